This design comes from an exercise in tuning for a short achievable clock period and few clock cycles on the open sky130 flow, not from production work.
Where RTL was checked, it was by simulation tests only, not by an equivalence proof against the original.
Runs are listed by start time; runs that overlapped did not see each other's results, and the first one shown may already differ from the original design.
The series may have gaps, and a smaller design here may also do less where the tests do not look.
No functional check of the RTL was part of runs 2 to 5.
No activity file was given, so power comes from the tool's default toggle rates.

## flow/config.mk

```make
export PLATFORM = sky130hd
export DESIGN_NAME = mips
export DESIGN_NICKNAME = mips
export VERILOG_FILES = /design/flow/design.v
export SDC_FILE = /design/flow/constraint.sdc
export NUM_CORES = 4
export LEC_CHECK = 0
export ABC_CLOCK_PERIOD_IN_PS = 3000
export CAP_MARGIN = 20
export CORE_MARGIN = 2
export CORE_UTILIZATION = 40
export SETUP_SLACK_MARGIN = 5
export SLEW_MARGIN = 20
```

## flow/constraint.sdc

```tcl
create_clock -name core_clock -period 10.0 [get_ports {clk}]
set_input_delay 2.0000 -clock core_clock [delete_from_list [all_inputs] [get_ports {clk}]]
set_output_delay 2.0000 -clock core_clock [all_outputs]
set_load 0.01 [all_outputs]
```

## flow/design.v

```verilog
module mips(input         clk, reset,
            output [31:0] pc,
            input  [31:0] instr,
            output        memwrite,
            output [31:0] memaddr,
            output [31:0] memwritedata,
            input  [31:0] memreaddata);
   reg  [31:0] pc_r;
   reg  [31:0] ras;
   assign pc = pc_r;
   wire [31:0] f_pcp4 = pc_r + 32'd4;
   wire [5:0]  f_op   = instr[31:26];
   wire        f_j    = (f_op == 6'h02);
   wire        f_jal  = (f_op == 6'h03);
   wire        f_beq  = (f_op == 6'h04);
   wire        f_bne  = (f_op == 6'h05);
   wire        f_jr   = (f_op == 6'h00) & (instr[5:0] == 6'h08);
   wire        f_same = (instr[25:21] == instr[20:16]);
   wire        f_bpred = (f_beq & f_same) | (f_bne & ~f_same);
   wire [16:0] f_blo  = {1'b0, f_pcp4[17:2]} + {1'b0, instr[15:0]};
   wire [13:0] f_hi   = f_pcp4[31:18];
   wire [13:0] f_hinc = f_hi + 14'd1;
   wire [13:0] f_hdec = f_hi - 14'd1;
   wire [13:0] f_bhi  = (instr[15] == f_blo[16]) ? f_hi :
                        f_blo[16] ? f_hinc : f_hdec;
   wire [31:0] f_btgt = {f_bhi, f_blo[15:0], f_pcp4[1:0]};
   wire [31:0] f_jtgt = {f_pcp4[31:28], instr[25:0], 2'b00};
   wire        f_taken = f_j | f_jal | f_jr | f_bpred;
   wire [31:0] f_tgt   = f_jr ? ras : (f_j | f_jal) ? f_jtgt : f_btgt;
   wire [31:0] f_alt   = f_jr ? ras : f_bpred ? f_pcp4 : f_btgt;
   reg         fd_valid;
   reg  [31:0] fd_instr, fd_pcp4, fd_alt;
   reg         fd_pred;
   wire [5:0]  op    = fd_instr[31:26];
   wire [4:0]  rs    = fd_instr[25:21];
   wire [4:0]  rt    = fd_instr[20:16];
   wire [4:0]  rd    = fd_instr[15:11];
   wire [5:0]  funct = fd_instr[5:0];
   wire [15:0] imm   = fd_instr[15:0];
   wire        d_r     = (op == 6'h00);
   wire        d_add_r = d_r & ((funct == 6'h20) | (funct == 6'h21));
   wire        d_sub_r = d_r & ((funct == 6'h22) | (funct == 6'h23));
   wire        d_and_r = d_r & (funct == 6'h24);
   wire        d_or_r  = d_r & (funct == 6'h25);
   wire        d_slt_r = d_r & (funct == 6'h2A);
   wire        d_jr    = d_r & (funct == 6'h08);
   wire        d_alur  = d_add_r | d_sub_r | d_and_r | d_or_r | d_slt_r;
   wire        d_addi  = (op == 6'h08) | (op == 6'h09);
   wire        d_ori   = (op == 6'h0D);
   wire        d_lui   = (op == 6'h0F);
   wire        d_lw    = (op == 6'h23);
   wire        d_sw    = (op == 6'h2B);
   wire        d_beq   = (op == 6'h04);
   wire        d_bne   = (op == 6'h05);
   wire        d_jal   = (op == 6'h03);
   wire        d_useimm = d_addi | d_ori | d_lui | d_jal;
   wire [4:0]  d_dst    = d_alur ? rd : d_jal ? 5'd31 : rt;
   wire        d_wr     = (d_alur | d_addi | d_ori | d_lui | d_lw | d_jal) &
                          (d_dst != 5'd0);
   wire [31:0] d_imm    = d_jal ? 32'd0 :
                          d_lui ? {imm, 16'd0} :
                          d_ori ? {16'd0, imm} : {{16{imm[15]}}, imm};
   reg         de_wr, de_load, de_mw, de_br, de_bne, de_jr, de_pred;
   reg         de_sub, de_and, de_or, de_slt;
   reg  [4:0]  de_dst;
   reg  [31:0] de_a, de_b, de_sd, de_addr, de_alt;
   reg         w_wr;
   reg  [4:0]  w_dst;
   reg  [31:0] w_res;
   wire [31:0] e_res;
   reg  [31:0] rf [1:31];
   wire [31:0] rf_s = (rs == 5'd0) ? 32'd0 : rf[rs];
   wire [31:0] rf_t = (rt == 5'd0) ? 32'd0 : rf[rt];
   wire [31:0] w_s = (w_wr & (w_dst == rs)) ? w_res : rf_s;
   wire [31:0] w_t = (w_wr & (w_dst == rt)) ? w_res : rf_t;
   wire        e_fs = de_wr & (de_dst == rs);
   wire        e_ft = de_wr & (de_dst == rt);
   wire [31:0] d_a  = (e_fs & ~d_jal) ? e_res : d_jal ? fd_pcp4 : w_s;
   wire [31:0] d_b  = (e_ft & ~d_useimm) ? e_res : d_useimm ? d_imm : w_t;
   wire [31:0] d_sd = e_ft ? e_res : w_t;
   wire [31:0] d_addr = w_s + {{16{imm[15]}}, imm};
   wire        d_stall = fd_valid & (d_lw | d_sw) & e_fs;
   wire [31:0] e_bx  = (de_sub | de_slt) ? ~de_b : de_b;
   wire [31:0] e_sum = de_a + e_bx + {31'd0, de_sub | de_slt};
   wire        e_lt  = (de_a[31] ^ de_b[31]) ? de_a[31] : e_sum[31];
   wire [31:0] e_alu = de_and ? (de_a & de_b) :
                       de_or  ? (de_a | de_b) :
                       de_slt ? {31'd0, e_lt} : e_sum;
   assign e_res = de_load ? memreaddata : e_alu;
   wire        e_eq    = (de_a == de_b);
   wire        e_taken = de_bne ? ~e_eq : e_eq;
   wire        e_redir = (de_br & (e_taken != de_pred)) |
                         (de_jr & (de_a != de_alt));
   wire [31:0] e_tgt   = de_jr ? de_a : de_alt;
   assign memwrite     = de_mw;
   assign memaddr      = de_addr;
   assign memwritedata = de_sd;
   wire        f_go = ~e_redir & ~d_stall;
   wire        d_go = fd_valid & ~e_redir & ~d_stall;
   always @(posedge clk, posedge reset)
     if (reset) begin
        pc_r     <= 32'd0;
        ras      <= 32'd0;
        fd_valid <= 1'b0;
     end else begin
        if (e_redir)
          pc_r <= e_tgt;
        else if (!d_stall)
          pc_r <= f_taken ? f_tgt : f_pcp4;
        if (f_go & f_jal)
          ras <= f_pcp4;
        if (e_redir)
          fd_valid <= 1'b0;
        else if (!d_stall)
          fd_valid <= 1'b1;
     end
   always @(posedge clk)
     if (f_go) begin
        fd_instr <= instr;
        fd_pcp4  <= f_pcp4;
        fd_alt   <= f_alt;
        fd_pred  <= f_bpred;
     end
   always @(posedge clk, posedge reset)
     if (reset) begin
        de_wr   <= 1'b0;
        de_load <= 1'b0;
        de_mw   <= 1'b0;
        de_br   <= 1'b0;
        de_jr   <= 1'b0;
        w_wr    <= 1'b0;
     end else begin
        de_wr   <= d_go & d_wr;
        de_load <= d_go & d_lw;
        de_mw   <= d_go & d_sw;
        de_br   <= d_go & (d_beq | d_bne);
        de_jr   <= d_go & d_jr;
        w_wr    <= de_wr;
     end
   always @(posedge clk) begin
      de_bne  <= d_bne;
      de_pred <= fd_pred;
      de_sub  <= d_sub_r;
      de_and  <= d_and_r;
      de_or   <= d_or_r | d_ori | d_jal;
      de_slt  <= d_slt_r;
      de_dst  <= d_dst;
      de_a    <= d_a;
      de_b    <= d_b;
      de_sd   <= d_sd;
      de_addr <= d_addr;
      de_alt  <= fd_alt;
      w_dst   <= de_dst;
      w_res   <= e_res;
      if (w_wr)
        rf[w_dst] <= w_res;
   end
endmodule  
```

## flow/run.sh

```bash
#!/bin/bash
# synth_recipe.tcl (not shown) runs the flow's synth.tcl, then flattens the netlist and writes it again
# the make line also repeats each setting of config.mk as NAME=value (left out here)
make -C /OpenROAD-flow-scripts/flow DESIGN_CONFIG=/design/flow/config.mk WORK_HOME=/design/flow/orfs CLKGATE_MAP_FILE= SYNTH_SCRIPT=/design/flow/synth_recipe.tcl finish
```

==> results.cfg, run 1 <==
[timing]
fmax_mhz = 202
period_share = 0.494
relSlewSlack = 0.257
fin_crit_ps = 4940
final-hold-violation-count = 0
setup_violations = 0
worstMarginPinSlew_ps = 1110
fin_worst_skew_ps = 47.8
drv_slew = 0
whs_ps = 341
fin_tns_setup_ps = 0
rsz0062_at_grt = yes

[worst_setup_path]
startpoint = instr[15]
reg2reg_depth = 14
startpoint_type = primary input
arrival_ps = 5470
crit_end = fd_alt[31]
r2r_slack_ps = 5090
crit_fanout = 9
rr_endpoint = de_addr[30]
crit_type = in2reg
worstPathRequired_ps = 10530
cp-end-kind = flop

[finish]
diodes = 0
final_cell_mix = 1089 x edfxtp_1, 554 x mux4_2, 309 x nor2_1
nets = 5036
fillerInstances = 14600
synthToLayoutAreaGrowth_pct = 16.5
drive_above_1_share = 0.237
final_common_cell = edfxtp_1
seqCellArea_um2 = 38900
largest_register_ffs = 992
multi_input_area_um2 = 28400
max_flop_register = rf

[clock_network]
cts_buffer_depth = 3
cts_root_buf = clkbuf_16
cts_buffers = 149
htreeDepth = 4
clk_latency_ps = 810
clk_pin_slew_worst_paths_ps = 60
cts_tree = yes
cts.sinks = 1378

[synth]
synth.yosys.seq_area_share = 0.572
synth_area_um2 = 67900
ys_dominant_reg_cell = edfxtp_1
synth.avg_cell_area_um2 = 14.7
synth_top_area_frac = 0.482
synth_edf_count = 1089
yosys-top-cells-area = edfxtp_1 48%, mux4_2 18%, dfxtp_1 6.4%
synth_cells = 4618
ys_ff_latch = 1378
synth_nets = 4842
yosys.area.top_type = edfxtp_1
yosys_warnings = 1
synth_cell_types = 81
async_reset_ff_frac = 0.0515

[grt]
grt_use_met2 = 0.420
top_usage_layer = met2
use_met1 = 0.353
grt_pass1_vias = 43800
grt_use_met3 = 0.0488
grt_pass1_wl_mm = 330
grt_max_degree = 109
antenna_found_initial = 7
grtUsageTotal = 0.267
overflow = 0

[outcome]
status = finished clean

[drt]
via_per_inst = 6.30
finalWirelength_mm = 235
wire_per_inst_um = 32.8
drt_iter0_markers = 5607
num_vias = 45100
antenna_left = 0
drt_pass1_iterations = 6
drc = 0

[job]
drv_cap = 0

[floorplan]
die_y_um = 416
die_area_um2 = 173000
row_count = 151
die_w_um = 416
initial_core_util = 0.402
ios = 163
core_area_um2 = 169000

[power_and_ir_drop]
vdd_drop_max_mv = 0.147
power.density_nw_per_um2 = 228
leakagePower_nw = 27.0

[place]
io_buffer_count = 162
dp_hpwl_mm = 144
routabilityCongestion = 0.980

[hold_path]
worstHoldPathType = reg2reg
cells in the mapped netlist, types with 20 or more instances:
cell and instances:
a211oi_1 96, a21o_1 34, a21oi_1 244, a31oi_1 29, and3_1 26, buf_1 49, buf_2 50, clkbuf_1 196
dfrtp_1 71, dfxtp_1 218, edfxtp_1 1089, ha_1 154, inv_1 120, mux2_2 20, mux2i_1 155, mux4_2 554
nand2_1 275, nand3_1 36, nand4_1 33, nor2_1 348, nor3_1 58, nor4_1 20, o21a_1 37, o21ai_0 190
o221ai_1 34, o22ai_1 28, xnor2_1 135, xor2_1 55
worst max-delay path, stage by stage:
cell	delay, ps
clkdlybuf4s15_2	380
ha_4	400
o21ai_0	90
or3_4	380
o21a_4	250
buf_12	130
buf_16	140
ha_4	270
nand4_1	90
mux2_2	310
a21boi_4	250
o21ai_4	100
or2_4	270
o31ai_4	170
xnor2_1	140
o21ai_1	70
cell families after synthesis:
family / Yosys count / synth area share
multiplexers: 729 / 0.210
flip-flops: 1378 / 0.572
AO/OA/AOI/OAI: 843 / 0.0798
buffers and inverters: 425 / 0.0249
adder cells (fa/ha/maj): 158 / 0.0296
XOR/XNOR: 190 / 0.0245
AND/OR/NAND/NOR: 895 / 0.0591
through the flow:
step / power [mW] / instances / cell area, um^2 / util / setup WS (ps)
3_5_place_dp: 12.0 / 6821 / 72500 / 0.429 / 3000
4_1_cts: 17.9 / 7130 / 78500 / 0.465 / 4900
2_1_floorplan: 10.2 / 4618 / 68000 / - / 4620
3_3_place_gp: 11.9 / 6821 / 72500 / 0.429 / 3170
5_1_grt: 18.6 / 7156 / 79100 / 0.468 / 4890
6_report: 18.0 / 7156 / 79100 / 0.468 / 5060
power by group:
| group | total [mW] | switching, mW | internal, mW |
|---|---|---|---|
| Sequential | 8.32 | 0.987 | 7.33 |
| Combinational | 3.96 | 2.23 | 1.73 |
| Clock | 5.75 | 2.39 | 3.35 |
worst min-delay path by stage:
stage | startpoint | to | slack (ps) | cells past startpoint
floorplan | fd_alt[0] | de_alt[0] | 320 | 0
global placement | fd_alt[30] | de_alt[30] | 330 | 0
detailed placement | fd_alt[31] | de_alt[31] | 330 | 0
CTS | fd_alt[31] | de_alt[31] | 340 | 0
global route | fd_alt[31] | de_alt[31] | 350 | 0
finish | fd_alt[30] | de_alt[30] | 340 | 0
per-layer routing:
metal / up-vias / share of wire
met5: - / 0.00013
met4: 4 / 0.059
met3: 513 / 0.089
met2: 2562 / 0.47
met1: 23300 / 0.38
li1: 18700 / -
layout make-up:
cell class	instances	share of cell area
Timing Repair Buffer	345	0.0442
Clock buffer	202	0.0526
Multi-Input combinational cell	2816	0.359
Sequential cell	1378	0.492
Clock inverter	75	0.0115
Inverter	122	0.00589
Tap cell	2218	0.0351
what timing repair did:
item / CTS / global route
hold buffers: 0 / 0
endpoints found under the setup margin: 101 / 50
gates resized for setup: 116 / 76
cloned: 6 / 2
pin swaps: 14 / 38
setup buffers: 26 / 23
Testbench counts, summed over its fixed seeds: cycles 48,741.
==> run 2, diff against run 1 <==
--- a/flow/design.v
+++ b/flow/design.v
@@ -1,2 +1,29 @@
+module ksadd #(parameter N = 32)
+             (input  [N-1:0] a, b,
+              input          ci,
+              output [N-1:0] y,
+              output         co);
+   localparam L = $clog2(N);
+   wire [N*(L+1)-1:0] g, p;
+   wire [N-1:0]       x = a ^ b;
+   assign g[N-1:0] = (a & b) | {{(N-1){1'b0}}, x[0] & ci};
+   assign p[N-1:0] = x;
+   genvar i, j;
+   generate
+      for (i = 0; i < L; i = i + 1) begin : lvl
+         for (j = 0; j < N; j = j + 1) begin : bt
+            if (j >= (1 << i)) begin : m
+               assign g[(i+1)*N+j] = g[i*N+j] | (p[i*N+j] & g[i*N+j-(1<<i)]);
+               assign p[(i+1)*N+j] = p[i*N+j] & p[i*N+j-(1<<i)];
+            end else begin : c
+               assign g[(i+1)*N+j] = g[i*N+j];
+               assign p[(i+1)*N+j] = p[i*N+j];
+            end
+         end
+      end
+   endgenerate
+   assign y  = x ^ {g[L*N +: N-1], ci};
+   assign co = g[L*N+N-1];
+endmodule
 module mips(input         clk, reset,
             output [31:0] pc,
@@ -11,4 +38,6 @@
    wire [31:0] f_pcp4 = pc_r + 32'd4;
    wire [5:0]  f_op   = instr[31:26];
+   wire [4:0]  f_rs   = instr[25:21];
+   wire [4:0]  f_rt   = instr[20:16];
    wire        f_j    = (f_op == 6'h02);
    wire        f_jal  = (f_op == 6'h03);
@@ -16,19 +45,24 @@
    wire        f_bne  = (f_op == 6'h05);
    wire        f_jr   = (f_op == 6'h00) & (instr[5:0] == 6'h08);
-   wire        f_same = (instr[25:21] == instr[20:16]);
+   wire        f_same = (f_rs == f_rt);
    wire        f_bpred = (f_beq & f_same) | (f_bne & ~f_same);
-   wire [16:0] f_blo  = {1'b0, f_pcp4[17:2]} + {1'b0, instr[15:0]};
+   wire [15:0] f_blo;
+   wire        f_bco;
+   ksadd #(16) f_badd(.a(f_pcp4[17:2]), .b(instr[15:0]), .ci(1'b0),
+                      .y(f_blo), .co(f_bco));
    wire [13:0] f_hi   = f_pcp4[31:18];
    wire [13:0] f_hinc = f_hi + 14'd1;
    wire [13:0] f_hdec = f_hi - 14'd1;
-   wire [13:0] f_bhi  = (instr[15] == f_blo[16]) ? f_hi :
-                        f_blo[16] ? f_hinc : f_hdec;
-   wire [31:0] f_btgt = {f_bhi, f_blo[15:0], f_pcp4[1:0]};
+   wire [13:0] f_bhi  = (instr[15] == f_bco) ? f_hi : f_bco ? f_hinc : f_hdec;
+   wire [31:0] f_btgt = {f_bhi, f_blo, f_pcp4[1:0]};
    wire [31:0] f_jtgt = {f_pcp4[31:28], instr[25:0], 2'b00};
    wire        f_taken = f_j | f_jal | f_jr | f_bpred;
    wire [31:0] f_tgt   = f_jr ? ras : (f_j | f_jal) ? f_jtgt : f_btgt;
    wire [31:0] f_alt   = f_jr ? ras : f_bpred ? f_pcp4 : f_btgt;
+   reg  [31:0] rf [1:31];
+   wire [31:0] f_rfs = (f_rs == 5'd0) ? 32'd0 : rf[f_rs];
+   wire [31:0] f_rft = (f_rt == 5'd0) ? 32'd0 : rf[f_rt];
    reg         fd_valid;
-   reg  [31:0] fd_instr, fd_pcp4, fd_alt;
+   reg  [31:0] fd_instr, fd_pcp4, fd_alt, fd_s, fd_t;
    reg         fd_pred;
    wire [5:0]  op    = fd_instr[31:26];
@@ -54,4 +88,5 @@
    wire        d_bne   = (op == 6'h05);
    wire        d_jal   = (op == 6'h03);
+   wire        d_br    = d_beq | d_bne;
    wire        d_useimm = d_addi | d_ori | d_lui | d_jal;
    wire [4:0]  d_dst    = d_alur ? rd : d_jal ? 5'd31 : rt;
@@ -65,22 +100,37 @@
    reg  [4:0]  de_dst;
    reg  [31:0] de_a, de_b, de_sd, de_addr, de_alt;
-   reg         w_wr;
-   reg  [4:0]  w_dst;
-   reg  [31:0] w_res;
+   reg         w_wr, x_wr;
+   reg  [4:0]  w_dst, x_dst;
+   reg  [31:0] w_res, x_res;
    wire [31:0] e_res;
-   reg  [31:0] rf [1:31];
-   wire [31:0] rf_s = (rs == 5'd0) ? 32'd0 : rf[rs];
-   wire [31:0] rf_t = (rt == 5'd0) ? 32'd0 : rf[rt];
-   wire [31:0] w_s = (w_wr & (w_dst == rs)) ? w_res : rf_s;
-   wire [31:0] w_t = (w_wr & (w_dst == rt)) ? w_res : rf_t;
+   wire [31:0] d_s = (w_wr & (w_dst == rs)) ? w_res :
+                     (x_wr & (x_dst == rs)) ? x_res : fd_s;
+   wire [31:0] d_t = (w_wr & (w_dst == rt)) ? w_res :
+                     (x_wr & (x_dst == rt)) ? x_res : fd_t;
    wire        e_fs = de_wr & (de_dst == rs);
    wire        e_ft = de_wr & (de_dst == rt);
-   wire [31:0] d_a  = (e_fs & ~d_jal) ? e_res : d_jal ? fd_pcp4 : w_s;
-   wire [31:0] d_b  = (e_ft & ~d_useimm) ? e_res : d_useimm ? d_imm : w_t;
-   wire [31:0] d_sd = e_ft ? e_res : w_t;
-   wire [31:0] d_addr = w_s + {{16{imm[15]}}, imm};
+   wire [31:0] d_a  = (e_fs & ~d_jal) ? e_res : d_jal ? fd_pcp4 : d_s;
+   wire [31:0] d_b  = (e_ft & ~d_useimm) ? e_res : d_useimm ? d_imm : d_t;
+   wire [31:0] d_sd = e_ft ? e_res : d_t;
+   wire [15:0] d_alo;
+   wire        d_aco;
+   ksadd #(16) d_aadd(.a(d_s[15:0]), .b(imm), .ci(1'b0), .y(d_alo), .co(d_aco));
+   wire [15:0] d_ahi  = d_s[31:16];
+   wire [15:0] d_ahin = d_ahi + 16'd1;
+   wire [15:0] d_ahde = d_ahi - 16'd1;
+   wire [31:0] d_addr = {(imm[15] == d_aco) ? d_ahi : d_aco ? d_ahin : d_ahde,
+                         d_alo};
    wire        d_stall = fd_valid & (d_lw | d_sw) & e_fs;
+   wire        d_late  = e_fs | (e_ft & d_br);
+   wire        d_eq    = (d_s == d_t);
+   wire        d_taken = d_bne ? ~d_eq : d_eq;
+   wire        d_redir = fd_valid & ~d_late &
+                         ((d_br & (d_taken != fd_pred)) |
+                          (d_jr & (d_s != fd_alt)));
+   wire [31:0] d_tgt   = d_jr ? d_s : fd_alt;
    wire [31:0] e_bx  = (de_sub | de_slt) ? ~de_b : de_b;
-   wire [31:0] e_sum = de_a + e_bx + {31'd0, de_sub | de_slt};
+   wire [31:0] e_sum;
+   wire        e_co;
+   ksadd #(32) e_add(.a(de_a), .b(e_bx), .ci(de_sub | de_slt), .y(e_sum), .co(e_co));
    wire        e_lt  = (de_a[31] ^ de_b[31]) ? de_a[31] : e_sum[31];
    wire [31:0] e_alu = de_and ? (de_a & de_b) :
@@ -96,6 +146,6 @@
    assign memaddr      = de_addr;
    assign memwritedata = de_sd;
-   wire        f_go = ~e_redir & ~d_stall;
-   wire        d_go = fd_valid & ~e_redir & ~d_stall;
+   wire        f_kill = e_redir | d_redir;
+   wire        d_go   = fd_valid & ~e_redir & ~d_stall;
    always @(posedge clk, posedge reset)
      if (reset) begin
@@ -106,20 +156,28 @@
         if (e_redir)
           pc_r <= e_tgt;
+        else if (d_redir)
+          pc_r <= d_tgt;
         else if (!d_stall)
           pc_r <= f_taken ? f_tgt : f_pcp4;
-        if (f_go & f_jal)
+        if (!d_stall & f_jal)
           ras <= f_pcp4;
-        if (e_redir)
+        if (f_kill)
           fd_valid <= 1'b0;
         else if (!d_stall)
           fd_valid <= 1'b1;
      end
-   always @(posedge clk)
-     if (f_go) begin
-        fd_instr <= instr;
-        fd_pcp4  <= f_pcp4;
-        fd_alt   <= f_alt;
-        fd_pred  <= f_bpred;
-     end
+   always @(posedge clk) begin
+      if (!d_stall) begin
+         fd_instr <= instr;
+         fd_pcp4  <= f_pcp4;
+         fd_alt   <= f_alt;
+         fd_pred  <= f_bpred;
+         fd_s     <= f_rfs;
+         fd_t     <= f_rft;
+      end else begin
+         fd_s     <= d_s;
+         fd_t     <= d_t;
+      end
+   end
    always @(posedge clk, posedge reset)
      if (reset) begin
@@ -130,11 +188,13 @@
         de_jr   <= 1'b0;
         w_wr    <= 1'b0;
+        x_wr    <= 1'b0;
      end else begin
         de_wr   <= d_go & d_wr;
         de_load <= d_go & d_lw;
         de_mw   <= d_go & d_sw;
-        de_br   <= d_go & (d_beq | d_bne);
-        de_jr   <= d_go & d_jr;
+        de_br   <= d_go & d_br & d_late;
+        de_jr   <= d_go & d_jr & d_late;
         w_wr    <= de_wr;
+        x_wr    <= w_wr;
      end
    always @(posedge clk) begin
@@ -153,4 +213,6 @@
       w_dst   <= de_dst;
       w_res   <= e_res;
+      x_dst   <= w_dst;
+      x_res   <= w_res;
       if (w_wr)
         rf[w_dst] <= w_res;
==> flow/flow/run.sh (new file) <==
#!/bin/bash
# The standard layout, with these changes to how it is made:
#  - adders are left to ABC instead of being mapped to adder cells first;
#  - the port buffers are buf_4 cells instead of the delay-type cell that
#    buffer_ports picks by default (every port still gets its buffer);
set -euo pipefail
bash standard.sh ADDER_MAP_FILE= \
  "BUFFER_PORTS_ARGS=-buffer_cell sky130_fd_sc_hd__buf_4" \
  SETUP_SLACK_MARGIN=6.8 finish > standard.log 2>&1
==> flow/standard.sh (new file) <==
#!/bin/bash
# synth_recipe.tcl (not shown) runs the flow's synth.tcl, then flattens the netlist and writes it again
# the make line also repeats each setting of config.mk as NAME=value (left out here)
make -C /OpenROAD-flow-scripts/flow DESIGN_CONFIG=/design/flow/config.mk WORK_HOME=/design/flow/orfs CLKGATE_MAP_FILE= SYNTH_SCRIPT=/design/flow/synth_recipe.tcl "${@:-finish}"
--- a/flow/config.mk
+++ b/flow/config.mk
@@ -9,5 +9,4 @@
 export CAP_MARGIN = 20
 export CORE_MARGIN = 2
-export CORE_UTILIZATION = 40
-export SETUP_SLACK_MARGIN = 5
+export CORE_UTILIZATION = 55
 export SLEW_MARGIN = 20
removed: flow/run.sh
==> run 2 against run 1 <==
Against the previous run: still clean on timing, DRC and antenna; via count increased by 34%; sequential share of layout area decreased by 7.6 points; die area decreased by 20%; synthesized cell count increased by 25%; critical path type unchanged.
==> results.cfg, run 2 <==
[drt]
wire_per_inst_um = 37.9
num_vias = 60400
drt_pass1_iterations = 7
finalWirelength_mm = 318
drc = 0
drt_iter0_markers = 9428
via_per_inst = 7.20
antenna_left = 0

[synth]
ys_dominant_reg_cell = edfxtp_1
synth_cells = 5767
async_reset_ff_frac = 0.0490
yosys_warnings = 1
synth-simple-area-share = 0.0715
ys_ff_latch = 1470
synth.avg_cell_area_um2 = 12.9
synth_top_area_frac = 0.439
synth_edf_count = 1089
synth.yosys.seq_area_share = 0.547
synth_cell_types = 102
yosys.area.top_type = edfxtp_1
synth_top_family_by_area = multiplexers
synth_area_um2 = 74400
synth_nets = 5833
synthXorXnorAreaFrac = 0.0452
synth_common_cells = 1089 x edfxtp_1, 442 x mux4_2, 403 x o21ai_0
synth_most_common_cell = edfxtp_1
synthMuxAreaShare = 0.183
synth_compound_area_frac = 0.121
yosys-top-cells-area = edfxtp_1 44%, mux4_2 13%, dfxtp_1 8.3%
synthAdderAreaFrac = 0.00229

[timing]
final-hold-violation-count = 0
fin_crit_ps = 4870
period_share = 0.487
worstMarginPinSlew_ps = 1100
drv_slew = 0
fmax_mhz = 205
setup_violations = 0
relSlewSlack = 0.261
fin_worst_skew_ps = 27.1
fin_tns_setup_ps = 0
rsz0062_at_grt = yes

[floorplan]
ios = 163
die_area_um2 = 138000
die_w_um = 372
die_y_um = 372
row_count = 134
core_area_um2 = 134000
initial_core_util = 0.556

[clock_network]
htreeDepth = 4
clk_latency_ps = 820
cts_tree = yes
cts_buffer_depth = 3
cts.sinks = 1470
clk_pin_slew_worst_paths_ps = 60
cts_root_buf = clkbuf_16
cts_buffers = 158
ctsHoldBuffers = 0

[finish]
synthToLayoutAreaGrowth_pct = 32.0
nets = 6548
final_area_um2 = 98200
final_cell_mix = 1089 x edfxtp_1, 527 x buf_4, 442 x mux4_2
final_common_cell = edfxtp_1
max_flop_register = rf
largest_register_ffs = 992
drive_above_1_share = 0.409

[worst_setup_path]
crit_type = in2reg
r2r_slack_ps = 5360
worstPathRequired_ps = 10690
arrival_ps = 5560
cp-end-kind = flop
crit_fanout = 6
startpoint_type = primary input

[hold_path]
worstHoldPathType = reg2reg

[outcome]
status = finished clean

[grt]
grt_pass1_vias = 56400
grt_max_degree = 73
grt_pass1_wl_mm = 430
overflow = 0
antenna_found_initial = 7
grtUsageTotal = 0.448

[power_and_ir_drop]
leakagePower_nw = 34.9
power.density_nw_per_um2 = 209
vdd_drop_max_mv = 0.171

[place]
place_area_um2 = 79000
routabilityCongestion = 0.971
io_buffer_count = 162
dp_hpwl_mm = 172

[job]
drv_cap = 0
run 2: cell types whose count changed in the layout (fill, tap and decap cells not counted), moves of 63 or more:
| cell | change |
|---|---|
| dfxtp_2 | +63 |
| nand2_1 | +69 |
| xnor2_1 | +81 |
| clkdlybuf4s50_1 | -147 |
| buf_4 | +379 |
| mux4_2 | -112 |
| buf_6 | +257 |
| a211oi_1 | -75 |
| ha_1 | -132 |
| buf_12 | +70 |
| mux2i_1 | +73 |
| nor2_1 | -72 |
| o21ai_1 | +103 |
run 2: path summary, 6_finish.rpt:
path                              startpoint        to  cells past startpoint
worst max-delay path                instr[1]  pc_r[26]                     18
worst min-delay path               de_dst[3]  w_dst[3]                      0
worst max register to register  fd_instr[21]  pc_r[31]                     20
worst min register to register     de_dst[3]  w_dst[3]                      0
max in group asynchronous              reset   pc_r[2]                      3
min in group asynchronous              reset   ras[10]                      2
run 2: per-stage QoR:
stage | total power, mW | hold WS, ps | instances | worst slack (ps) | util
2_1_floorplan | 10.9 | 326 | 5767 | 4690 | -
3_3_place_gp | 12.7 | 388 | 7387 | 3730 | 0.590
3_5_place_dp | 12.7 | 387 | 7389 | 3750 | 0.590
4_1_cts | 19.6 | 392 | 8129 | 5220 | 0.702
5_1_grt | 21.0 | 398 | 8384 | 5110 | 0.734
6_report | 20.5 | 394 | 8388 | 5130 | 0.734
run 2: where the power goes:
part	internal, mW	switching [mW]
Sequential	7.70	0.670
Combinational	2.68	3.54
Clock	3.37	2.55
run 2: routing by layer:
metal | track usage | up-vias | share of wire
li1 | - | 24000 | -
met1 | 0.564 | 30200 | 0.34
met2 | 0.684 | 4906 | 0.45
met3 | 0.109 | 1294 | 0.12
met4 | 0.315 | 4 | 0.090
met5 | 0 | - | 0.000085
run 2: cells by family (layout without fill, tap and decap cells):
group	Yosys count	after routing
AOI/OAI and AO/OA	1375	1375
xor gates and xnor gates	383	383
other	0	4
muxes	798	798
DFF	1470	1470
buffers and inverters	579	1413
and+or+nand+nor	1145	1160
adders and majority gates	17	17
run 2: worst max-delay path, cell delays in order:
cell      delay, ps
buf_12          120
o31ai_4         290
a311oi_4        160
maj3_2          370
nor3_4          230
o32ai_4         130
o221ai_2        210
a221o_1         290
nand3_2         130
buf_4           170
a211oi_4        220
buf_6           180
nand2_4          90
o22ai_4         190
o21ai_1         110
a211oi_2        320
a211oi_1         80
a221oi_1        250
run 2: layout make-up:
cell class	instances	area, um^2
flip-flops and latches	1470	40900
clock inverters	76	728
diodes	4	10.0
fillers	8639	35500
clock buffers	218	4430
repair inverters	5	61.3
repair buffers	1015	12400
multi-input cells	3733	37100
inverters	99	437
well taps	1768	2210
run 2: repair_timing:
item                                    4_1_cts  5_1_grt
pin swaps                                   229      315
gates cloned                                 96       14
buffers inserted                            350      239
endpoints found under the setup margin      516      484
resized for setup                          1016      487
==> run 3, diff against run 2 <==
--- a/flow/design.v
+++ b/flow/design.v
@@ -47,23 +47,21 @@
    wire        f_same = (f_rs == f_rt);
    wire        f_bpred = (f_beq & f_same) | (f_bne & ~f_same);
-   wire [15:0] f_blo;
-   wire        f_bco;
-   ksadd #(16) f_badd(.a(f_pcp4[17:2]), .b(instr[15:0]), .ci(1'b0),
-                      .y(f_blo), .co(f_bco));
-   wire [13:0] f_hi   = f_pcp4[31:18];
-   wire [13:0] f_hinc = f_hi + 14'd1;
-   wire [13:0] f_hdec = f_hi - 14'd1;
-   wire [13:0] f_bhi  = (instr[15] == f_bco) ? f_hi : f_bco ? f_hinc : f_hdec;
-   wire [31:0] f_btgt = {f_bhi, f_blo, f_pcp4[1:0]};
+   reg  [15:0] btb_v;
+   reg  [3:0]  btb_tag [0:15];
+   reg  [13:0] btb_tgt [0:15];
+   wire [3:0]  f_bi   = pc_r[5:2];
+   wire        f_hit  = btb_v[f_bi] & (btb_tag[f_bi] == pc_r[9:6]);
+   wire [31:0] f_btgt = {f_pcp4[31:16], btb_tgt[f_bi], 2'b00};
    wire [31:0] f_jtgt = {f_pcp4[31:28], instr[25:0], 2'b00};
-   wire        f_taken = f_j | f_jal | f_jr | f_bpred;
+   wire        f_taken = f_j | f_jal | f_jr | (f_bpred & f_hit);
    wire [31:0] f_tgt   = f_jr ? ras : (f_j | f_jal) ? f_jtgt : f_btgt;
-   wire [31:0] f_alt   = f_jr ? ras : f_bpred ? f_pcp4 : f_btgt;
+   wire [31:0] f_next  = f_taken ? f_tgt : f_pcp4;
    reg  [31:0] rf [1:31];
    wire [31:0] f_rfs = (f_rs == 5'd0) ? 32'd0 : rf[f_rs];
    wire [31:0] f_rft = (f_rt == 5'd0) ? 32'd0 : rf[f_rt];
    reg         fd_valid;
-   reg  [31:0] fd_instr, fd_pcp4, fd_alt, fd_s, fd_t;
-   reg         fd_pred;
+   reg  [31:0] fd_instr, fd_pcp4, fd_next, fd_s, fd_t;
+   reg  [7:0]  fd_pcb;
+   reg         fd_pred, fd_ftk;
    wire [5:0]  op    = fd_instr[31:26];
    wire [4:0]  rs    = fd_instr[25:21];
@@ -122,11 +120,18 @@
                          d_alo};
    wire        d_stall = fd_valid & (d_lw | d_sw) & e_fs;
+   wire [29:0] d_btgt30;
+   wire        d_bco;
+   ksadd #(30) d_badd(.a(fd_pcp4[31:2]), .b({{14{imm[15]}}, imm}), .ci(1'b0),
+                      .y(d_btgt30), .co(d_bco));
+   wire [31:0] d_btgt  = {d_btgt30, fd_pcp4[1:0]};
    wire        d_late  = e_fs | (e_ft & d_br);
    wire        d_eq    = (d_s == d_t);
-   wire        d_taken = d_bne ? ~d_eq : d_eq;
-   wire        d_redir = fd_valid & ~d_late &
-                         ((d_br & (d_taken != fd_pred)) |
-                          (d_jr & (d_s != fd_alt)));
-   wire [31:0] d_tgt   = d_jr ? d_s : fd_alt;
+   wire        d_taken = d_late ? fd_pred : (d_bne ? ~d_eq : d_eq);
+   wire        d_mt    = (d_btgt == fd_next);
+   wire        d_redir = fd_valid &
+                         ((d_br & (d_taken ? ~d_mt : fd_ftk)) |
+                          (d_jr & ~d_late & (d_s != fd_next)));
+   wire [31:0] d_tgt   = d_jr ? d_s : d_taken ? d_btgt : fd_pcp4;
+   wire [31:0] d_alt   = d_jr ? fd_next : fd_pred ? fd_pcp4 : d_btgt;
    wire [31:0] e_bx  = (de_sub | de_slt) ? ~de_b : de_b;
    wire [31:0] e_sum;
@@ -152,6 +157,9 @@
         pc_r     <= 32'd0;
         ras      <= 32'd0;
+        btb_v    <= 16'd0;
         fd_valid <= 1'b0;
      end else begin
+        if (d_go & d_br & fd_pred)
+          btb_v[fd_pcb[3:0]] <= 1'b1;
         if (e_redir)
           pc_r <= e_tgt;
@@ -159,5 +167,5 @@
           pc_r <= d_tgt;
         else if (!d_stall)
-          pc_r <= f_taken ? f_tgt : f_pcp4;
+          pc_r <= f_next;
         if (!d_stall & f_jal)
           ras <= f_pcp4;
@@ -171,6 +179,8 @@
          fd_instr <= instr;
          fd_pcp4  <= f_pcp4;
-         fd_alt   <= f_alt;
+         fd_next  <= f_next;
+         fd_pcb   <= pc_r[9:2];
          fd_pred  <= f_bpred;
+         fd_ftk   <= f_taken;
          fd_s     <= f_rfs;
          fd_t     <= f_rft;
@@ -210,5 +220,5 @@
       de_sd   <= d_sd;
       de_addr <= d_addr;
-      de_alt  <= fd_alt;
+      de_alt  <= d_alt;
       w_dst   <= de_dst;
       w_res   <= e_res;
@@ -217,4 +227,8 @@
       if (w_wr)
         rf[w_dst] <= w_res;
+      if (d_go & d_br & fd_pred) begin
+         btb_tag[fd_pcb[3:0]] <= fd_pcb[7:4];
+         btb_tgt[fd_pcb[3:0]] <= d_btgt[15:2];
+      end
    end
 endmodule  
==> run 3 against run 2 <==
Against the previous run: still clean; via count up 14%; sequential cell count up 313; sequential share of layout area up 1.6 points; largest cell class unchanged.
==> results.cfg, run 3 <==
[clock_network]
cts.sinks = 1783
cts_buffers = 186
clk_latency_ps = 860
ctsHoldBuffers = 0
clk_pin_slew_worst_paths_ps = 60
cts_tree = yes
cts_buffer_depth = 3
cts_root_buf = clkbuf_16
htreeDepth = 4

[worst_setup_path]
reg2reg_depth = 19
r2r_slack_ps = 5400
timing.rr.start = fd_instr[25]
startpoint = fd_instr[25]
startpoint_type = flop
crit_type = reg2reg
crit_end = de_addr[19]
arrival_ps = 5250
crit_fanout = 7
rr_endpoint = de_addr[19]
cp-end-kind = flop
worstPathRequired_ps = 10650

[timing]
fin_tns_setup_ps = 0
fin_crit_ps = 4600
fin_worst_skew_ps = 56.9
final-hold-violation-count = 0
fmax_mhz = 217
relSlewSlack = 0.161
layout_setup_ws_ps = 5400
worstMarginPinSlew_ps = 1250
whs_ps = 399
drv_slew = 0
period_share = 0.460
rsz0062_at_grt = yes
setup_violations = 0

[finish]
final_cells = 9523
synthToLayoutAreaGrowth_pct = 33.0
max_flop_register = rf
final_common_cell = edfxtp_1
drive_above_1_share = 0.429
nets = 7345
largest_register_ffs = 992
final_area_um2 = 116000
final_core_util = 0.735
fillerInstances = 9918
final_cell_mix = 1386 x edfxtp_1, 620 x buf_4, 541 x mux4_2

[drt]
drc = 0
drt_iter0_markers = 11700
via_per_inst = 7.24
antenna_left = 0
finalWirelength_mm = 370
num_vias = 68900
wire_per_inst_um = 38.9
drt_pass1_iterations = 8

[power_and_ir_drop]
power.density_nw_per_um2 = 224
vdd_drop_max_mv = 0.207
leakagePower_nw = 41.3
p_total_mw = 26.0

[floorplan]
die_y_um = 403
initial_core_util = 0.553
die_w_um = 403
core_area_um2 = 158000
die_area_um2 = 162000
ios = 163
row_count = 146

[synth]
synth_nets = 6435
yosys-top-cells-area = edfxtp_1 48%, mux4_2 14%, dfxtp_1 7.1%
synth_edf_count = 1386
async_reset_ff_frac = 0.0494
synth_top_area_frac = 0.476
synth.yosys.seq_area_share = 0.572
yosys.area.top_type = edfxtp_1
yosys_warnings = 1
synth_common_cells = 1386 x edfxtp_1, 541 x mux4_2, 391 x nand2_1
ys_ff_latch = 1783
synth_area_um2 = 87400
synth_most_common_cell = edfxtp_1
ys_dominant_reg_cell = edfxtp_1
synth.avg_cell_area_um2 = 13.7
synth_cells = 6369
synth_cell_types = 101

[place]
place_inst = 8303
routabilityCongestion = 1.02
dp_hpwl_mm = 200
pre_cts_ws_ps = 3670
place_area_um2 = 92700
io_buffer_count = 162

[grt]
grt_pass1_vias = 64300
antenna_found_initial = 18
grt_pass1_wl_mm = 498
grt_max_degree = 93
overflow = 0
grtUsageTotal = 0.442

[hold_path]
worstHoldPathType = reg2reg

[outcome]
status = finished clean

[job]
drv_cap = 0
[run 3: changes by cell type in the layout (fill, tap and decap cells not counted), sizes merged, moves of 16 or more]
| cell | change |
|---|---|
| nor2 | +46 |
| dfrtp | +16 |
| clkbuf | +31 |
| o21ai | -40 |
| edfxtp | +297 |
| mux4 | +99 |
| clkinv | +21 |
| buf | +197 |
| a31oi | -27 |
| nand3 | -30 |
| a21oi | +16 |
| xnor2 | +30 |
| mux2i | +56 |
[run 3: timing repair]
item                                     CTS  global route
endpoints found under the setup margin   908           925
endpoints found under the hold margin      0             0
buffers inserted                         493           254
gates resized for setup                 1235           522
pin swaps                                246           303
cloned                                    94            19
[run 3: cell type report]
cell class | count | area (um^2) | area share
Sequential cell | 1783 | 50200 | 0.432
Multi-Input combinational cell | 3983 | 41900 | 0.360
Timing Repair Buffer | 1218 | 14600 | 0.125
Clock buffer | 241 | 5290 | 0.0454
Tap cell | 2072 | 2590 | 0.0223
Clock inverter | 110 | 1290 | 0.0111
Inverter | 106 | 442 | 0.00380
Antenna cell | 9 | 22.5 | 0.000194
Timing Repair inverter | 1 | 11.3 | 0.0000968
[run 3: power breakdown]
| part | total (mW) | internal [mW] | switching (mW) |
|---|---|---|---|
| clock | 7.46 | 4.35 | 3.11 |
| combinational | 8.28 | 3.54 | 4.74 |
| sequential | 10.3 | 9.47 | 0.804 |
[run 3: how the worst min path moves through the flow]
stage,from,end,slack (ps),cells past startpoint
4_1_cts,de_dst[0],w_dst[0],410,0
3_3_place_gp,de_dst[0],w_dst[0],390,0
6_report,de_dst[0],w_dst[0],400,0
5_1_grt,de_dst[0],w_dst[0],430,0
2_1_floorplan,w_dst[0],x_dst[0],330,0
3_5_place_dp,de_dst[0],w_dst[0],390,0
[run 3: metal layers]
| layer | routed length, um | vias up | GRT usage |
|---|---|---|---|
| met4 | 28100 | 16 | 0.255 |
| met2 | 156000 | 5674 | 0.629 |
| met1 | 131000 | 34900 | 0.605 |
| met5 | 90 | - | 0 |
| met3 | 55200 | 1371 | 0.133 |
| li1 | - | 27000 | - |
[run 3: worst max-delay path: stages, from the launching register on]
cell and delay, ps:
edfxtp_1 460, buf_4 180, xnor2_2 190, nand2_2 150
or2_4 350, buf_4 170, a31oi_4 300, a22oi_2 170
a2bb2oi_4 180, a22oi_2 170, buf_6 140, a31oi_4 120
buf_12 190, o31ai_4 320, o221a_4 270, nor2_4 50
buf_6 130, a21oi_4 240, a22oi_2 150, xnor2_2 460
[run 3: cells by family after synthesis]
kind of cell / count (synthesis) / share of synthesized area
buffers and inverters: 617 / 0.0278
adder cells (fa/ha/maj): 13 / 0.00149
flip-flops: 1783 / 0.572
multiplexers: 947 / 0.187
AND/OR/NAND/NOR: 1206 / 0.0641
XOR/XNOR: 415 / 0.0421
AO/OA/AOI/OAI: 1388 / 0.106
==> run 4, diff against run 3 <==
==> flow/design.v (replaced) <==
module ksadd #(parameter N = 32)
             (input  [N-1:0] a, b,
              input          ci,
              output [N-1:0] y,
              output         co);
   localparam L = $clog2(N);
   wire [N*(L+1)-1:0] g, p;
   wire [N-1:0]       x = a ^ b;
   assign g[N-1:0] = (a & b) | {{(N-1){1'b0}}, x[0] & ci};
   assign p[N-1:0] = x;
   genvar i, j;
   generate
      for (i = 0; i < L; i = i + 1) begin : lvl
         for (j = 0; j < N; j = j + 1) begin : bt
            if (j >= (1 << i)) begin : m
               assign g[(i+1)*N+j] = g[i*N+j] | (p[i*N+j] & g[i*N+j-(1<<i)]);
               assign p[(i+1)*N+j] = p[i*N+j] & p[i*N+j-(1<<i)];
            end else begin : c
               assign g[(i+1)*N+j] = g[i*N+j];
               assign p[(i+1)*N+j] = p[i*N+j];
            end
         end
      end
   endgenerate
   assign y  = x ^ {g[L*N +: N-1], ci};
   assign co = g[L*N+N-1];
endmodule
module mips(input         clk, reset,
            output [31:0] pc,
            input  [31:0] instr,
            output        memwrite,
            output [31:0] memaddr,
            output [31:0] memwritedata,
            input  [31:0] memreaddata);
   reg  [31:0] pc_r;
   reg  [31:0] ras;
   reg         fd_valid;
   reg  [31:0] fd_instr, fd_pcp4, fd_next, fd_s, fd_t;
   reg  [31:0] fd_pc;
   reg         fd_pred, fd_ftk;
   reg  [4:0]  fd_dst;
   reg         fd_wr, fd_br, fd_bne, fd_jr, fd_jal, fd_lw, fd_sw, fd_useimm;
   reg         fd_inv, fd_and, fd_or, fd_slt;
   reg         fd_es, fd_ws, fd_xs, fd_et, fd_wt, fd_xt;
   reg         de_wr, de_load, de_mw, de_br, de_jr;
   reg         de_bne, de_pred, de_inv, de_and, de_or, de_slt, de_fa, de_fb;
   reg  [4:0]  de_dst;
   reg  [31:0] de_a, de_bx, de_sd, de_addr, de_alt;
   reg         w_wr, x_wr;
   reg  [4:0]  w_dst, x_dst;
   reg  [31:0] w_res, x_res;
   assign pc = pc_r;
   wire [31:0] f_pcp4 = pc_r + 32'd4;
   wire [5:0]  f_op   = instr[31:26];
   wire [4:0]  f_rs   = instr[25:21];
   wire [4:0]  f_rt   = instr[20:16];
   wire [4:0]  f_rd   = instr[15:11];
   wire [5:0]  f_fn   = instr[5:0];
   wire        f_r    = (f_op == 6'h00);
   wire        f_j    = (f_op == 6'h02);
   wire        f_jal  = (f_op == 6'h03);
   wire        f_beq  = (f_op == 6'h04);
   wire        f_bne  = (f_op == 6'h05);
   wire        f_jr   = f_r & (f_fn == 6'h08);
   wire        f_same = (f_rs == f_rt);
   wire        f_bpred = (f_beq & f_same) | (f_bne & ~f_same);
   reg  [7:0]  btb_v;
   reg  [26:0] btb_tag [0:7];
   reg  [29:0] btb_tgt [0:7];
   wire [2:0]  f_bi   = pc_r[4:2];
   wire        f_hit  = btb_v[f_bi] & (btb_tag[f_bi] == pc_r[31:5]);
   wire [31:0] f_btgt = {btb_tgt[f_bi], 2'b00};
   wire [31:0] f_jtgt = {f_pcp4[31:28], instr[25:0], 2'b00};
   wire        f_taken = f_j | f_jal | f_jr | (f_bpred & f_hit);
   wire [31:0] f_tgt   = f_jr ? ras : (f_j | f_jal) ? f_jtgt : f_btgt;
   wire [31:0] f_next  = f_taken ? f_tgt : f_pcp4;
   wire        f_add_r = f_r & ((f_fn == 6'h20) | (f_fn == 6'h21));
   wire        f_sub_r = f_r & ((f_fn == 6'h22) | (f_fn == 6'h23));
   wire        f_and_r = f_r & (f_fn == 6'h24);
   wire        f_or_r  = f_r & (f_fn == 6'h25);
   wire        f_slt_r = f_r & (f_fn == 6'h2A);
   wire        f_alur  = f_add_r | f_sub_r | f_and_r | f_or_r | f_slt_r;
   wire        f_addi  = (f_op == 6'h08) | (f_op == 6'h09);
   wire        f_ori   = (f_op == 6'h0D);
   wire        f_lui   = (f_op == 6'h0F);
   wire        f_lw    = (f_op == 6'h23);
   wire        f_sw    = (f_op == 6'h2B);
   wire [4:0]  f_dst   = f_alur ? f_rd : f_jal ? 5'd31 : f_rt;
   wire        f_wr    = (f_alur | f_addi | f_ori | f_lui | f_lw | f_jal) &
                         (f_dst != 5'd0);
   reg  [31:0] rf [1:31];
   wire [31:0] f_rfs = (f_rs == 5'd0) ? 32'd0 : rf[f_rs];
   wire [31:0] f_rft = (f_rt == 5'd0) ? 32'd0 : rf[f_rt];
   wire        f_es = fd_valid & fd_wr & (fd_dst == f_rs);
   wire        f_ws = de_wr & (de_dst == f_rs);
   wire        f_xs = w_wr & (w_dst == f_rs);
   wire        f_et = fd_valid & fd_wr & (fd_dst == f_rt);
   wire        f_wt = de_wr & (de_dst == f_rt);
   wire        f_xt = w_wr & (w_dst == f_rt);
   wire [15:0] imm = fd_instr[15:0];
   wire [31:0] d_s = fd_ws ? w_res : fd_xs ? x_res : fd_s;
   wire [31:0] d_t = fd_wt ? w_res : fd_xt ? x_res : fd_t;
   wire [31:0] d_imm = fd_jal ? 32'd0 :
                       fd_instr[28] ? (fd_instr[27] ? {imm, 16'd0} : {16'd0, imm}) :
                       {{16{imm[15]}}, imm};
   wire [31:0] d_a   = fd_jal ? fd_pcp4 : d_s;
   wire [31:0] d_b   = fd_useimm ? d_imm : d_t;
   wire [31:0] e_res;
   wire [31:0] d_sd  = fd_et ? e_res : d_t;
   wire [15:0] d_alo;
   wire        d_aco;
   ksadd #(16) d_aadd(.a(d_s[15:0]), .b(imm), .ci(1'b0), .y(d_alo), .co(d_aco));
   wire [15:0] d_ahi  = d_s[31:16];
   wire [15:0] d_ahin = d_ahi + 16'd1;
   wire [15:0] d_ahde = d_ahi - 16'd1;
   wire [31:0] d_addr = {(imm[15] == d_aco) ? d_ahi : d_aco ? d_ahin : d_ahde,
                         d_alo};
   wire        d_stall = fd_valid & (fd_lw | fd_sw) & fd_es;
   wire        s_f = ~fd_ws & ~fd_xs;
   wire        t_f = ~fd_wt & ~fd_xt;
   wire        s_x = ~fd_ws & fd_xs;
   wire        t_x = ~fd_wt & fd_xt;
   wire        q_ff = (fd_s == fd_t);
   wire        q_fw = (fd_s == w_res);
   wire        q_fx = (fd_s == x_res);
   wire        q_wf = (w_res == fd_t);
   wire        q_xf = (x_res == fd_t);
   wire        q_wx = (w_res == x_res);
   wire        d_eq = s_f ? (t_f ? q_ff : fd_wt ? q_fw : q_fx) :
                      fd_ws ? (t_f ? q_wf : fd_wt ? 1'b1 : q_wx) :
                              (t_f ? q_xf : fd_wt ? q_wx : 1'b1);
   wire        d_late  = fd_es | (fd_et & fd_br);
   wire        d_taken = d_late ? fd_pred : (fd_bne ? ~d_eq : d_eq);
   wire [29:0] d_btgt30;
   wire        d_bco;
   ksadd #(30) d_badd(.a(fd_pcp4[31:2]), .b({{14{imm[15]}}, imm}), .ci(1'b0),
                      .y(d_btgt30), .co(d_bco));
   wire [31:0] d_btgt = {d_btgt30, fd_pcp4[1:0]};
   wire        j_f = (fd_s == fd_next);
   wire        j_w = (w_res == fd_next);
   wire        j_x = (x_res == fd_next);
   wire        d_jok = fd_ws ? j_w : fd_xs ? j_x : j_f;
   wire        d_redir = fd_valid &
                         ((fd_br & (d_taken ^ fd_ftk)) |
                          (fd_jr & ~d_late & ~d_jok));
   wire [31:0] d_tgt   = fd_jr ? d_s : d_taken ? d_btgt : fd_pcp4;
   wire [31:0] d_alt   = fd_jr ? fd_next : fd_pred ? fd_pcp4 : d_btgt;
   wire [31:0] e_a   = de_fa ? w_res : de_a;
   wire [31:0] e_bx  = de_fb ? (de_inv ? ~w_res : w_res) : de_bx;
   wire [31:0] e_sum;
   wire        e_co;
   ksadd #(32) e_add(.a(e_a), .b(e_bx), .ci(de_inv), .y(e_sum), .co(e_co));
   wire        e_lt  = (e_a[31] == e_bx[31]) ? e_a[31] : e_sum[31];
   wire [31:0] e_alu = de_and ? (e_a & e_bx) :
                       de_or  ? (e_a | e_bx) :
                       de_slt ? {31'd0, e_lt} : e_sum;
   assign e_res = de_load ? memreaddata : e_alu;
   wire        e_eq    = (e_a == e_bx);
   wire        e_taken = de_bne ? ~e_eq : e_eq;
   wire        e_redir = (de_br & (e_taken != de_pred)) |
                         (de_jr & (e_a != de_alt));
   wire [31:0] e_tgt   = de_jr ? e_a : de_alt;
   assign memwrite     = de_mw;
   assign memaddr      = de_addr;
   assign memwritedata = de_sd;
   wire        f_kill = e_redir | d_redir;
   wire        d_go   = fd_valid & ~e_redir & ~d_stall;
   wire        d_bw   = fd_valid & fd_br & fd_pred;
   always @(posedge clk, posedge reset)
     if (reset) begin
        pc_r     <= 32'd0;
        ras      <= 32'd0;
        btb_v    <= 8'd0;
        fd_valid <= 1'b0;
     end else begin
        if (e_redir)
          pc_r <= e_tgt;
        else if (d_redir)
          pc_r <= d_tgt;
        else if (!d_stall)
          pc_r <= f_next;
        if (!d_stall & f_jal)
          ras <= f_pcp4;
        if (d_bw)
          btb_v[fd_pc[4:2]] <= 1'b1;
        if (f_kill)
          fd_valid <= 1'b0;
        else if (!d_stall)
          fd_valid <= 1'b1;
     end
   always @(posedge clk) begin
      if (!d_stall) begin
         fd_instr  <= instr;
         fd_pcp4   <= f_pcp4;
         fd_next   <= f_next;
         fd_pc     <= pc_r;
         fd_pred   <= f_bpred;
         fd_ftk    <= f_taken;
         fd_dst    <= f_dst;
         fd_wr     <= f_wr;
         fd_br     <= f_beq | f_bne;
         fd_bne    <= f_bne;
         fd_jr     <= f_jr;
         fd_jal    <= f_jal;
         fd_lw     <= f_lw;
         fd_sw     <= f_sw;
         fd_useimm <= f_addi | f_ori | f_lui | f_jal;
         fd_inv    <= f_sub_r | f_slt_r;
         fd_and    <= f_and_r;
         fd_or     <= f_or_r | f_ori | f_jal;
         fd_slt    <= f_slt_r;
         fd_s      <= f_rfs;
         fd_t      <= f_rft;
         fd_es     <= f_es;
         fd_ws     <= f_ws;
         fd_xs     <= f_xs;
         fd_et     <= f_et;
         fd_wt     <= f_wt;
         fd_xt     <= f_xt;
      end else begin
         fd_s      <= d_s;
         fd_t      <= d_t;
         fd_es     <= 1'b0;
         fd_ws     <= fd_es;
         fd_xs     <= 1'b0;
         fd_et     <= 1'b0;
         fd_wt     <= fd_et;
         fd_xt     <= 1'b0;
      end
   end
   always @(posedge clk, posedge reset)
     if (reset) begin
        de_wr   <= 1'b0;
        de_load <= 1'b0;
        de_mw   <= 1'b0;
        de_br   <= 1'b0;
        de_jr   <= 1'b0;
        w_wr    <= 1'b0;
        x_wr    <= 1'b0;
     end else begin
        de_wr   <= d_go & fd_wr;
        de_load <= d_go & fd_lw;
        de_mw   <= d_go & fd_sw;
        de_br   <= d_go & fd_br & d_late;
        de_jr   <= d_go & fd_jr & d_late;
        w_wr    <= de_wr;
        x_wr    <= w_wr;
     end
   always @(posedge clk) begin
      de_bne  <= fd_bne;
      de_pred <= fd_pred;
      de_inv  <= fd_inv;
      de_and  <= fd_and;
      de_or   <= fd_or;
      de_slt  <= fd_slt;
      de_fa   <= fd_es & ~fd_jal;
      de_fb   <= fd_et & ~fd_useimm;
      de_dst  <= fd_dst;
      de_a    <= d_a;
      de_bx   <= fd_inv ? ~d_b : d_b;
      de_sd   <= d_sd;
      de_addr <= d_addr;
      de_alt  <= d_alt;
      w_dst   <= de_dst;
      w_res   <= e_res;
      x_dst   <= w_dst;
      x_res   <= w_res;
      if (w_wr)
        rf[w_dst] <= w_res;
      if (d_bw) begin
         btb_tag[fd_pc[4:2]] <= fd_pc[31:5];
         btb_tgt[fd_pc[4:2]] <= d_btgt[31:2];
      end
   end
endmodule  
--- a/flow/config.mk
+++ b/flow/config.mk
@@ -11,2 +11,3 @@
 export CORE_UTILIZATION = 55
 export SLEW_MARGIN = 20
+export TNS_END_PERCENT = 5
==> run 4 against run 3 <==
Against the previous run: final cell count is 3.0% lower; first-iteration DRC count is 31% lower; hold slack worse by 55 ps; power is 1.0% higher; clock skew is 3.0 ps lower; critical path type is now in2reg; critical endpoint is now ras[1].
==> results.cfg, run 4 <==
[outcome]
status = finished clean

[synth]
synth_edf_count = 1579
yosys-top-cells-area = edfxtp_1 50%, mux4_2 13%, dfxtp_1 6.6%
ys_dominant_reg_cell = edfxtp_1
yosys_warnings = 1
yosys.area.top_type = edfxtp_1
async_reset_ff_frac = 0.0401
ys_ff_latch = 1970
synth_cell_types = 105
synth_cells = 6480
synth_common_cells = 1579 x edfxtp_1, 550 x mux4_2, 371 x mux2i_1
synth_area_um2 = 94000
synth_nets = 6546
synth.avg_cell_area_um2 = 14.5
synth_most_common_cell = edfxtp_1
synth_top_area_frac = 0.504
synth.yosys.seq_area_share = 0.592

[timing]
fin_worst_skew_ps = 53.9
fin_crit_ps = 4150
rsz0062_at_grt = yes
relSlewSlack = 0.143
fin_tns_setup_ps = 0
drv_slew = 0
worstMarginPinSlew_ps = 1280
fmax_mhz = 241
period_share = 0.415
final-hold-violation-count = 0
setup_violations = 0

[finish]
largest_register_ffs = 992
seqCellArea_um2 = 55700
fillerInstances = 12100
final_common_cell = edfxtp_1
max_flop_register = rf
synthToLayoutAreaGrowth_pct = 18.3
final_cells = 9234
nets = 6896
drive_above_1_share = 0.303
final_area_um2 = 111000
final_cell_mix = 1579 x edfxtp_1, 550 x mux4_2, 490 x buf_4
final_core_util = 0.655
multi_input_area_um2 = 39000

[worst_setup_path]
worstPathRequired_ps = 10730
crit_type = in2reg
arrival_ps = 4880
cp-end-kind = flop
startpoint_type = primary input
crit_fanout = 52

[power_and_ir_drop]
power.density_nw_per_um2 = 236
p_total_mw = 26.3
vdd_drop_max_mv = 0.227
leakagePower_nw = 37.6

[floorplan]
initial_core_util = 0.554
die_w_um = 417
die_y_um = 417
die_area_um2 = 174000
core_area_um2 = 170000
row_count = 151
ios = 163

[drt]
antenna_left = 0
drt_pass1_iterations = 8
num_vias = 64200
via_per_inst = 6.95
drt_iter0_markers = 8031
drc = 0
wire_per_inst_um = 37.3
finalWirelength_mm = 344

[job]
drv_cap = 0

[clock_network]
clk_latency_ps = 890
cts_root_buf = clkbuf_16
cts_buffers = 202
htreeDepth = 4
cts_tree = yes
cts_buffer_depth = 3
clk_pin_slew_worst_paths_ps = 60
cts.sinks = 1970

[hold_path]
worstHoldPathType = reg2reg

[place]
place_inst = 8573
routabilityCongestion = 1.00
dp_hpwl_mm = 216
place_area_um2 = 98100
io_buffer_count = 162

[grt]
grt_max_degree = 100
overflow = 0
grtUsageTotal = 0.389
antenna_found_initial = 26
grt_pass1_wl_mm = 475
grt_pass1_vias = 61800
-- run 4: power by group --
| group | internal [mW] | total (mW) | switching [mW] |
|---|---|---|---|
| Combinational | 2.84 | 7.28 | 4.44 |
| Clock | 4.28 | 7.60 | 3.31 |
| Sequential | 10.4 | 11.4 | 1.03 |
| Total | 17.5 | 26.3 | 8.78 |
-- run 4: logic make-up (layout without fill, tap and decap cells) --
group,count (synthesis),count (layout),share of synthesized area
AOI/OAI and AO/OA,1224,1224,0.0858
xor gates and xnor gates,509,509,0.0474
adders and majority gates,34,34,0.00369
buffers and inverters,570,1095,0.0253
DFF,1970,1970,0.592
muxes,1082,1082,0.191
other,0,8,0
and+or+nand+nor,1091,1094,0.0546
-- run 4: worst max-delay path, cell delays in order --
cell and delay, ps:
buf_4 180, nor2_1 260, nand2_1 140, nor3_1 980
and2_1 480, nand2_2 60, buf_4 330, mux2_2 370
-- run 4: through the flow --
step | worst slack, ps | hold WS [ps]
floorplan | 5560 | 323
global placement | 3290 | 330
detailed placement | 3520 | 332
CTS | 5980 | 347
global route | 5780 | 350
finish | 5850 | 345
-- run 4: layer usage --
layer	share of wire	up-vias	GRT usage
met2	0.46	3918	0.594
met3	0.096	976	0.0797
met4	0.077	18	0.252
li1	-	26200	-
met5	0.00045	-	0
met1	0.37	33100	0.511
-- run 4: layout make-up --
| type | instances | area share |
|---|---|---|
| well taps | 2218 | 0.0250 |
| clock buffers | 257 | 0.0485 |
| diodes | 8 | 0.000180 |
| flip-flops and latches | 1970 | 0.501 |
| repair buffers | 647 | 0.0609 |
| inverters | 66 | 0.00248 |
| clock inverters | 125 | 0.0113 |
| multi-input cells | 3943 | 0.351 |
-- run 4: timing repair --
action,CTS,global route
endpoints found under the setup margin,833,897
resized for setup,523,183
pin swaps,113,91
setup buffers,160,72
gates cloned,30,9
hold buffers,0,0
-- run 4: path summary, 6_finish.rpt --
kind / startpoint / end / slack [ps] / cells past startpoint
setup / recovery: instr[28] / ras[1] / 5850 / 8
setup reg to reg: de_fa / de_sd[13] / 5920 / 16
hold reg to reg: fd_or / de_or / 340 / 0
hold / removal: fd_or / de_or / 340 / 0
min in group asynchronous: reset / btb_v[3] / 1090 / 2
max in group asynchronous: reset / pc_r[4] / 7490 / 3
==> run 5, diff against run 4 <==
--- a/flow/design.v
+++ b/flow/design.v
@@ -72,5 +72,5 @@
    wire [31:0] f_btgt = {btb_tgt[f_bi], 2'b00};
    wire [31:0] f_jtgt = {f_pcp4[31:28], instr[25:0], 2'b00};
-   wire        f_taken = f_j | f_jal | f_jr | (f_bpred & f_hit);
+   wire        f_taken = f_j | f_jal | f_jr | f_hit;
    wire [31:0] f_tgt   = f_jr ? ras : (f_j | f_jal) ? f_jtgt : f_btgt;
    wire [31:0] f_next  = f_taken ? f_tgt : f_pcp4;
@@ -180,6 +180,6 @@
         else if (!d_stall)
           pc_r <= f_next;
-        if (!d_stall & f_jal)
-          ras <= f_pcp4;
+        if (fd_valid & fd_jal)
+          ras <= fd_pcp4;
         if (d_bw)
           btb_v[fd_pc[4:2]] <= 1'b1;
==> run 5 against run 4 <==
Against the previous run: synthesized cell count increased by 3.3%; via count increased by 5.6%; final cell count increased by 2.7%; critical path type is now reg2reg; critical endpoint is now pc_r[16].
==> results.cfg, run 5 <==
[worst_setup_path]
cp_top_family = simple AND/OR/NAND/NOR gates
arrival_ps = 4800
worst-path-buf-inv = 4
slowest_stage = dfxtp_4
timing.rr.start = w_res[22]
path_cells = xor2_1, nor4_1, nand3_1, nor4_4, o32ai_1, a41o_1, or3_4, buf_12, buf_4, buf_8, nand2b_4, a21bo_4, buf_12, nand3_4, o22ai_1, a211oi_2
rr_endpoint = pc_r[16]
cp-end-kind = flop
r2r_slack_ps = 5960
crit_fanout = 23
reg2reg_depth = 16
crit_type = reg2reg
startpoint_type = flop
slowest_delay_ps = 680
crit_top_cell = buf_12
worstPathRequired_ps = 10760

[timing]
setup_violations = 0
relSlewSlack = 0.149
fin_crit_ps = 4040
worstMarginPinSlew_ps = 1270
drv_slew = 0
whs_ps = 345
fin_worst_skew_ps = 46.2
final-hold-violation-count = 0
fmax_mhz = 248
period_share = 0.404
rsz0062_at_grt = yes
fin_tns_setup_ps = 0

[floorplan]
die_area_um2 = 175000
ios = 163
core_area_um2 = 171000
die_w_um = 419
row_count = 152
die_y_um = 419
initial_core_util = 0.553

[synth]
synth_area_um2 = 94600
synth.avg_cell_area_um2 = 14.1
yosys_warnings = 1
async_reset_ff_frac = 0.0401
yosys.area.top_type = edfxtp_1
ys_ff_latch = 1970
synth.yosys.seq_area_share = 0.588
synth_common_cells = 1579 x edfxtp_1, 554 x mux4_2, 444 x nor2_1
synth_top_area_frac = 0.501
yosys-top-cells-area = edfxtp_1 50%, mux4_2 13%, dfxtp_1 6.6%
synth_cells = 6695
synth_nets = 6761
ys_dominant_reg_cell = edfxtp_1
synth_edf_count = 1579
synth_cell_types = 100
synth_most_common_cell = edfxtp_1

[clock_network]
cts_tree = yes
cts_buffers = 205
cts_buffer_depth = 3
clk_latency_ps = 900
clk_pin_slew_worst_paths_ps = 70
htreeDepth = 4
cts_root_buf = clkbuf_16
ctsHoldBuffers = 0
cts.sinks = 1970

[drt]
num_vias = 67800
drc = 0
antenna_left = 0
via_per_inst = 7.15
wire_per_inst_um = 39.4
finalWirelength_mm = 374
drt_iter0_markers = 9913
drt_pass1_iterations = 10

[finish]
largest_register_ffs = 992
final_common_cell = edfxtp_1
final_cell_mix = 1579 x edfxtp_1, 554 x mux4_2, 461 x buf_4
fillerInstances = 12300
synthToLayoutAreaGrowth_pct = 19.5
nets = 7127
max_flop_register = rf
drive_above_1_share = 0.295
final_cells = 9483

[place]
place_inst = 8786
routabilityCongestion = 1.01
dp_hpwl_mm = 223
io_buffer_count = 162

[grt]
grtUsageTotal = 0.415
antenna_found_initial = 26
grt_pass1_vias = 64900
grt_pass1_wl_mm = 503
overflow = 0
grt_max_degree = 84

[hold_path]
worstHoldStart = fd_or
worstHoldPathType = reg2reg
holdPathStages = 0
min_to = de_or

[job]
drv_cap = 0

[power_and_ir_drop]
vdd_drop_max_mv = 0.205
leakagePower_nw = 39.0
power.density_nw_per_um2 = 239

[outcome]
status = finished clean
[run 5: cell types whose count changed in the layout (fill, tap and decap cells not counted), moves of 51 or more]
cell / change
o22ai_1: +99
nor2_1: +96
mux2_2: -60
o21ai_0: -60
o32ai_1: -51
a211oi_1: +99
[run 5: report_power, final]
| group | internal [mW] | total [mW] | switching, mW | leakage, nW |
|---|---|---|---|---|
| sequential | 10.4 | 11.4 | 1.04 | 18.1 |
| clock | 4.33 | 7.68 | 3.35 | 3.25 |
| combinational | 2.99 | 7.96 | 4.97 | 17.6 |
[run 5: layer usage]
layer  share of wire  up-vias  GRT usage
met1            0.35    34600      0.527
met4           0.085       16      0.285
met2            0.45     4894      0.634
met5         0.00028        -          0
met3            0.11     1243     0.0987
li1                -    27000          -
[run 5: layout make-up]
type	instances	area [um^2]	area share
inverter	79	364	0.00322
clock buffer	272	5540	0.0490
timing repair buffer	668	7680	0.0679
tap	2233	2790	0.0247
multi-input combinational	4137	39700	0.352
antenna	14	35.0	0.000310
sequential	1970	55700	0.493
clock inverter	110	1160	0.0103
[run 5: how the worst max path moves through the flow]
| stage | startpoint | end | slack [ps] | cells past startpoint |
|---|---|---|---|---|
| floorplan | instr[16] | fd_t[16] | 5980 | 9 |
| global placement | de_fa | pc_r[10] | 3900 | 15 |
| detailed placement | de_fa | pc_r[10] | 4050 | 14 |
| CTS | pc_r[2] | pc_r[29] | 6140 | 16 |
| global route | fd_xt | pc_r[26] | 5900 | 16 |
| finish | w_res[22] | pc_r[16] | 5960 | 16 |
[run 5: cell families (layout without fill, tap and decap cells)]
group | after synthesis | after routing | synth area share
multiplexers | 1056 | 1056 | 0.186
flip-flops | 1970 | 1970 | 0.588
XOR/XNOR | 477 | 477 | 0.0442
buffers and inverters | 595 | 1129 | 0.0259
AO/OA/AOI/OAI | 1313 | 1315 | 0.0903
AND/OR/NAND/NOR | 1250 | 1255 | 0.0613
other | 0 | 14 | 0
adder cells (fa/ha/maj) | 34 | 34 | 0.00360
[run 5: through the flow]
| stage | power, mW | util | worst slack [ps] | instance area, um^2 |
|---|---|---|---|---|
| global placement | 17.8 | 0.576 | 3900 | 98600 |
| global route | 27.6 | 0.660 | 5900 | 113000 |
| detailed placement | 17.9 | 0.576 | 4050 | 98600 |
| CTS | 26.4 | 0.648 | 6140 | 111000 |
| floorplan | 14.8 | - | 5980 | 94700 |
| finish | 27.1 | 0.661 | 5960 | 113000 |
[run 5: timing repair]
item | in CTS | in global routing
cloned | 43 | 22
pin swaps | 100 | 61
endpoints found under the setup margin | 763 | 798
resized for setup | 625 | 207
setup buffers | 176 | 59
[run 5: worst reg2reg max path: stages (launching register included)]
cell,delay (ps)
dfxtp_4,680
xor2_1,200
nor4_1,260
nand3_1,220
nor4_4,390
o32ai_1,190
a41o_1,310
or3_4,400
buf_12,150
buf_4,140
buf_8,130
nand2b_4,80
a21bo_4,150
buf_12,120
nand3_4,180
o22ai_1,260
a211oi_2,70
==> run 6, diff against run 5 <==
--- a/flow/design.v
+++ b/flow/design.v
@@ -1,8 +1,7 @@
-module ksadd #(parameter N = 32)
+module ksadd #(parameter N = 32, parameter L = 5)
              (input  [N-1:0] a, b,
               input          ci,
               output [N-1:0] y,
               output         co);
-   localparam L = $clog2(N);
    wire [N*(L+1)-1:0] g, p;
    wire [N-1:0]       x = a ^ b;
@@ -43,6 +42,11 @@
    reg         fd_inv, fd_and, fd_or, fd_slt;
    reg         fd_es, fd_ws, fd_xs, fd_et, fd_wt, fd_xt;
-   reg         de_wr, de_load, de_mw, de_br, de_jr;
-   reg         de_bne, de_pred, de_inv, de_and, de_or, de_slt, de_fa, de_fb;
+   reg         de_wr_r, de_load, de_mw_r, de_br_r, de_jr_r, de_bw, e_kill;
+   reg  [29:0] de_bpc, de_btgt;
+   wire        de_wr = de_wr_r & ~e_kill;
+   wire        de_mw = de_mw_r & ~e_kill;
+   wire        de_br = de_br_r & ~e_kill;
+   wire        de_jr = de_jr_r & ~e_kill;
+   reg         de_bne, de_pred, de_inv, de_and, de_or, de_slt, de_fa, de_fb, de_sfw;
    reg  [4:0]  de_dst;
    reg  [31:0] de_a, de_bx, de_sd, de_addr, de_alt;
@@ -107,13 +111,9 @@
    wire [31:0] d_b   = fd_useimm ? d_imm : d_t;
    wire [31:0] e_res;
-   wire [31:0] d_sd  = fd_et ? e_res : d_t;
-   wire [15:0] d_alo;
-   wire        d_aco;
-   ksadd #(16) d_aadd(.a(d_s[15:0]), .b(imm), .ci(1'b0), .y(d_alo), .co(d_aco));
-   wire [15:0] d_ahi  = d_s[31:16];
-   wire [15:0] d_ahin = d_ahi + 16'd1;
-   wire [15:0] d_ahde = d_ahi - 16'd1;
-   wire [31:0] d_addr = {(imm[15] == d_aco) ? d_ahi : d_aco ? d_ahin : d_ahde,
-                         d_alo};
+   wire [31:0] d_addr_f, d_addr_w, d_addr_x;
+   agu d_aguf(.base(fd_s),  .imm(imm), .addr(d_addr_f));
+   agu d_aguw(.base(w_res), .imm(imm), .addr(d_addr_w));
+   agu d_agux(.base(x_res), .imm(imm), .addr(d_addr_x));
+   wire [31:0] d_addr = fd_ws ? d_addr_w : fd_xs ? d_addr_x : d_addr_f;
    wire        d_stall = fd_valid & (fd_lw | fd_sw) & fd_es;
    wire        s_f = ~fd_ws & ~fd_xs;
@@ -134,5 +134,5 @@
    wire [29:0] d_btgt30;
    wire        d_bco;
-   ksadd #(30) d_badd(.a(fd_pcp4[31:2]), .b({{14{imm[15]}}, imm}), .ci(1'b0),
+   ksadd #(.N(30), .L(5)) d_badd(.a(fd_pcp4[31:2]), .b({{14{imm[15]}}, imm}), .ci(1'b0),
                       .y(d_btgt30), .co(d_bco));
    wire [31:0] d_btgt = {d_btgt30, fd_pcp4[1:0]};
@@ -150,5 +150,5 @@
    wire [31:0] e_sum;
    wire        e_co;
-   ksadd #(32) e_add(.a(e_a), .b(e_bx), .ci(de_inv), .y(e_sum), .co(e_co));
+   ksadd #(.N(32), .L(5)) e_add(.a(e_a), .b(e_bx), .ci(de_inv), .y(e_sum), .co(e_co));
    wire        e_lt  = (e_a[31] == e_bx[31]) ? e_a[31] : e_sum[31];
    wire [31:0] e_alu = de_and ? (e_a & e_bx) :
@@ -156,14 +156,18 @@
                        de_slt ? {31'd0, e_lt} : e_sum;
    assign e_res = de_load ? memreaddata : e_alu;
-   wire        e_eq    = (e_a == e_bx);
+   wire        e_q_ab  = (de_a == de_bx);
+   wire        e_q_wb  = (w_res == de_bx);
+   wire        e_q_aw  = (de_a == w_res);
+   wire        e_eq    = de_fa ? (de_fb | e_q_wb) : (de_fb ? e_q_aw : e_q_ab);
+   wire        e_jok   = de_fa ? (w_res == de_alt) : (de_a == de_alt);
    wire        e_taken = de_bne ? ~e_eq : e_eq;
    wire        e_redir = (de_br & (e_taken != de_pred)) |
-                         (de_jr & (e_a != de_alt));
+                         (de_jr & ~e_jok);
    wire [31:0] e_tgt   = de_jr ? e_a : de_alt;
    assign memwrite     = de_mw;
    assign memaddr      = de_addr;
-   assign memwritedata = de_sd;
+   assign memwritedata = de_sfw ? w_res : de_sd;
    wire        f_kill = e_redir | d_redir;
-   wire        d_go   = fd_valid & ~e_redir & ~d_stall;
+   wire        d_go   = fd_valid & ~d_stall;
    wire        d_bw   = fd_valid & fd_br & fd_pred;
    always @(posedge clk, posedge reset)
@@ -182,6 +186,6 @@
         if (fd_valid & fd_jal)
           ras <= fd_pcp4;
-        if (d_bw)
-          btb_v[fd_pc[4:2]] <= 1'b1;
+        if (de_bw)
+          btb_v[de_bpc[2:0]] <= 1'b1;
         if (f_kill)
           fd_valid <= 1'b0;
@@ -231,17 +235,21 @@
    always @(posedge clk, posedge reset)
      if (reset) begin
-        de_wr   <= 1'b0;
+        de_wr_r <= 1'b0;
+        de_bw   <= 1'b0;
+        e_kill  <= 1'b0;
         de_load <= 1'b0;
-        de_mw   <= 1'b0;
-        de_br   <= 1'b0;
-        de_jr   <= 1'b0;
+        de_mw_r <= 1'b0;
+        de_br_r <= 1'b0;
+        de_jr_r <= 1'b0;
         w_wr    <= 1'b0;
         x_wr    <= 1'b0;
      end else begin
-        de_wr   <= d_go & fd_wr;
+        de_wr_r <= d_go & fd_wr;
         de_load <= d_go & fd_lw;
-        de_mw   <= d_go & fd_sw;
-        de_br   <= d_go & fd_br & d_late;
-        de_jr   <= d_go & fd_jr & d_late;
+        de_mw_r <= d_go & fd_sw;
+        de_br_r <= d_go & fd_br & d_late;
+        de_jr_r <= d_go & fd_jr & d_late;
+        de_bw   <= d_bw;
+        e_kill  <= e_redir;
         w_wr    <= de_wr;
         x_wr    <= w_wr;
@@ -259,5 +267,6 @@
       de_a    <= d_a;
       de_bx   <= fd_inv ? ~d_b : d_b;
-      de_sd   <= d_sd;
+      de_sd   <= d_t;
+      de_sfw  <= fd_et;
       de_addr <= d_addr;
       de_alt  <= d_alt;
@@ -268,8 +277,21 @@
       if (w_wr)
         rf[w_dst] <= w_res;
-      if (d_bw) begin
-         btb_tag[fd_pc[4:2]] <= fd_pc[31:5];
-         btb_tgt[fd_pc[4:2]] <= d_btgt[31:2];
+      de_bpc  <= fd_pc[31:2];
+      de_btgt <= d_btgt[31:2];
+      if (de_bw) begin
+         btb_tag[de_bpc[2:0]] <= de_bpc[29:3];
+         btb_tgt[de_bpc[2:0]] <= de_btgt;
       end
    end
 endmodule  
+module agu(input  [31:0] base,
+           input  [15:0] imm,
+           output [31:0] addr);
+   wire [15:0] lo;
+   wire        co;
+   ksadd #(.N(16), .L(4)) add(.a(base[15:0]), .b(imm), .ci(1'b0), .y(lo), .co(co));
+   wire [15:0] hi   = base[31:16];
+   wire [15:0] hinc = hi + 16'd1;
+   wire [15:0] hdec = hi - 16'd1;
+   assign addr = {(imm[15] == co) ? hi : co ? hinc : hdec, lo};
+endmodule
==> run 6 against run 5 <==
Against the previous run: fmax shrank 5.7%; synthesized area grew 4.4%; sequential cell count grew 63; clock power grew 4.9%; clock skew grew 12 ps; largest cell class unchanged; largest power group unchanged.
==> results.cfg, run 6 <==
[drt]
finalWirelength_mm = 370
drt_pass1_iterations = 8
num_vias = 69000
wire_per_inst_um = 37.1
antenna_left = 0
drc = 0
drt_iter0_markers = 9399
via_per_inst = 6.92

[place]
dp_hpwl_mm = 233
pre_cts_ws_ps = 4400
io_buffer_count = 162
routabilityCongestion = 0.999
place_inst = 9360

[timing]
period_share = 0.428
fin_crit_ps = 4280
fin_worst_skew_ps = 57.7
worstMarginPinSlew_ps = 1220
rsz0062_at_grt = yes
drv_slew = 0
fmax_mhz = 234
final-hold-violation-count = 0
fin_tns_setup_ps = 0
setup_violations = 0
relSlewSlack = 0.178
layout_setup_ws_ps = 5720

[synth]
yosys_warnings = 1
synth_common_cells = 1579 x edfxtp_1, 564 x mux4_2, 489 x nor2_1
ys_ff_latch = 2033
synth_cell_types = 103
async_reset_ff_frac = 0.0398
yosys.area.top_type = edfxtp_1
synth_most_common_cell = edfxtp_1
synth.avg_cell_area_um2 = 13.7
synth_top_area_frac = 0.480
synth_top_family_by_area = multiplexers
ys_dominant_reg_cell = edfxtp_1
synth_area_um2 = 98800
yosys-top-cells-area = edfxtp_1 48%, mux4_2 13%, dfxtp_1 7.6%
synth_nets = 7272
synth_cells = 7206
synthAdderAreaFrac = 0.00491
synth_compound_area_frac = 0.0848
synth_edf_count = 1579
synthXorXnorAreaFrac = 0.0562
synth.yosys.seq_area_share = 0.576
synth-simple-area-share = 0.0644
synthMuxAreaShare = 0.184

[power_and_ir_drop]
vdd_drop_max_mv = 0.203
power.density_nw_per_um2 = 241
leakagePower_nw = 39.3
p_total_mw = 27.6

[clock_network]
ctsHoldBuffers = 0
clk_pin_slew_worst_paths_ps = 60
htreeDepth = 4
cts_buffers = 206
cts_tree = yes
cts.sinks = 2033
cts_buffer_depth = 3
cts_root_buf = clkbuf_16
clk_latency_ps = 900

[worst_setup_path]
startpoint_type = primary input
slowest_stage = nor2b_2
arrival_ps = 4970
crit_top_cell = buf_4
path_cells = buf_4, buf_4, nor2b_2, a21oi_1, nand3_1, o21ai_0
crit_fanout = 33
crit_type = in2reg
cp-end-kind = flop
slowest_delay_ps = 950
worstPathRequired_ps = 10690

[finish]
synthToLayoutAreaGrowth_pct = 15.7
fillerInstances = 13200
final_cells = 9976
nets = 7491
max_flop_register = rf
final_common_cell = edfxtp_1
largest_register_ffs = 992
drive_above_1_share = 0.262
final_cell_mix = 1579 x edfxtp_1, 564 x mux4_2, 467 x buf_4

[floorplan]
row_count = 155
core_area_um2 = 178000
ios = 163
die_area_um2 = 183000
die_y_um = 428
initial_core_util = 0.554
die_w_um = 428

[grt]
grt_max_degree = 140
grtUsageTotal = 0.400
overflow = 0
grt_pass1_wl_mm = 509
antenna_found_initial = 34
grt_pass1_vias = 66100

[job]
drv_cap = 0

[outcome]
status = finished clean

[hold_path]
worstHoldPathType = reg2reg
-- run 6: changes by cell type after synthesis, moves of 21 or more --
cell      before  now
clkbuf_1     338  409
a21oi_1      320  377
mux2_2        84  108
nor2_1       444  489
xnor2_1      291  373
xor2_1       186  261
nor3_1        55   77
o22ai_1      172  125
a211oi_1     156  135
o21ai_0      236  274
inv_1         72  104
o211a_1       27    4
dfxtp_1      312  373
-- run 6: layout make-up --
cell class	count	area, um^2	share of cell area
repair buffers	606	6140	0.0537
inverters	111	439	0.00384
clock buffers	276	5710	0.0500
multi-input cells	4467	40600	0.355
diodes	18	45.0	0.000394
flip-flops and latches	2033	57000	0.499
well taps	2355	2950	0.0258
clock inverters	110	1360	0.0119
-- run 6: path summary, 6_finish.rpt --
path	endpoint	depth (start not counted)	startpoint	slack (ps)
min in group asynchronous	btb_v[4]	2	reset	1030
max in group asynchronous	de_load	3	reset	7840
min reg2reg	de_bpc[21]	0	fd_pc[23]	340
max reg2reg	pc_r[23]	19	w_res[24]	5790
max	fd_t[12]	6	instr[19]	5720
min	de_bpc[21]	0	fd_pc[23]	340
-- run 6: timing repair --
action | 4_1_cts | 5_1_grt
gates cloned | 19 | 9
resized for setup | 369 | 147
buffers inserted | 124 | 59
endpoints found under the setup margin | 361 | 426
pin swaps | 46 | 63
-- run 6: report_power, final --
group | switching [mW] | total (mW) | internal, mW
combinational | 4.68 | 7.63 | 2.95
sequential | 1.30 | 11.9 | 10.6
clock | 3.42 | 8.06 | 4.65
total | 9.40 | 27.6 | 18.2
-- run 6: worst max-delay path, delay by kind of cell --
kind	cells	cell delay (ps)
AOI/OAI and AO/OA	2	360
buffers and inverters	2	1150
and+or+nand+nor	2	1390
-- run 6: cell families (layout without fill, tap and decap cells) --
group | Yosys count | after routing
other cells | 0 | 18
flops | 2033 | 2033
xor+xnor | 634 | 634
buf+inv | 707 | 1103
simple gates | 1366 | 1367
mux | 1099 | 1099
fa+ha+maj | 48 | 48
compound gates | 1319 | 1319
-- run 6: through the flow --
step	cell area [um^2]	hold WS [ps]	util
after floorplan	99000	323	-
after global placement	103000	325	0.576
after detailed placement	103000	327	0.576
after CTS	113000	339	0.633
after global routing	114000	345	0.640
final	114000	339	0.641
-- run 6: routing by layer --
layer  vias up  global-route usage  part of all wire
met5         -                   0           0.00040
met4        24               0.241             0.072
met3      1110              0.0873              0.10
met2      4444               0.619              0.46
met1     35200               0.521              0.37
li1      28300                   -                 -
Testbench counts for the RTL of run 6, summed over its fixed seeds: cycles 50,816.
==> run 7, diff against run 6 <==
--- a/flow/design.v
+++ b/flow/design.v
@@ -42,11 +42,6 @@
    reg         fd_inv, fd_and, fd_or, fd_slt;
    reg         fd_es, fd_ws, fd_xs, fd_et, fd_wt, fd_xt;
-   reg         de_wr_r, de_load, de_mw_r, de_br_r, de_jr_r, de_bw, e_kill;
-   reg  [29:0] de_bpc, de_btgt;
-   wire        de_wr = de_wr_r & ~e_kill;
-   wire        de_mw = de_mw_r & ~e_kill;
-   wire        de_br = de_br_r & ~e_kill;
-   wire        de_jr = de_jr_r & ~e_kill;
-   reg         de_bne, de_pred, de_inv, de_and, de_or, de_slt, de_fa, de_fb, de_sfw;
+   reg         de_wr, de_load, de_mw, de_br, de_jr;
+   reg         de_bne, de_pred, de_inv, de_and, de_or, de_slt, de_fa, de_fb;
    reg  [4:0]  de_dst;
    reg  [31:0] de_a, de_bx, de_sd, de_addr, de_alt;
@@ -111,9 +106,13 @@
    wire [31:0] d_b   = fd_useimm ? d_imm : d_t;
    wire [31:0] e_res;
-   wire [31:0] d_addr_f, d_addr_w, d_addr_x;
-   agu d_aguf(.base(fd_s),  .imm(imm), .addr(d_addr_f));
-   agu d_aguw(.base(w_res), .imm(imm), .addr(d_addr_w));
-   agu d_agux(.base(x_res), .imm(imm), .addr(d_addr_x));
-   wire [31:0] d_addr = fd_ws ? d_addr_w : fd_xs ? d_addr_x : d_addr_f;
+   wire [31:0] d_sd  = fd_et ? e_res : d_t;
+   wire [15:0] d_alo;
+   wire        d_aco;
+   ksadd #(.N(16), .L(4)) d_aadd(.a(d_s[15:0]), .b(imm), .ci(1'b0), .y(d_alo), .co(d_aco));
+   wire [15:0] d_ahi  = d_s[31:16];
+   wire [15:0] d_ahin = d_ahi + 16'd1;
+   wire [15:0] d_ahde = d_ahi - 16'd1;
+   wire [31:0] d_addr = {(imm[15] == d_aco) ? d_ahi : d_aco ? d_ahin : d_ahde,
+                         d_alo};
    wire        d_stall = fd_valid & (fd_lw | fd_sw) & fd_es;
    wire        s_f = ~fd_ws & ~fd_xs;
@@ -156,18 +155,14 @@
                        de_slt ? {31'd0, e_lt} : e_sum;
    assign e_res = de_load ? memreaddata : e_alu;
-   wire        e_q_ab  = (de_a == de_bx);
-   wire        e_q_wb  = (w_res == de_bx);
-   wire        e_q_aw  = (de_a == w_res);
-   wire        e_eq    = de_fa ? (de_fb | e_q_wb) : (de_fb ? e_q_aw : e_q_ab);
-   wire        e_jok   = de_fa ? (w_res == de_alt) : (de_a == de_alt);
+   wire        e_eq    = (e_a == e_bx);
    wire        e_taken = de_bne ? ~e_eq : e_eq;
    wire        e_redir = (de_br & (e_taken != de_pred)) |
-                         (de_jr & ~e_jok);
+                         (de_jr & (e_a != de_alt));
    wire [31:0] e_tgt   = de_jr ? e_a : de_alt;
    assign memwrite     = de_mw;
    assign memaddr      = de_addr;
-   assign memwritedata = de_sfw ? w_res : de_sd;
+   assign memwritedata = de_sd;
    wire        f_kill = e_redir | d_redir;
-   wire        d_go   = fd_valid & ~d_stall;
+   wire        d_go   = fd_valid & ~e_redir & ~d_stall;
    wire        d_bw   = fd_valid & fd_br & fd_pred;
    always @(posedge clk, posedge reset)
@@ -186,6 +181,6 @@
         if (fd_valid & fd_jal)
           ras <= fd_pcp4;
-        if (de_bw)
-          btb_v[de_bpc[2:0]] <= 1'b1;
+        if (d_bw)
+          btb_v[fd_pc[4:2]] <= 1'b1;
         if (f_kill)
           fd_valid <= 1'b0;
@@ -235,21 +230,17 @@
    always @(posedge clk, posedge reset)
      if (reset) begin
-        de_wr_r <= 1'b0;
-        de_bw   <= 1'b0;
-        e_kill  <= 1'b0;
+        de_wr   <= 1'b0;
         de_load <= 1'b0;
-        de_mw_r <= 1'b0;
-        de_br_r <= 1'b0;
-        de_jr_r <= 1'b0;
+        de_mw   <= 1'b0;
+        de_br   <= 1'b0;
+        de_jr   <= 1'b0;
         w_wr    <= 1'b0;
         x_wr    <= 1'b0;
      end else begin
-        de_wr_r <= d_go & fd_wr;
+        de_wr   <= d_go & fd_wr;
         de_load <= d_go & fd_lw;
-        de_mw_r <= d_go & fd_sw;
-        de_br_r <= d_go & fd_br & d_late;
-        de_jr_r <= d_go & fd_jr & d_late;
-        de_bw   <= d_bw;
-        e_kill  <= e_redir;
+        de_mw   <= d_go & fd_sw;
+        de_br   <= d_go & fd_br & d_late;
+        de_jr   <= d_go & fd_jr & d_late;
         w_wr    <= de_wr;
         x_wr    <= w_wr;
@@ -267,6 +258,5 @@
       de_a    <= d_a;
       de_bx   <= fd_inv ? ~d_b : d_b;
-      de_sd   <= d_t;
-      de_sfw  <= fd_et;
+      de_sd   <= d_sd;
       de_addr <= d_addr;
       de_alt  <= d_alt;
@@ -277,21 +267,8 @@
       if (w_wr)
         rf[w_dst] <= w_res;
-      de_bpc  <= fd_pc[31:2];
-      de_btgt <= d_btgt[31:2];
-      if (de_bw) begin
-         btb_tag[de_bpc[2:0]] <= de_bpc[29:3];
-         btb_tgt[de_bpc[2:0]] <= de_btgt;
+      if (d_bw) begin
+         btb_tag[fd_pc[4:2]] <= fd_pc[31:5];
+         btb_tgt[fd_pc[4:2]] <= d_btgt[31:2];
       end
    end
 endmodule  
-module agu(input  [31:0] base,
-           input  [15:0] imm,
-           output [31:0] addr);
-   wire [15:0] lo;
-   wire        co;
-   ksadd #(.N(16), .L(4)) add(.a(base[15:0]), .b(imm), .ci(1'b0), .y(lo), .co(co));
-   wire [15:0] hi   = base[31:16];
-   wire [15:0] hinc = hi + 16'd1;
-   wire [15:0] hdec = hi - 16'd1;
-   assign addr = {(imm[15] == co) ? hi : co ? hinc : hdec, lo};
-endmodule
==> run 7 against run 6 <==
Against the previous run: still clean; synthesized area fell by 4.3%; hold slack better by 6.1 ps; die area is 4.2% lower; critical path depth up 10; register-to-register slack better by 170 ps; final cell count shrank 4.9%; core utilization increased by 2.0 points; sequential cell count down 63; first-iteration DRC count increased by 5.5%; non-clock buffer count is 62 higher; count of clock-buffer cells in the layout decreased by 4; largest power group unchanged; highest routed layer unchanged.
==> results.cfg, run 7 <==
[timing]
period_share = 0.404
drv_slew = 0
fin_worst_skew_ps = 46.2
rsz0062_at_grt = yes
relSlewSlack = 0.149
fmax_mhz = 248
setup_violations = 0
worstMarginPinSlew_ps = 1270
final-hold-violation-count = 0
fin_crit_ps = 4040
fin_tns_setup_ps = 0

[finish]
final_cells = 9483
nets = 7127
synthToLayoutAreaGrowth_pct = 19.5
drive_above_1_share = 0.295
final_core_util = 0.661
final_area_um2 = 113000
final_common_cell = edfxtp_1
largest_register_ffs = 992
max_flop_register = rf
final_cell_mix = 1579 x edfxtp_1, 554 x mux4_2, 461 x buf_4

[synth]
synth_common_cells = 1579 x edfxtp_1, 554 x mux4_2, 444 x nor2_1
synth_edf_count = 1579
synth.avg_cell_area_um2 = 14.1
synth_cell_types = 100
yosys.area.top_type = edfxtp_1
synth_area_um2 = 94600
synth_most_common_cell = edfxtp_1
ys_ff_latch = 1970
synth_nets = 6761
synth_top_area_frac = 0.501
synth.yosys.seq_area_share = 0.588
yosys_warnings = 1
yosys-top-cells-area = edfxtp_1 50%, mux4_2 13%, dfxtp_1 6.6%
ys_dominant_reg_cell = edfxtp_1
synth_cells = 6695
async_reset_ff_frac = 0.0401

[worst_setup_path]
cp_top_family = simple AND/OR/NAND/NOR gates
path_cells = xor2_1, nor4_1, nand3_1, nor4_4, o32ai_1, a41o_1, or3_4, buf_12, buf_4, buf_8, nand2b_4, a21bo_4, buf_12, nand3_4, o22ai_1, a211oi_2
arrival_ps = 4800
worstPathRequired_ps = 10760
crit_type = reg2reg
cp-end-kind = flop
slowest_stage = dfxtp_4
worst-path-buf-inv = 4
r2r_slack_ps = 5960
slowest_delay_ps = 680
crit_top_cell = buf_12
startpoint_type = flop
crit_fanout = 23

[floorplan]
ios = 163
core_area_um2 = 171000
die_w_um = 419
row_count = 152
die_area_um2 = 175000
die_y_um = 419
initial_core_util = 0.553

[power_and_ir_drop]
p_total_mw = 27.1
leakagePower_nw = 39.0
power.density_nw_per_um2 = 239
vdd_drop_max_mv = 0.205

[grt]
use_met1 = 0.527
grt_use_met3 = 0.0987
antenna_found_initial = 26
overflow = 0
grt_pass1_vias = 64900
top_usage_layer = met2
grt_use_met2 = 0.634
grt_pass1_wl_mm = 503
grt_max_degree = 84
grtUsageTotal = 0.415

[place]
place_inst = 8786
routabilityCongestion = 1.01
place_area_um2 = 98600
dp_hpwl_mm = 223
io_buffer_count = 162

[clock_network]
clk_latency_ps = 900
cts_buffer_depth = 3
cts_root_buf = clkbuf_16
cts.sinks = 1970
htreeDepth = 4
cts_tree = yes
clk_pin_slew_worst_paths_ps = 70
cts_buffers = 205
ctsHoldBuffers = 0

[drt]
drt_iter0_markers = 9913
num_vias = 67800
antenna_left = 0
via_per_inst = 7.15
drc = 0
finalWirelength_mm = 374
drt_pass1_iterations = 10
wire_per_inst_um = 39.4

[hold_path]
worstHoldPathType = reg2reg

[job]
drv_cap = 0

[outcome]
status = finished clean
run 7: worst paths after layout:
| kind | cells after the start | start | end |
|---|---|---|---|
| min reg2reg | 0 | fd_or | de_or |
| min | 0 | fd_or | de_or |
| max in group asynchronous | 3 | reset | pc_r[3] |
| min in group asynchronous | 2 | reset | btb_v[5] |
| max reg2reg | 16 | w_res[22] | pc_r[16] |
| max | 16 | w_res[22] | pc_r[16] |
run 7: timing repair:
action / CTS / global route
setup endpoints to repair: 763 / 798
cloned: 43 / 22
resized for setup: 625 / 207
buffers inserted: 176 / 59
pin swaps: 100 / 61
run 7: cells by family (layout without fill, tap and decap cells):
family / count (synthesis) / in the layout / share of synthesized area
flip-flops: 1970 / 1970 / 0.588
AO/OA/AOI/OAI: 1313 / 1315 / 0.0903
AND/OR/NAND/NOR: 1250 / 1255 / 0.0613
multiplexers: 1056 / 1056 / 0.186
buffers and inverters: 595 / 1129 / 0.0259
XOR/XNOR: 477 / 477 / 0.0442
adder cells (fa/ha/maj): 34 / 34 / 0.00360
other: 0 / 14 / 0
run 7: final cells by class:
cell class | instances | area, um^2
Inverter | 79 | 364
Tap cell | 2233 | 2790
Clock inverter | 110 | 1160
Fill cell | 12300 | 58100
Clock buffer | 272 | 5540
Sequential cell | 1970 | 55700
Antenna cell | 14 | 35.0
Multi-Input combinational cell | 4137 | 39700
Timing Repair Buffer | 668 | 7680
run 7: where the power goes:
group	total, mW	switching (mW)	internal (mW)
clock network	7.68	3.35	4.33
logic	7.96	4.97	2.99
registers	11.4	1.04	10.4
run 7: routing by layer:
| metal | part of all wire | routed length [um] |
|---|---|---|
| met4 | 0.085 | 31900 |
| met2 | 0.45 | 169000 |
| met1 | 0.35 | 131000 |
| met5 | 0.00028 | 104 |
| met3 | 0.11 | 41100 |
run 7: stage by stage:
stage | setup slack [ps] | hold WS [ps]
global route | 5900 | 360
global placement | 3900 | 329
CTS | 6140 | 345
detailed placement | 4050 | 332
floorplan | 5980 | 323
finish | 5960 | 345
Testbench counts for the RTL of run 7, summed over its fixed seeds: cycles 50,844.
==> run 8, diff against run 7 <==
--- a/flow/design.v
+++ b/flow/design.v
@@ -64,10 +64,10 @@
    wire        f_same = (f_rs == f_rt);
    wire        f_bpred = (f_beq & f_same) | (f_bne & ~f_same);
-   reg  [7:0]  btb_v;
-   reg  [26:0] btb_tag [0:7];
-   reg  [29:0] btb_tgt [0:7];
-   wire [2:0]  f_bi   = pc_r[4:2];
-   wire        f_hit  = btb_v[f_bi] & (btb_tag[f_bi] == pc_r[31:5]);
-   wire [31:0] f_btgt = {btb_tgt[f_bi], 2'b00};
+   reg  [15:0] btb_v;
+   reg  [27:0] btb_tag [0:15];
+   reg  [31:0] btb_tgt [0:15];
+   wire [3:0]  f_bi   = pc_r[5:2];
+   wire        f_hit  = btb_v[f_bi] & (btb_tag[f_bi] == {pc_r[31:6], pc_r[1:0]});
+   wire [31:0] f_btgt = btb_tgt[f_bi];
    wire [31:0] f_jtgt = {f_pcp4[31:28], instr[25:0], 2'b00};
    wire        f_taken = f_j | f_jal | f_jr | f_hit;
@@ -170,5 +170,5 @@
         pc_r     <= 32'd0;
         ras      <= 32'd0;
-        btb_v    <= 8'd0;
+        btb_v    <= 16'd0;
         fd_valid <= 1'b0;
      end else begin
@@ -182,5 +182,5 @@
           ras <= fd_pcp4;
         if (d_bw)
-          btb_v[fd_pc[4:2]] <= 1'b1;
+          btb_v[fd_pc[5:2]] <= 1'b1;
         if (f_kill)
           fd_valid <= 1'b0;
@@ -268,6 +268,6 @@
         rf[w_dst] <= w_res;
       if (d_bw) begin
-         btb_tag[fd_pc[4:2]] <= fd_pc[31:5];
-         btb_tgt[fd_pc[4:2]] <= d_btgt[31:2];
+         btb_tag[fd_pc[5:2]] <= {fd_pc[31:6], fd_pc[1:0]};
+         btb_tgt[fd_pc[5:2]] <= d_btgt;
       end
    end
--- a/flow/config.mk
+++ b/flow/config.mk
@@ -9,5 +9,5 @@
 export CAP_MARGIN = 20
 export CORE_MARGIN = 2
-export CORE_UTILIZATION = 55
+export CORE_UTILIZATION = 45
 export SLEW_MARGIN = 20
 export TNS_END_PERCENT = 5
==> run 8 against run 7 <==
Against the previous run: wire length increased by 9.2%; combinational power grew 13%; critical endpoint is now fd_s[25]; hold slack better by 2.2 ps; sequential share of layout area grew 3.3 points.
==> results.cfg, run 8 <==
[outcome]
status = finished clean

[worst_setup_path]
rr_endpoint = pc_r[1]
cp-end-kind = flop
crit_fanout = 89
r2r_slack_ps = 5770
arrival_ps = 5020
timing.rr.start = fd_xt
reg2reg_depth = 17
startpoint_type = primary input
crit_type = in2reg
worstPathRequired_ps = 10780

[place]
pre_cts_ws_ps = 3250
io_buffer_count = 162
place_area_um2 = 118000
routabilityCongestion = 0.977
dp_hpwl_mm = 244
place_inst = 10500

[timing]
rsz0062_at_grt = yes
whs_ps = 347
layout_setup_ws_ps = 5760
fin_tns_setup_ps = 0
fin_worst_skew_ps = 82.9
setup_violations = 0
period_share = 0.424
relSlewSlack = 0.251
drv_slew = 0
fin_crit_ps = 4240
worstMarginPinSlew_ps = 1120
final-hold-violation-count = 0
fmax_mhz = 236

[drt]
finalWirelength_mm = 408
antenna_left = 0
wire_per_inst_um = 36.1
drc = 0
drt_pass1_iterations = 6
via_per_inst = 6.60
drt_iter0_markers = 11100
num_vias = 74500

[grt]
grt_pass1_vias = 71500
grt_max_degree = 97
overflow = 0
grtUsageTotal = 0.309
grt_pass1_wl_mm = 558
antenna_found_initial = 22

[floorplan]
die_area_um2 = 254000
initial_core_util = 0.453
core_area_um2 = 249000
die_y_um = 504
die_w_um = 504
row_count = 183
ios = 163

[finish]
max_flop_register = rf
final_area_um2 = 133000
final_cells = 11300
drive_above_1_share = 0.299
largest_register_ffs = 992
final_common_cell = edfxtp_1
nets = 7842
synthToLayoutAreaGrowth_pct = 18.3
final_core_util = 0.536
final_cell_mix = 2051 x edfxtp_1, 733 x mux4_2, 551 x buf_4

[clock_network]
cts_tree = yes
ctsHoldBuffers = 0
clk_latency_ps = 980
cts.sinks = 2450
clk_pin_slew_worst_paths_ps = 60
htreeDepth = 5
cts_buffer_depth = 4
cts_buffers = 275
cts_root_buf = clkbuf_16

[synth]
synth_top_area_frac = 0.547
yosys.area.top_type = edfxtp_1
synth_common_cells = 2051 x edfxtp_1, 733 x mux4_2, 405 x nor2_1
yosys_warnings = 1
async_reset_ff_frac = 0.0355
synth_cells = 7314
synth_edf_count = 2051
ys_ff_latch = 2450
ys_dominant_reg_cell = edfxtp_1
yosys-top-cells-area = edfxtp_1 55%, mux4_2 15%, dfxtp_1 5.5%
synth_most_common_cell = edfxtp_1
synth_area_um2 = 113000
synth.yosys.seq_area_share = 0.622
synth_cell_types = 97
synth_nets = 7380
synth.avg_cell_area_um2 = 15.4

[power_and_ir_drop]
leakagePower_nw = 44.5
p_total_mw = 32.5
power.density_nw_per_um2 = 244
vdd_drop_max_mv = 0.194

[hold_path]
worstHoldStart = fd_or
worstHoldPathType = reg2reg
min_to = de_or
holdPathStages = 0

[job]
drv_cap = 0
==> run 8: cell count changes in the layout (fill, tap and decap cells not counted), moves of 29 or more <==
| cell | delta |
|---|---|
| a211oi_1 | -67 |
| a31oi_1 | +31 |
| buf_4 | +90 |
| clkbuf_16 | +66 |
| edfxtp_1 | +472 |
| mux2i_1 | -38 |
| mux4_2 | +179 |
| nand2_1 | +32 |
| nor2_1 | -43 |
| nor3_1 | +29 |
==> run 8: what timing repair did <==
action / in CTS / in global routing
gates resized for setup: 465 / 171
pin swaps: 94 / 57
buffers inserted: 169 / 87
setup endpoints to repair: 903 / 971
gates cloned: 30 / 18
==> run 8: per-layer routing <==
layer / track usage / routed length [um] / vias to the layer above
met1: 0.450 / 165000 / 39100
li1: - / - / 29900
met2: 0.452 / 178000 / 4727
met5: 0 / 69 / -
met3: 0.0635 / 44700 / 827
met4: 0.131 / 19900 / 8
==> run 8: worst max path at each step <==
stage           endpoint  startpoint  cells after the start
6_report        fd_s[25]   instr[22]                      9
5_1_grt         pc_r[30]     pc_r[5]                     16
2_1_floorplan    fd_s[7]   instr[21]                      8
3_5_place_dp    pc_r[18]      de_inv                     15
4_1_cts        de_sd[28]       de_fa                     16
3_3_place_gp     pc_r[4]     pc_r[2]                     12
==> run 8: cells by family after synthesis <==
logic type | after synthesis | synth area share
compound gates | 1213 | 0.0686
xor+xnor | 505 | 0.0393
fa+ha+maj | 36 | 0.00322
buf+inv | 620 | 0.0231
flops | 2450 | 0.622
mux | 1216 | 0.192
simple gates | 1274 | 0.0524
==> run 8: power by group <==
group | internal, mW | total [mW] | switching (mW) | leakage (nW)
clock | 5.58 | 9.66 | 4.08 | 4.10
combinational | 3.70 | 9.00 | 5.30 | 18.1
sequential | 12.8 | 13.9 | 1.11 | 22.4
total | 22.0 | 32.5 | 10.5 | 44.5
==> run 8: cell type report <==
class | count | area [um^2]
inverters | 77 | 343
repair inverters | 1 | 8.76
flip-flops and latches | 2450 | 70100
diodes | 10 | 25.0
multi-input cells | 4254 | 42900
clock inverters | 104 | 960
fillers | 20000 | 115000
clock buffers | 355 | 7380
well taps | 3330 | 4170
repair buffers | 717 | 7390
==> run 8: critical path, stage by stage <==
cell and delay [ps]:
buf_12 440, buf_4 520, nor2b_2 630, buf_4 330, a221oi_1 100, o21ai_0 110, nand2_1 90, a31oi_1 530
o32ai_1 160
Testbench counts for the RTL of run 8, summed over its fixed seeds: cycles 50,633.
==> run 9, diff against run 8 <==
--- a/flow/config.mk
+++ b/flow/config.mk
@@ -9,5 +9,5 @@
 export CAP_MARGIN = 20
 export CORE_MARGIN = 2
-export CORE_UTILIZATION = 45
+export CORE_UTILIZATION = 38
 export SLEW_MARGIN = 20
 export TNS_END_PERCENT = 5
==> run 9 against run 8 <==
Against the previous run: still clean; first-iteration DRC count is 2.4% lower; sequential cell count stayed put; register-to-register slack worse by 30 ps; hold slack worse by 3.0 ps; sequential share of layout area is 0.90 points lower; count of clock-buffer cells in the layout is 50 lower; sequential power hardly changed; combinational power is 3.1% higher; critical path type is now reg2reg; critical endpoint is now pc_r[22].
==> results.cfg, run 9 <==
[worst_setup_path]
timing.rr.start = pc_r[2]
slowest_delay_ps = 560
reg2reg_depth = 18
cp_num_cells = 18
r2r_slack_ps = 5740
worstPathRequired_ps = 10810
path_cells = buf_12, buf_12, buf_16, buf_12, mux4_2, mux4_2, xnor2_2, nand4_1, nor4_2, nand4_1, buf_6, buf_12, o21ai_2, o221ai_1, nand2_1, mux2i_1, a22o_1, a311oi_2
crit_type = reg2reg
cp-end-kind = flop
rr_endpoint = pc_r[22]
startpoint = pc_r[2]
crit_fanout = 8
worst-path-buf-inv = 6
crit_end = pc_r[22]
arrival_ps = 5070
slowest_stage = mux4_2
cp_top_family = multiplexers
startpoint_type = flop
crit_top_cell = buf_12

[clock_network]
htreeDepth = 4
cts_buffers = 244
clk_pin_slew_worst_paths_ps = 60
cts_buffer_depth = 4
cts.sinks = 2450
cts_root_buf = clkbuf_16
ctsHoldBuffers = 0
clk_latency_ps = 930
cts_tree = yes

[finish]
nets = 7871
final_cells = 11900
synthToLayoutAreaGrowth_pct = 20.4
seqCellArea_um2 = 70100
fillerInstances = 25300
final_core_util = 0.460
final_common_cell = edfxtp_1
drive_above_1_share = 0.319
final_cell_mix = 2051 x edfxtp_1, 733 x mux4_2, 569 x buf_4
max_flop_register = rf
largest_register_ffs = 992
multi_input_area_um2 = 43700
final_area_um2 = 136000

[synth]
yosys-top-cells-area = edfxtp_1 55%, mux4_2 15%, dfxtp_1 5.5%
synth_common_cells = 2051 x edfxtp_1, 733 x mux4_2, 405 x nor2_1
ys_ff_latch = 2450
synth.yosys.seq_area_share = 0.622
synth_top_area_frac = 0.547
synth.avg_cell_area_um2 = 15.4
synth_area_um2 = 113000
yosys_warnings = 1
synth_edf_count = 2051
async_reset_ff_frac = 0.0355
ys_dominant_reg_cell = edfxtp_1
synth_most_common_cell = edfxtp_1
yosys.area.top_type = edfxtp_1
synth_cell_types = 97
synth_cells = 7314
synth_nets = 7380

[floorplan]
ios = 163
die_w_um = 548
die_area_um2 = 301000
row_count = 199
die_y_um = 548
core_area_um2 = 294000
initial_core_util = 0.383

[timing]
fin_crit_ps = 4260
fmax_mhz = 235
final-hold-violation-count = 0
drv_slew = 0
rsz0062_at_grt = yes
layout_setup_ws_ps = 5740
fin_worst_skew_ps = 49.8
fin_tns_setup_ps = 0
period_share = 0.426
setup_violations = 0
relSlewSlack = 0.171
worstMarginPinSlew_ps = 1240
whs_ps = 344

[grt]
grt_pass1_vias = 72100
grtUsageTotal = 0.263
grt_pass1_wl_mm = 562
antenna_found_initial = 34
grt_max_degree = 122
overflow = 0

[place]
place_area_um2 = 119000
io_buffer_count = 162
place_inst = 11100
dp_hpwl_mm = 240
pre_cts_ws_ps = 3340
routabilityCongestion = 0.976

[power_and_ir_drop]
power.density_nw_per_um2 = 239
pwr-share-seq = 0.423
vdd_drop_max_mv = 0.152
p_sw_frac = 0.321
clkPwrFrac = 0.291
combPwrFrac = 0.287
power.switching_mw = 10.4
p_total_mw = 32.4
leakagePower_nw = 45.1
p_int_mw = 22.0

[job]
drv_cap = 0

[drt]
drt_iter0_markers = 10900
drt_pass1_iterations = 7
num_vias = 74900
finalWirelength_mm = 411
drc = 0
wire_per_inst_um = 34.4
via_per_inst = 6.27
antenna_left = 0

[hold_path]
worstHoldPathType = reg2reg

[outcome]
status = finished clean
## run 9: cell counts after synthesis
No cell type changed its count.
## run 9: worst min-delay path by stage
| stage | depth (start not counted) | endpoint | startpoint |
|---|---|---|---|
| after global placement | 0 | de_or | fd_or |
| after detailed placement | 0 | de_slt | fd_slt |
| after global routing | 0 | de_or | fd_or |
| final | 0 | de_slt | fd_slt |
| after floorplan | 0 | de_and | fd_and |
| after CTS | 0 | de_slt | fd_slt |
## run 9: logic make-up (layout without fill, tap and decap cells)
family                     after synthesis  after routing  share of synthesized area
and+or+nand+nor                       1274           1285                     0.0524
other                                    0             18                          0
buffers and inverters                  620           1301                     0.0231
muxes                                 1216           1216                      0.192
xor gates and xnor gates               505            505                     0.0393
DFF                                   2450           2450                      0.622
adders and majority gates               36             36                    0.00322
AOI/OAI and AO/OA                     1213           1213                     0.0686
## run 9: timing repair
item / CTS / global route
resized for setup: 661 / 251
endpoints found under the setup margin: 1261 / 1226
pin swaps: 145 / 112
setup buffers: 213 / 89
cloned: 43 / 20
## run 9: cell type report
| cell class | count | area share |
|---|---|---|
| clock buffers | 305 | 0.0482 |
| repair buffers | 777 | 0.0617 |
| multi-input cells | 4255 | 0.323 |
| inverters | 77 | 0.00262 |
| well taps | 3919 | 0.0362 |
| clock inverters | 142 | 0.0113 |
| diodes | 18 | 0.000332 |
| flip-flops and latches | 2450 | 0.517 |
## run 9: per-layer routing
| metal | up-vias | GRT usage | part of all wire |
|---|---|---|---|
| li1 | 30000 | - | - |
| met1 | 39200 | 0.371 | 0.40 |
| met2 | 4844 | 0.395 | 0.45 |
| met3 | 876 | 0.0545 | 0.11 |
| met4 | 18 | 0.111 | 0.047 |
| met5 | - | 0 | 0.00033 |
## run 9: power by group through the flow
stage	logic (mW)	registers, mW	clock network, mW
2_1_floorplan	4.63	13.7	0
3_3_place_gp	7.48	13.9	0
3_5_place_dp	7.55	14.0	0
4_1_cts	8.77	13.6	9.52
5_1_grt	9.66	13.7	9.87
6_report	9.28	13.7	9.40
==> run 10, diff against run 9 <==
--- a/flow/design.v
+++ b/flow/design.v
@@ -64,10 +64,10 @@
    wire        f_same = (f_rs == f_rt);
    wire        f_bpred = (f_beq & f_same) | (f_bne & ~f_same);
-   reg  [15:0] btb_v;
-   reg  [27:0] btb_tag [0:15];
-   reg  [31:0] btb_tgt [0:15];
-   wire [3:0]  f_bi   = pc_r[5:2];
-   wire        f_hit  = btb_v[f_bi] & (btb_tag[f_bi] == {pc_r[31:6], pc_r[1:0]});
-   wire [31:0] f_btgt = btb_tgt[f_bi];
+   reg  [7:0]  btb_v;
+   reg  [26:0] btb_tag [0:7];
+   reg  [29:0] btb_tgt [0:7];
+   wire [2:0]  f_bi   = pc_r[4:2];
+   wire        f_hit  = btb_v[f_bi] & (btb_tag[f_bi] == pc_r[31:5]);
+   wire [31:0] f_btgt = {btb_tgt[f_bi], 2'b00};
    wire [31:0] f_jtgt = {f_pcp4[31:28], instr[25:0], 2'b00};
    wire        f_taken = f_j | f_jal | f_jr | f_hit;
@@ -170,5 +170,5 @@
         pc_r     <= 32'd0;
         ras      <= 32'd0;
-        btb_v    <= 16'd0;
+        btb_v    <= 8'd0;
         fd_valid <= 1'b0;
      end else begin
@@ -182,5 +182,5 @@
           ras <= fd_pcp4;
         if (d_bw)
-          btb_v[fd_pc[5:2]] <= 1'b1;
+          btb_v[fd_pc[4:2]] <= 1'b1;
         if (f_kill)
           fd_valid <= 1'b0;
@@ -268,6 +268,6 @@
         rf[w_dst] <= w_res;
       if (d_bw) begin
-         btb_tag[fd_pc[5:2]] <= {fd_pc[31:6], fd_pc[1:0]};
-         btb_tgt[fd_pc[5:2]] <= d_btgt;
+         btb_tag[fd_pc[4:2]] <= fd_pc[31:5];
+         btb_tgt[fd_pc[4:2]] <= d_btgt[31:2];
       end
    end
--- a/flow/config.mk
+++ b/flow/config.mk
@@ -9,5 +9,5 @@
 export CAP_MARGIN = 20
 export CORE_MARGIN = 2
-export CORE_UTILIZATION = 38
+export CORE_UTILIZATION = 45
 export SLEW_MARGIN = 20
 export TNS_END_PERCENT = 5
==> run 10 against run 9 <==
Against the previous run: non-clock buffer count grew 18; critical path depth shrank 1; final cell count shrank 15%; register-to-register slack gained 240 ps; still clean on timing, DRC and antenna; sequential cell count shrank 480; fmax grew 5.9%; highest routed layer unchanged; combinational power shrank about 10%; largest cell class unchanged; synthesized area shrank 16%.
==> results.cfg, run 10 <==
[synth]
synth_common_cells = 1579 x edfxtp_1, 554 x mux4_2, 444 x nor2_1
synth_nets = 6761
yosys.area.top_type = edfxtp_1
ys_dominant_reg_cell = edfxtp_1
synth_most_common_cell = edfxtp_1
synth_cell_types = 100
yosys_warnings = 1
synth_area_um2 = 94600
yosys-top-cells-area = edfxtp_1 50%, mux4_2 13%, dfxtp_1 6.6%
ys_ff_latch = 1970
synth_edf_count = 1579
synth_top_area_frac = 0.501
synth_cells = 6695
synth.yosys.seq_area_share = 0.588
synth.avg_cell_area_um2 = 14.1
async_reset_ff_frac = 0.0401

[timing]
rsz0062_at_grt = yes
setup_violations = 0
layout_setup_ws_ps = 5980
final-hold-violation-count = 0
fin_crit_ps = 4020
fin_worst_skew_ps = 82.2
relSlewSlack = 0.191
fmax_mhz = 249
drv_slew = 0
fin_tns_setup_ps = 0
worstMarginPinSlew_ps = 1210
period_share = 0.402

[worst_setup_path]
r2r_slack_ps = 5980
startpoint_type = flop
timing.rr.start = de_fa
worstPathRequired_ps = 10780
crit_type = reg2reg
arrival_ps = 4800
reg2reg_depth = 17
rr_endpoint = pc_r[26]
crit_fanout = 25
cp-end-kind = flop

[floorplan]
die_y_um = 462
core_area_um2 = 209000
die_area_um2 = 214000
die_w_um = 462
initial_core_util = 0.452
ios = 163
row_count = 168

[finish]
final_common_cell = edfxtp_1
final_cell_mix = 1579 x edfxtp_1, 554 x mux4_2, 548 x buf_4
drive_above_1_share = 0.316
max_flop_register = rf
final_area_um2 = 116000
fillerInstances = 16600
largest_register_ffs = 992
synthToLayoutAreaGrowth_pct = 22.6
nets = 7261

[power_and_ir_drop]
leakagePower_nw = 40.1
power.density_nw_per_um2 = 239
vdd_drop_max_mv = 0.208

[drt]
via_per_inst = 6.78
wire_per_inst_um = 37.5
drc = 0
num_vias = 69100
finalWirelength_mm = 382
antenna_left = 0
drt_iter0_markers = 10600
drt_pass1_iterations = 8

[hold_path]
holdPathStages = 0
worstHoldStart = de_dst[3]
worstHoldPathType = reg2reg
min_to = w_dst[3]

[clock_network]
cts_buffer_depth = 3
cts.sinks = 1970
cts_buffers = 208
clk_pin_slew_worst_paths_ps = 60
clk_latency_ps = 930
cts_tree = yes
htreeDepth = 4
cts_root_buf = clkbuf_16

[job]
drv_cap = 0

[outcome]
status = finished clean

[grt]
grtUsageTotal = 0.338
grt_max_degree = 119
overflow = 0
grt_pass1_wl_mm = 511
antenna_found_initial = 23
grt_pass1_vias = 65600

[place]
place_area_um2 = 99300
pre_cts_ws_ps = 3970
io_buffer_count = 162
routabilityCongestion = 1.01
dp_hpwl_mm = 221
[run 10: cell count changes in the layout (fill, tap and decap cells not counted), moves of 23 or more]
cell and delta:
a31oi_1 -24, a21oi_1 +31, edfxtp_1 -472, mux2i_1 +37
mux4_2 -179, dfxtp_1 -24, nor2_1 +42, nor3_1 -23
nand2_1 -23, o21a_1 +25, o211a_1 +26, clkbuf_16 -24
a211oi_1 +65
[run 10: how the worst max path moves through the flow]
stage | start | to | slack (ps) | cells past startpoint
floorplan | instr[16] | fd_t[16] | 5980 | 9
global placement | instr[21] | fd_s[7] | 3890 | 8
detailed placement | instr[21] | fd_s[7] | 3970 | 8
CTS | pc_r[2] | pc[2] | 6100 | 3
global route | de_fa | pc_r[26] | 5920 | 16
finish | de_fa | pc_r[26] | 5980 | 17
[run 10: logic make-up after synthesis]
logic type                 Yosys count  synth area share
xor gates and xnor gates           477            0.0442
buffers and inverters              595            0.0259
adders and majority gates           34           0.00360
and+or+nand+nor                   1250            0.0613
muxes                             1056             0.186
AOI/OAI and AO/OA                 1313            0.0903
DFF                               1970             0.588
[run 10: layer usage]
metal | part of all wire | global-route usage | wire length (um) | up-vias
met3 | 0.12 | 0.0831 | 45600 | 1377
li1 | - | - | - | 27300
met1 | 0.35 | 0.434 | 135000 | 35300
met4 | 0.079 | 0.211 | 30000 | 8
met2 | 0.45 | 0.517 | 172000 | 5140
met5 | 0.00014 | 0 | 53 | -
[run 10: worst max-delay path, stage by stage, from the launching register on]
cell	delay (ps)
dfxtp_4	400
buf_4	160
nand2b_4	160
buf_4	160
clkbuf_16	170
mux2_2	270
nand3_1	130
o21ai_4	130
nor4_2	290
nand3_1	160
nor4_4	410
xnor2_1	190
a22oi_2	100
buf_4	210
buf_16	180
nand4_1	110
o21ai_0	110
or4_1	530
[run 10: power breakdown]
group	switching, mW	internal [mW]	total, mW
Sequential	1.08	10.4	11.5
Clock	3.44	4.49	7.93
Combinational	5.10	3.21	8.31
[run 10: final cells by class]
cell class	count	area [um^2]	area share
diodes	11	27.5	0.000237
clock buffers	281	5700	0.0492
clock inverters	111	1280	0.0110
inverters	79	384	0.00331
multi-input cells	4141	40200	0.347
flip-flops and latches	1970	55800	0.481
well taps	2805	3510	0.0303
repair buffers	795	9100	0.0785
[run 10: what timing repair did]
item | CTS | global route
pin swaps | 123 | 102
setup buffers | 244 | 112
hold buffers | 0 | 0
resized for setup | 706 | 299
endpoints found under the setup margin | 784 | 796
cloned | 43 | 37
[run 10: through the flow]
stage / hold WS, ps / total power [mW] / utilization / std cells
global placement: 397 / 17.8 / 0.474 / 9353
global route: 411 / 28.3 / 0.554 / 10200
floorplan: 323 / 14.8 / - / 6695
CTS: 406 / 27.1 / 0.540 / 10000
detailed placement: 393 / 17.9 / 0.475 / 9354
finish: 409 / 27.7 / 0.554 / 10200
Testbench counts for the RTL of run 10, summed over its fixed seeds: cycles 50,844.
==> run 11, diff against run 10 <==
--- a/flow/design.v
+++ b/flow/design.v
@@ -155,8 +155,12 @@
                        de_slt ? {31'd0, e_lt} : e_sum;
    assign e_res = de_load ? memreaddata : e_alu;
-   wire        e_eq    = (e_a == e_bx);
+   wire        e_q_ab  = (de_a == de_bx);
+   wire        e_q_wb  = (w_res == de_bx);
+   wire        e_q_aw  = (de_a == w_res);
+   wire        e_eq    = de_fa ? (de_fb | e_q_wb) : (de_fb ? e_q_aw : e_q_ab);
+   wire        e_jok   = de_fa ? (w_res == de_alt) : (de_a == de_alt);
    wire        e_taken = de_bne ? ~e_eq : e_eq;
    wire        e_redir = (de_br & (e_taken != de_pred)) |
-                         (de_jr & (e_a != de_alt));
+                         (de_jr & ~e_jok);
    wire [31:0] e_tgt   = de_jr ? e_a : de_alt;
    assign memwrite     = de_mw;
==> run 11 against run 10 <==
Against the previous run: sequential share of layout area fell by 0.12 points; setup slack worse by 130 ps; register-to-register slack worse by 130 ps; critical endpoint is now de_sd[31]; sequential cell count unchanged; largest cell class unchanged; sequential power about the same; die area increased by 0.71%; largest power group unchanged; still clean.
==> results.cfg, run 11 <==
[outcome]
status = finished clean

[power_and_ir_drop]
p_sw_frac = 0.349
clkPwrFrac = 0.280
p_int_mw = 17.9
leakagePower_nw = 39.6
power.switching_mw = 9.60
vdd_drop_max_mv = 0.276
combPwrFrac = 0.303
pwr-share-seq = 0.416
p_total_mw = 27.5
power.density_nw_per_um2 = 237

[clock_network]
cts_buffer_depth = 3
cts_tree = yes
ctsHoldBuffers = 0
clk_pin_slew_worst_paths_ps = 60
clk_latency_ps = 880
cts_buffers = 206
cts_root_buf = clkbuf_16
cts.sinks = 1970
htreeDepth = 4

[worst_setup_path]
crit_type = reg2reg
startpoint = de_fa
path_cells = buf_12, buf_16, buf_6, mux2i_4, xor2_1, o22ai_2, nand4_1, or4_4, buf_6, nor3_4, nor3_4, maj3_2, a21oi_4, nand4_1, a31oi_2, nor3_2, buf_4, o22ai_4
timing.rr.start = de_fa
cp_top_family = simple AND/OR/NAND/NOR gates
worstPathRequired_ps = 10760
startpoint_type = flop
arrival_ps = 4910
crit_fanout = 8
worst-path-buf-inv = 5
slowest_delay_ps = 620
slowest_stage = or4_4
cp-end-kind = flop

[grt]
top_usage_layer = met2
grt_use_met3 = 0.0753
overflow = 0
antenna_found_initial = 20
grt_use_met2 = 0.518
grt_pass1_wl_mm = 500
use_met1 = 0.413
grt_max_degree = 134
grtUsageTotal = 0.330
grt_pass1_vias = 64500

[drt]
finalWirelength_mm = 378
antenna_left = 0
drc = 0
drt_iter0_markers = 10300
num_vias = 67800
drt_pass1_iterations = 8
wire_per_inst_um = 37.0
via_per_inst = 6.63

[floorplan]
die_w_um = 464
die_y_um = 464
die_area_um2 = 215000
core_area_um2 = 210000
ios = 163
row_count = 168
initial_core_util = 0.454

[synth]
synth_nets = 6791
ys_dominant_reg_cell = edfxtp_1
yosys_warnings = 1
yosys-top-cells-area = edfxtp_1 50%, mux4_2 13%, dfxtp_1 6.6%
synth_edf_count = 1579
synth_area_um2 = 95300
synth_most_common_cell = edfxtp_1
synth_common_cells = 1579 x edfxtp_1, 558 x mux4_2, 442 x nor2_1
synth.yosys.seq_area_share = 0.584
synth_top_area_frac = 0.498
ys_ff_latch = 1970
yosys.area.top_type = edfxtp_1
synth_cell_types = 100
synth.avg_cell_area_um2 = 14.2
synth_cells = 6725
async_reset_ff_frac = 0.0401

[hold_path]
worstHoldPathType = reg2reg
worstHoldStart = fd_slt

[timing]
setup_violations = 0
worstMarginPinSlew_ps = 1170
period_share = 0.415
final-hold-violation-count = 0
fmax_mhz = 241
relSlewSlack = 0.219
fin_worst_skew_ps = 55.7
fin_tns_setup_ps = 0
drv_slew = 0
rsz0062_at_grt = yes
fin_crit_ps = 4150

[finish]
drive_above_1_share = 0.317
final_cell_mix = 1579 x edfxtp_1, 583 x buf_4, 558 x mux4_2
max_flop_register = rf
nets = 7294
largest_register_ffs = 992
final_common_cell = edfxtp_1
synthToLayoutAreaGrowth_pct = 22.0

[place]
routabilityCongestion = 1.03
io_buffer_count = 162
dp_hpwl_mm = 225

[job]
drv_cap = 0
==> run 11: cell types whose count changed after synthesis, sizes merged, moves of 14 or more <==
| cell | before | now |
|---|---|---|
| nor3b | 5 | 19 |
| xnor2 | 291 | 335 |
| a21oi | 329 | 343 |
| a211oi | 156 | 115 |
| o211a | 27 | 6 |
| mux2 | 84 | 101 |
| mux2i | 418 | 443 |
| o21a | 48 | 28 |
| nand2 | 362 | 302 |
| nand4 | 52 | 67 |
| xor2 | 186 | 232 |
| nor4 | 68 | 53 |
==> run 11: power by group through the flow <==
stage	logic, mW	registers [mW]	clock network (mW)
after floorplan	3.84	11.2	0
after global placement	6.45	11.6	0
after detailed placement	6.50	11.6	0
after CTS	7.53	11.4	7.77
after global routing	8.60	11.5	8.08
final	8.35	11.5	7.71
==> run 11: worst reg2reg max path, delay by kind of cell (launching register included) <==
family	cells	cell delay, ps
fa+ha+maj	1	340
xor+xnor	1	170
compound gates	4	900
simple gates	6	1310
mux	1	180
buf+inv	5	780
flops	1	350
==> run 11: final cells by class <==
type / count / area, um^2
Tap cell: 2805 / 3510
Inverter: 66 / 309
Antenna cell: 13 / 32.5
Sequential cell: 1970 / 55700
Clock inverter: 117 / 1160
Multi-Input combinational cell: 4167 / 40700
Clock buffer: 273 / 5610
Timing Repair Buffer: 817 / 9150
Fill cell: 16600 / 93800
==> run 11: what timing repair did <==
item,4_1_cts,5_1_grt
gates resized for setup,599,328
pin swaps,122,118
setup endpoints to repair,778,860
gates cloned,35,43
buffers inserted,218,164
==> run 11: metrics by stage <==
step | hold slack [ps] | cell area [um^2] | util | instances | worst slack (ps)
global route | 373 | 116000 | 0.553 | 10200 | 5760
floorplan | 323 | 95600 | - | 6725 | 5980
CTS | 370 | 112000 | 0.535 | 10000 | 5890
global placement | 369 | 99900 | 0.476 | 9363 | 3790
finish | 378 | 116000 | 0.553 | 10200 | 5850
detailed placement | 350 | 99900 | 0.476 | 9364 | 3770
==> run 11: worst paths after layout <==
| path | to | slack (ps) | depth (start not counted) |
|---|---|---|---|
| max in group asynchronous | ras[18] | 7840 | 4 |
| setup / recovery | de_sd[31] | 5850 | 18 |
| min in group asynchronous | de_jr | 1150 | 2 |
| hold reg to reg | de_slt | 380 | 0 |
| hold / removal | de_slt | 380 | 0 |
| setup reg to reg | de_sd[31] | 5850 | 18 |
==> run 11: logic make-up (layout without fill, tap and decap cells) <==
group	Yosys count	after routing	share of synthesized area
AOI/OAI and AO/OA	1252	1252	0.0833
adders and majority gates	39	39	0.00423
xor gates and xnor gates	567	567	0.0521
DFF	1970	1970	0.584
other	0	13	0
muxes	1102	1102	0.191
and+or+nand+nor	1203	1207	0.0593
buffers and inverters	592	1273	0.0256
==> run 11: per-layer routing <==
| layer | vias up | wire length [um] |
|---|---|---|
| met4 | 6 | 30400 |
| met3 | 1155 | 40000 |
| met2 | 4662 | 172000 |
| met1 | 34700 | 135000 |
| met5 | - | 54 |
| li1 | 27400 | - |
Testbench counts for the RTL of run 11, summed over its fixed seeds: cycles 50,844.
==> run 12, diff against run 11 <==
--- a/flow/design.v
+++ b/flow/design.v
@@ -65,9 +65,9 @@
    wire        f_bpred = (f_beq & f_same) | (f_bne & ~f_same);
    reg  [7:0]  btb_v;
-   reg  [26:0] btb_tag [0:7];
-   reg  [29:0] btb_tgt [0:7];
+   reg  [28:0] btb_tag [0:7];
+   reg  [31:0] btb_tgt [0:7];
    wire [2:0]  f_bi   = pc_r[4:2];
-   wire        f_hit  = btb_v[f_bi] & (btb_tag[f_bi] == pc_r[31:5]);
-   wire [31:0] f_btgt = {btb_tgt[f_bi], 2'b00};
+   wire        f_hit  = btb_v[f_bi] & (btb_tag[f_bi] == {pc_r[31:5], pc_r[1:0]});
+   wire [31:0] f_btgt = btb_tgt[f_bi];
    wire [31:0] f_jtgt = {f_pcp4[31:28], instr[25:0], 2'b00};
    wire        f_taken = f_j | f_jal | f_jr | f_hit;
@@ -155,12 +155,8 @@
                        de_slt ? {31'd0, e_lt} : e_sum;
    assign e_res = de_load ? memreaddata : e_alu;
-   wire        e_q_ab  = (de_a == de_bx);
-   wire        e_q_wb  = (w_res == de_bx);
-   wire        e_q_aw  = (de_a == w_res);
-   wire        e_eq    = de_fa ? (de_fb | e_q_wb) : (de_fb ? e_q_aw : e_q_ab);
-   wire        e_jok   = de_fa ? (w_res == de_alt) : (de_a == de_alt);
+   wire        e_eq    = (e_a == e_bx);
    wire        e_taken = de_bne ? ~e_eq : e_eq;
    wire        e_redir = (de_br & (e_taken != de_pred)) |
-                         (de_jr & ~e_jok);
+                         (de_jr & (e_a != de_alt));
    wire [31:0] e_tgt   = de_jr ? e_a : de_alt;
    assign memwrite     = de_mw;
@@ -272,6 +268,6 @@
         rf[w_dst] <= w_res;
       if (d_bw) begin
-         btb_tag[fd_pc[4:2]] <= fd_pc[31:5];
-         btb_tgt[fd_pc[4:2]] <= d_btgt[31:2];
+         btb_tag[fd_pc[4:2]] <= {fd_pc[31:5], fd_pc[1:0]};
+         btb_tgt[fd_pc[4:2]] <= d_btgt;
       end
    end
--- a/flow/config.mk
+++ b/flow/config.mk
@@ -7,7 +7,7 @@
 export LEC_CHECK = 0
 export ABC_CLOCK_PERIOD_IN_PS = 3000
-export CAP_MARGIN = 20
+export CAP_MARGIN = 25
 export CORE_MARGIN = 2
-export CORE_UTILIZATION = 45
-export SLEW_MARGIN = 20
+export CORE_UTILIZATION = 50
+export SLEW_MARGIN = 25
 export TNS_END_PERCENT = 5
==> run 12 against run 11 <==
Against the previous run: still clean; wire length down 5.0%; critical path depth down 12; highest routed layer unchanged; cell area down 4.9%; sequential cell count up 16; die area down 10%; core utilization up 3.0 points; hold slack worse by 33 ps; synthesized cell count down 0.49%; fmax down 4.4%.
==> results.cfg, run 12 <==
[outcome]
status = finished clean

[grt]
grt_pass1_vias = 63000
grt_pass1_wl_mm = 494
grt_max_degree = 92
grtUsageTotal = 0.367
overflow = 0
antenna_found_initial = 25

[job]
drv_cap = 0

[timing]
period_share = 0.434
setup_violations = 0
fin_crit_ps = 4340
rsz0062_at_grt = yes
layout_setup_ws_ps = 5660
relSlewSlack = 0.242
fin_worst_skew_ps = 67.3
worstMarginPinSlew_ps = 1130
drv_slew = 0
fmax_mhz = 230
fin_tns_setup_ps = 0
final-hold-violation-count = 0

[floorplan]
die_area_um2 = 194000
initial_core_util = 0.502
die_y_um = 440
die_w_um = 440
row_count = 160
ios = 163
core_area_um2 = 190000

[finish]
final_cell_mix = 1595 x edfxtp_1, 566 x mux4_2, 458 x buf_4
final_common_cell = edfxtp_1
max_flop_register = rf
seqCellArea_um2 = 56200
largest_register_ffs = 992
nets = 7035
final_core_util = 0.583
synthToLayoutAreaGrowth_pct = 16.2
fillerInstances = 14700
multi_input_area_um2 = 38300
drive_above_1_share = 0.263

[synth]
yosys-top-cells-area = edfxtp_1 50%, mux4_2 13%, dfxtp_1 6.6%
ys_dominant_reg_cell = edfxtp_1
ys_ff_latch = 1986
synth_edf_count = 1595
synth_nets = 6758
synth_common_cells = 1595 x edfxtp_1, 566 x mux4_2, 395 x mux2i_1
synth.avg_cell_area_um2 = 14.2
synth_cell_types = 97
synth_area_um2 = 95100
synth_cells = 6692
yosys_warnings = 1
synth_top_area_frac = 0.503
synth_most_common_cell = edfxtp_1
yosys.area.top_type = edfxtp_1
async_reset_ff_frac = 0.0398
synth.yosys.seq_area_share = 0.590

[drt]
antenna_left = 0
drt_pass1_iterations = 6
num_vias = 65700
wire_per_inst_um = 37.1
drc = 0
drt_iter0_markers = 9365
finalWirelength_mm = 359
via_per_inst = 6.79

[clock_network]
cts.sinks = 1986
cts_tree = yes
cts_buffers = 207
clk_latency_ps = 910
cts_root_buf = clkbuf_16
clk_pin_slew_worst_paths_ps = 60
htreeDepth = 4
cts_buffer_depth = 3

[power_and_ir_drop]
pwr-share-seq = 0.421
power.switching_mw = 9.09
power.density_nw_per_um2 = 244
combPwrFrac = 0.282
clkPwrFrac = 0.297
leakagePower_nw = 37.9
p_sw_frac = 0.337
p_total_mw = 26.9
vdd_drop_max_mv = 0.186
p_int_mw = 17.9

[place]
routabilityCongestion = 1.00
pre_cts_ws_ps = 3360
io_buffer_count = 162
dp_hpwl_mm = 229

[worst_setup_path]
crit_type = in2reg
crit_fanout = 81
arrival_ps = 5090
worstPathRequired_ps = 10750
cp-end-kind = flop
startpoint_type = primary input
reg2reg_depth = 15

[hold_path]
holdPathStages = 0
worstHoldPathType = reg2reg
[run 12: changes by cell type after synthesis, moves of 24 or more]
cell	delta
a211oi_1	-28
mux2i_1	-38
o22ai_1	-56
inv_1	+29
nor2_1	-63
a21oi_1	-30
and2_1	+39
a211o_1	+34
nand2b_1	+24
xnor2_1	-49
nand2_1	+74
o211ai_1	+48
xor2_1	-43
[run 12: final cells by class]
class / count / share of cell area
sequential: 1986 / 0.508
multi-input combinational: 4101 / 0.346
clock buffer: 265 / 0.0504
timing repair buffer: 571 / 0.0497
tap: 2511 / 0.0284
clock inverter: 125 / 0.0130
inverter: 102 / 0.00385
antenna: 11 / 0.000249
[run 12: final timing paths]
path                             to       from  slack, ps
hold reg to reg              de_and     fd_and        340
min in group asynchronous   ras[23]      reset       1220
max in group asynchronous   de_load      reset       7600
setup / recovery           fd_s[15]  instr[22]       5660
setup reg to reg           pc_r[27]    pc_r[3]       5670
hold / removal               de_and     fd_and        340
[run 12: routing by layer]
metal  vias up  share of wire  global-route usage
li1      26800              -                   -
met1     33900           0.37               0.475
met2      4020           0.46               0.573
met3      1022          0.093              0.0690
met4         8          0.076               0.226
met5         -        0.00016                   0
[run 12: repair_timing]
item	in CTS	in global routing
gates resized for setup	279	114
cloned	19	5
setup buffers	70	72
hold buffers	0	0
pin swaps	21	34
setup endpoints to repair	516	528
[run 12: stage by stage]
step	cell area, um^2	hold slack [ps]	cells
6_report	111000	345	9672
5_1_grt	110000	362	9662
4_1_cts	109000	344	9584
3_5_place_dp	99900	331	9105
3_3_place_gp	99800	338	9101
2_1_floorplan	95200	323	6692
[run 12: kinds of logic after synthesis]
| family | synth area share |
|---|---|
| flip-flops | 0.590 |
| AND/OR/NAND/NOR | 0.0625 |
| AO/OA/AOI/OAI | 0.0847 |
| multiplexers | 0.190 |
| buffers and inverters | 0.0260 |
| XOR/XNOR | 0.0437 |
| adder cells (fa/ha/maj) | 0.00360 |
[run 12: critical path, cell delays in order]
cell	delay [ps]
buf_8	520
buf_4	680
mux4_2	440
mux4_2	480
mux2i_1	790
o22ai_1	120
[run 12: power groups by stage]
stage / Clock, mW / Combinational (mW) / Sequential (mW)
floorplan: 0 / 3.72 / 11.3
global placement: 0 / 6.64 / 11.5
detailed placement: 0 / 6.67 / 11.6
CTS: 8.07 / 7.15 / 11.3
global route: 8.36 / 7.88 / 11.4
finish: 7.99 / 7.59 / 11.4
Testbench counts for the RTL of run 12, summed over its fixed seeds: cycles 50,844.
==> run 13, diff against run 12 <==
--- a/flow/config.mk
+++ b/flow/config.mk
@@ -7,7 +7,7 @@
 export LEC_CHECK = 0
 export ABC_CLOCK_PERIOD_IN_PS = 3000
-export CAP_MARGIN = 25
+export CAP_MARGIN = 30
 export CORE_MARGIN = 2
-export CORE_UTILIZATION = 50
-export SLEW_MARGIN = 25
+export CORE_UTILIZATION = 45
+export SLEW_MARGIN = 30
 export TNS_END_PERCENT = 5
==> run 13 against run 12 <==
Against the previous run: still clean on timing, DRC and antenna; clock power is essentially flat; critical path depth up 9; non-clock buffer count is 106 higher; power is 0.54% higher; critical path type is now reg2reg; largest cell class unchanged; largest power group unchanged; highest routed layer unchanged.
==> results.cfg, run 13 <==
[timing]
worstMarginPinSlew_ps = 1060
period_share = 0.425
setup_violations = 0
whs_ps = 354
drv_slew = 0
fin_tns_setup_ps = 0
fin_worst_skew_ps = 98.0
rsz0062_at_grt = yes
final-hold-violation-count = 0
relSlewSlack = 0.288
fin_crit_ps = 4250
fmax_mhz = 235

[worst_setup_path]
crit_fanout = 24
arrival_ps = 4990
rr_endpoint = de_sd[19]
crit_type = reg2reg
startpoint_type = flop
worstPathRequired_ps = 10740
reg2reg_depth = 15
cp-end-kind = flop
timing.rr.start = de_inv
r2r_slack_ps = 5750

[floorplan]
initial_core_util = 0.453
die_y_um = 464
die_area_um2 = 215000
row_count = 168
ios = 163
core_area_um2 = 210000
die_w_um = 464

[clock_network]
cts.sinks = 1986
cts_root_buf = clkbuf_16
cts_tree = yes
clk_pin_slew_worst_paths_ps = 80
clk_latency_ps = 910
cts_buffers = 208
htreeDepth = 4
cts_buffer_depth = 3

[synth]
synth_top_family_by_area = multiplexers
synth_common_cells = 1595 x edfxtp_1, 566 x mux4_2, 395 x mux2i_1
yosys.area.top_type = edfxtp_1
synth_compound_area_frac = 0.0847
synth.avg_cell_area_um2 = 14.2
synth_edf_count = 1595
ys_ff_latch = 1986
yosys-top-cells-area = edfxtp_1 50%, mux4_2 13%, dfxtp_1 6.6%
synth_cell_types = 97
synth_top_area_frac = 0.503
yosys_warnings = 1
async_reset_ff_frac = 0.0398
ys_dominant_reg_cell = edfxtp_1
synth.yosys.seq_area_share = 0.590
synthMuxAreaShare = 0.190
synthAdderAreaFrac = 0.00360
synth_area_um2 = 95100
synthXorXnorAreaFrac = 0.0437
synth_nets = 6758
synth_cells = 6692
synth_most_common_cell = edfxtp_1
synth-simple-area-share = 0.0625

[drt]
drt_iter0_markers = 10300
drt_pass1_iterations = 10
wire_per_inst_um = 37.2
drc = 0
via_per_inst = 6.69
finalWirelength_mm = 375
num_vias = 67400
antenna_left = 0

[finish]
nets = 7147
synthToLayoutAreaGrowth_pct = 19.5
drive_above_1_share = 0.287
largest_register_ffs = 992
final_common_cell = edfxtp_1
final_cell_mix = 1595 x edfxtp_1, 566 x mux4_2, 479 x buf_4
max_flop_register = rf

[grt]
overflow = 0
antenna_found_initial = 22
grt_max_degree = 101
grt_pass1_vias = 64100
grt_pass1_wl_mm = 498
grtUsageTotal = 0.328

[hold_path]
min_to = de_slt
holdPathStages = 0
worstHoldPathType = reg2reg
worstHoldStart = fd_slt

[job]
drv_cap = 0

[power_and_ir_drop]
power.density_nw_per_um2 = 238
leakagePower_nw = 39.1
vdd_drop_max_mv = 0.317
p_total_mw = 27.1

[place]
dp_hpwl_mm = 222
routabilityCongestion = 0.985
io_buffer_count = 162

[outcome]
status = finished clean
[run 13: cell counts after synthesis]
Identical to the previous run, type by type.
[run 13: what timing repair did]
action | 4_1_cts | 5_1_grt
gates resized for setup | 445 | 216
endpoints found under the setup margin | 596 | 578
pin swaps | 71 | 30
hold buffers | 0 | 0
setup buffers | 145 | 65
gates cloned | 33 | 48
[run 13: stage by stage]
stage / std cells / area (um^2) / setup slack (ps) / util
finish: 10100 / 114000 / 5750 / 0.542
global route: 10100 / 114000 / 5690 / 0.542
CTS: 9953 / 111000 / 5810 / 0.530
detailed placement: 9384 / 100000 / 3280 / 0.478
global placement: 9381 / 100000 / 3310 / 0.477
floorplan: 6692 / 95200 / 5770 / -
[run 13: worst max-delay path by stage]
stage / from / endpoint / slack, ps / cells after the start
2_1_floorplan: instr[1] / pc_r[17] / 5770 / 10
3_3_place_gp: de_fa / pc_r[1] / 3310 / 14
3_5_place_dp: de_fa / pc_r[9] / 3280 / 14
4_1_cts: pc_r[2] / pc[2] / 5810 / 3
5_1_grt: pc_r[3] / pc_r[25] / 5690 / 17
6_report: de_inv / de_sd[19] / 5750 / 15
[run 13: layer usage]
layer	share of wire	vias up	wire length, um	GRT usage
li1	-	27000	-	-
met1	0.37	34500	138000	0.430
met2	0.45	4782	168000	0.500
met3	0.11	1115	40900	0.0750
met4	0.072	14	27000	0.196
met5	0.00027	-	102	0
[run 13: final cells by class]
type	count	area, um^2
sequential	1986	56200
multi-input combinational	4106	39000
clock inverter	114	1330
inverter	102	444
timing repair buffer	677	7560
fill	17000	96100
antenna	10	25.0
clock buffer	277	5700
tap	2805	3510
[run 13: kinds of logic (layout without fill, tap and decap cells)]
| kind of cell | count (synthesis) | after routing |
|---|---|---|
| AOI/OAI and AO/OA | 1247 | 1248 |
| xor gates and xnor gates | 475 | 475 |
| adders and majority gates | 34 | 34 |
| buffers and inverters | 614 | 1170 |
| DFF | 1986 | 1986 |
| muxes | 1076 | 1076 |
| other | 0 | 10 |
| and+or+nand+nor | 1260 | 1273 |
[run 13: critical path, stage by stage, from the launching register on]
cell	delay, ps
dfxtp_4	400
buf_16	190
inv_2	130
a21oi_4	300
buf_4	230
a21oi_1	70
a221oi_1	510
o21ai_0	230
a31o_2	280
a211oi_4	420
o31a_1	240
nand3b_1	120
a31oi_1	90
o21ai_2	350
nand2_1	110
o21ai_1	390
[run 13: report_power, final]
part	total, mW	internal, mW	switching, mW
Sequential	11.4	10.5	0.919
Combinational	7.76	2.92	4.85
Clock	7.96	4.50	3.45
Total	27.1	17.9	9.22

[re-timing with driven ports]
Ports are ideal in the flow. The routed layouts listed here were re-timed in OpenROAD.
Step 1 (the two cells are an assumption about what drives the block):
set clk [get_ports {clk}]
set_driving_cell -lib_cell sky130_fd_sc_hd__clkbuf_16 $clk
set_driving_cell -lib_cell sky130_fd_sc_hd__buf_2 [delete_from_list [all_inputs] $clk]
Step 2 moves the port delays by t, midway between the first and last clock arrival at a register: inputs arrive t later, outputs are due t later. That takes back most of the time a late clock gives input paths.
Three values: ideal ports, drivers, drivers and shift; two values: the first two.
run | shift t [ns] | slack for setup (ns) | hold WS [ns] | clock arrival spread, ns | slew at the worst register clock pin (ns)
run 1 | 0.875 | 5.060 / 5.091 / 4.217 | 0.341 / 0.341 / 0.341 | 0.060 / 0.060 | 0.07 / 0.07
run 2 | 0.887 | 5.131 / 5.159 / 4.273 | 0.394 / 0.394 / 0.394 | 0.028 / 0.029 | 0.07 / 0.07
run 3 | 0.929 | 5.396 / 5.396 / 5.324 | 0.399 / 0.399 / 0.399 | 0.059 / 0.059 | 0.07 / 0.07
run 4 | 0.957 | 5.853 / 5.772 / 4.816 | 0.345 / 0.345 / 0.345 | 0.055 / 0.055 | 0.08 / 0.08
run 5 | 0.969 | 5.960 / 5.960 / 5.054 | 0.345 / 0.345 / 0.345 | 0.051 / 0.052 | 0.07 / 0.07
run 6 | 0.958 | 5.718 / 5.777 / 4.819 | 0.339 / 0.339 / 0.339 | 0.060 / 0.060 | 0.07 / 0.07
run 7 | 0.969 | 5.960 / 5.960 / 5.054 | 0.345 / 0.345 / 0.345 | 0.051 / 0.052 | 0.07 / 0.07
run 8 | 1.022 | 5.762 / 5.770 / 4.763 | 0.347 / 0.347 / 0.347 | 0.089 / 0.089 | 0.07 / 0.07
run 9 | 1.014 | 5.743 / 5.714 / 4.871 | 0.344 / 0.344 / 0.344 | 0.054 / 0.054 | 0.08 / 0.08
run 10 | 0.968 | 5.980 / 5.980 / 5.208 | 0.409 / 0.409 / 0.409 | 0.087 / 0.087 | 0.07 / 0.07
run 11 | 0.953 | 5.850 / 5.850 / 4.996 | 0.378 / 0.378 / 0.378 | 0.058 / 0.058 | 0.07 / 0.07
run 12 | 0.972 | 5.658 / 5.666 / 4.735 | 0.345 / 0.345 / 0.345 | 0.068 / 0.067 | 0.07 / 0.07
run 13 | 0.949 | 5.748 / 5.748 / 5.019 | 0.354 / 0.354 / 0.354 | 0.102 / 0.102 | 0.08 / 0.08
After both steps setup and hold are still met in every run listed. For run 4, which loses most, drivers alone change the setup slack by -0.081 ns; drivers and shift together by -1.037 ns.
